Context: an optimization exercise on an open-source flow, tuned for small area. The choices shown serve that exercise and are no tape-out recipe. Only simulation tests tie the RTL to the original design; equivalence was not proved. Order is by start time. A run may have started before the one above it ended, and the first run may already hold edits. The series may have gaps, and a smaller design here may also do less where the tests do not look. No driver is modelled on the clock port, so clocking that relies on it looks cheaper here than on a real chip.

File: design.v
module decoder(clk, rst, infra_vr, done, key);
parameter infinity_high_dur = 2621;  
parameter lead_low_dur = 2300;  
parameter lead_high_dur = 2100;  
parameter read_high_dur = 415;  
parameter is_a_bit = 200;  
parameter infinity = 2'b00;     
parameter lead = 2'b01;     
parameter read = 2'b10;     
input clk; 
input rst;
input infra_vr;     
output done;
output [7:0] key;
reg [7:0] key;                
reg [7:0] key_temp;             
reg [7:0] data; 
reg [7:0] data_inverse; 
reg [15:0] trash;                
reg [17:0] lead_low_count;           
reg [17:0] lead_high_count;          
reg [17:0] time_count;           
reg [5:0] pos;             
reg [1:0] state;                
reg lead_low_bool;
reg lead_high_bool;      
reg time_count_bool;  
reg done_bool;          
reg data_ready, done;          
always @(posedge clk) 
	if (rst) state <= infinity; else
	case (state)
 	   	infinity: begin
 	   		if (lead_low_count > lead_low_dur) begin 
 	   			 state <= lead; 
 	   		end       
 	   	end 
		lead: begin
			if (lead_high_count > lead_high_dur) begin
				state <= read;
			end  	
		end 
		read: begin
			if ((time_count >= infinity_high_dur) || (pos >= 33)) begin
				state <= infinity;
			end  	
		end 
	    default: begin
	    	state <= infinity; 
	    end
	endcase
always @(posedge clk) begin
	if (rst) begin
		lead_low_count <= 0; lead_high_count <= 0; time_count <= 0;
		lead_low_bool <= 1'b0; lead_high_bool <= 1'b0; time_count_bool <= 1'b0;
	end else begin
		if (lead_low_bool)   
			 lead_low_count <= lead_low_count + 1'b1;
		else  
			 lead_low_count <= 0;	      	      		 	
	  	if ((state == infinity) && !infra_vr)
			 lead_low_bool <= 1'b1;
		else                           
			 lead_low_bool <= 1'b0;		     		 	
	  	if (lead_high_bool)   
			 lead_high_count <= lead_high_count + 1'b1;
		else  
			 lead_high_count <= 0;	          		 	
	  	if ((state == lead) && infra_vr)
			 lead_high_bool <= 1'b1;
		else  
			 lead_high_bool <= 1'b0;     		 	
	 	if(time_count_bool)     
			 time_count <= time_count + 1'b1;
		else 
			 time_count <= 1'b0;   
	 	if ((state == read) && infra_vr)
			 time_count_bool <= 1'b1;  
		else
			 time_count_bool <= 1'b0; 
	end
end
always @(posedge clk) begin
	if (rst) begin
		pos <= 6'b0; data <= 0; data_inverse <= 0; trash <= 0;
	end else begin
	if (state == read) begin
		if (time_count == is_a_bit)
				pos <= pos + 1'b1;
	end else
     	pos <= 6'b0;
	if (state == read) begin
		 if (time_count >= read_high_dur && pos <= 16) begin
			trash[pos-1'b1] <= 1'b1; 
		 end else if (time_count >= read_high_dur && pos <= 24) begin
		 	data[pos-17] <= 1'b1; 
		 end else if (time_count >= read_high_dur) begin
		 	data_inverse[pos-25] <= 1'b1; 
		 end
	end else begin
		data <= 0;
		data_inverse <= 0;
		trash <= 0;
	end
	end
end
always @(posedge clk) begin
	if (rst) begin
		key_temp <= 0; data_ready <= 1'b0; done <= 1'b0; done_bool <= 1'b0; key <= 0;
	end else begin
	if (pos == 32) begin
		if (data_inverse[7:0] == ~data[7:0]) begin		
			key_temp <= data;     
			data_ready <= 1'b1;  
		end	else
			data_ready <= 1'b0 ; 
	end else
		data_ready <= 1'b0 ;
	if(done_bool==1) begin
		done <= 1;
		done_bool <= 0;
	end else
		done <= 0;
	if (data_ready) begin
	    key <= key_temp; 
	    done_bool <= 1;
	end
	end
end
endmodule
module all_in (infra,CLK,rst,A0, A1, B0, B1, C0, C1, C2, signA, signB, signC);
input infra, CLK, rst;
output [6:0] A1, A0, B1, B0, C1, C2, C0;
reg [6:0] A1, A0, B1, B0, C1, C2, C0;
output signA, signB, signC;
reg signA, signB, signC;
parameter [3:0] wait_for_command=4'b0000, preA=4'b0001, Aedit1=4'b0010, Aedit2=4'b0011, preB=4'b0100, Bedit1=4'b0101;
parameter [3:0] Bedit2=4'b0110, zerar_tudo=4'b0111, soma_sub=4'b1000;
parameter [6:0] desligado = 7'b1111111, zero = 7'b0000001, um = 7'b1001111, dois = 7'b0010010, tres = 7'b0000110, quatro = 7'b1001100; 
parameter [6:0] cinco = 7'b0100100, seis = 7'b0100000, sete = 7'b0001111, oito = 7'b0000000, nove = 7'b0000100;
parameter wait_until = 50000;  
reg [2:0] estado;
reg [2:0] prev_estado;
reg [1:0] pos;
reg [7:0] key;
reg [7:0] A, B;
integer result,result_temp, A_temp, B_temp;
reg [30:0] count;
wire [7:0] fio;
wire key_ok;
reg flag, flag_on, soma, from_a, from_b;
decoder hope(.clk(CLK), .rst(rst), .infra_vr(infra), .done(key_ok), .key(fio));
always @(posedge CLK) begin
	if (rst) begin
		key <= 8'd0; count <= 31'd0; flag <= 1'b0; flag_on <= 1'b0; soma <= 1'b1;
		estado <= wait_for_command; prev_estado <= wait_for_command;
		A0 <= desligado; A1 <= desligado; B0 <= desligado; B1 <= desligado;
		A <= 8'd0; B <= 8'd0; signA <= 1'b0; signB <= 1'b0; from_a <= 1'b0; from_b <= 1'b0;
	end else begin
	key <= fio;
	if(flag)begin
		count <= count + 1;
		if(count == wait_until) begin
			count <= 0;
			flag <=0;
			estado <= prev_estado;
		end
	end else begin
		count<=0;
		flag <=0;
		if(key_ok==1) begin
			if(key==8'h12 && flag_on==0) begin
				flag_on <= ~flag_on;
				A0 <= zero;
				A1 <= zero;
				B0 <= zero;
				B1 <= zero;
				flag <= 1;
				prev_estado <= wait_for_command;
			end else if(key==8'h12 && flag_on==1) begin
				flag_on <= ~flag_on;
				A0 <= desligado;
				A1 <= desligado;
				B0 <= desligado;
				B1 <= desligado;
				A <= 0;
				B <= 0;
				signA <= 0;
				signB <= 0;
				flag <= 1;
				prev_estado <= wait_for_command;
			end
			if(flag_on==1) begin	
				case(estado)
					wait_for_command:begin
		            	if(key==8'hF)begin  
		            		flag <= 1;
		            		A0 <= zero;
							A1 <= zero;
							signA <= 0;
							from_a <= 0;
							from_b <= 0;
							A <= 0;
							prev_estado <= Aedit1;
		            	end
		            	if(key==8'h13)begin  
		            		flag <= 1;
		            		B <= 0;
							B0 <= zero;
							B1 <= zero;
							signB <= 0;
							from_a <= 0;
							from_b <= 0;
							prev_estado <= Bedit1;
		            	end
		            	if(key==8'h10)begin  
							flag <= 1;
							A0 <= zero;
							A1 <= zero;
							B0 <= zero;
							B1 <= zero;
							A <= 0;
							B <= 0;
							signB <= 0;
							signA <= 0;
							from_a <= 0;
							from_b <= 0; 
							flag <= 1;
							prev_estado <= wait_for_command;
						end
						if(key==8'h1A)begin  
							flag <= 1;
							soma <= 1;
							from_a <= 0;
							from_b <= 0;
						end
						if(key==8'h1E)begin  
							flag <= 1;
							soma <= 0;
							from_a <= 0;
							from_b <= 0;
						end
						if(key==8'hC && from_a==1)begin  
							signA <= ~signA;
							flag <= 1;
							from_a <= 1;
							from_b <= 0;
							prev_estado <= wait_for_command;
						end
						if(key==8'hC && from_b)begin  
							signB <= ~signB;
							flag <= 1;
							from_a <= 0;
							from_b <= 1;
							prev_estado <= wait_for_command;
						end
					end 
					Aedit1:begin
						if(key==8'hC && signA==1'b0)begin  
							signA <= 1'b1;
							flag <= 1;
							prev_estado <= Aedit1;
						end else if(key==8'hC && signA==1'b1)begin  
							signA <= 1'b0;
							flag <= 1;
							prev_estado <= Aedit1;
						end
						if(key==8'd0)begin
							flag <= 1;
							A <= A + 8'd0;
							A0 <= zero;
							prev_estado <= Aedit2;
						end
						if(key==8'd1)begin
							flag <= 1;
							A <= A + 8'd10;
							prev_estado <= Aedit2;
							A0 <= um;
						end
						if(key==8'd2)begin
							flag <= 1;
							A <= A + 8'd20;
							prev_estado <= Aedit2;
							A0 <= dois;
						end
						if(key==8'd3)begin
							flag <= 1;
							A <= A + 8'd30;
							prev_estado <= Aedit2;
							A0 <= tres;
						end
						if(key==8'd4)begin
							flag <= 1;
							A <= A + 8'd40;
							prev_estado <= Aedit2;
							A0 <= quatro;
						end
						if(key==8'd5)begin
							flag <= 1;
							A <= A + 8'd50;
							prev_estado <= Aedit2;
							A0 <= cinco;
						end
						if(key==8'd6)begin
							flag <= 1;
							A <= A + 8'd60;
							prev_estado <= Aedit2;
							A0 <= seis;
						end
						if(key==8'd7)begin
							flag <= 1;
							A <= A + 8'd70;
							prev_estado <= Aedit2;
							A0 <= sete;
						end
						if(key==8'd8)begin
							flag <= 1;
							A <= A + 8'd80;
							prev_estado <= Aedit2;
							A0 <= oito;
						end
						if(key==8'd9)begin
							flag <= 1;
							A <= A + 8'd90;
							prev_estado <= Aedit2;
							A0 <= nove;
						end					
					end  
					Aedit2: begin
						if(key==8'hC && signA==1'b0)begin  
							signA <= 1'b1;
							flag <= 1;
							prev_estado <= Aedit2;
						end else if(key==8'hC && signA==1'b1)begin  
							signA <= 1'b0;
							flag <= 1;
							prev_estado <= Aedit2;
						end
						if(key==8'd0)begin
							A1 <= zero;
							flag <= 1;
							A <= A + 8'd0;
							prev_estado <= wait_for_command;
						end
						if(key==8'd1)begin
							A1 <= um;
							flag <= 1;
							A <= A + 8'd1;
							prev_estado <= wait_for_command;
						end
						if(key==8'd2)begin
							A1 <= dois;
							flag <= 1;
							A <= A + 8'd2;
							prev_estado <= wait_for_command;
						end
						if(key==8'd3)begin
							A1 <= tres;
							flag <= 1;
							A <= A + 8'd3;
							prev_estado <= wait_for_command;
						end
						if(key==8'd4)begin
							A1 <= quatro;
							flag <= 1;
							A <= A + 8'd4;
							prev_estado <= wait_for_command;
						end
						if(key==8'd5)begin
							A1 <= cinco;
							flag <= 1;
							A <= A + 8'd5;
							prev_estado <= wait_for_command;
						end
						if(key==8'd6)begin
							A1 <= seis;
							flag <= 1;
							A <= A + 8'd6;
							prev_estado <= wait_for_command;
						end
						if(key==8'd7)begin
							A1 <= sete;
							flag <= 1;
							A <= A + 8'd7;
							prev_estado <= wait_for_command;
						end
						if(key==8'd8)begin
							A1 <= oito;
							flag <= 1;
							A <= A + 8'd8;
							prev_estado <= wait_for_command;
						end
						if(key==8'd9)begin
							A1 <= nove;
							flag <= 1;
							A <= A + 8'd9;
							prev_estado <= wait_for_command;
						end
						from_a <= 1;
						from_b <= 0;
					end  
					Bedit1:begin
						if(key==8'hC && signB==1'b0)begin
							signB <= 1'b1;
							flag <= 1;
							prev_estado <= Bedit1;
						end else if(key==8'hC && signB==1'b1)begin
							signB <= 1'b0;
							flag <= 1;
							prev_estado <= Bedit1;
						end
						if(key==8'd0)begin
							B0 <= zero;
							B <= B + 8'd0;
							flag <= 1;
							prev_estado <= Bedit2;
						end
						if(key==8'd1)begin
							B0 <= um;
							B <= B + 8'd10;
							flag <= 1;
							prev_estado <= Bedit2;
						end
						if(key==8'd2)begin
							B0 <= dois;
							B <= B + 8'd20;
							flag <= 1;
							prev_estado <= Bedit2;
						end
						if(key==8'd3)begin
							B0 <= tres;
							B <= B + 8'd30;
							flag <= 1;
							prev_estado <= Bedit2;
						end
						if(key==8'd4)begin
							B0 <= quatro;
							B <= B + 8'd40;
							flag <= 1;
							prev_estado <= Bedit2;
						end
						if(key==8'd5)begin
							B0 <= cinco;
							B <= B + 8'd50;
							flag <= 1;
							prev_estado <= Bedit2;
						end
						if(key==8'd6)begin
							B0 <= seis;
							B <= B + 8'd60;
							flag <= 1;
							prev_estado <= Bedit2;
						end
						if(key==8'd7)begin
							B0 <= sete;
							B <= B + 8'd70;
							flag <= 1;
							prev_estado <= Bedit2;
						end
						if(key==8'd8)begin
							B0 <= oito;
							B <= B + 8'd80;
							flag <= 1;
							prev_estado <= Bedit2;
						end
						if(key==8'd9)begin
							B0 <= nove;
							B <= B + 8'd90;
							flag <= 1;
							prev_estado <= Bedit2;
						end	
					end  
					Bedit2: begin
						if(key==8'd0)begin
							B1 <= zero;
							B <= B + 8'd0;
							flag <= 1;
							prev_estado <= wait_for_command;
						end
						if(key==8'd1)begin
							B1 <= um;
							B <= B + 8'd1;
							flag <= 1;
							prev_estado <= wait_for_command;
						end
						if(key==8'd2)begin
							B1 <= dois;
							B <= B + 8'd2;
							flag <= 1;
							prev_estado <= wait_for_command;
						end
						if(key==8'd3)begin
							B1 <= tres;
							B <= B + 8'd3;
							flag <= 1;
							prev_estado <= wait_for_command;
						end
						if(key==8'd4)begin
							B1 <= quatro;
							B <= B + 8'd4;
							flag <= 1;
							prev_estado <= wait_for_command;
						end
						if(key==8'd5)begin
							B1 <= cinco;
							B <= B + 8'd5;
							flag <= 1;
							prev_estado <= wait_for_command;
						end
						if(key==8'd6)begin
							B1 <= seis;
							B <= B + 8'd6;
							flag <= 1;
							prev_estado <= wait_for_command;
						end
						if(key==8'd7)begin
							B1 <= sete;
							B <= B + 8'd7;
							flag <= 1;
							prev_estado <= wait_for_command;
						end
						if(key==8'd8)begin
							B1 <= oito;
							B <= B + 8'd8;
							flag <= 1;
							prev_estado <= wait_for_command;
						end
						if(key==8'd9)begin
							B1 <= nove;
							B <= B + 8'd9;
							flag <= 1;
							prev_estado <= wait_for_command;
						end
						from_a <= 0;
						from_b <= 1;
					end  
				endcase  
			end  
		end  
	end  
	end  
end  
always @(posedge CLK) begin
	if (rst) begin
		C0 <= desligado; C1 <= desligado; C2 <= desligado; signC <= 1'b0;
	end else if(flag_on==1) begin
		if(signA==1) begin
			A_temp = -A;
		end else begin
			A_temp = A;
		end
		if(signB==1) begin
			B_temp = -B;
		end else begin
			B_temp = B;
		end
		if(soma) begin
			result = A_temp + B_temp;
		end else begin
			result = A_temp - B_temp;
		end
		if(result<0) begin
			result = -result;
			signC = 1;
		end else begin
			signC = 0;
		end
		result_temp = result;
		if((result_temp%10)==0) begin
			C2 <= zero;
			result_temp = result_temp/10;
		end else if ((result_temp%10)==1) begin
			C2 <= um;
			result_temp = result_temp/10;
		end else if ((result_temp%10)==2) begin
			C2 <= dois;
			result_temp = result_temp/10;
		end else if ((result_temp%10)==3) begin
			C2 <= tres;
			result_temp = result_temp/10;
		end else if ((result_temp%10)==4) begin
			C2 <= quatro;
			result_temp = result_temp/10;
		end else if ((result_temp%10)==5) begin
			C2 <= cinco;
			result_temp = result_temp/10;
		end else if ((result_temp%10)==6) begin
			C2 <= seis;
			result_temp = result_temp/10;
		end else if ((result_temp%10)==7) begin
			C2 <= sete;
			result_temp = result_temp/10;
		end else if ((result_temp%10)==8) begin
			C2 <= oito;
			result_temp = result_temp/10;
		end else if ((result_temp%10)==9) begin
			C2 <= nove;
			result_temp = result_temp/10;
		end
		if((result_temp%10)==0) begin
			C1 <= zero;
			result_temp = result_temp/10;
		end else if ((result_temp%10)==1) begin
			C1 <= um;
			result_temp = result_temp/10;
		end else if ((result_temp%10)==2) begin
			C1 <= dois;
			result_temp = result_temp/10;
		end else if ((result_temp%10)==3) begin
			C1 <= tres;
			result_temp = result_temp/10;
		end else if ((result_temp%10)==4) begin
			C1 <= quatro;
			result_temp = result_temp/10;
		end else if ((result_temp%10)==5) begin
			C1 <= cinco;
			result_temp = result_temp/10;
		end else if ((result_temp%10)==6) begin
			C1 <= seis;
			result_temp = result_temp/10;
		end else if ((result_temp%10)==7) begin
			C1 <= sete;
			result_temp = result_temp/10;
		end else if ((result_temp%10)==8) begin
			C1 <= oito;
			result_temp = result_temp/10;
		end else if ((result_temp%10)==9) begin
			C1 <= nove;
			result_temp = result_temp/10;
		end
		if((result_temp%10)==0) begin
			C0 <= zero;
			result_temp = result_temp/10;
		end else if ((result_temp%10)==1) begin
			C0 <= um;
			result_temp = result_temp/10;
		end else if ((result_temp%10)==2) begin
			C0 <= dois;
			result_temp = result_temp/10;
		end else if ((result_temp%10)==3) begin
			C0 <= tres;
			result_temp = result_temp/10;
		end else if ((result_temp%10)==4) begin
			C0 <= quatro;
			result_temp = result_temp/10;
		end else if ((result_temp%10)==5) begin
			C0 <= cinco;
			result_temp = result_temp/10;
		end else if ((result_temp%10)==6) begin
			C0 <= seis;
			result_temp = result_temp/10;
		end else if ((result_temp%10)==7) begin
			C0 <= sete;
			result_temp = result_temp/10;
		end else if ((result_temp%10)==8) begin
			C0 <= oito;
			result_temp = result_temp/10;
		end else if ((result_temp%10)==9) begin
			C0 <= nove;
			result_temp = result_temp/10;
		end
	end else begin
		C0 <= desligado;
		C1 <= desligado;
		C2 <= desligado;
		signC <= 0;
	end
end
endmodule
module ula (infra, CLK, rst, A0, A1, B0, B1, C0, C1, C2, signA, signB, signC);
input infra, CLK, rst;
output [6:0] A0, A1, B0, B1, C0, C1, C2;
output signA, signB, signC;
wire signC_n;
all_in inst (.infra(infra), .CLK(CLK), .rst(rst), .A0(A0), .A1(A1), .B0(B0), .B1(B1),
             .C0(C0), .C1(C1), .C2(C2), .signA(signA), .signB(signB), .signC(signC_n));
assign signC = ~signC_n;
endmodule
File: config.mk
export PLATFORM = sky130hd
export DESIGN_NAME = ula
export DESIGN_NICKNAME = ula
export VERILOG_FILES = /design/flow/design.v
export SDC_FILE = /design/flow/constraint.sdc
export NUM_CORES = 4
export LEC_CHECK = 0
export CAP_MARGIN = 20
export CORE_MARGIN = 2
export CORE_UTILIZATION = 40
export SLEW_MARGIN = 20
File: run.sh
#!/bin/bash
# synth_recipe.tcl (not shown) runs the flow's synth.tcl, then flattens the netlist and writes it again
# the make line also repeats each setting of config.mk as NAME=value (left out here)
make -C /OpenROAD-flow-scripts/flow DESIGN_CONFIG=/design/flow/config.mk WORK_HOME=/design/flow/orfs CLKGATE_MAP_FILE= SYNTH_SCRIPT=/design/flow/synth_recipe.tcl finish
File: constraint.sdc
create_clock -name core_clock -period 200.0 [get_ports {CLK}]
set_input_delay 40.0000 -clock core_clock [delete_from_list [all_inputs] [get_ports {CLK}]]
set_output_delay 40.0000 -clock core_clock [all_outputs]
set_load 0.01 [all_outputs]
==> results_dict.tcl, run 1 <==
set metrics [dict create \
    outcome "timing/DRC/antenna clean" \
    boundaryPins 55 \
    critPathCaptureType "register" \
    max_freq_mhz 11.1 \
    worst_slack_ns 110.24 \
    wl_per_cell_um 22.5 \
    drive_gt1_share_pct 16.1 \
    worst_path_largest_cell_delay_ns 1.01 \
    core_area_mm2 0.172 \
    ant_nets 0 \
    viasPerCell 6.70 \
    hold_viol 0 \
    syn-num-nets 9627 \
    skew_ns 0.0265 \
    grt_pass1_wl_mm 402 \
    core.rowCount 152 \
    cts-resized-gates 0 \
    root_buffer "clkbuf_16" \
    postCtsSetupRepairBufs 0 \
    grt_max_degree 67 \
    fin_area_mm2 0.0699 \
    grt-ovfl-total 0 \
    synth_xor_area_share_pct 10.4 \
    grt.total_usage_pct 27.5 \
    rsz0062_at_grt "no" \
    post-route-util_pct 40.7 \
    cts_tree "built" \
    maxCapViolCount 0 \
    synthArstFlopShare_pct 0 \
    route.vias.total 76800 \
    tns_ns 0 \
    final_cell_mix "nor2_1, nand2_1, a21oi_1, o21ai_0, xnor2_1" \
    ys_warn_count 2 \
    cp.required_ns 200.49 \
    synth_mux_area_share_pct 3.71 \
    syn_area_per_cell_um2 7.28 \
    die_area_mm2 0.176 \
    clk_path_buf_depth 3 \
    final-setup-viol-count 0 \
    path_clk_slew_ns 0.08 \
    drt_wl_total_mm 258 \
    yosysTopAreaCell "dfxtp_1" \
    ys_seq_area_share_pct 6.31 \
    insertion_delay_ns 0.61 \
    placed_area_mm2 0.0689 \
    hpwl_mm 198 \
    portBuffers 54 \
    ys_types 231 \
    die_x_um 420 \
    synth_top_flop_cell "dfxtp_1" \
    period_needed_ns 89.76 \
    die_y_um 420 \
    drt-initial-drc-count 8032 \
    post-route-drc-count 0 \
    antenna_found_initial 1 \
    criticalPathCategory "reg2reg" \
    fillers 18000 \
    path_max_fanout 51 \
    worstSetupStartpointType "register" \
    synth_top_area_share_pct 6.31 \
    ys_ff_latch 218 \
    synth-simple-area-share_pct 32.9 \
    hp-class "reg2reg" \
    area_growth_pct 1.06 \
    yosys.area_share.adder_pct 2.47 \
    syn_inst 9504 \
    slowest_stage "nor4_4" \
    final_common_cell "nor2_1" \
    netlist_area_mm2 0.0691 \
    worst_pin_slew_ns 1.12 \
    place.gp.congestion 0.994 \
    synth-compound-area-share_pct 36.2 \
    pre_cts_ws_ns 112.03 \
    cts-hold-fix-buffers 0 \
    synth_top_family_by_area "compound AO/OA/AOI/OAI gates" \
    cts_max_level 1 \
    fin_crit_sh_pct 44.9 \
    first_pass_iters 8 \
    start_util_pct 40.3 \
    crit_arrival_ns 90.25 \
    synth.area.top_cells "dfxtp_1, xnor2_1, nor2_1" \
    synth_edf_count 0 \
    nets 9254 \
    cts_made_buffers 26 \
    cts_sinks 218 \
    grt_pass1_vias 70200 \
    slew_headroom_pct 24.6 \
    finalMaxSlewViolations 0 \
]
[cell families (layout without fill, tap and decap cells)]
kind of cell	count (synthesis)	after routing
and+or+nand+nor	4103	4103
AOI/OAI and AO/OA	3263	3263
buffers and inverters	785	431
xor gates and xnor gates	765	765
muxes	231	231
DFF	218	218
adders and majority gates	139	139
other	0	2
[registers in the layout, summed over array words and instances (netlist names), 8 cells and up]
| name | cells |
|---|---|
| inst.hope.lead_low_count | 18 |
| inst.hope.key | 8 |
| inst.hope.time_count | 18 |
| inst.hope.lead_high_count | 18 |
| inst.A | 8 |
| inst.hope.data_inverse | 8 |
| inst.hope.key_temp | 8 |
| inst.B | 8 |
| inst.key | 8 |
| inst.count | 31 |
| inst.hope.data | 8 |
[worst max-delay path: cells and delay by family (launching register included)]
| kind | cells | cell delay, ns |
|---|---|---|
| adders and majority gates | 10 | 3.31 |
| buffers and inverters | 11 | 3.12 |
| and+or+nand+nor | 97 | 37.23 |
| muxes | 13 | 5.63 |
| DFF | 1 | 0.89 |
| xor gates and xnor gates | 12 | 4.33 |
| AOI/OAI and AO/OA | 97 | 34.84 |
[through the flow]
stage | cells | hold WS (ns)
after floorplan | 9504 | 0.414
after CTS | 11500 | 0.432
after global routing | 11500 | 0.445
after global placement | 11400 | 0.422
final | 11500 | 0.439
after detailed placement | 11400 | 0.423
[per-layer routing]
| layer | routed length [um] | GRT usage, % | vias up |
|---|---|---|---|
| li1 | - | - | 35800 |
| met4 | 11500 | 11.1 | 2 |
| met3 | 19700 | 3.64 | 655 |
| met1 | 110000 | 36.6 | 36600 |
| met2 | 116000 | 44.6 | 3664 |
| met5 | 16 | 0 | - |
[area by class of cell]
cell class | instances | area, um^2 | share of cell area (%)
Timing Repair Buffer | 200 | 1630 | 2.33
Tap cell | 2310 | 2890 | 4.14
Clock buffer | 33 | 727 | 1.04
Sequential cell | 218 | 4370 | 6.25
Antenna cell | 2 | 5.00 | 0.00716
Inverter | 184 | 699 | 1.00
Clock inverter | 14 | 219 | 0.313
Multi-Input combinational cell | 8501 | 59300 | 84.9
[path summary, 6_finish.rpt]
check / start / end / slack (ns) / cells after the start
max: inst.B[3] / inst.C0[3] / 110.24 / 240
min reg2reg: inst.hope.done_bool / inst.hope.done / 0.44 / 1
max reg2reg: inst.B[3] / inst.C0[3] / 110.24 / 240
min: inst.hope.done_bool / inst.hope.done / 0.44 / 1
[synth_stat cells (all sizes together), types with 59 or more instances]
| cell | instances |
|---|---|
| xnor2 | 519 |
| inv | 175 |
| a211oi | 176 |
| or3 | 111 |
| nor3 | 380 |
| o31ai | 86 |
| mux2i | 158 |
| nand3 | 404 |
| o22ai | 89 |
| nor2 | 1043 |
| mux2 | 70 |
| a21oi | 683 |
| ha | 119 |
| and2 | 143 |
| or2 | 91 |
| buf | 247 |
| a21o | 100 |
| o2111ai | 71 |
| or4 | 80 |
| clkbuf | 336 |
| o21ai | 658 |
| dfxtp | 218 |
| nand4 | 181 |
| o211ai | 149 |
| nand2b | 59 |
| a2111oi | 108 |
| xor2 | 245 |
| o21a | 72 |
| and3 | 158 |
| nand2 | 931 |
| a31oi | 176 |
| nor4 | 158 |
Power of run 1 is left out: the tool's default activity adds up to more than one toggle a clock period on the data nets, which glitch-free logic cannot reach.
==> inputs of run 2 (changes only) <==
==> design.v (replaced) <==
module decoder(clk, rst, infra_vr, done, key);
input clk;
input rst;
input infra_vr;
output done;
output [7:0] key;
reg [1:0] st;           
reg [11:0] cnt;         
reg bc;                 
reg [5:0] pos;          
reg [7:0] sr;           
reg invb;               
reg mism;               
reg dr, db, done;
wire s_inf  = ~st[0] & ~st[1];
wire s_lead = st[0];
wire s_read = st[1];
wire hit200  = (cnt == 12'd200);
wire hit415  = (cnt & 12'd415)  == 12'd415;
wire hit2101 = (cnt & 12'd2101) == 12'd2101;
wire hit2301 = (cnt & 12'd2301) == 12'd2301;
wire hit2621 = (cnt & 12'd2621) == 12'd2621;
wire p32 = pos[5] & ~pos[0];
wire p33 = pos[5] & pos[0];
wire trans = s_inf ? hit2301 : s_lead ? hit2101 : (hit2621 | p33);
wire cond = s_inf ? ~infra_vr : infra_vr;
wire shift = s_read & hit200 & ~pos[5];
wire phb   = pos[4] & pos[3];                        
wire ge25  = pos[5] | (pos[4] & pos[3] & (pos[2] | pos[1] | pos[0]));
wire setc  = s_read & hit415;
always @(posedge clk) begin
	if (rst) begin
		st <= 2'b00;
	end else if (trans) begin
		st <= {s_lead, s_inf};
	end
	if (rst | ~bc | trans)
		cnt <= 12'd0;
	else
		cnt <= cnt + 1'b1;
	bc <= ~rst & ~trans & cond;
	if (rst | ~s_read)
		pos <= 6'd0;
	else if (hit200)
		pos <= pos + 1'b1;
	if (shift) begin
		sr <= {phb & sr[0], sr[7:1]};
		invb <= 1'b0;
		mism <= ge25 & (mism | (invb == sr[7]));
	end else if (setc) begin
		if (ge25) invb <= 1'b1;
		else sr[7] <= 1'b1;
	end
	dr <= ~rst & p32 & ~mism & (invb ^ sr[7]);
	db <= ~rst & dr;
	done <= ~rst & db;
end
assign key = sr;
endmodule
module all_in (CLK, rst, key_ok, key, A0, A1, B0, B1, C0, C1, C2, signA, signB, negC);
input CLK, rst, key_ok;
input [7:0] key;
output [6:0] A0, A1, B0, B1, C0, C1, C2;
output signA, signB, negC;
localparam [2:0] W0 = 3'd0, WA = 3'd1, WB = 3'd2, EA1 = 3'd3, EA2 = 3'd4, EB1 = 3'd5, EB2 = 3'd6;
localparam [15:0] CNT_END = 16'h290F;    
function [6:0] seg;
	input [3:0] d;
	case (d)
		4'd0: seg = 7'b0000001;
		4'd1: seg = 7'b1001111;
		4'd2: seg = 7'b0010010;
		4'd3: seg = 7'b0000110;
		4'd4: seg = 7'b1001100;
		4'd5: seg = 7'b0100100;
		4'd6: seg = 7'b0100000;
		4'd7: seg = 7'b0001111;
		4'd8: seg = 7'b0000000;
		4'd9: seg = 7'b0000100;
		default: seg = 7'b1111111;
	endcase
endfunction
function [3:0] nines;
	input [3:0] d;
	nines = 4'd9 - d;
endfunction
reg [2:0] q;
reg soma, sa, sb;
reg [3:0] at, au, bt, bu;
reg flag, ja;
reg [15:0] count;
wire on = ~(at[3] & at[2]);
wire kd  = (key[7:4] == 4'd0) & (key[3:0] <= 4'd9);
wire k12 = key == 8'h12;
wire k0F = key == 8'h0F;
wire k13 = key == 8'h13;
wire k10 = key == 8'h10;
wire k1A = key == 8'h1A;
wire k1E = key == 8'h1E;
wire k0C = key == 8'h0C;
wire qw = (q == W0) | (q == WA) | (q == WB);
wire lock = k12 |
	(qw & on & (k0F | k13 | k10 | k1A | k1E | (k0C & ((q == WA) | (q == WB))))) |
	(((q == EA1) | (q == EA2) | (q == EB1)) & (k0C | kd)) |
	((q == EB2) & kd);
reg [2:0] nq;
reg nsoma, nsa, nsb;
reg [3:0] nat, nau, nbt, nbu;
always @* begin
	nq = q; nsoma = soma; nsa = sa; nsb = sb;
	nat = at; nau = au; nbt = bt; nbu = bu;
	if (k12) begin
		if (on) begin
			nat = 4'hF; nau = 4'hF; nbt = 4'hF; nbu = 4'hF;
			nsa = 1'b0; nsb = 1'b0;
			case (q)
				EA1, EB1: nq = W0;
				EA2: nq = WA;
				EB2: nq = WB;
				default: nq = q;
			endcase
		end else begin
			nat = 4'd0; nau = 4'd0; nbt = 4'd0; nbu = 4'd0;
		end
	end else begin
		case (q)
			EA1: begin
				if (k0C) nsa = ~sa;
				else begin nat = key[3:0]; nq = EA2; end
			end
			EA2: begin
				if (k0C) nsa = ~sa;
				else begin nau = key[3:0]; nq = WA; end
			end
			EB1: begin
				if (k0C) nsb = ~sb;
				else begin nbt = key[3:0]; nq = EB2; end
			end
			EB2: begin
				nbu = key[3:0]; nq = WB;
			end
			default: begin
				if (k0F) begin nat = 4'd0; nau = 4'd0; nsa = 1'b0; nq = EA1; end
				else if (k13) begin nbt = 4'd0; nbu = 4'd0; nsb = 1'b0; nq = EB1; end
				else if (k10) begin nat = 4'd0; nau = 4'd0; nbt = 4'd0; nbu = 4'd0; nsa = 1'b0; nsb = 1'b0; nq = W0; end
				else if (k1A) begin nsoma = 1'b1; nq = W0; end
				else if (k1E) begin nsoma = 1'b0; nq = W0; end
				else begin  
					if (q == WA) nsa = ~sa;
					else nsb = ~sb;
				end
			end
		endcase
	end
end
wire [2:0] cq = ja ? nq : q;
wire csoma = ja ? nsoma : soma;
wire csa = ja ? nsa : sa;
wire csb = ja ? nsb : sb;
wire [3:0] cat = ja ? nat : at;
wire [3:0] cau = ja ? nau : au;
wire [3:0] cbt = ja ? nbt : bt;
wire [3:0] cbu = ja ? nbu : bu;
wire cnt_end = count == CNT_END;
always @(posedge CLK) begin
	if (rst) begin
		q <= W0; soma <= 1'b1; sa <= 1'b0; sb <= 1'b0;
		at <= 4'hF; au <= 4'hF; bt <= 4'hF; bu <= 4'hF;
		flag <= 1'b0; ja <= 1'b0;
	end else begin
		q <= cq; soma <= csoma; sa <= csa; sb <= csb;
		at <= cat; au <= cau; bt <= cbt; bu <= cbu;
		ja <= ~flag & key_ok & lock;
		if (flag) flag <= ~cnt_end;
		else flag <= key_ok & lock;
	end
	if (flag)
		count <= {count[14:0], ~(count[15] ^ count[14] ^ count[12] ^ count[3])};
	else
		count <= 16'd0;
end
assign A0 = seg(cat);
assign A1 = seg(cau);
assign B0 = seg(cbt);
assign B1 = seg(cbu);
assign signA = csa;
assign signB = csb;
wire sub = sa ^ sb ^ ~soma;
wire gt = {at, au} > {bt, bu};
wire [3:0] bt2 = sub ? nines(bt) : bt;
wire [3:0] bu2 = sub ? nines(bu) : bu;
wire cin = sub & gt;
wire [4:0] xu = au + bu2 + cin;
wire cu = xu > 5'd9;
wire [3:0] su = cu ? xu[3:0] + 4'd6 : xu[3:0];
wire [4:0] xt = at + bt2 + cu;
wire ct = xt > 5'd9;
wire [3:0] stt = ct ? xt[3:0] + 4'd6 : xt[3:0];
wire cmp = sub & ~gt;
wire [3:0] ru = cmp ? nines(su) : su;
wire [3:0] rt = cmp ? nines(stt) : stt;
wire rh = ~sub & ct;
wire nz = rh | (ru != 4'd0) | (rt != 4'd0);
assign negC = on & (sa ^ cmp) & nz;
assign C0 = on ? {rh, 2'b00, rh, rh, rh, 1'b1} : 7'b1111111;
assign C1 = on ? seg(rt) : 7'b1111111;
assign C2 = on ? seg(ru) : 7'b1111111;
endmodule
module ula (infra, CLK, rst, A0, A1, B0, B1, C0, C1, C2, signA, signB, signC);
input infra, CLK, rst;
output [6:0] A0, A1, B0, B1, C0, C1, C2;
output signA, signB, signC;
wire key_ok;
wire [7:0] key;
wire negC;
decoder hope (.clk(CLK), .rst(rst), .infra_vr(infra), .done(key_ok), .key(key));
all_in inst (.CLK(CLK), .rst(rst), .key_ok(key_ok), .key(key), .A0(A0), .A1(A1), .B0(B0), .B1(B1),
             .C0(C0), .C1(C1), .C2(C2), .signA(signA), .signB(signB), .negC(negC));
assign signC = ~negC;
endmodule
--- a/config.mk
+++ b/config.mk
@@ -5,6 +5,7 @@
 export SDC_FILE = /design/flow/constraint.sdc
 export NUM_CORES = 4
 export LEC_CHECK = 0
+export ABC_AREA = 1
 export CAP_MARGIN = 20
 export CORE_MARGIN = 2
 export CORE_UTILIZATION = 40
==> results_dict.tcl, run 2 <==
set metrics [dict create \
    outcome "timing/DRC/antenna clean" \
    worst_path_largest_cell_delay_ns 0.57 \
    nets 1060 \
    drt_wl_total_mm 15.0 \
    cts-resized-gates 0 \
    yosysTopAreaCell "dfxtp_1" \
    synth_edf_count 9 \
    post-synth-top-count-cell "nand2_1" \
    start_util_pct 40.4 \
    maxCapViolCount 0 \
    cp.required_ns 160.00 \
    synth.area.top_cells "dfxtp_1, nand2_1, ha_1" \
    slew_headroom_pct 47.9 \
    fin_crit_sh_pct 23.3 \
    post-route-drc-count 0 \
    worstSetupStartpointType "register" \
    area_growth_pct 16.2 \
    reg2reg_slack_ns 197.38 \
    worst_pin_slew_ns 0.781 \
    final_cell_mix "nand2_1, inv_1, nand3_1, nor2_1, dfxtp_1" \
    drt-initial-drc-count 478 \
    cts-hold-fix-buffers 0 \
    r2r_start "hope.sr[3]" \
    hp-class "reg2reg" \
    wl_per_cell_um 12.6 \
    cts_sinks 74 \
    ant_nets 0 \
    final_common_cell "nand2_1" \
    viasPerCell 4.98 \
    antenna_found_initial 0 \
    ys_types 49 \
    min_to "hope.done" \
    ys_ff_latch 74 \
    wl_met1_mm 7.22 \
    hpwl_mm 11.7 \
    met2_length_mm 6.58 \
    grt_max_degree 22 \
    finalMaxSlewViolations 0 \
    cpMostUsedCell "nand2_1" \
    route.met3.wl_um 873 \
    crit_arrival_ns 6.61 \
    synthArstFlopShare_pct 0 \
    ys_seq_area_share_pct 25.9 \
    die_area_mm2 0.0162 \
    rsz0062_at_grt "no" \
    synthTopCellsByCount "nand2_1, inv_1, nand3_1" \
    synth_top_flop_cell "dfxtp_1" \
    drive_gt1_share_pct 6.59 \
    syn_inst 947 \
    grt.total_usage_pct 18.9 \
    tns_ns 0 \
    slowest_stage "fa_1" \
    boundaryPins 55 \
    grt_pass1_vias 5308 \
    core.rowCount 45 \
    reg_top3 "inst.count x16, hope.cnt x12, hope.sr x8" \
    worst-r2r-cell-count 8 \
    syn_area_per_cell_um2 6.41 \
    min_path_cells 2 \
    fin_area_mm2 0.00705 \
    hold_viol 0 \
    synth_top_area_share_pct 21.4 \
    placed_area_mm2 0.00676 \
    final-setup-viol-count 0 \
    syn-num-nets 1010 \
    r2r-end "inst.bt[0]" \
    netlist_area_mm2 0.00607 \
    hold_start "hope.db" \
    portBuffers 53 \
    grt-ovfl-total 0 \
    largest_reg_flops 16 \
    core_area_mm2 0.0150 \
    path_clk_slew_ns 0.06 \
    postCtsSetupRepairBufs 0 \
    first_pass_iters 6 \
    top_register "inst.count" \
    critPathCaptureType "output port" \
    route.vias.total 5928 \
    insertion_delay_ns 0.34 \
    die_y_um 127 \
    cts_max_level 3 \
    place.gp.congestion 0.923 \
    cts_tree "built" \
    root_buffer "clkbuf_16" \
    criticalPathCategory "reg2out" \
    clk_path_buf_depth 2 \
    path_max_fanout 6 \
    skew_ns 0.00696 \
    period_needed_ns 46.61 \
    cts_made_buffers 9 \
    max_freq_mhz 21.5 \
    die_x_um 127 \
    antennaDiodeCount 0 \
    ys_warn_count 2 \
    routed.top_layer "met4" \
    grt_pass1_wl_mm 25.0 \
]
## run 2: cell count changes in the layout (fill, tap and decap cells not counted), moves of 137 or more
cell      change
xor2_1      -222
nor2_1      -902
nand4_1     -151
o21ai_0     -484
a211oi_1    -137
nand2_1     -598
a31oi_1     -160
buf_4       -144
mux2i_1     -147
xnor2_1     -463
a21oi_1     -577
nor3_1      -326
dfxtp_1     -152
nand3_1     -270
## run 2: logic make-up after synthesis
| logic type | synth area share (%) |
|---|---|
| simple gates | 40.5 |
| buf+inv | 10.4 |
| compound gates | 7.85 |
| flops | 25.9 |
| fa+ha+maj | 12.9 |
| xor+xnor | 2.45 |
| other cells | 0.0617 |
## run 2: metal layers
metal / GRT usage (%) / up-vias
met5: 0 / -
met4: 7.82 / 0
met3: 2.51 / 28
met2: 29.2 / 161
met1: 26.7 / 2620
li1: - / 3119
## run 2: how the worst max path moves through the flow
stage	from	end	slack [ns]	depth (start not counted)
floorplan	inst.bt[1]	C1[0]	154.75	30
global placement	inst.bt[1]	C1[3]	153.84	31
detailed placement	inst.bt[1]	C1[3]	153.69	31
CTS	inst.bt[1]	C1[3]	153.32	31
global route	inst.bt[1]	C1[5]	152.73	31
finish	inst.bt[1]	C1[3]	153.39	31
## run 2: layout make-up
type,count,area [um^2]
clock buffers,10,229
clock inverters,6,63.8
fillers,1613,7980
inverters,145,547
multi-input cells,713,3870
flip-flops and latches,74,1570
well taps,188,235
repair buffers,54,538
## run 2: through the flow
step,util [%],hold WS (ns),setup WS (ns),std cells
after global placement,45.0,0.395,153.84,1174
after CTS,46.9,0.404,153.32,1190
after global routing,46.9,0.434,152.73,1190
after detailed placement,45.0,0.396,153.69,1174
after floorplan,-,0.388,154.75,947
final,46.9,0.400,153.39,1190
## run 2: worst max-delay path: cells and delay by family (launching register included)
| kind | cells | cell delay (ns) |
|---|---|---|
| simple gates | 20 | 2.14 |
| buf+inv | 4 | 0.79 |
| fa+ha+maj | 6 | 2.53 |
| flops | 1 | 0.46 |
| compound gates | 1 | 0.35 |
Power of run 2 is not shown: the default activity estimate is doubtful for this run.
==> inputs of run 3 (changes only) <==
==> flow/run.sh (new file) <==
#!/bin/bash
# Own layout flow: the standard synthesis, then its combinational logic remapped for area
# with ABC (registers kept as they are, same names and cells), then the standard layout
# steps with plain buf_1 port buffers.
set -euo pipefail
W=$(pwd)
F=$W/flow
LIB=$FLOW_HOME/platforms/sky130hd/lib/sky130_fd_sc_hd__tt_025C_1v80.lib
YOSYS=$FLOW_HOME/../tools/install/yosys/bin/yosys
R=$W/orfs/results/sky130hd/ula/base

bash standard.sh synth > $W/std_synth.log 2>&1
cp $R/1_2_yosys.v $W/std_netlist.v

# remap the combinational logic
python3 $F/gen_models.py $LIB $W/std_netlist.v $W/models_in.v
DU=$(sed 's/^/-dont_use /' $F/dontuse.txt | tr '\n' ' ')
cat > $W/resyn.ys <<EOT
read_verilog $W/models_in.v
read_verilog $W/std_netlist.v
hierarchy -top $FLOW_TOP
flatten
opt_clean -purge
techmap
opt -fast
abc -script $F/resyn.abc -liberty $LIB $DU
opt_clean -purge
hilomap -singleton -hicell sky130_fd_sc_hd__conb_1 HI -locell sky130_fd_sc_hd__conb_1 LO
opt_clean -purge
splitnets
opt_clean -purge
stat -liberty $LIB
write_verilog -noattr -noexpr -nohex -nodec $W/resyn_netlist.v
EOT
$YOSYS -s $W/resyn.ys > $W/resyn.log 2>&1

# check: same registers, and combinationally equivalent to the standard netlist
ok=1
grep -oE "sky130_fd_sc_hd__\w*df\w* \S+" $W/std_netlist.v | sort > $W/regs_std.txt
grep -oE "sky130_fd_sc_hd__\w*df\w* \S+" $W/resyn_netlist.v | sort > $W/regs_resyn.txt
cmp -s $W/regs_std.txt $W/regs_resyn.txt || ok=0
if [[ $ok == 1 ]]; then
  cat $W/std_netlist.v $W/resyn_netlist.v > $W/both_netlists.v
  python3 $F/gen_models.py $LIB $W/both_netlists.v $W/models_eq.v
  python3 $F/cutff.py $W/std_netlist.v $W/eq_gold.v gold
  python3 $F/cutff.py $W/resyn_netlist.v $W/eq_gate.v gate
  cat > $W/eq.ys <<EOT
read_verilog $W/models_eq.v
read_verilog $W/eq_gold.v
read_verilog $W/eq_gate.v
flatten gold gate
select -set ports gold/i:* gold/o:* gate/i:* gate/o:*
rename -hide gold/w:* gate/w:* @ports %d
opt_clean -purge
equiv_make gold gate eq
hierarchy -top eq
equiv_simple
equiv_status -assert
EOT
  $YOSYS -s $W/eq.ys > $W/eq.log 2>&1 || ok=0
fi
if [[ $ok == 1 ]]; then
  echo "resynthesis equivalent; using it" > $W/resyn_used.txt
  cp $W/resyn_netlist.v $R/1_2_yosys.v
  touch $R/1_2_yosys.v
else
  echo "resynthesis not used" > $W/resyn_used.txt
fi

bash standard.sh "BUFFER_PORTS_ARGS=-buffer_cell sky130_fd_sc_hd__buf_1" finish > $W/layout.log 2>&1
==> flow/cutff.py (new file) <==
#!/usr/bin/env python3
"""Turn a yosys-written gate netlist into a combinational one: every flip-flop instance is
removed, its Q net becomes input port, its D/DE nets output ports, named after the instance.
usage: cutff.py IN OUT MODNAME"""
import re, sys
src, dst, modname = sys.argv[1:4]
s = open(src).read()
inst_re = re.compile(r'^\s*(sky130_fd_sc_hd__\w*df\w*)\s+(\S+)\s*\((.*?)\);\s*$', re.M | re.S)
ports_in, ports_out, assigns = [], [], []
def canon(n):
    return 'ff_' + re.sub(r'[^A-Za-z0-9_]', '_', n)
def repl(m):
    cell, inst, body = m.groups()
    conns = dict((p, n.strip()) for p, n in re.findall(r'\.(\w+)\(([^()]*)\)', body))
    c = canon(inst)
    ports_in.append(c + '_Q')
    assigns.append(f'  assign {conns["Q"]} = {c}_Q ;')
    for p in ('D', 'DE'):
        if p in conns:
            ports_out.append(f'{c}_{p}')
            assigns.append(f'  assign {c}_{p} = {conns[p]} ;')
    return ''
s = inst_re.sub(repl, s)
m = re.search(r'module\s+(\w+)\s*\((.*?)\);', s, re.S)
newhdr = f'module {modname}({m.group(2)}, ' + ', '.join(ports_in + ports_out) + ');\n' + \
    ''.join(f'  input {p};\n' for p in ports_in) + ''.join(f'  output {p};\n' for p in ports_out)
s = s[:m.start()] + newhdr + s[m.end():]
i = s.rindex('endmodule')
s = s[:i] + '\n'.join(assigns) + '\n' + s[i:]
open(dst, 'w').write(s)
==> flow/dontuse.txt (new file) <==
sky130_fd_sc_hd__probe_p_8
sky130_fd_sc_hd__probec_p_8
sky130_fd_sc_hd__lpflow_bleeder_1
sky130_fd_sc_hd__lpflow_clkbufkapwr_1
sky130_fd_sc_hd__lpflow_clkbufkapwr_16
sky130_fd_sc_hd__lpflow_clkbufkapwr_2
sky130_fd_sc_hd__lpflow_clkbufkapwr_4
sky130_fd_sc_hd__lpflow_clkbufkapwr_8
sky130_fd_sc_hd__lpflow_clkinvkapwr_1
sky130_fd_sc_hd__lpflow_clkinvkapwr_16
sky130_fd_sc_hd__lpflow_clkinvkapwr_2
sky130_fd_sc_hd__lpflow_clkinvkapwr_4
sky130_fd_sc_hd__lpflow_clkinvkapwr_8
sky130_fd_sc_hd__lpflow_decapkapwr_12
sky130_fd_sc_hd__lpflow_decapkapwr_3
sky130_fd_sc_hd__lpflow_decapkapwr_4
sky130_fd_sc_hd__lpflow_decapkapwr_6
sky130_fd_sc_hd__lpflow_decapkapwr_8
sky130_fd_sc_hd__lpflow_inputiso0n_1
sky130_fd_sc_hd__lpflow_inputiso0p_1
sky130_fd_sc_hd__lpflow_inputiso1n_1
sky130_fd_sc_hd__lpflow_inputiso1p_1
sky130_fd_sc_hd__lpflow_inputisolatch_1
sky130_fd_sc_hd__lpflow_isobufsrc_1
sky130_fd_sc_hd__lpflow_isobufsrc_16
sky130_fd_sc_hd__lpflow_isobufsrc_2
sky130_fd_sc_hd__lpflow_isobufsrc_4
sky130_fd_sc_hd__lpflow_isobufsrc_8
sky130_fd_sc_hd__lpflow_isobufsrckapwr_16
sky130_fd_sc_hd__lpflow_lsbuf_lh_hl_isowell_tap_1
sky130_fd_sc_hd__lpflow_lsbuf_lh_hl_isowell_tap_2
sky130_fd_sc_hd__lpflow_lsbuf_lh_hl_isowell_tap_4
sky130_fd_sc_hd__lpflow_lsbuf_lh_isowell_4
sky130_fd_sc_hd__lpflow_lsbuf_lh_isowell_tap_1
sky130_fd_sc_hd__lpflow_lsbuf_lh_isowell_tap_2
sky130_fd_sc_hd__lpflow_lsbuf_lh_isowell_tap_4
sky130_fd_sc_hd__fill_1
sky130_fd_sc_hd__fill_2
sky130_fd_sc_hd__fill_4
sky130_fd_sc_hd__fill_8
==> flow/gen_models.py (new file) <==
#!/usr/bin/env python3
"""Write Verilog models of the liberty cells a netlist uses: combinational cells as
assign statements (from the liberty 'function'), sequential cells as blackbox stubs.
usage: gen_models.py LIB NETLIST OUT"""
import re, sys

lib, netlist, out = sys.argv[1:4]
txt = open(lib).read()
used = set(re.findall(r'\b(sky130_fd_sc_hd__\w+)\s+\S+\s*\(', open(netlist).read()))

def blocks(s, kw):
    """yield (name, body) for each 'kw (name) { body }' at top level of s"""
    for m in re.finditer(r'\b' + kw + r'\s*\(\s*"?([^")]*)"?\s*\)\s*\{', s):
        i = m.end(); depth = 1
        while depth:
            c = s[i]
            if c == '{': depth += 1
            elif c == '}': depth -= 1
            i += 1
        yield m.group(1), s[m.end():i - 1], m.start(), i

def tover(f):
    f = f.replace('!', '~').replace("'", '')
    # juxtaposition = AND: insert & between operands separated by space
    f = re.sub(r'([\w\)])\s+(?=[\w\(~])', r'\1 & ', f)
    return f

cells = {}
for name, body, s0, s1 in blocks(txt, 'cell'):
    if name in used:
        cells[name] = body

o = open(out, 'w')
for name, body in sorted(cells.items()):
    # strip nested pin blocks
    pins = []
    for pname, pbody, a, b in blocks(body, 'pin'):
        d = re.search(r'direction\s*:\s*"?(\w+)"?', pbody).group(1)
        fn = re.search(r'\bfunction\s*:\s*"([^"]*)"', pbody)
        pins.append((pname, d, fn.group(1) if fn else None))
    seq = re.search(r'\b(ff|latch|statetable)\s*\(', body) is not None
    ports = [p[0] for p in pins]
    if seq:
        o.write('(* blackbox *)\n')
    o.write(f'module {name} ({", ".join(ports)});\n')
    for p, d, fn in pins:
        o.write(f'  {"input" if d == "input" else "output"} {p};\n')
    if not seq:
        for p, d, fn in pins:
            if d == 'output':
                assert fn, (name, p)
                o.write(f'  assign {p} = {tover(fn)};\n')
    o.write('endmodule\n\n')
==> flow/resyn.abc (new file) <==
strash
&get -n
&fraig -x
&put
dc2
strash
&get -n
&dch -f
&nf -R 1000
&put
==> standard.sh (new file) <==
#!/bin/bash
# synth_recipe.tcl (not shown) runs the flow's synth.tcl, then flattens the netlist and writes it again
# the make line also repeats each setting of config.mk as NAME=value (left out here)
make -C /OpenROAD-flow-scripts/flow DESIGN_CONFIG=/design/flow/config.mk WORK_HOME=/design/flow/orfs CLKGATE_MAP_FILE= SYNTH_SCRIPT=/design/flow/synth_recipe.tcl "${@:-finish}"
--- a/config.mk
+++ b/config.mk
@@ -9,4 +9,5 @@
 export CAP_MARGIN = 20
 export CORE_MARGIN = 2
 export CORE_UTILIZATION = 40
+export CTS_BUF_LIST = sky130_fd_sc_hd__clkbuf_4
 export SLEW_MARGIN = 20
removed: run.sh
==> results_dict.tcl, run 3 <==
set metrics [dict create \
    outcome "timing/DRC/antenna clean" \
    first_pass_iters 5 \
    reg_top3 "inst.count x16, hope.cnt x12, hope.sr x8" \
    cp.required_ns 160.00 \
    largest_reg_flops 16 \
    worst_slack_ns 153.56 \
    die_x_um 109 \
    worst-r2r-cell-count 9 \
    final-setup-viol-count 0 \
    core_area_mm2 0.0108 \
    rsz0062_at_grt "no" \
    core.rowCount 38 \
    viasPerCell 5.45 \
    die_y_um 109 \
    netlist_area_mm2 0.00441 \
    route.vias.total 4358 \
    clk_path_buf_depth 2 \
    hp-class "reg2reg" \
    worst_pin_slew_ns 0.777 \
    boundaryPins 55 \
    syn_area_per_cell_um2 7.48 \
    crit_start "inst.au[3]" \
    syn-num-nets 593 \
    tns_ns 0 \
    slew_headroom_pct 47.6 \
    r2r_start "hope.sr[7]" \
    slowest_stage "dfxtp_1" \
    endpoint "C1[5]" \
    post-route-drc-count 0 \
    path_max_fanout 8 \
    start_util_pct 40.9 \
    cts_tree "built" \
    cts_max_level 3 \
    skew_ns 0.0175 \
    critPathTopFamily "compound AO/OA/AOI/OAI gates" \
    grt_pass1_vias 3843 \
    period_needed_ns 46.44 \
    path_clk_slew_ns 0.12 \
    fillers 1104 \
    place.gp.congestion 0.912 \
    portBuffers 53 \
    antenna_found_initial 0 \
    cts_made_buffers 9 \
    insertion_delay_ns 0.41 \
    worst_path_largest_cell_delay_ns 0.51 \
    critPathCaptureType "output port" \
    finalMaxSlewViolations 0 \
    maxCapViolCount 0 \
    reg2reg_slack_ns 196.92 \
    hpwl_mm 8.30 \
    area_growth_pct 12.2 \
    final_common_cell "nand2_1" \
    wl_per_cell_um 13.8 \
    syn_inst 590 \
    postCtsSetupRepairBufs 0 \
    die_area_mm2 0.0119 \
    pre_cts_ws_ns 154.06 \
    grt-ovfl-total 0 \
    hold_viol 0 \
    crit_arrival_ns 6.44 \
    whs_ns 0.461 \
    cts-resized-gates 0 \
    dp_cells 784 \
    cts_sinks 74 \
    cp.depth 26 \
    drt_wl_total_mm 11.0 \
    fin_crit_sh_pct 23.2 \
    ant_nets 0 \
    fin_cells 799 \
    criticalPathCategory "reg2out" \
    ys_warn_count 2 \
    top_register "inst.count" \
    cpMostUsedCell "o21ai_0" \
    grt_max_degree 22 \
    worstSetupStartpointType "register" \
    antennaDiodeCount 0 \
    nets 658 \
    max_freq_mhz 21.5 \
    cts-hold-fix-buffers 0 \
    root_buffer "clkbuf_4" \
    grt.total_usage_pct 18.7 \
    grt_pass1_wl_mm 17.9 \
    final_cell_mix "nand2_1, nor2_1, dfxtp_1, a21oi_1, buf_1" \
    cp.buffers_inverters 1 \
    drt-initial-drc-count 288 \
    min_path_cells 1 \
    drive_gt1_share_pct 2.28 \
    r2r-end "inst.at[0]" \
]
## run 3: worst min path at each step
stage,start,end,slack [ns]
after floorplan,hope.dr,hope.db,0.41
after global placement,hope.db,hope.done,0.43
after detailed placement,hope.db,hope.done,0.44
after CTS,hope.dr,hope.db,0.46
after global routing,hope.db,hope.done,0.48
final,hope.dr,hope.db,0.46
## run 3: per-stage QoR
stage,utilization (%),instance area (um^2)
2_1_floorplan,-,4410
3_3_place_gp,44.4,4800
3_5_place_dp,44.4,4800
4_1_cts,45.9,4950
5_1_grt,45.9,4950
6_report,45.9,4950
## run 3: layout make-up
class / instances / area, um^2 / area share (%)
Clock inverter: 6 / 90.1 / 1.82
Sequential cell: 74 / 1570 / 31.7
Tap cell: 140 / 175 / 3.54
Inverter: 19 / 71.3 / 1.44
Timing Repair Buffer: 54 / 206 / 4.17
Clock buffer: 9 / 67.6 / 1.36
Multi-Input combinational cell: 497 / 2770 / 55.9
## run 3: worst reg2reg max path, delay by kind of cell (launching register included)
| family | cells | cell delay, ns |
|---|---|---|
| compound gates | 3 | 1.04 |
| simple gates | 5 | 1.22 |
| buf+inv | 1 | 0.27 |
| flops | 1 | 0.46 |
## run 3: routing by layer
layer,vias to the layer above,track usage [%],part of all wire [%]
li1,2216,-,-
met1,2013,24.2,47
met2,117,31.8,47
met3,12,2.81,4.7
met4,0,6.59,1.3
met5,-,0,0
Power of run 3 is not shown: the default activity estimate is doubtful for this run.
==> inputs of run 4 (changes only) <==
==> flow/run.sh (replaced) <==
#!/bin/bash
# Own layout flow: the standard synthesis, then its combinational logic remapped for area
# with ABC (registers kept as they are, same names and cells), then the standard layout
# steps with plain buf_1 port buffers.
set -euo pipefail
W=$(pwd)
F=$W/flow
LIB=$FLOW_HOME/platforms/sky130hd/lib/sky130_fd_sc_hd__tt_025C_1v80.lib
YOSYS=$FLOW_HOME/../tools/install/yosys/bin/yosys
R=$W/orfs/results/sky130hd/ula/base

bash standard.sh synth > $W/std_synth.log 2>&1
cp $R/1_2_yosys.v $W/std_netlist.v

python3 $F/gen_models.py $LIB $W/std_netlist.v $W/models_in.v
DU=$(sed 's/^/-dont_use /' $F/dontuse.txt | tr '\n' ' ')
grep -oE "sky130_fd_sc_hd__\w*df\w* \S+" $W/std_netlist.v | sort > $W/regs_std.txt || true
python3 $F/cutff.py $W/std_netlist.v $W/eq_gold.v gold
echo "resynthesis not used" > $W/resyn_used.txt
for S in resyn resyn_fallback; do
  cat > $W/$S.ys <<EOT
read_verilog $W/models_in.v
read_verilog $W/std_netlist.v
hierarchy -top $FLOW_TOP
flatten
opt_clean -purge
techmap
opt -fast
abc -script $F/$S.abc -liberty $LIB $DU
opt_clean -purge
hilomap -singleton -hicell sky130_fd_sc_hd__conb_1 HI -locell sky130_fd_sc_hd__conb_1 LO
opt_clean -purge
splitnets
opt_clean -purge
stat -liberty $LIB
write_verilog -noattr -noexpr -nohex -nodec $W/${S}_netlist.v
EOT
  $YOSYS -s $W/$S.ys > $W/$S.log 2>&1 || continue
  grep -oE "sky130_fd_sc_hd__\w*df\w* \S+" $W/${S}_netlist.v | sort > $W/regs_$S.txt || true
  cmp -s $W/regs_std.txt $W/regs_$S.txt || continue
  cat $W/std_netlist.v $W/${S}_netlist.v > $W/both_$S.v
  python3 $F/gen_models.py $LIB $W/both_$S.v $W/models_eq_$S.v
  python3 $F/cutff.py $W/${S}_netlist.v $W/eq_gate_$S.v gate
  cat > $W/eq_$S.ys <<EOT
read_verilog $W/models_eq_$S.v
read_verilog $W/eq_gold.v
read_verilog $W/eq_gate_$S.v
flatten gold gate
select -set ports gold/i:* gold/o:* gate/i:* gate/o:*
rename -hide gold/w:* gate/w:* @ports %d
opt_clean -purge
equiv_make gold gate eq
hierarchy -top eq
equiv_simple
equiv_status -assert
EOT
  $YOSYS -s $W/eq_$S.ys > $W/eq_$S.log 2>&1 || continue
  echo "used $S: equivalent to the standard netlist" > $W/resyn_used.txt
  cp $W/${S}_netlist.v $R/1_2_yosys.v
  touch $R/1_2_yosys.v
  break
done

bash standard.sh "BUFFER_PORTS_ARGS=-buffer_cell sky130_fd_sc_hd__buf_1" finish > $W/layout.log 2>&1
==> flow/resyn.abc (replaced) <==
strash
&get -n
&fraig -x
&put
dc2
&get -n
&deepsyn -T 60
&put
&get -n
&dch -f
&nf -R 1000
&put
topo
==> flow/resyn_fallback.abc (new file) <==
strash
&get -n
&fraig -x
&put
dc2
strash
&get -n
&dch -f
&nf -R 1000
&put
--- a/config.mk
+++ b/config.mk
@@ -8,6 +8,6 @@
 export ABC_AREA = 1
 export CAP_MARGIN = 20
 export CORE_MARGIN = 2
-export CORE_UTILIZATION = 40
-export CTS_BUF_LIST = sky130_fd_sc_hd__clkbuf_4
+export CORE_UTILIZATION = 50
+export CTS_BUF_LIST = sky130_fd_sc_hd__clkbuf_4 sky130_fd_sc_hd__clkbuf_8
 export SLEW_MARGIN = 20
==> results_dict.tcl, run 4 <==
set metrics [dict create \
    outcome "timing/DRC/antenna clean" \
    core.rowCount 32 \
    grt-ovfl-total 0 \
    max_freq_mhz 21.2 \
    worst_path_largest_cell_delay_ns 0.42 \
    post-route-drc-count 0 \
    clk_path_buf_depth 2 \
    drt-initial-drc-count 214 \
    cpMostUsedCell "nor2_1" \
    finalMaxSlewViolations 0 \
    worst_pin_slew_ns 0.876 \
    syn-num-nets 517 \
    ant_nets 0 \
    path_max_fanout 6 \
    area_growth_pct 13.2 \
    fin_crit_sh_pct 23.6 \
    cp.required_ns 160.00 \
    slowest_stage "xor2_1" \
    skew_ns 0.0122 \
    grt_pass1_wl_mm 16.0 \
    drt_wl_total_mm 9.57 \
    insertion_delay_ns 0.35 \
    netlist_area_mm2 0.00403 \
    first_pass_iters 4 \
    cts-hold-fix-buffers 0 \
    die_x_um 93.8 \
    syn_area_per_cell_um2 7.84 \
    viasPerCell 5.55 \
    portBuffers 53 \
    boundaryPins 55 \
    grt.total_usage_pct 22.6 \
    place.gp.congestion 0.866 \
    route.vias.total 3806 \
    whs_ns 0.439 \
    nets 582 \
    grt_pass1_vias 3389 \
    hold_viol 0 \
    grt_max_degree 19 \
    cts_sinks 74 \
    worst_slack_ns 152.79 \
    period_needed_ns 47.21 \
    ys_warn_count 2 \
    start_util_pct 51.9 \
    final-setup-viol-count 0 \
    die_area_mm2 0.00880 \
    hp-class "reg2reg" \
    wl_per_cell_um 14.0 \
    maxCapViolCount 0 \
    final_cell_mix "nand2_1, nor2_1, dfxtp_1, buf_1, a21oi_1" \
    rsz0062_at_grt "no" \
    worstSetupStartpointType "register" \
    postCtsSetupRepairBufs 0 \
    largest_reg_flops 16 \
    die_y_um 93.8 \
    cts_tree "built" \
    antennaDiodeCount 0 \
    cts_made_buffers 9 \
    final_common_cell "nand2_1" \
    pre_cts_ws_ns 153.30 \
    tns_ns 0 \
    cts-resized-gates 0 \
    hpwl_mm 7.26 \
    critPathCaptureType "output port" \
    root_buffer "clkbuf_8" \
    antenna_found_initial 0 \
    reg_top3 "inst.count x16, hope.cnt x12, hope.sr x8" \
    drive_gt1_share_pct 2.91 \
    criticalPathCategory "reg2out" \
    top_register "inst.count" \
    crit_arrival_ns 7.21 \
    slew_headroom_pct 41.3 \
    cts_max_level 3 \
    path_clk_slew_ns 0.08 \
    core_area_mm2 0.00777 \
    syn_inst 514 \
]
[run 4: layout make-up]
| class | instances | area, um^2 |
|---|---|---|
| fillers | 769 | 3200 |
| multi-input cells | 423 | 2400 |
| flip-flops and latches | 74 | 1570 |
| repair buffers | 54 | 206 |
| clock buffers | 10 | 131 |
| well taps | 102 | 128 |
| clock inverters | 6 | 66.3 |
| inverters | 17 | 63.8 |
[run 4: critical path: cells and delay by family (launching register included)]
kind,cells,cell delay [ns]
simple gates,17,2.39
flops,1,0.37
mux,1,0.12
compound gates,11,2.01
buf+inv,2,0.26
xor+xnor,5,1.40
fa+ha+maj,1,0.30
[run 4: through the flow]
step	instances	area (um^2)	utilization, %
global placement	670	4370	56.2
CTS	686	4560	58.7
detailed placement	670	4370	56.2
floorplan	514	4030	-
global route	686	4560	58.7
finish	686	4560	58.7
[run 4: path summary, 6_finish.rpt]
path	start	endpoint	slack [ns]	cells after the start
max	inst.au[3]	C1[6]	152.79	37
min	hope.db	hope.done	0.44	1
max reg2reg	hope.sr[7]	inst.bu[2]	196.75	10
min reg2reg	hope.db	hope.done	0.44	1
[run 4: metal layers]
layer  vias to the layer above  share of wire, %  wire [um]  global-route usage [%]
met5                         -                 0          0                       0
met4                         0              0.80         77                    5.07
met3                         7               5.1        491                    4.74
met2                        89                44       4180                    35.5
met1                      1754                50       4820                    32.0
li1                       1956                 -          -                       -
Power of run 4 is not shown: the default activity estimate is doubtful for this run.
==> inputs of run 5 (changes only) <==
==> design.v (replaced) <==
module decoder(clk, rst, infra_vr, done, key);
input clk;
input rst;
input infra_vr;
output done;
output [7:0] key;
reg [1:0] st;           
reg [11:0] cnt;         
reg bc;                 
reg [5:0] pos;          
reg [7:0] sr;           
reg invb;               
reg mism;               
reg dr, db, done;
wire s_inf  = ~st[0] & ~st[1];
wire s_lead = st[0];
wire s_read = st[1];
wire hit200  = (cnt == 12'he14);
wire hit415  = (cnt == 12'h8e8);
wire hit2101 = (cnt == 12'h5a2);
wire hit2301 = (cnt == 12'hb4e);
wire hit2621 = (cnt == 12'h190);
wire p32 = pos[5] & ~pos[0];
wire p33 = pos[5] & pos[0];
wire trans = s_inf ? hit2301 : s_lead ? hit2101 : (hit2621 | p33);
wire cond = s_inf ? ~infra_vr : infra_vr;
wire shift = s_read & hit200 & ~pos[5];
wire phb   = pos[4] & pos[3];                        
wire ge25  = pos[5] | (pos[4] & pos[3] & (pos[2] | pos[1] | pos[0]));
wire setc  = s_read & hit415;
always @(posedge clk) begin
	if (rst) begin
		st <= 2'b00;
	end else if (trans) begin
		st <= {s_lead, s_inf};
	end
	if (rst | ~bc | trans)
		cnt <= 12'd0;
	else
		cnt <= {~cnt[10:0], ~(cnt[11] ^ cnt[10] ^ cnt[9] ^ cnt[3])};
	bc <= ~rst & ~trans & cond;
	if (rst | ~s_read)
		pos <= 6'd0;
	else if (hit200)
		pos <= pos + 1'b1;
	if (shift) begin
		sr <= {phb & sr[0], sr[7:1]};
		invb <= 1'b0;
		mism <= ge25 & (mism | (invb == sr[7]));
	end else if (setc) begin
		if (ge25) invb <= 1'b1;
		else sr[7] <= 1'b1;
	end
	dr <= ~rst & p32 & ~mism & (invb ^ sr[7]);
	db <= ~rst & dr;
	done <= ~rst & db;
end
assign key = sr;
endmodule
module all_in (CLK, rst, key_ok, key, A0, A1, B0, B1, C0, C1, C2, signA, signB, negC);
input CLK, rst, key_ok;
input [7:0] key;
output [6:0] A0, A1, B0, B1, C0, C1, C2;
output signA, signB, negC;
localparam [15:0] CNT_END = 16'hE705;    
function [6:0] seg_ab;
	input [3:0] d;
	case (d)
		4'd0: seg_ab = 7'b0000001;
		4'd1: seg_ab = 7'b1001111;
		4'd2: seg_ab = 7'b0010010;
		4'd3: seg_ab = 7'b0000110;
		4'd4: seg_ab = 7'b1001100;
		4'd5: seg_ab = 7'b0100100;
		4'd6: seg_ab = 7'b0100000;
		4'd7: seg_ab = 7'b0001111;
		4'd8: seg_ab = 7'b0000000;
		4'd9: seg_ab = 7'b0000100;
		4'd10: seg_ab = 7'b0010000;
		4'd11: seg_ab = 7'b0011110;
		4'd12: seg_ab = 7'b1001000;
		4'd13: seg_ab = 7'b1100100;
		4'd14: seg_ab = 7'b1110000;
		default: seg_ab = 7'b1111111;
	endcase
endfunction
function [6:0] seg_c;
	input [3:0] d;
	case (d)
		4'd0: seg_c = 7'b0000001;
		4'd1: seg_c = 7'b1001111;
		4'd2: seg_c = 7'b0010010;
		4'd3: seg_c = 7'b0000110;
		4'd4: seg_c = 7'b1001100;
		4'd5: seg_c = 7'b0100100;
		4'd6: seg_c = 7'b0100000;
		4'd7: seg_c = 7'b0001111;
		4'd8: seg_c = 7'b0000000;
		4'd9: seg_c = 7'b0000100;
		4'd10: seg_c = 7'b0010000;
		4'd11: seg_c = 7'b0001110;
		4'd12: seg_c = 7'b0001000;
		4'd13: seg_c = 7'b0100100;
		4'd14: seg_c = 7'b0100000;
		default: seg_c = 7'b0001111;
	endcase
endfunction
reg [2:0] q;
reg soma, sa, sb;
reg [3:0] at, au, bt, bu;
reg idle;               
reg ja;                 
reg [15:0] count;
wire on = ~(at[3] & at[2]);
wire kd  = (key[7:4] == 4'd0) & (key[3:0] <= 4'd9);
wire k12 = key == 8'h12;
wire k0F = key == 8'h0F;
wire k13 = key == 8'h13;
wire k10 = key == 8'h10;
wire k1A = key == 8'h1A;
wire k1E = key == 8'h1E;
wire k0C = key == 8'h0C;
wire lock = k12 |
	(~q[2] & on & (k0F | k13 | k10 | k1A | k1E | (k0C & q[0]))) |
	(q[2] & (kd | (k0C & ~(q[1] & q[0]))));
wire p12 = key[4] & ~key[3] & key[1] & ~key[0];
wire p0C = ~key[4] & key[3] & key[2] & ~key[0];
wire pd  = ~key[4] & ~(key[3] & key[2]);
wire p0F = ~key[4] & key[0];
wire p13 = key[4] & key[0];
wire p10 = key[4] & ~key[1];
wire p1A = key[4] & key[3] & ~key[2];
wire p1E = key[4] & key[2];
wire w = ~q[2];
wire blank = p12 & on;
wire clrA = (p12 & ~on) | (w & (p0F | p10));
wire clrB = (p12 & ~on) | (w & (p13 | p10));
wire ldd = q[2] & pd;
function [3:0] ndig;
	input [3:0] cur;
	input ld, clr, blk;
	input [3:0] k;
	ndig = ld ? k : clr ? 4'd0 : blk ? 4'hF : cur;
endfunction
wire [3:0] nat = ndig(at, ldd & ~q[1] & ~q[0], clrA, blank, key[3:0]);
wire [3:0] nau = ndig(au, ldd & ~q[1] & q[0], clrA, blank, key[3:0]);
wire [3:0] nbt = ndig(bt, ldd & q[1] & ~q[0], clrB, blank, key[3:0]);
wire [3:0] nbu = ndig(bu, ldd & q[1] & q[0], clrB, blank, key[3:0]);
reg [2:0] nq;
always @* begin
	if (p12) nq = on ? {1'b0, q[1] & q[0], q[0]} : q;
	else if (q[2]) nq = p0C ? q : q[0] ? {1'b0, q[1], q[0]} : {q[2], q[1], 1'b1};
	else if (p0F) nq = 3'b100;
	else if (p13) nq = 3'b110;
	else if (p0C) nq = q;
	else nq = 3'b000;
end
wire nsa = (blank | (w & (p0F | p10))) ? 1'b0 : (p0C & ~q[1]) ? ~sa : sa;
wire nsb = (blank | (w & (p13 | p10))) ? 1'b0 : (p0C & q[1]) ? ~sb : sb;
wire nsoma = (w & p1A) ? 1'b1 : (w & p1E) ? 1'b0 : soma;
wire [3:0] cat = ja ? nat : at;
wire [3:0] cau = ja ? nau : au;
wire [3:0] cbt = ja ? nbt : bt;
wire [3:0] cbu = ja ? nbu : bu;
wire csa = ja ? nsa : sa;
wire csb = ja ? nsb : sb;
always @(posedge CLK) begin
	if (rst) begin
		q <= 3'b000; soma <= 1'b1; sa <= 1'b0; sb <= 1'b0;
		at <= 4'hF; au <= 4'hF; bt <= 4'hF; bu <= 4'hF;
		idle <= 1'b1; ja <= 1'b0;
	end else begin
		if (ja) begin
			q <= nq; soma <= nsoma;
		end
		sa <= csa; sb <= csb;
		at <= cat; au <= cau; bt <= cbt; bu <= cbu;
		ja <= idle & key_ok & lock;
		if (~idle) idle <= count == CNT_END;
		else idle <= ~(key_ok & lock);
	end
	if (~idle)
		count <= {~count[14:0], ~(count[15] ^ count[14] ^ count[12] ^ count[3])};
	else
		count <= 16'd0;
end
assign A0 = seg_ab(cat);
assign A1 = seg_ab(cau);
assign B0 = seg_ab(cbt);
assign B1 = seg_ab(cbu);
assign signA = csa;
assign signB = csb;
wire sub = sa ^ sb ^ ~soma;
wire gt = {at, au} > {bt, bu};
wire cmp = sub & ~gt;
wire cin = sub & gt;
wire [3:0] yu = {sub ? ~(bu[3] | bu[2] | bu[1]) : bu[3], bu[2] ^ (sub & bu[1]), bu[1], bu[0] ^ sub};
wire [3:0] yt = {sub ? ~(bt[3] | bt[2] | bt[1]) : bt[3], bt[2] ^ (sub & bt[1]), bt[1], bt[0] ^ sub};
wire [4:0] zu = au + yu + cin;
wire cu = zu[4] | (zu[3] & (zu[2] | zu[1]));
wire [3:0] su = {cu ? zu[4] & zu[1] : zu[3], cu ? (zu[2] & zu[1]) | (zu[4] & ~zu[1]) : zu[2], zu[1] ^ cu, zu[0]};
wire [4:0] zt = at + yt + cu;
wire ct = zt[4] | (zt[3] & (zt[2] | zt[1]));
wire [3:0] st = {ct ? zt[4] & zt[1] : zt[3], ct ? (zt[2] & zt[1]) | (zt[4] & ~zt[1]) : zt[2], zt[1] ^ ct, zt[0]};
wire [3:0] ru = {cmp ? ~(su[3] | su[2] | su[1]) : su[3], su[2] ^ (cmp & su[1]), su[1], su[0] ^ cmp};
wire [3:0] rt = {cmp ? ~(st[3] | st[2] | st[1]) : st[3], st[2] ^ (cmp & st[1]), st[1], st[0] ^ cmp};
wire rh = ~sub & ct;
wire nz = rh | (ru != 4'd0) | (rt != 4'd0);
assign negC = on & (sa ^ cmp) & nz;
assign C0 = on ? {rh, 2'b00, rh, rh, rh, 1'b1} : 7'b1111111;
assign C1 = on ? seg_c(rt) : 7'b1111111;
assign C2 = on ? seg_c(ru) : 7'b1111111;
endmodule
module ula (infra, CLK, rst, A0, A1, B0, B1, C0, C1, C2, signA, signB, signC);
input infra, CLK, rst;
output [6:0] A0, A1, B0, B1, C0, C1, C2;
output signA, signB, signC;
wire key_ok;
wire [7:0] key;
wire negC;
decoder hope (.clk(CLK), .rst(rst), .infra_vr(infra), .done(key_ok), .key(key));
all_in inst (.CLK(CLK), .rst(rst), .key_ok(key_ok), .key(key), .A0(A0), .A1(A1), .B0(B0), .B1(B1),
             .C0(C0), .C1(C1), .C2(C2), .signA(signA), .signB(signB), .negC(negC));
assign signC = ~negC;
endmodule
==> results_dict.tcl, run 5 <==
set metrics [dict create \
    fillers 692 \
    worstSetupStartpointType "register" \
    drive_gt1_share_pct 3.48 \
    cts-resized-gates 0 \
    antennaDiodeCount 0 \
    outcome "timing/DRC/antenna clean" \
    skew_ns 0.0155 \
    final_common_cell "nor2_1" \
    die_x_um 91.6 \
    hold_viol 0 \
    top_register "inst.count" \
    placed_area_mm2 0.00418 \
    clk_path_buf_depth 2 \
    crit_arrival_ns 6.32 \
    hpwl_mm 6.40 \
    slowest_stage "dfxtp_1" \
    grt.total_usage_pct 21.8 \
    postCtsSetupRepairBufs 0 \
    syn_area_per_cell_um2 8.08 \
    insertion_delay_ns 0.35 \
    die_y_um 91.6 \
    finalMaxSlewViolations 0 \
    first_pass_iters 4 \
    ys_warn_count 2 \
    worst_path_largest_cell_delay_ns 0.48 \
    syn-num-nets 478 \
    hp-class "reg2reg" \
    critPathCaptureType "output port" \
    cts_max_level 3 \
    drt-initial-drc-count 200 \
    netlist_area_mm2 0.00384 \
    largest_reg_flops 16 \
    min_path_cells 1 \
    cts_made_buffers 9 \
    area_growth_pct 14.2 \
    grt_pass1_vias 3364 \
    nets 544 \
    core_area_mm2 0.00733 \
    cts-hold-fix-buffers 0 \
    grt_pass1_wl_mm 15.0 \
    die_area_mm2 0.00840 \
    cts_tree "built" \
    syn_inst 475 \
    period_needed_ns 46.32 \
    antenna_found_initial 0 \
    ant_nets 0 \
    viasPerCell 5.49 \
    rsz0062_at_grt "no" \
    maxCapViolCount 0 \
    root_buffer "clkbuf_8" \
    drt_wl_total_mm 8.61 \
    whs_ns 0.407 \
    portBuffers 53 \
    wl_per_cell_um 13.3 \
    post-route-drc-count 0 \
    route.vias.total 3538 \
    grt_max_degree 33 \
    criticalPathCategory "reg2out" \
    cp.required_ns 160.00 \
    reg_top3 "inst.count x16, hope.cnt x12, hope.sr x8" \
    fin_area_mm2 0.00439 \
    core.rowCount 31 \
    place.gp.congestion 0.864 \
    path_max_fanout 8 \
    final-setup-viol-count 0 \
    path_clk_slew_ns 0.08 \
    boundaryPins 55 \
    worst_pin_slew_ns 0.924 \
    cts_sinks 74 \
    fin_crit_sh_pct 23.2 \
    slew_headroom_pct 37.9 \
    final_cell_mix "nor2_1, dfxtp_1, buf_1, nand2_1, a21oi_1" \
    cpMostUsedCell "o21ai_0" \
    tns_ns 0 \
    start_util_pct 52.4 \
    max_freq_mhz 21.6 \
    grt-ovfl-total 0 \
    worst-r2r-cell-count 6 \
]
## run 5: area by class of cell
type	count	area, um^2	share of cell area [%]
multi-input combinational	378	2190	49.9
sequential	74	1570	35.8
timing repair buffer	55	214	4.88
clock buffer	11	139	3.17
tap	99	124	2.82
inverter	23	86.3	1.97
clock inverter	5	62.6	1.43
## run 5: metrics by stage
step	util, %	instances	setup WS, ns
2_1_floorplan	-	475	154.45
3_3_place_gp	57.1	629	154.31
3_5_place_dp	57.1	629	154.07
4_1_cts	59.8	645	153.67
5_1_grt	59.8	645	153.10
6_report	59.8	645	153.68
## run 5: per-layer routing
metal / part of all wire [%] / up-vias / GRT usage [%]
li1: - / 1842 / -
met1: 47 / 1619 / 26.5
met2: 48 / 68 / 37.5
met3: 4.2 / 9 / 4.93
met4: 1.3 / 0 / 8.21
met5: 0 / - / 0
## run 5: path summary, 6_finish.rpt
path	endpoint	slack (ns)	from
worst min register to register	inst.count[11]	0.41	inst.count[10]
worst max register to register	inst.bu[1]	197.28	hope.sr[3]
worst min-delay path	inst.count[11]	0.41	inst.count[10]
worst max-delay path	C1[4]	153.68	inst.bu[1]
## run 5: critical path, delay by kind of cell, from the launching register on
family	cells	cell delay [ns]
compound gates	14	2.60
simple gates	7	0.94
fa+ha+maj	2	0.82
mux	2	0.53
flops	1	0.48
xor+xnor	2	0.46
buf+inv	1	0.17
Power of run 5 is not shown: the default activity estimate is doubtful for this run.
==> inputs of run 6 (changes only) <==
--- a/config.mk
+++ b/config.mk
@@ -10,4 +10,6 @@
 export CORE_MARGIN = 2
 export CORE_UTILIZATION = 50
 export CTS_BUF_LIST = sky130_fd_sc_hd__clkbuf_4 sky130_fd_sc_hd__clkbuf_8
+export CTS_CLUSTER_DIAMETER = 150
+export CTS_CLUSTER_SIZE = 40
 export SLEW_MARGIN = 20
==> results_dict.tcl, run 6 <==
set metrics [dict create \
    outcome "timing/DRC/antenna clean" \
    grt-ovfl-total 0 \
    top_register "inst.count" \
    syn_area_per_cell_um2 8.08 \
    hpwl_mm 6.40 \
    tns_ns 0 \
    cts-hold-fix-buffers 0 \
    core.rowCount 31 \
    worstSetupStartpointType "register" \
    insertion_delay_ns 0.35 \
    worst_pin_slew_ns 0.924 \
    finalMaxSlewViolations 0 \
    max_freq_mhz 21.6 \
    ys_warn_count 2 \
    cpMostUsedCell "o21ai_0" \
    final_common_cell "nor2_1" \
    place.gp.congestion 0.864 \
    cts_max_level 3 \
    path_clk_slew_ns 0.08 \
    cts_sinks 74 \
    hold_viol 0 \
    slew_headroom_pct 37.9 \
    fillers 692 \
    final-setup-viol-count 0 \
    whs_ns 0.407 \
    nets 544 \
    antenna_found_initial 0 \
    core_area_mm2 0.00733 \
    critPathCaptureType "output port" \
    slowest_stage "dfxtp_1" \
    route.vias.total 3538 \
    reg_top3 "inst.count x16, hope.cnt x12, hope.sr x8" \
    multi_input_area_mm2 0.00219 \
    hp-class "reg2reg" \
    drt_wl_total_mm 8.61 \
    cts_made_buffers 9 \
    postCtsSetupRepairBufs 0 \
    antennaDiodeCount 0 \
    die_x_um 91.6 \
    drive_gt1_share_pct 3.48 \
    die_area_mm2 0.00840 \
    syn_inst 475 \
    first_pass_iters 4 \
    cts_tree "built" \
    cts-resized-gates 0 \
    wl_per_cell_um 13.3 \
    fin_crit_sh_pct 23.2 \
    regArea_mm2 0.00157 \
    criticalPathCategory "reg2out" \
    path_max_fanout 8 \
    die_y_um 91.6 \
    grt.total_usage_pct 21.8 \
    start_util_pct 52.4 \
    reg2reg_slack_ns 197.28 \
    viasPerCell 5.49 \
    clk_path_buf_depth 2 \
    grt_pass1_wl_mm 15.0 \
    ant_nets 0 \
    drt-initial-drc-count 200 \
    netlist_area_mm2 0.00384 \
    largest_reg_flops 16 \
    grt_pass1_vias 3364 \
    worst_path_largest_cell_delay_ns 0.48 \
    grt_max_degree 33 \
    cp.required_ns 160.00 \
    boundaryPins 55 \
    root_buffer "clkbuf_8" \
    rsz0062_at_grt "no" \
    area_growth_pct 14.2 \
    portBuffers 53 \
    syn-num-nets 478 \
    crit_arrival_ns 6.32 \
    post-route-drc-count 0 \
    period_needed_ns 46.32 \
    maxCapViolCount 0 \
    skew_ns 0.0155 \
    final_cell_mix "nor2_1, dfxtp_1, buf_1, nand2_1, a21oi_1" \
]
## run 6: worst max-delay path: cells and delay by family, from the launching register on
family / cells / cell delay (ns)
adders and majority gates: 2 / 0.82
xor gates and xnor gates: 2 / 0.46
buffers and inverters: 1 / 0.17
and+or+nand+nor: 7 / 0.94
muxes: 2 / 0.53
DFF: 1 / 0.48
AOI/OAI and AO/OA: 14 / 2.60
## run 6: stage by stage
step	std cells	cell area, um^2	setup WS (ns)	utilization [%]
2_1_floorplan	475	3840	154.45	-
3_3_place_gp	629	4180	154.31	57.1
3_5_place_dp	629	4180	154.07	57.1
4_1_cts	645	4390	153.67	59.8
5_1_grt	645	4390	153.10	59.8
6_report	645	4390	153.68	59.8
## run 6: final timing paths
path                                     start        endpoint  cells after the start
worst min register to register  inst.count[10]  inst.count[11]                      1
worst min-delay path            inst.count[10]  inst.count[11]                      1
worst max register to register      hope.sr[3]      inst.bu[1]                      6
worst max-delay path                inst.bu[1]           C1[4]                     28
## run 6: metal layers
layer	vias up	wire, um	track usage, %
met1	1619	4040	26.5
met3	9	363	4.93
li1	1842	-	-
met2	68	4100	37.5
met4	0	110	8.21
met5	-	0	0
## run 6: area by class of cell
class	count	share of cell area, %
multi-input cells	378	49.9
flip-flops and latches	74	35.8
repair buffers	55	4.88
clock buffers	11	3.17
well taps	99	2.82
inverters	23	1.97
clock inverters	5	1.43
Power of run 6 is not shown: the default activity estimate is doubtful for this run.
==> inputs of run 7 (changes only) <==
--- a/flow/run.sh
+++ b/flow/run.sh
@@ -61,4 +61,6 @@
   break
 done
 
-bash standard.sh "BUFFER_PORTS_ARGS=-buffer_cell sky130_fd_sc_hd__buf_1" finish > $W/layout.log 2>&1
+EXTRA=()
+if [[ -f $F/cts_args.txt ]]; then EXTRA+=("CTS_ARGS=$(cat $F/cts_args.txt)"); fi
+bash standard.sh "BUFFER_PORTS_ARGS=-buffer_cell sky130_fd_sc_hd__buf_1" "${EXTRA[@]}" finish > $W/layout.log 2>&1
==> flow/cts_args.txt (new file) <==
-sink_clustering_enable -sink_clustering_size 40 -sink_clustering_max_diameter 200 -buf_list sky130_fd_sc_hd__clkbuf_8 -root_buf sky130_fd_sc_hd__clkbuf_8 -dont_use_dummy_load -repair_clock_nets
--- a/config.mk
+++ b/config.mk
@@ -9,7 +9,4 @@
 export CAP_MARGIN = 20
 export CORE_MARGIN = 2
 export CORE_UTILIZATION = 50
-export CTS_BUF_LIST = sky130_fd_sc_hd__clkbuf_4 sky130_fd_sc_hd__clkbuf_8
-export CTS_CLUSTER_DIAMETER = 150
-export CTS_CLUSTER_SIZE = 40
 export SLEW_MARGIN = 20
==> results_dict.tcl, run 7 <==
set metrics [dict create \
    outcome "timing/DRC/antenna clean" \
    boundaryPins 55 \
    worstSetupStartpointType "register" \
    grt_pass1_vias 3350 \
    cts-hold-fix-buffers 0 \
    die_x_um 91.6 \
    syn_area_per_cell_um2 8.08 \
    cts-resized-gates 0 \
    die_area_mm2 0.00840 \
    post-route-util_pct 58.8 \
    area_growth_pct 12.2 \
    max_freq_mhz 21.6 \
    hold_viol 0 \
    path_max_fanout 8 \
    ant_nets 0 \
    worst_pin_slew_ns 0.923 \
    drt-initial-drc-count 167 \
    tns_ns 0 \
    cts_max_level 3 \
    slowest_stage "dfxtp_1" \
    cp.required_ns 160.00 \
    core_area_mm2 0.00733 \
    worst_path_largest_cell_delay_ns 0.47 \
    postCtsSetupRepairBufs 0 \
    slew_headroom_pct 37.9 \
    skew_ns 0.0259 \
    antennaDiodeCount 0 \
    min_path_cells 1 \
    worst-r2r-cell-count 6 \
    nets 544 \
    r2r-end "inst.bu[1]" \
    r2r_start "hope.sr[3]" \
    netlist_area_mm2 0.00384 \
    grt_pass1_wl_mm 14.9 \
    wl_per_cell_um 13.4 \
    maxCapViolCount 0 \
    first_pass_iters 4 \
    root_buffer "clkbuf_8" \
    viasPerCell 5.51 \
    path_clk_slew_ns 0.07 \
    rsz0062_at_grt "no" \
    cts_made_buffers 9 \
    crit_arrival_ns 6.30 \
    grt_max_degree 33 \
    top_register "inst.count" \
    portBuffers 53 \
    route.vias.total 3516 \
    final_common_cell "nor2_1" \
    criticalPathCategory "reg2out" \
    core.rowCount 31 \
    grt.total_usage_pct 21.5 \
    hp-class "reg2reg" \
    antenna_found_initial 0 \
    fin_crit_sh_pct 23.1 \
    largest_reg_flops 16 \
    final_cell_mix "nor2_1, dfxtp_1, buf_1, nand2_1, a21oi_1" \
    cts_tree "built" \
    drive_gt1_share_pct 2.23 \
    reg2reg_slack_ns 197.25 \
    grt-ovfl-total 0 \
    insertion_delay_ns 0.34 \
    clk_path_buf_depth 2 \
    hpwl_mm 6.40 \
    fin_cells 638 \
    start_util_pct 52.4 \
    die_y_um 91.6 \
    cts_sinks 74 \
    finalMaxSlewViolations 0 \
    min_to "inst.count[11]" \
    place.gp.congestion 0.864 \
    cpMostUsedCell "o21ai_0" \
    syn-num-nets 478 \
    final-setup-viol-count 0 \
    syn_inst 475 \
    ys_warn_count 2 \
    period_needed_ns 46.30 \
    dp_cells 629 \
    drt_wl_total_mm 8.55 \
    hold_start "inst.count[10]" \
    critPathCaptureType "output port" \
    reg_top3 "inst.count x16, hope.cnt x12, hope.sr x8" \
    post-route-drc-count 0 \
]
run 7: final cells by class:
type / instances / area, um^2
timing repair buffer: 55 / 214
inverter: 23 / 86.3
sequential: 74 / 1570
clock buffer: 9 / 124
tap: 99 / 124
multi-input combinational: 378 / 2190
fill: 699 / 3020
run 7: worst max path at each step:
stage                from  endpoint  slack [ns]
4_1_cts        inst.bu[1]     C1[4]      153.70
5_1_grt        inst.bu[1]     C1[4]      153.13
3_3_place_gp   inst.bu[1]     C1[4]      154.31
3_5_place_dp   inst.bu[1]     C1[4]      154.07
6_report       inst.bu[1]     C1[4]      153.70
2_1_floorplan  inst.bu[1]     C1[4]      154.45
run 7: per-stage QoR:
step	hold slack (ns)	instance area [um^2]	setup slack, ns
finish	0.406	4310	153.70
global route	0.431	4310	153.13
CTS	0.410	4310	153.70
detailed placement	0.396	4180	154.07
global placement	0.394	4180	154.31
floorplan	0.386	3840	154.45
run 7: worst max-delay path, delay by kind of cell (launching register included):
kind,cells,cell delay (ns)
AOI/OAI and AO/OA,14,2.59
and+or+nand+nor,7,0.94
adders and majority gates,2,0.82
muxes,2,0.53
DFF,1,0.47
xor gates and xnor gates,2,0.46
buffers and inverters,1,0.17
run 7: layer usage:
layer	routed length (um)	part of all wire [%]	global-route usage [%]
met1	4060	47	26.3
met2	4060	47	37.6
met3	325	3.8	4.19
met4	106	1.2	7.83
met5	0	0	0
Power of run 7 is not shown: the default activity estimate is doubtful for this run.
==> inputs of run 8 (changes only) <==
==> flow/cts_args.txt (replaced) <==
-buf_list sky130_fd_sc_hd__clkbuf_16 -root_buf sky130_fd_sc_hd__clkbuf_16 -dont_use_dummy_load -sink_clustering_size 100 -sink_clustering_max_diameter 500 -sink_clustering_enable
==> results_dict.tcl, run 8 <==
set metrics [dict create \
    fin_crit_sh_pct 23.1 \
    post-route-drc-count 0 \
    place.gp.congestion 0.864 \
    hpwl_mm 6.40 \
    portBuffers 53 \
    reg_top3 "inst.count x16, hope.cnt x12, hope.sr x8" \
    die_x_um 91.6 \
    slew_headroom_pct 37.7 \
    worst_slack_ns 153.72 \
    maxCapViolCount 0 \
    drt-initial-drc-count 158 \
    final-setup-viol-count 0 \
    worst_pin_slew_ns 0.926 \
    finalMaxSlewViolations 0 \
    crit_arrival_ns 6.28 \
    die_y_um 91.6 \
    ys_warn_count 2 \
    min_to "inst.count[11]" \
    insertion_delay_ns 0.32 \
    fin_area_mm2 0.00441 \
    hp-class "reg2reg" \
    critPathCaptureType "output port" \
    tns_ns 0 \
    hold_viol 0 \
    rsz0062_at_grt "no" \
    syn-num-nets 478 \
    hold_start "inst.count[10]" \
    final_cell_mix "nor2_1, dfxtp_1, buf_1, nand2_1, a21oi_1" \
    grt.total_usage_pct 21.6 \
    grt_max_degree 33 \
    cpMostUsedCell "o21ai_0" \
    first_pass_iters 4 \
    boundaryPins 55 \
    r2r_start "hope.sr[3]" \
    pre_cts_ws_ns 154.07 \
    placed_area_mm2 0.00418 \
    ant_nets 0 \
    grt_pass1_wl_mm 15.0 \
    cts_max_level 3 \
    cts_made_buffers 9 \
    fillers 686 \
    cp.required_ns 160.00 \
    fin_cells 638 \
    syn_inst 475 \
    die_area_mm2 0.00840 \
    reg2reg_slack_ns 197.23 \
    worst_path_largest_cell_delay_ns 0.47 \
    antenna_found_initial 0 \
    netlist_area_mm2 0.00384 \
    outcome "timing/DRC/antenna clean" \
    root_buffer "clkbuf_16" \
    core_area_mm2 0.00733 \
    area_growth_pct 14.8 \
    clk_path_buf_depth 2 \
    top_register "inst.count" \
    wl_per_cell_um 13.5 \
    postCtsSetupRepairBufs 0 \
    cts_sinks 74 \
    viasPerCell 5.51 \
    criticalPathCategory "reg2out" \
    r2r-end "inst.bu[1]" \
    cts_tree "built" \
    slowest_stage "dfxtp_1" \
    grt_pass1_vias 3399 \
    start_util_pct 52.4 \
    syn_area_per_cell_um2 8.08 \
    final_common_cell "nor2_1" \
    max_freq_mhz 21.6 \
    period_needed_ns 46.28 \
    core.rowCount 31 \
    cts-resized-gates 0 \
    nets 544 \
    path_max_fanout 8 \
    min_path_cells 1 \
    drt_wl_total_mm 8.58 \
    cts-hold-fix-buffers 0 \
    worst-r2r-cell-count 6 \
    drive_gt1_share_pct 2.23 \
    dp_cells 629 \
    route.vias.total 3517 \
    largest_reg_flops 16 \
    worstSetupStartpointType "register" \
    antennaDiodeCount 0 \
    grt-ovfl-total 0 \
    skew_ns 0.0183 \
    path_clk_slew_ns 0.05 \
]
## run 8: cell count changes in the layout (fill, tap and decap cells not counted)
cell       before  now
clkbuf_16       0    9
clkbuf_8        9    0
## run 8: through the flow
step,hold WS (ns),util [%]
after floorplan,0.386,-
after global placement,0.394,57.1
after detailed placement,0.396,57.1
after CTS,0.408,60.1
after global routing,0.427,60.1
final,0.404,60.1
## run 8: worst max-delay path by stage
stage          startpoint  endpoint  slack, ns  cells after the start
2_1_floorplan  inst.bu[1]     C1[4]     154.45                     27
5_1_grt        inst.bu[1]     C1[4]     153.15                     28
4_1_cts        inst.bu[1]     C1[4]     153.72                     28
3_5_place_dp   inst.bu[1]     C1[4]     154.07                     28
6_report       inst.bu[1]     C1[4]     153.72                     28
3_3_place_gp   inst.bu[1]     C1[4]     154.31                     28
## run 8: metal layers
metal,up-vias,part of all wire (%),global-route usage [%]
met5,-,0,0
met4,0,1.1,6.57
met3,8,3.5,4.11
met2,65,48,38.4
met1,1616,47,26.4
li1,1828,-,-
## run 8: worst max-delay path, delay by kind of cell, from the launching register on
family                   cells  cell delay (ns)
AO/OA/AOI/OAI               14             2.60
XOR/XNOR                     2             0.46
adder cells (fa/ha/maj)      2             0.82
buffers and inverters        1             0.17
flip-flops                   1             0.47
multiplexers                 2             0.53
AND/OR/NAND/NOR              7             0.94
## run 8: cell type report
class,instances,area (um^2),share of cell area (%)
multi-input cells,378,2190,49.6
flip-flops and latches,74,1570,35.6
clock buffers,9,225,5.11
repair buffers,55,214,4.85
well taps,99,124,2.81
inverters,23,86.3,1.96
Power of run 8 is not shown: the default activity estimate is doubtful for this run.
==> inputs of run 9 (changes only) <==
--- a/design.v
+++ b/design.v
@@ -107,7 +107,8 @@
 endfunction
 reg [2:0] q;
 reg soma, sa, sb;
-reg [3:0] at, au, bt, bu;
+reg [3:0] atn, aun, btn, bun;    
+wire [3:0] at = ~atn, au = ~aun, bt = ~btn, bu = ~bun;
 reg idle;               
 reg ja;                 
 reg [15:0] count;
@@ -136,16 +137,17 @@
 wire clrA = (p12 & ~on) | (w & (p0F | p10));
 wire clrB = (p12 & ~on) | (w & (p13 | p10));
 wire ldd = q[2] & pd;
-function [3:0] ndig;
-	input [3:0] cur;
-	input ld, clr, blk;
-	input [3:0] k;
-	ndig = ld ? k : clr ? 4'd0 : blk ? 4'hF : cur;
-endfunction
-wire [3:0] nat = ndig(at, ldd & ~q[1] & ~q[0], clrA, blank, key[3:0]);
-wire [3:0] nau = ndig(au, ldd & ~q[1] & q[0], clrA, blank, key[3:0]);
-wire [3:0] nbt = ndig(bt, ldd & q[1] & ~q[0], clrB, blank, key[3:0]);
-wire [3:0] nbu = ndig(bu, ldd & q[1] & q[0], clrB, blank, key[3:0]);
+wire dset = ja & blank;
+wire ld_at = ja & ldd & ~q[1] & ~q[0];
+wire ld_au = ja & ldd & ~q[1] & q[0];
+wire ld_bt = ja & ldd & q[1] & ~q[0];
+wire ld_bu = ja & ldd & q[1] & q[0];
+wire jclrA = ja & clrA;
+wire jclrB = ja & clrB;
+wire [3:0] cat = {4{dset}} | (at & {4{~(jclrA | ld_at)}}) | (key[3:0] & {4{ld_at}});
+wire [3:0] cau = {4{dset}} | (au & {4{~(jclrA | ld_au)}}) | (key[3:0] & {4{ld_au}});
+wire [3:0] cbt = {4{dset}} | (bt & {4{~(jclrB | ld_bt)}}) | (key[3:0] & {4{ld_bt}});
+wire [3:0] cbu = {4{dset}} | (bu & {4{~(jclrB | ld_bu)}}) | (key[3:0] & {4{ld_bu}});
 reg [2:0] nq;
 always @* begin
 	if (p12) nq = on ? {1'b0, q[1] & q[0], q[0]} : q;
@@ -158,27 +160,22 @@
 wire nsa = (blank | (w & (p0F | p10))) ? 1'b0 : (p0C & ~q[1]) ? ~sa : sa;
 wire nsb = (blank | (w & (p13 | p10))) ? 1'b0 : (p0C & q[1]) ? ~sb : sb;
 wire nsoma = (w & p1A) ? 1'b1 : (w & p1E) ? 1'b0 : soma;
-wire [3:0] cat = ja ? nat : at;
-wire [3:0] cau = ja ? nau : au;
-wire [3:0] cbt = ja ? nbt : bt;
-wire [3:0] cbu = ja ? nbu : bu;
 wire csa = ja ? nsa : sa;
 wire csb = ja ? nsb : sb;
 always @(posedge CLK) begin
 	if (rst) begin
 		q <= 3'b000; soma <= 1'b1; sa <= 1'b0; sb <= 1'b0;
-		at <= 4'hF; au <= 4'hF; bt <= 4'hF; bu <= 4'hF;
 		idle <= 1'b1; ja <= 1'b0;
 	end else begin
 		if (ja) begin
 			q <= nq; soma <= nsoma;
 		end
 		sa <= csa; sb <= csb;
-		at <= cat; au <= cau; bt <= cbt; bu <= cbu;
 		ja <= idle & key_ok & lock;
 		if (~idle) idle <= count == CNT_END;
 		else idle <= ~(key_ok & lock);
 	end
+	atn <= ~(cat | {4{rst}}); aun <= ~(cau | {4{rst}}); btn <= ~(cbt | {4{rst}}); bun <= ~(cbu | {4{rst}});
 	if (~idle)
 		count <= {~count[14:0], ~(count[15] ^ count[14] ^ count[12] ^ count[3])};
 	else
@@ -191,9 +188,7 @@
 assign signA = csa;
 assign signB = csb;
 wire sub = sa ^ sb ^ ~soma;
-wire gt = {at, au} > {bt, bu};
-wire cmp = sub & ~gt;
-wire cin = sub & gt;
+wire cin = 1'b0;
 wire [3:0] yu = {sub ? ~(bu[3] | bu[2] | bu[1]) : bu[3], bu[2] ^ (sub & bu[1]), bu[1], bu[0] ^ sub};
 wire [3:0] yt = {sub ? ~(bt[3] | bt[2] | bt[1]) : bt[3], bt[2] ^ (sub & bt[1]), bt[1], bt[0] ^ sub};
 wire [4:0] zu = au + yu + cin;
@@ -202,8 +197,14 @@
 wire [4:0] zt = at + yt + cu;
 wire ct = zt[4] | (zt[3] & (zt[2] | zt[1]));
 wire [3:0] st = {ct ? zt[4] & zt[1] : zt[3], ct ? (zt[2] & zt[1]) | (zt[4] & ~zt[1]) : zt[2], zt[1] ^ ct, zt[0]};
-wire [3:0] ru = {cmp ? ~(su[3] | su[2] | su[1]) : su[3], su[2] ^ (cmp & su[1]), su[1], su[0] ^ cmp};
-wire [3:0] rt = {cmp ? ~(st[3] | st[2] | st[1]) : st[3], st[2] ^ (cmp & st[1]), st[1], st[0] ^ cmp};
+wire gt = ct;
+wire cmp = sub & ~gt;
+wire inc = sub & gt;
+wire u9 = su[3] & su[0];
+wire [3:0] su1 = u9 ? 4'd0 : su + 4'd1;
+wire [3:0] st1 = (inc & u9) ? st + 4'd1 : st;
+wire [3:0] ru = cmp ? 4'd9 - su : inc ? su1 : su;
+wire [3:0] rt = cmp ? 4'd9 - st : st1;
 wire rh = ~sub & ct;
 wire nz = rh | (ru != 4'd0) | (rt != 4'd0);
 assign negC = on & (sa ^ cmp) & nz;
--- a/flow/run.sh
+++ b/flow/run.sh
@@ -12,12 +12,15 @@
 bash standard.sh synth > $W/std_synth.log 2>&1
 cp $R/1_2_yosys.v $W/std_netlist.v
 
+# remap the combinational logic with ABC: several seeds in parallel, then the smallest
+# result that keeps the registers and is combinationally equivalent to the standard netlist
 python3 $F/gen_models.py $LIB $W/std_netlist.v $W/models_in.v
 DU=$(sed 's/^/-dont_use /' $F/dontuse.txt | tr '\n' ' ')
 grep -oE "sky130_fd_sc_hd__\w*df\w* \S+" $W/std_netlist.v | sort > $W/regs_std.txt || true
 python3 $F/cutff.py $W/std_netlist.v $W/eq_gold.v gold
 echo "resynthesis not used" > $W/resyn_used.txt
-for S in resyn resyn_fallback; do
+CANDS="resyn_s1 resyn_s2 resyn_s3 resyn_s4 resyn_fallback"
+for S in $CANDS; do
   cat > $W/$S.ys <<EOT
 read_verilog $W/models_in.v
 read_verilog $W/std_netlist.v
@@ -32,10 +35,17 @@
 opt_clean -purge
 splitnets
 opt_clean -purge
-stat -liberty $LIB
+tee -o $W/$S.stat stat -liberty $LIB
 write_verilog -noattr -noexpr -nohex -nodec $W/${S}_netlist.v
 EOT
-  $YOSYS -s $W/$S.ys > $W/$S.log 2>&1 || continue
+  ( $YOSYS -s $W/$S.ys > $W/$S.log 2>&1 || true ) &
+done
+wait
+for S in $CANDS; do
+  a=$(grep -s "Chip area" $W/$S.stat | awk '{print $NF}')
+  [[ -n "$a" ]] && echo "$a $S"
+done | sort -g > $W/resyn_areas.txt
+for S in $(awk '{print $2}' $W/resyn_areas.txt); do
   grep -oE "sky130_fd_sc_hd__\w*df\w* \S+" $W/${S}_netlist.v | sort > $W/regs_$S.txt || true
   cmp -s $W/regs_std.txt $W/regs_$S.txt || continue
   cat $W/std_netlist.v $W/${S}_netlist.v > $W/both_$S.v
==> flow/cts_args.txt (replaced) <==
-sink_clustering_enable -sink_clustering_size 40 -sink_clustering_max_diameter 200 -buf_list sky130_fd_sc_hd__clkbuf_8 -root_buf sky130_fd_sc_hd__clkbuf_8 -dont_use_dummy_load -repair_clock_nets
==> flow/resyn_s1.abc (new file) <==
strash
&get -n
&fraig -x
&put
dc2
&get -n
&deepsyn -T 60 -S 1
&put
&get -n
&dch -f
&nf -R 1000
&put
topo
==> flow/resyn_s2.abc (new file) <==
strash
&get -n
&fraig -x
&put
dc2
&get -n
&deepsyn -T 60 -S 2
&put
&get -n
&dch -f
&nf -R 1000
&put
topo
==> flow/resyn_s3.abc (new file) <==
strash
&get -n
&fraig -x
&put
dc2
&get -n
&deepsyn -T 60 -S 3
&put
&get -n
&dch -f
&nf -R 1000
&put
topo
==> flow/resyn_s4.abc (new file) <==
strash
&get -n
&fraig -x
&put
dc2
&get -n
&deepsyn -T 60 -S 4
&put
&get -n
&dch -f
&nf -R 1000
&put
topo
removed: flow/resyn.abc
==> results_dict.tcl, run 9 <==
set metrics [dict create \
    fillers 738 \
    grt-ovfl-total 0 \
    path_clk_slew_ns 0.08 \
    regArea_mm2 0.00157 \
    ys_warn_count 2 \
    fin_crit_sh_pct 23.3 \
    drt_wl_total_mm 8.37 \
    worst_pin_slew_ns 0.775 \
    postCtsSetupRepairBufs 0 \
    cts-resized-gates 0 \
    grt_max_degree 33 \
    use_met3_pct 3.17 \
    use_met1_pct 25.1 \
    wl_per_cell_um 12.9 \
    root_buffer "clkbuf_8" \
    antennaDiodeCount 0 \
    syn-num-nets 491 \
    worst-r2r-cell-count 7 \
    skew_ns 0.0251 \
    tns_ns 0 \
    place.gp.congestion 0.870 \
    crit_start "inst.soma" \
    rsz0062_at_grt "no" \
    slowest_stage "maj3_1" \
    portBuffers 53 \
    hp-class "reg2reg" \
    max_freq_mhz 21.5 \
    grt-busiest-layer "met2" \
    core.rowCount 31 \
    final_cell_mix "nor2_1, dfxtp_1, nand2_1, buf_1" \
    antenna_found_initial 0 \
    hold_viol 0 \
    area_growth_pct 12.3 \
    nets 557 \
    top_register "inst.count" \
    start_util_pct 51.6 \
    first_pass_iters 4 \
    use_met2_pct 37.7 \
    hold_start "inst.count[11]" \
    die_area_mm2 0.00820 \
    die_x_um 90.6 \
    drive_gt1_share_pct 1.99 \
    period_needed_ns 46.51 \
    maxCapViolCount 0 \
    cts_sinks 74 \
    syn_area_per_cell_um2 7.68 \
    viasPerCell 5.44 \
    slew_headroom_pct 48.2 \
    cts-hold-fix-buffers 0 \
    clk_path_buf_depth 2 \
    hpwl_mm 6.20 \
    final-setup-viol-count 0 \
    reg_top3 "inst.count x16, hope.cnt x12, hope.sr x8" \
    path_max_fanout 14 \
    cts_made_buffers 9 \
    largest_reg_flops 16 \
    cts_max_level 3 \
    cp.required_ns 160.00 \
    grt.total_usage_pct 21.1 \
    netlist_area_mm2 0.00375 \
    ant_nets 0 \
    syn_inst 488 \
    insertion_delay_ns 0.35 \
    die_y_um 90.6 \
    criticalPathCategory "reg2out" \
    grt_pass1_wl_mm 14.4 \
    worstSetupStartpointType "register" \
    min_path_cells 1 \
    multi_input_area_mm2 0.00211 \
    route.vias.total 3542 \
    drt-initial-drc-count 195 \
    outcome "timing/DRC/antenna clean" \
    boundaryPins 55 \
    critPathCaptureType "output port" \
    crit_arrival_ns 6.51 \
    cts_tree "built" \
    post-route-drc-count 0 \
    final_common_cell "nor2_1" \
    core_area_mm2 0.00725 \
    finalMaxSlewViolations 0 \
    grt_pass1_vias 3250 \
    r2r_start "hope.sr[0]" \
    cpMostUsedCell "nand2_1" \
    worst_path_largest_cell_delay_ns 0.41 \
]
## run 9: worst max-delay path: cells and delay by family (launching register included)
family	cells	cell delay, ns
fa+ha+maj	2	0.69
simple gates	14	1.70
flops	1	0.32
compound gates	9	1.75
buf+inv	5	0.68
xor+xnor	5	1.05
## run 9: final timing paths
path | endpoint | slack, ns
hold reg to reg | inst.count[12] | 0.41
setup / recovery | C1[0] | 153.49
hold / removal | inst.count[12] | 0.41
setup reg to reg | inst.bun[1] | 197.03
## run 9: per-stage QoR
| stage | hold slack (ns) | instances | cell area, um^2 | setup slack (ns) | utilization [%] |
|---|---|---|---|---|---|
| 2_1_floorplan | 0.378 | 488 | 3750 | 154.18 | - |
| 3_3_place_gp | 0.391 | 642 | 4080 | 154.25 | 56.3 |
| 3_5_place_dp | 0.396 | 642 | 4080 | 153.93 | 56.3 |
| 4_1_cts | 0.408 | 651 | 4210 | 153.56 | 58.0 |
| 5_1_grt | 0.424 | 651 | 4210 | 152.81 | 58.0 |
| 6_report | 0.406 | 651 | 4210 | 153.49 | 58.0 |
## run 9: layer usage
metal	part of all wire (%)	wire length, um	vias to the layer above
li1	-	-	1840
met1	46	3890	1634
met2	49	4110	56
met3	3.1	258	12
met4	1.4	120	0
met5	0	0	-
## run 9: layout make-up
cell class | instances | share of cell area, %
multi-input cells | 397 | 50.2
clock buffers | 9 | 2.94
well taps | 99 | 2.94
repair buffers | 55 | 5.08
flip-flops and latches | 74 | 37.3
inverters | 17 | 1.52
Power of run 9 is not shown: the default activity estimate is doubtful for this run.
==> inputs of run 10 (changes only) <==
==> flow/cts_args.txt (replaced) <==
-sink_clustering_enable -buf_list sky130_fd_sc_hd__clkbuf_4 -root_buf sky130_fd_sc_hd__clkbuf_8 -dont_use_dummy_load -repair_clock_nets
--- a/config.mk
+++ b/config.mk
@@ -8,5 +8,5 @@
 export ABC_AREA = 1
 export CAP_MARGIN = 20
 export CORE_MARGIN = 2
-export CORE_UTILIZATION = 50
+export CORE_UTILIZATION = 70
 export SLEW_MARGIN = 20
==> results_dict.tcl, run 10 <==
set metrics [dict create \
    cts_max_level 3 \
    antennaDiodeCount 0 \
    cp.required_ns 160.00 \
    ant_nets 0 \
    worst-r2r-cell-count 9 \
    grt-ovfl-total 0 \
    max_freq_mhz 21.3 \
    crit_arrival_ns 6.98 \
    die_y_um 77.6 \
    grt.total_usage_pct 31.0 \
    cp.buffers_inverters 1 \
    slowest_stage "xnor2_1" \
    tns_ns 0 \
    cts-resized-gates 0 \
    nets 557 \
    boundaryPins 55 \
    grt_pass1_vias 3372 \
    hold_start "inst.count[5]" \
    grt_pass1_wl_mm 15.2 \
    drt-initial-drc-count 297 \
    ys_warn_count 2 \
    hold_viol 0 \
    skew_ns 0.0275 \
    worst_path_largest_cell_delay_ns 0.80 \
    wl_per_cell_um 14.4 \
    die_area_mm2 0.00603 \
    syn_inst 488 \
    min_to "inst.count[6]" \
    start_util_pct 73.4 \
    grt_max_degree 33 \
    syn-num-nets 491 \
    postCtsSetupRepairBufs 0 \
    final-setup-viol-count 0 \
    die_x_um 77.6 \
    cts-hold-fix-buffers 0 \
    drt_wl_total_mm 8.98 \
    min_path_cells 1 \
    cts_made_buffers 9 \
    hp-class "reg2reg" \
    worstSetupStartpointType "register" \
    drive_gt1_share_pct 1.99 \
    path_clk_slew_ns 0.08 \
    syn_area_per_cell_um2 7.78 \
    critPathTopFamily "XOR/XNOR gates" \
    cpMostUsedCell "xnor2_1" \
    hpwl_mm 6.35 \
    top_register "inst.count" \
    period_needed_ns 46.98 \
    r2r_start "hope.sr[3]" \
    fin_crit_sh_pct 23.5 \
    maxCapViolCount 0 \
    worst_pin_slew_ns 0.986 \
    portBuffers 53 \
    final_common_cell "nor2_1" \
    post-route-drc-count 0 \
    finalMaxSlewViolations 0 \
    reg2reg_slack_ns 197.12 \
    core_area_mm2 0.00517 \
    final_cell_mix "nor2_1, dfxtp_1, o21ai_0, buf_1, a21oi_1" \
    first_pass_iters 5 \
    path_max_fanout 12 \
    area_growth_pct 11.2 \
    r2r-end "inst.aun[0]" \
    criticalPathCategory "reg2out" \
    outcome "timing/DRC/antenna clean" \
    clk_path_buf_depth 2 \
    critPathCaptureType "output port" \
    route.vias.total 3793 \
    reg_top3 "inst.count x16, hope.cnt x12, hope.sr x8" \
    largest_reg_flops 16 \
    netlist_area_mm2 0.00380 \
    rsz0062_at_grt "no" \
    antenna_found_initial 0 \
    fillers 372 \
    core.rowCount 26 \
    viasPerCell 6.10 \
    insertion_delay_ns 0.35 \
    slew_headroom_pct 33.8 \
    cts_tree "built" \
    cts_sinks 74 \
    place.gp.congestion 0.906 \
    root_buffer "clkbuf_8" \
]
-- run 10: layout make-up --
cell class	count	area (um^2)	share of cell area, %
Multi-Input combinational cell	394	2150	50.9
Tap cell	70	87.6	2.07
Timing Repair Buffer	55	214	5.07
Inverter	20	75.1	1.78
Clock buffer	9	124	2.93
Sequential cell	74	1570	37.2
-- run 10: per-stage QoR --
step	hold slack, ns	instance area (um^2)	instances	worst slack (ns)	utilization [%]
after floorplan	0.378	3800	488	154.12	-
after global placement	0.390	4100	613	153.95	79.2
after detailed placement	0.396	4100	613	153.56	79.2
after CTS	0.400	4220	622	153.16	81.6
after global routing	0.412	4220	622	152.37	81.6
final	0.400	4220	622	153.02	81.6
-- run 10: worst max path at each step --
stage | start | slack (ns) | cells after the start | end
after floorplan | inst.sb | 154.12 | 26 | C2[2]
after global placement | inst.sb | 153.95 | 27 | C2[2]
after detailed placement | inst.sb | 153.56 | 27 | C2[2]
after CTS | inst.sb | 153.16 | 27 | C2[2]
after global routing | inst.sb | 152.37 | 29 | C2[2]
final | inst.sb | 153.02 | 27 | C2[2]
-- run 10: metal layers --
layer,track usage (%),vias up,part of all wire [%]
li1,-,1866,-
met1,38.9,1758,42
met2,52.7,147,49
met3,6.98,22,6.1
met4,10.2,0,2.1
met5,0,-,0
Power of run 10 is not shown: the default activity estimate is doubtful for this run.
==> inputs of run 11 (changes only) <==
==> flow/cts_args.txt (replaced) <==
-sink_clustering_enable -buf_list sky130_fd_sc_hd__clkbuf_4 -root_buf sky130_fd_sc_hd__clkbuf_4 -dont_use_dummy_load -repair_clock_nets
==> results_dict.tcl, run 11 <==
set metrics [dict create \
    outcome "timing/DRC/antenna clean" \
    largest_reg_flops 16 \
    path_clk_slew_ns 0.12 \
    die_y_um 77.4 \
    root_buffer "clkbuf_4" \
    worst_pin_slew_ns 0.976 \
    viasPerCell 5.95 \
    first_pass_iters 5 \
    skew_ns 0.0344 \
    postCtsSetupRepairBufs 0 \
    path_max_fanout 7 \
    cts-resized-gates 0 \
    cts_tree "built" \
    rsz0062_at_grt "no" \
    boundaryPins 55 \
    nets 552 \
    core.rowCount 26 \
    grt-ovfl-total 0 \
    die_area_mm2 0.00600 \
    finalMaxSlewViolations 0 \
    clk_path_buf_depth 2 \
    hp-class "reg2reg" \
    whs_ns 0.374 \
    cts-hold-fix-buffers 0 \
    cts_sinks 74 \
    antenna_found_initial 0 \
    core_area_mm2 0.00514 \
    drive_gt1_share_pct 1.65 \
    antennaDiodeCount 0 \
    place.gp.congestion 0.928 \
    tns_ns 0 \
    grt_max_degree 19 \
    fin_crit_sh_pct 23.8 \
    max_freq_mhz 21.0 \
    syn-num-nets 488 \
    portBuffers 53 \
    grt_pass1_wl_mm 14.8 \
    ant_nets 0 \
    route.vias.total 3672 \
    critPathCaptureType "output port" \
    cts_max_level 3 \
    netlist_area_mm2 0.00377 \
    pre_cts_ws_ns 153.05 \
    worstSetupStartpointType "register" \
    irDropWorstVdd_mv 0.00660 \
    hold_viol 0 \
    area_growth_pct 9.38 \
    die_x_um 77.4 \
    power_leakage_nw 1.56 \
    final-setup-viol-count 0 \
    reg_top3 "inst.count x16, hope.cnt x12, hope.sr x8" \
    power_density_mw_per_mm2 5.34 \
    insertion_delay_ns 0.42 \
    syn_inst 485 \
    cp.required_ns 160.00 \
    finalPower_uw 22.1 \
    drt_wl_total_mm 8.81 \
    drt-initial-drc-count 182 \
    cts_made_buffers 9 \
    syn_area_per_cell_um2 7.78 \
    crit_arrival_ns 7.55 \
    grt.total_usage_pct 30.6 \
    grt_pass1_vias 3393 \
    final_common_cell "nor2_1" \
    worst_slack_ns 152.45 \
    maxCapViolCount 0 \
    final_cell_mix "nor2_1, dfxtp_1, nand2_1, buf_1, o21ai_0" \
    post-route-drc-count 0 \
    criticalPathCategory "reg2out" \
    slew_headroom_pct 34.7 \
    period_needed_ns 47.55 \
    wl_per_cell_um 14.3 \
    ys_warn_count 2 \
    start_util_pct 73.4 \
    top_register "inst.count" \
    hpwl_mm 6.47 \
]
run 11: stage by stage:
stage	utilization [%]	cells	cell area [um^2]
4_1_cts	80.3	617	4130
5_1_grt	80.3	617	4130
3_5_place_dp	79.0	608	4060
2_1_floorplan	-	485	3770
3_3_place_gp	79.0	608	4060
6_report	80.3	617	4130
run 11: final timing paths:
kind | startpoint | endpoint | slack (ns) | depth (start not counted)
max | inst.soma | signC | 152.45 | 26
min | inst.count[13] | inst.count[14] | 0.37 | 1
max reg2reg | hope.sr[0] | inst.btn[1] | 197.28 | 6
min reg2reg | inst.count[13] | inst.count[14] | 0.37 | 1
run 11: cell type report:
| class | count | area (um^2) |
|---|---|---|
| sequential | 74 | 1570 |
| fill | 371 | 1010 |
| clock buffer | 9 | 67.6 |
| multi-input combinational | 395 | 2140 |
| inverter | 16 | 60.1 |
| timing repair buffer | 53 | 199 |
| tap | 70 | 87.6 |
run 11: report_power, final:
group          total, mW  switching [mW]  internal, mW
clock            0.00645         0.00436       0.00209
combinational   0.000402        0.000276      0.000124
sequential        0.0152        0.000123        0.0151
total             0.0221         0.00476        0.0173
run 11: routing by layer:
metal	track usage, %	vias up	wire length, um
met5	0	-	0
met4	16.4	0	211
met3	6.05	22	429
met2	52.3	115	4330
met1	36.1	1707	3840
li1	-	1828	-
run 11: worst max-delay path, stage by stage (launching register included):
cell and delay, ns:
dfxtp_1 0.38, xor2_1 0.35, xor2_1 0.49, o21ai_0 0.23, maj3_1 0.43, maj3_1 0.38
a21oi_1 0.42, nor4_1 0.17, o21ai_0 0.19, nand2_1 0.12, maj3_1 0.40, maj3_1 0.39
maj3_1 0.42, nand2b_1 0.15, nor2_1 0.05, nor2_1 0.30, nand2_1 0.22, nor2_1 0.25
nor2_1 0.09, xnor2_1 0.39, clkinv_1 0.16, nor2_1 0.22, clkinv_1 0.12, nor3_1 0.32
a311oi_1 0.14, o21ai_0 0.18, buf_1 0.17
==> inputs of run 12 (changes only) <==
--- a/config.mk
+++ b/config.mk
@@ -8,5 +8,5 @@
 export ABC_AREA = 1
 export CAP_MARGIN = 20
 export CORE_MARGIN = 2
-export CORE_UTILIZATION = 70
+export CORE_UTILIZATION = 80
 export SLEW_MARGIN = 20
==> results_dict.tcl, run 12 <==
set metrics [dict create \
    syn_inst 488 \
    boundaryPins 55 \
    outcome "stopped before the end" \
    start_util_pct 84.6 \
    syn_area_per_cell_um2 7.70 \
    syn-num-nets 491 \
    portBuffers 53 \
    error "[ERROR GPL-0301] Utilization 101.360 % exceeds 100%." \
    core.rowCount 24 \
    ys_warn_count 2 \
    netlist_area_mm2 0.00376 \
    die_y_um 72.6 \
    die_x_um 72.6 \
    failed_stage "global placement (3_3_place_gp)" \
]
==> inputs of run 13 (changes only) <==
--- a/flow/run.sh
+++ b/flow/run.sh
@@ -19,7 +19,8 @@
 grep -oE "sky130_fd_sc_hd__\w*df\w* \S+" $W/std_netlist.v | sort > $W/regs_std.txt || true
 python3 $F/cutff.py $W/std_netlist.v $W/eq_gold.v gold
 echo "resynthesis not used" > $W/resyn_used.txt
-CANDS="resyn_s1 resyn_s2 resyn_s3 resyn_s4 resyn_fallback"
+CANDS="resyn_s1 resyn_s2 resyn_s3 resyn_s4 resyn_s5 resyn_s6 resyn_s7 resyn_s8 resyn_fallback"
+n=0
 for S in $CANDS; do
   cat > $W/$S.ys <<EOT
 read_verilog $W/models_in.v
@@ -39,11 +40,13 @@
 write_verilog -noattr -noexpr -nohex -nodec $W/${S}_netlist.v
 EOT
   ( $YOSYS -s $W/$S.ys > $W/$S.log 2>&1 || true ) &
+  n=$((n + 1))
+  if (( n % 4 == 0 )); then wait; fi
 done
 wait
 for S in $CANDS; do
   a=$(grep -s "Chip area" $W/$S.stat | awk '{print $NF}')
-  [[ -n "$a" ]] && echo "$a $S"
+  if [[ -n "$a" ]]; then echo "$a $S"; fi
 done | sort -g > $W/resyn_areas.txt
 for S in $(awk '{print $2}' $W/resyn_areas.txt); do
   grep -oE "sky130_fd_sc_hd__\w*df\w* \S+" $W/${S}_netlist.v | sort > $W/regs_$S.txt || true
@@ -73,4 +76,5 @@
 
 EXTRA=()
 if [[ -f $F/cts_args.txt ]]; then EXTRA+=("CTS_ARGS=$(cat $F/cts_args.txt)"); fi
+EXTRA+=("POST_CTS_TCL=$F/clk_downsize.tcl" "CLK_SLEW_TARGET=0.105")
 bash standard.sh "BUFFER_PORTS_ARGS=-buffer_cell sky130_fd_sc_hd__buf_1" "${EXTRA[@]}" finish > $W/layout.log 2>&1
==> flow/clk_downsize.tcl (new file) <==
# Downsize the clock tree's buffers one at a time, keeping each change only while the
# largest clock-pin slew of the registers, estimated from placement, stays below
# CLK_SLEW_TARGET (ns).
proc clk_pin_max_slew {} {
  estimate_parasitics -placement
  set mx 0
  foreach pin [get_pins -hierarchical */CLK] {
    foreach p {slew_max_rise slew_max_fall} {
      set s [get_property $pin $p]
      if {$s > $mx} { set mx $s }
    }
  }
  return $mx
}
set target $::env(CLK_SLEW_TARGET)
set small sky130_fd_sc_hd__clkbuf_4
set bufs {}
foreach inst [get_cells *] {
  set m [get_property $inst ref_name]
  if {$m eq "sky130_fd_sc_hd__clkbuf_8" || $m eq "sky130_fd_sc_hd__clkbuf_16"} { lappend bufs [list $inst $m] }
}
puts "clock downsizing: start slew [clk_pin_max_slew], [llength $bufs] buffers"
# leaves (names with _f_) before the root
set bufs [lsort -command {apply {{a b} {expr {[string match "*_f_*" [get_full_name [lindex $b 0]]] - [string match "*_f_*" [get_full_name [lindex $a 0]]]}}}} $bufs]
foreach b $bufs {
  lassign $b inst m
  replace_cell $inst $small
  set s [clk_pin_max_slew]
  if {$s > $target} {
    replace_cell $inst $m
    puts "clock downsizing: kept [get_full_name $inst] ($s)"
  } else {
    puts "clock downsizing: [get_full_name $inst] -> $small ($s)"
  }
}
puts "clock downsizing: end slew [clk_pin_max_slew]"
==> flow/cts_args.txt (replaced) <==
-sink_clustering_enable -sink_clustering_size 40 -sink_clustering_max_diameter 200 -buf_list sky130_fd_sc_hd__clkbuf_8 -root_buf sky130_fd_sc_hd__clkbuf_8 -dont_use_dummy_load -repair_clock_nets
==> flow/resyn_s5.abc (new file) <==
strash
&get -n
&fraig -x
&put
dc2
&get -n
&deepsyn -T 60 -S 5
&put
&get -n
&dch -f
&nf -R 1000
&put
topo
==> flow/resyn_s6.abc (new file) <==
strash
&get -n
&fraig -x
&put
dc2
&get -n
&deepsyn -T 60 -S 6
&put
&get -n
&dch -f
&nf -R 1000
&put
topo
==> flow/resyn_s7.abc (new file) <==
strash
&get -n
&fraig -x
&put
dc2
&get -n
&deepsyn -T 60 -S 7
&put
&get -n
&dch -f
&nf -R 1000
&put
topo
==> flow/resyn_s8.abc (new file) <==
strash
&get -n
&fraig -x
&put
dc2
&get -n
&deepsyn -T 60 -S 8
&put
&get -n
&dch -f
&nf -R 1000
&put
topo
--- a/config.mk
+++ b/config.mk
@@ -8,5 +8,5 @@
 export ABC_AREA = 1
 export CAP_MARGIN = 20
 export CORE_MARGIN = 2
-export CORE_UTILIZATION = 80
+export CORE_UTILIZATION = 70
 export SLEW_MARGIN = 20
==> results_dict.tcl, run 13 <==
set metrics [dict create \
    syn_inst 475 \
    critPathCaptureType "output port" \
    grt_pass1_vias 3502 \
    place.gp.congestion 0.918 \
    critPathTopFamily "compound AO/OA/AOI/OAI gates" \
    finalMaxSlewViolations 0 \
    grt.total_usage_pct 32.0 \
    route.vias.total 3679 \
    reg_top3 "inst.count x16, hope.cnt x12, hope.sr x8" \
    core_area_mm2 0.00514 \
    syn-num-nets 478 \
    final_common_cell "nor2_1" \
    fillers 401 \
    netlist_area_mm2 0.00373 \
    worst_path_largest_cell_delay_ns 0.64 \
    viasPerCell 6.04 \
    worst_pin_slew_ns 0.894 \
    grt_pass1_wl_mm 15.5 \
    max_freq_mhz 20.5 \
    core.rowCount 26 \
    fin_crit_sh_pct 24.4 \
    skew_ns 0.0235 \
    ys_warn_count 2 \
    hpwl_mm 6.38 \
    first_pass_iters 5 \
    worstSetupStartpointType "register" \
    crit_arrival_ns 8.76 \
    hold_viol 0 \
    path_clk_slew_ns 0.09 \
    largest_reg_flops 16 \
    hp-class "reg2reg" \
    tns_ns 0 \
    start_util_pct 72.6 \
    cts_sinks 74 \
    rsz0062_at_grt "no" \
    period_needed_ns 48.76 \
    path_max_fanout 11 \
    die_x_um 77.0 \
    insertion_delay_ns 0.41 \
    syn_area_per_cell_um2 7.85 \
    ant_nets 0 \
    criticalPathCategory "reg2out" \
    wl_per_cell_um 14.7 \
    outcome "timing/DRC/antenna clean" \
    final_cell_mix "nor2_1, dfxtp_1, buf_1" \
    reg2reg_slack_ns 197.41 \
    drt-initial-drc-count 213 \
    die_y_um 77.0 \
    slowest_stage "xor2_1" \
    portBuffers 53 \
    drt_wl_total_mm 8.95 \
    boundaryPins 55 \
    drive_gt1_share_pct 2.04 \
    grt-ovfl-total 0 \
    cts_tree "built" \
    maxCapViolCount 0 \
    top_register "inst.count" \
    antenna_found_initial 0 \
    die_area_mm2 0.00593 \
    cp.required_ns 160.00 \
    grt_max_degree 19 \
    final-setup-viol-count 0 \
    antennaDiodeCount 0 \
    post-route-drc-count 0 \
    cp.buffers_inverters 2 \
    nets 544 \
    area_growth_pct 10.1 \
    slew_headroom_pct 40.4 \
]
==> run 13: per-layer routing <==
metal / vias up / wire, um / global-route usage, % / part of all wire, %
met4: 0 / 141 / 10.9 / 1.6
met1: 1700 / 3830 / 38.1 / 43
li1: 1818 / - / - / -
met3: 18 / 555 / 7.65 / 6.2
met5: - / 0 / 0 / 0
met2: 143 / 4430 / 56.4 / 49
==> run 13: stage by stage <==
stage               cell area [um^2]  std cells  hold slack, ns  worst slack [ns]  utilization [%]
finish                          4110        609           0.406            151.24             79.9
global placement                4030        600           0.390            152.32             78.4
detailed placement              4030        600           0.398            151.81             78.4
floorplan                       3730        475           0.378            152.74                -
global route                    4110        609           0.419            150.55             79.9
==> run 13: final timing paths <==
| check | startpoint | end | depth (start not counted) |
|---|---|---|---|
| setup / recovery | inst.sb | C1[0] | 33 |
| hold / removal | inst.count[11] | inst.count[12] | 1 |
| setup reg to reg | hope.sr[3] | inst.btn[0] | 7 |
| hold reg to reg | inst.count[11] | inst.count[12] | 1 |
==> run 13: final cells by class <==
| cell class | count | area [um^2] | share of cell area [%] |
|---|---|---|---|
| clock buffers | 9 | 73.8 | 1.80 |
| inverters | 12 | 45.0 | 1.10 |
| multi-input cells | 389 | 2110 | 51.5 |
| flip-flops and latches | 74 | 1570 | 38.3 |
| well taps | 70 | 87.6 | 2.13 |
| repair buffers | 55 | 214 | 5.21 |
Power of run 13 is not shown: the default activity estimate is doubtful for this run.
==> inputs of run 14 (changes only) <==
--- a/design.v
+++ b/design.v
@@ -15,11 +15,11 @@
 wire s_inf  = ~st[0] & ~st[1];
 wire s_lead = st[0];
 wire s_read = st[1];
-wire hit200  = (cnt == 12'he14);
-wire hit415  = (cnt == 12'h8e8);
-wire hit2101 = (cnt == 12'h5a2);
-wire hit2301 = (cnt == 12'hb4e);
-wire hit2621 = (cnt == 12'h190);
+wire hit200  = (cnt & 12'hfde) == 12'he14;
+wire hit415  = (cnt & 12'hfc9) == 12'h8c8;
+wire hit2101 = (cnt & 12'hff9) == 12'h5a0;
+wire hit2301 = (cnt & 12'hfe7) == 12'hb46;
+wire hit2621 = (cnt & 12'hf77) == 12'h110;
 wire p32 = pos[5] & ~pos[0];
 wire p33 = pos[5] & pos[0];
 wire trans = s_inf ? hit2301 : s_lead ? hit2101 : (hit2621 | p33);
@@ -172,7 +172,7 @@
 		end
 		sa <= csa; sb <= csb;
 		ja <= idle & key_ok & lock;
-		if (~idle) idle <= count == CNT_END;
+		if (~idle) idle <= (count & 16'hffef) == (CNT_END & 16'hffef);    
 		else idle <= ~(key_ok & lock);
 	end
 	atn <= ~(cat | {4{rst}}); aun <= ~(cau | {4{rst}}); btn <= ~(cbt | {4{rst}}); bun <= ~(cbu | {4{rst}});
==> results_dict.tcl, run 14 <==
set metrics [dict create \
    outcome "timing/DRC/antenna clean" \
    wl_per_cell_um 14.0 \
    period_needed_ns 46.84 \
    place.gp.congestion 0.897 \
    fillers 379 \
    antennaDiodeCount 0 \
    path_clk_slew_ns 0.08 \
    nets 553 \
    critPathCaptureType "output port" \
    final_cell_mix "nor2_1, dfxtp_1, buf_1, o21ai_0, a21oi_1" \
    slowest_stage "xnor2_1" \
    start_util_pct 72.9 \
    drt-initial-drc-count 335 \
    final_common_cell "nor2_1" \
    antenna_found_initial 0 \
    tns_ns 0 \
    finalMaxSlewViolations 0 \
    reg_top3 "inst.count x16, hope.cnt x12, hope.sr x8" \
    syn_inst 485 \
    hp-class "reg2reg" \
    syn_area_per_cell_um2 7.72 \
    worst_pin_slew_ns 0.925 \
    netlist_area_mm2 0.00375 \
    drt_wl_total_mm 8.62 \
    fin_crit_sh_pct 23.4 \
    worst_path_largest_cell_delay_ns 0.56 \
    core.rowCount 26 \
    cts_tree "built" \
    r2r_start "hope.sr[3]" \
    cts_sinks 74 \
    boundaryPins 55 \
    crit_arrival_ns 6.84 \
    largest_reg_flops 16 \
    grt.total_usage_pct 30.1 \
    path_max_fanout 8 \
    area_growth_pct 9.82 \
    top_register "inst.count" \
    dp_cells 609 \
    grt_max_degree 32 \
    hold_viol 0 \
    hpwl_mm 6.05 \
    route.vias.total 3725 \
    first_pass_iters 6 \
    syn-num-nets 488 \
    die_y_um 77.2 \
    grt_pass1_vias 3377 \
    final-setup-viol-count 0 \
    slew_headroom_pct 38.1 \
    die_area_mm2 0.00595 \
    post-route-drc-count 0 \
    grt_pass1_wl_mm 14.7 \
    die_x_um 77.2 \
    rsz0062_at_grt "no" \
    grt-ovfl-total 0 \
    drive_gt1_share_pct 1.82 \
    ys_warn_count 2 \
    maxCapViolCount 0 \
    viasPerCell 6.03 \
    worstSetupStartpointType "register" \
    criticalPathCategory "reg2out" \
    insertion_delay_ns 0.42 \
    max_freq_mhz 21.4 \
    cpMostUsedCell "o21ai_0" \
    core_area_mm2 0.00514 \
    hold_start "inst.count[4]" \
    crit_start "inst.sb" \
    fin_cells 618 \
    portBuffers 53 \
    ant_nets 0 \
    skew_ns 0.0297 \
    cp.required_ns 160.00 \
]
## run 14: cell types whose count changed in the layout (fill, tap and decap cells not counted), sizes merged, moves of 4 or more
cell    change
and3        -5
nor4        +4
nand3       +6
maj3        -4
and2        -6
clkinv      +8
o21a        -6
nor2b      +13
nand2b      +5
a21o        +4
## run 14: area by class of cell
class	instances	area, um^2	area share (%)
flip-flops and latches	74	1570	38.2
repair buffers	54	206	5.02
well taps	70	87.6	2.13
inverters	20	75.1	1.82
multi-input cells	391	2100	51.0
clock buffers	9	73.8	1.79
## run 14: worst max-delay path: cells and delay by family (launching register included)
kind            cells  cell delay, ns
buf+inv             2            0.29
flops               1            0.34
xor+xnor            4            1.27
compound gates     13            2.91
simple gates       11            1.63
## run 14: final timing paths
kind | endpoint | slack [ns] | depth (start not counted)
setup / recovery | C1[5] | 153.16 | 30
hold / removal | inst.count[5] | 0.39 | 1
setup reg to reg | inst.atn[2] | 197.22 | 8
hold reg to reg | inst.count[5] | 0.39 | 1
## run 14: metal layers
layer | up-vias | track usage (%) | wire (um)
li1 | 1832 | - | -
met1 | 1688 | 37.0 | 3630
met2 | 177 | 50.8 | 4150
met3 | 28 | 6.00 | 614
met4 | 0 | 13.9 | 231
met5 | - | 0 | 0
## run 14: metrics by stage
step	hold slack [ns]	utilization (%)	area, um^2	worst slack, ns
finish	0.386	80.0	4110	153.16
detailed placement	0.380	78.6	4040	153.70
global route	0.394	80.0	4110	152.31
global placement	0.372	78.6	4040	154.21
floorplan	0.363	-	3750	154.71
Power of run 14 is not shown: the default activity estimate is doubtful for this run.
==> inputs of run 15 (changes only) <==
--- a/config.mk
+++ b/config.mk
@@ -9,4 +9,5 @@
 export CAP_MARGIN = 20
 export CORE_MARGIN = 2
 export CORE_UTILIZATION = 70
+export GPL_TIMING_DRIVEN = 0
 export SLEW_MARGIN = 20
==> results_dict.tcl, run 15 <==
set metrics [dict create \
    core.rowCount 26 \
    regArea_mm2 0.00157 \
    outcome "timing/DRC/antenna clean" \
    core_area_mm2 0.00514 \
    critPathCaptureType "output port" \
    final_cell_mix "nor2_1, dfxtp_1, buf_1, nand2_1, a21oi_1" \
    slew_headroom_pct 40.1 \
    place.gp.congestion 0.934 \
    viasPerCell 6.04 \
    pre_cts_ws_ns 153.88 \
    hold_viol 0 \
    drt-initial-drc-count 228 \
    multi_input_area_mm2 0.00213 \
    cts_tree "built" \
    use_met2_pct 49.4 \
    syn_inst 475 \
    worstSetupStartpointType "register" \
    ys_warn_count 2 \
    path_clk_slew_ns 0.10 \
    fillers 366 \
    grt_pass1_vias 3111 \
    use_met3_pct 5.70 \
    grt_max_degree 25 \
    area_growth_pct 10.1 \
    placed_area_mm2 0.00406 \
    insertion_delay_ns 0.42 \
    criticalPathCategory "reg2out" \
    route.vias.total 3665 \
    post-route-drc-count 0 \
    fin_cells 607 \
    nets 542 \
    cts_sinks 74 \
    tns_ns 0 \
    worst_pin_slew_ns 0.898 \
    start_util_pct 73.3 \
    grt.total_usage_pct 29.0 \
    grt_pass1_wl_mm 14.1 \
    final-setup-viol-count 0 \
    period_needed_ns 46.58 \
    skew_ns 0.0269 \
    boundaryPins 55 \
    reg_top3 "inst.count x16, hope.cnt x12, hope.sr x8" \
    syn-num-nets 478 \
    final_common_cell "nor2_1" \
    grt-ovfl-total 0 \
    fin_area_mm2 0.00415 \
    path_max_fanout 6 \
    drt_wl_total_mm 8.38 \
    drive_gt1_share_pct 2.05 \
    maxCapViolCount 0 \
    largest_reg_flops 16 \
    use_met1_pct 36.4 \
    hpwl_mm 5.98 \
    portBuffers 53 \
    top_register "inst.count" \
    die_y_um 77.4 \
    worst_slack_ns 153.42 \
    ant_nets 0 \
    finalMaxSlewViolations 0 \
    cp.required_ns 160.00 \
    antennaDiodeCount 0 \
    first_pass_iters 5 \
    die_area_mm2 0.00599 \
    max_freq_mhz 21.5 \
    hp-class "reg2reg" \
    rsz0062_at_grt "no" \
    fin_crit_sh_pct 23.3 \
    syn_area_per_cell_um2 7.93 \
    netlist_area_mm2 0.00377 \
    wl_per_cell_um 13.8 \
    antenna_found_initial 0 \
    dp_cells 598 \
    crit_arrival_ns 6.58 \
    die_x_um 77.4 \
    grt-busiest-layer "met2" \
]
## run 15: per-layer routing
layer / vias to the layer above / share of wire [%]
met5: - / 0
met3: 29 / 5.7
met2: 145 / 48
met4: 0 / 2.8
li1: 1804 / -
met1: 1687 / 44
## run 15: worst paths after layout
path / start / to / slack [ns] / depth (start not counted)
worst min-delay path: inst.count[10] / inst.count[11] / 0.38 / 1
worst max-delay path: inst.soma / signC / 153.42 / 26
worst min register to register: inst.count[10] / inst.count[11] / 0.38 / 1
worst max register to register: hope.sr[0] / inst.bun[1] / 197.11 / 7
## run 15: worst max-delay path, cell delays in order, from the launching register on
cell,delay (ns)
dfxtp_1,0.33
xnor2_1,0.32
xnor2_1,0.26
a21oi_1,0.20
nand2_1,0.11
maj3_1,0.41
maj3_1,0.39
nor2_1,0.10
a21oi_1,0.08
a31oi_1,0.36
o21ai_0,0.22
maj3_1,0.42
maj3_1,0.37
nand2_1,0.14
nand2_1,0.06
o21ai_0,0.18
nor2_1,0.19
or3_1,0.41
or2_0,0.28
nand3_1,0.11
xnor2_1,0.13
a21o_1,0.19
or2_0,0.22
o41ai_1,0.31
nand2_1,0.09
o211ai_1,0.11
buf_1,0.17
## run 15: per-stage QoR
stage / hold slack (ns) / utilization, %
2_1_floorplan: 0.363 / -
3_3_place_gp: 0.369 / 78.9
3_5_place_dp: 0.373 / 79.0
5_1_grt: 0.405 / 80.7
6_report: 0.384 / 80.7
## run 15: area by class of cell
class,instances,share of cell area (%)
inverters,18,1.63
well taps,70,2.11
clock buffers,9,2.08
repair buffers,53,4.83
multi-input cells,383,51.5
flip-flops and latches,74,37.9
Power of run 15 is not shown: the default activity estimate is doubtful for this run.
==> inputs of run 16 (changes only) <==
--- a/flow/run.sh
+++ b/flow/run.sh
@@ -19,7 +19,7 @@
 grep -oE "sky130_fd_sc_hd__\w*df\w* \S+" $W/std_netlist.v | sort > $W/regs_std.txt || true
 python3 $F/cutff.py $W/std_netlist.v $W/eq_gold.v gold
 echo "resynthesis not used" > $W/resyn_used.txt
-CANDS="resyn_s1 resyn_s2 resyn_s3 resyn_s4 resyn_s5 resyn_s6 resyn_s7 resyn_s8 resyn_fallback"
+CANDS="$(cd $F && ls resyn_s*.abc | sed "s/\.abc$//" | tr "\n" " ") resyn_fallback"
 n=0
 for S in $CANDS; do
   cat > $W/$S.ys <<EOT
==> flow/resyn_s10.abc (new file) <==
strash
&get -n
&fraig -x
&put
dc2
&get -n
&deepsyn -T 60 -S 10
&put
&get -n
&dch -f
&nf -R 1000
&put
topo
==> flow/resyn_s11.abc (new file) <==
strash
&get -n
&fraig -x
&put
dc2
&get -n
&deepsyn -T 60 -S 11
&put
&get -n
&dch -f
&nf -R 1000
&put
topo
==> flow/resyn_s12.abc (new file) <==
strash
&get -n
&fraig -x
&put
dc2
&get -n
&deepsyn -T 60 -S 12
&put
&get -n
&dch -f
&nf -R 1000
&put
topo
==> flow/resyn_s13.abc (new file) <==
strash
&get -n
&fraig -x
&put
dc2
&get -n
&deepsyn -T 60 -S 13
&put
&get -n
&dch -f
&nf -R 1000
&put
topo
==> flow/resyn_s14.abc (new file) <==
strash
&get -n
&fraig -x
&put
dc2
&get -n
&deepsyn -T 60 -S 14
&put
&get -n
&dch -f
&nf -R 1000
&put
topo
==> flow/resyn_s15.abc (new file) <==
strash
&get -n
&fraig -x
&put
dc2
&get -n
&deepsyn -T 60 -S 15
&put
&get -n
&dch -f
&nf -R 1000
&put
topo
==> flow/resyn_s16.abc (new file) <==
strash
&get -n
&fraig -x
&put
dc2
&get -n
&deepsyn -T 60 -S 16
&put
&get -n
&dch -f
&nf -R 1000
&put
topo
==> flow/resyn_s9.abc (new file) <==
strash
&get -n
&fraig -x
&put
dc2
&get -n
&deepsyn -T 60 -S 9
&put
&get -n
&dch -f
&nf -R 1000
&put
topo
==> results_dict.tcl, run 16 <==
set metrics [dict create \
    hold_viol 0 \
    wl_per_cell_um 13.7 \
    start_util_pct 72.7 \
    grt_pass1_wl_mm 14.5 \
    ant_nets 0 \
    reg_top3 "inst.count x16, hope.cnt x12, hope.sr x8" \
    grt_pass1_vias 3248 \
    final_cell_mix "nor2_1, dfxtp_1, buf_1, nand2_1, a21oi_1" \
    maxCapViolCount 0 \
    drt-initial-drc-count 226 \
    worst_path_largest_cell_delay_ns 0.63 \
    final-setup-viol-count 0 \
    core_area_mm2 0.00514 \
    worstSetupStartpointType "register" \
    ys_warn_count 2 \
    crit_arrival_ns 7.47 \
    slowest_stage "o31ai_1" \
    viasPerCell 5.97 \
    die_y_um 77.0 \
    cts_tree "built" \
    drt_wl_total_mm 8.37 \
    cp.required_ns 160.00 \
    syn-num-nets 483 \
    route.vias.total 3660 \
    boundaryPins 55 \
    max_freq_mhz 21.1 \
    fillers 383 \
    period_needed_ns 47.47 \
    antennaDiodeCount 0 \
    grt_max_degree 23 \
    path_clk_slew_ns 0.09 \
    syn_inst 480 \
    netlist_area_mm2 0.00373 \
    insertion_delay_ns 0.43 \
    rsz0062_at_grt "no" \
    first_pass_iters 4 \
    regArea_mm2 0.00157 \
    die_x_um 77.0 \
    hpwl_mm 6.05 \
    nets 548 \
    tns_ns 0 \
    fin_cells 613 \
    portBuffers 53 \
    largest_reg_flops 16 \
    finalMaxSlewViolations 0 \
    multi_input_area_mm2 0.00209 \
    die_area_mm2 0.00594 \
    path_max_fanout 9 \
    skew_ns 0.0283 \
    antenna_found_initial 0 \
    hp-class "reg2reg" \
    grt.total_usage_pct 29.8 \
    place.gp.congestion 0.951 \
    drive_gt1_share_pct 1.84 \
    whs_ns 0.388 \
    criticalPathCategory "reg2out" \
    post-route-util_pct 80.2 \
    post-route-drc-count 0 \
    fin_crit_sh_pct 23.7 \
    slew_headroom_pct 45.8 \
    top_register "inst.count" \
    area_growth_pct 10.4 \
    cpMostUsedCell "o21ai_0" \
    syn_area_per_cell_um2 7.78 \
    final_common_cell "nor2_1" \
    grt-ovfl-total 0 \
    outcome "timing/DRC/antenna clean" \
    dp_cells 603 \
    critPathCaptureType "output port" \
    worst_pin_slew_ns 0.809 \
    cts_sinks 74 \
    core.rowCount 26 \
]
[run 16: area by class of cell]
cell class | count | share of cell area (%)
sequential | 74 | 38.1
inverter | 19 | 1.73
clock buffer | 9 | 2.09
multi-input combinational | 387 | 50.7
timing repair buffer | 54 | 5.19
tap | 70 | 2.12
[run 16: path summary, 6_finish.rpt]
| kind | from | endpoint | slack, ns | cells after the start |
|---|---|---|---|---|
| setup / recovery | inst.sb | signC | 152.53 | 32 |
| hold reg to reg | inst.count[4] | inst.count[5] | 0.39 | 1 |
| setup reg to reg | hope.sr[0] | inst.aun[1] | 197.41 | 7 |
| hold / removal | inst.count[4] | inst.count[5] | 0.39 | 1 |
[run 16: per-layer routing]
layer / track usage (%) / part of all wire (%)
met1: 37.4 / 45
met3: 6.35 / 4.7
met4: 10.2 / 1.9
met5: 0 / 0
met2: 51.1 / 48
[run 16: metrics by stage]
step	setup slack (ns)	area, um^2
3_3_place_gp	153.16	4020
2_1_floorplan	154.10	3730
5_1_grt	151.58	4120
3_5_place_dp	152.98	4020
6_report	152.53	4120
[run 16: critical path: cells and delay by family (launching register included)]
family,cells,cell delay [ns]
compound gates,14,3.12
simple gates,11,1.45
xor+xnor,3,1.16
flops,1,0.38
mux,1,0.38
fa+ha+maj,1,0.28
buf+inv,2,0.25
Power of run 16 is not shown: the default activity estimate is doubtful for this run.

-- re-timing with driven ports --
No port has a modelled driver above. Below, the same layouts with a new extraction and two added sets of constraints. Step 1, drivers: a clkbuf_16 drives CLK and a buf_2 each remaining input, both assumed. Step 2, shift: input delay + t, output delay - t, t = (earliest + latest rising clock arrival at the registers) / 2. This alone moves slack from input paths to output paths. Three values: ideal ports, drivers, drivers and shift; two values: the first two.
| run | shift t [ns] | setup WS [ns] | hold slack, ns | clock arrival spread, ns |
|---|---|---|---|---|
| run 1 | 0.657 | 110.237 / 110.237 / 110.237 | 0.439 / 0.439 / 0.439 | 0.028 / 0.028 |
| run 2 | 0.378 | 153.391 / 153.349 / 153.727 | 0.400 / 0.400 / 0.400 | 0.008 / 0.008 |
| run 3 | 0.434 | 153.564 / 153.536 / 153.970 | 0.461 / 0.461 / 0.461 | 0.017 / 0.018 |
| run 4 | 0.373 | 152.789 / 152.757 / 153.130 | 0.439 / 0.439 / 0.439 | 0.013 / 0.012 |
| run 5 | 0.373 | 153.684 / 153.651 / 154.025 | 0.407 / 0.407 / 0.407 | 0.016 / 0.015 |
| run 6 | 0.373 | 153.684 / 153.651 / 154.025 | 0.407 / 0.407 / 0.407 | 0.016 / 0.015 |
| run 7 | 0.358 | 153.701 / 153.671 / 154.030 | 0.406 / 0.406 / 0.406 | 0.026 / 0.027 |
| run 8 | 0.350 | 153.718 / 153.684 / 154.034 | 0.404 / 0.404 / 0.404 | 0.020 / 0.019 |
| run 9 | 0.368 | 153.487 / 153.456 / 153.824 | 0.406 / 0.406 / 0.406 | 0.026 / 0.027 |
| run 10 | 0.362 | 153.018 / 152.988 / 153.351 | 0.400 / 0.400 / 0.400 | 0.028 / 0.027 |
| run 11 | 0.432 | 152.449 / 152.423 / 152.856 | 0.374 / 0.374 / 0.374 | 0.035 / 0.035 |
| run 13 | 0.431 | 151.235 / 151.207 / 151.638 | 0.406 / 0.406 / 0.406 | 0.024 / 0.024 |
| run 14 | 0.431 | 153.164 / 153.137 / 153.568 | 0.386 / 0.386 / 0.386 | 0.036 / 0.036 |
| run 15 | 0.430 | 153.424 / 153.396 / 153.827 | 0.384 / 0.384 / 0.384 | 0.027 / 0.027 |
| run 16 | 0.439 | 152.532 / 152.508 / 152.947 | 0.388 / 0.388 / 0.388 | 0.032 / 0.032 |
After both steps setup and hold are still met in every run listed.
